Background: an optimization exercise with open tools, aiming at small area, a short achievable clock period and few clock cycles. Do not read the settings as production practice.
Where RTL was checked, it was by simulation tests only, not by an equivalence proof against the original.
The runs stand in the order in which they began. Some may have run side by side, so a run need not build on the results above it, and the first need not be the original design.
Not every run is shown, and edits may drop behaviour that the tests do not exercise.
Only the layout flow was run in runs 2 to 7, 10 to 13, 16, 17 and 22; the RTL was not checked for function there.
No activity file was given, so power comes from the tool's default toggle rates.

==> flow/design.v <==
module mips_div(
    input         div_clk,
    input         resetn,
    input         div_signed,
    input         div,
    input  [31:0] x, 
    input  [31:0] y,
    output [31:0] s,       
    output [31:0] r,       
    output        complete
);
    reg [5 :0] count;
    reg [63:0] x_div;
    reg [32:0] y_div;
    reg [31:0] q_div;
    reg        div_signed_r;
    reg        complete_r;
    reg [32:0] temp_32;
    wire        x_signed = x[31] & div_signed;
    wire        y_signed = y[31] & div_signed;
    wire [63:0] x_abs = {32'd0, ({32{x_signed}}^x) + x_signed};
    wire [32:0] y_abs = {1'd0, ({32{y_signed}}^y) + y_signed};
    wire [31:0] r_abs;
    wire        s_signed = (x[31]^y[31])&div_signed_r;
    wire        r_signed = x[31] & div_signed_r;   
    wire [32:0] temp = count==6'd33 ? temp_32 : x_div[63:31] - y_div;
    always @(posedge div_clk) begin
      if(!resetn) begin
        count        <= 6'd0;
        x_div        <= 64'd0;
        y_div        <= 33'd0;
        q_div        <= 32'd0;
        complete_r   <= 1'd0;
        temp_32      <= 33'd0;
      end
      else if(div) begin
        y_div        <= y_abs;
        q_div        <= count==6'd33 ? 32'd0 : (q_div<<1) + {31'd0, ~temp[32]};
        count        <= count==6'd33 ? 6'd0  : (count + 6'd1);
        complete_r   <= count==6'd32;
        div_signed_r <= count==6'd0  ? div_signed : div_signed_r;
        temp_32      <= count==6'd32 ? x_div[63:31] - y_div : temp_32;
        x_div        <= count==6'd0  ? x_abs                  :
                        temp[32]     ? x_div << 1             :
                                      {temp, x_div[30:0]} << 1;
      end
      else begin
        complete_r   <= count==6'd33 ? 1'd0 : complete_r;
      end
    end
    assign complete = complete_r;
    assign r_abs    = temp[32] ? x_div[63:32] : temp[31:0];
    assign s        = ({32{s_signed}}^q_div) + {30'd0,s_signed};
    assign r        = ({32{r_signed}}^r_abs) + {30'd0,r_signed};
endmodule
==> flow/run.sh <==
#!/bin/bash
# synth_recipe.tcl (not shown) runs the flow's synth.tcl, then flattens the netlist and writes it again
# the make line also repeats each setting of config.mk as NAME=value (left out here)
make -C /OpenROAD-flow-scripts/flow DESIGN_CONFIG=/design/flow/config.mk WORK_HOME=/design/flow/orfs CLKGATE_MAP_FILE= SYNTH_SCRIPT=/design/flow/synth_recipe.tcl finish
==> flow/config.mk <==
export PLATFORM = sky130hd
export DESIGN_NAME = mips_div
export DESIGN_NICKNAME = mips_div
export VERILOG_FILES = /design/flow/design.v
export SDC_FILE = /design/flow/constraint.sdc
export NUM_CORES = 4
export LEC_CHECK = 0
export CAP_MARGIN = 20
export CORE_MARGIN = 2
export CORE_UTILIZATION = 40
export SLEW_MARGIN = 20
==> flow/constraint.sdc <==
create_clock -name core_clock -period 8.0 [get_ports {div_clk}]
set_input_delay 1.6000 -clock core_clock [delete_from_list [all_inputs] [get_ports {div_clk}]]
set_output_delay 1.6000 -clock core_clock [all_outputs]
set_load 0.01 [all_outputs]
==> summary.md, run 1 <==
| Metric | Value |
|---|---|
| Num CTS Buffers | `17` |
| Commonest non-fill, non-tap cell in the layout | `nand2_1` |
| Cell count after synthesis | `1,919` |
| Final Hold Viols | `0` |
| Hpwl dp | `31,500 um` |
| Critical path endpoint category | `output port` |
| Relative slew margins | `0.335` |
| Layout cells sized above 1 | `0.0513` |
| Power Density | `169 nW/um^2` |
| R2R setup slack | `4.24 ns` |
| Routability cong. | `0.929` |
| Hold Path Class | `flip-flop to flip-flop` |
| Post-synthesis sequential area ratio | `0.238` |
| RSZ-0062 raised after global routing | `no` |
| Mapped Area | `14,200 sq um` |
| Die height | `193 um` |
| Max frequency | `132 MHz` |
| Flop and latch count out of synthesis | `169` |
| # nets final | `2,065` |
| Comb power frac | `0.351` |
| Hold path start | `temp_32[3]` |
| Leak pwr | `6.29 nW` |
| Ports | `133` |
| CTS clk-pin slew, worst paths | `0.07 ns` |
| DR WL/cell | `17.9 um` |
| R2R Path End | `x_div[63]` |
| Power Internal | `1.78 mW` |
| Skew-Pair Late Insertion Delay | `0.44 ns` |
| Share of the synthesized area in the top cell type | `0.236` |
| Switch Pwr | `992 uW` |
| Row count | `69` |
| Vias in the first global route | `12,600` |
| Placeable Area | `35,300 sq um` |
| Syn_nets | `2,030` |
| Drt total wl | `43,400 um` |
| DR vias | `14,000` |
| Ant. Diodes | `0` |
| Sw frac | `0.357` |
| H-tree depth | `4` |
| Clock share of power | `0.325` |
| Initial Util | `0.404` |
| Hold Path Stages | `2` |
| Crit-path max FO | `7` |
| WP data arrival | `5.99 ns` |
| Worst clock skew | `0.0130 ns` |
| Final setup vio count | `0` |
| Post-route minimum period | `7.59 ns` |
| Status | `timing/DRC/antenna clean` |
| Count of different cell masters after synthesis | `86` |
| Initial antenna violation count | `0` |
| CTS Hold Bufs | `0` |
| Warnings from Yosys | `1` |
| FF-to-FF path depth | `13` |
| Max capacitance violation total | `0` |
| CTS tree | `built` |
| Max Slew Vio Count | `0` |
| Synth area leader | `dfxtp_1` |
| Vias/cell | `5.77` |
| Die Wd | `193 um` |
| Most frequent cells in the layout | `217 x nand2_1, 168 x dfxtp_1, 161 x o21ai_0` |
| Worst slew pin tran | `0.997 ns` |
| Die area | `37,100 sq um` |
| Synth top area cells | `dfxtp_1 24%, xnor2_1 9.7%, nand2_1 5.7%` |
| Critical Path RT | `6.40 ns` |
| Worst Hold End | `temp_32[3]` |
| First-pass GRT wire length | `67,800 um` |
| CTS Buffer Depth | `2` |
| Layout area overhead | `15.2%` |
| Critical path class | `flip-flop to output port` |
| Detail Route Antenna Nets | `0` |
| Crit Reg-Reg Startpoint | `x_div[35]` |
| DR pass1 iterations | `7` |
| Clk sinks | `169` |
| GRT Util Overall | `0.230` |
| Async SR Flop Fraction | `0` |
| DRC | `0` |
| Flop pwr share | `0.324` |
| Startpoint types | `flip-flop` |
| Pre-CTS WS | `0.456 ns` |
| Final period utilization | `0.949` |
| Congestion Overflow GR | `0` |
| Sum Neg Setup Slack | `0 ns` |
| Port bufs | `132` |
| Clock root cell | `clkbuf_16` |
| Final Non-Filler Cells | `2,428` |
| Post-synth EDFFs | `1` |
| Pin count of the biggest net entering global routing | `98` |
| Worst setup margin | `0.406 ns` |
| Initial DRC Count | `1,106` |
| Placed cells | `2,395` |
| VDD IR max | `0.113 mV` |
| Syn_area_per_cell | `7.43 sq um` |
| Post-synth top flop | `dfxtp_1` |
[state kept, by name (all words and copies together), names as in the netlist]
signal        count
count             6
q_div            32
x_div            64
div_signed_r      1
temp_32          33
complete_r        1
y_div            32
[Yosys cell counts, types with 6 or more instances]
cell        n
nand2b_1   25
a21oi_1   140
clkbuf_1  102
nand4_1    25
a22oi_1     9
buf_1      17
dfxtp_1   168
nor4_1     11
a31oi_1    23
and3_1     22
o31ai_1    14
nand3b_1    6
nor2_1    116
xnor2_1   157
xor2_1     49
o211ai_1   15
o21ai_0   161
nand2_1   217
nor3_1     41
nor3b_1     8
a22o_1     37
and4_1      9
buf_2      17
nor2b_1    35
o221ai_1    9
a32o_1      6
ha_1       42
a21boi_0   25
o21a_1      7
or3_1      27
o211a_1    21
inv_1      61
o22ai_1     7
or4_1       7
a211oi_1   12
mux2i_1    57
and2_1     31
nand3_1    56
or2_2      12
a21o_1     17
[worst max-delay path by stage]
stage	cells after the start	endpoint	from	slack, ns
global route	20	r[31]	x_div[31]	0.004
finish	19	r[30]	x_div[31]	0.41
global placement	20	r[29]	x_div[31]	0.64
CTS	20	r[29]	x_div[31]	0.19
detailed placement	20	r[29]	x_div[31]	0.46
floorplan	16	s[31]	y[31]	1.06
[worst max-delay path: stages, from the launching register on]
cell and delay, ns:
dfxtp_1 0.36, inv_1 0.06, ha_1 0.22, fa_1 0.41
and2b_1 0.27, o2111ai_1 0.21, a211oi_2 0.34, o211ai_2 0.23
a21boi_4 0.37, nor2_4 0.07, o211ai_1 0.11, a21boi_0 0.33
ha_1 0.28, ha_1 0.26, nand3_1 0.12, or4_4 0.48
nor4_4 0.47, nor3b_2 0.28, xnor2_1 0.14, clkdlybuf4s50_1 0.55
[layout make-up]
cell class                      instances  area, sq um
Fill cell                            3569        18900
Tap cell                              461          577
Sequential cell                       169         3390
Multi-Input combinational cell       1546        10100
Clock buffer                           18          429
Inverter                               63          236
Clock inverter                         14          190
Timing Repair Buffer                  157         1500
[power by group through the flow]
stage / clock network (mW) / logic (mW) / registers, mW
after floorplan: 0 / 0.639 / 0.908
after global placement: 0 / 0.955 / 0.915
after detailed placement: 0 / 0.959 / 0.918
after CTS: 0.924 / 0.964 / 0.898
after global routing: 0.953 / 1.06 / 0.902
final: 0.902 / 0.974 / 0.899
[repair_timing]
| item | in CTS | in global routing |
|---|---|---|
| gates cloned | 0 | 0 |
| setup endpoints to repair | 2 | 9 |
| gates resized for setup | 1 | 3 |
| buffers inserted | 0 | 1 |
| pin swaps | 0 | 2 |
[metrics by stage]
stage                     utilization  hold WS [ns]  cell area (sq um)  power [mW]
after floorplan                     -         0.425              14200        1.55
final                           0.465         0.467              16400        2.78
after detailed placement        0.446         0.459              15800        1.88
after CTS                       0.464         0.468              16400        2.79
after global routing            0.465         0.484              16400        2.92
after global placement          0.446         0.437              15800        1.87
[logic make-up after synthesis]
logic type,synth area share
buf+inv,0.0569
compound gates,0.262
simple gates,0.236
xor+xnor,0.127
flops,0.238
mux,0.0424
fa+ha+maj,0.0383
[metal layers]
metal | vias to the layer above | global-route usage | part of all wire
met2 | 455 | 0.340 | 0.43
met4 | 0 | 0.0722 | 0.021
met3 | 56 | 0.0315 | 0.060
met5 | - | 0 | 0
met1 | 6556 | 0.340 | 0.49
li1 | 6933 | - | -
Testbench counts, summed over its fixed seeds: cycles 167,992.
==> run 2: changes to the inputs <==
==> flow/design.v (replaced) <==
module mips_div(
    input         div_clk,
    input         resetn,
    input         div_signed,
    input         div,
    input  [31:0] x,
    input  [31:0] y,
    output [31:0] s,       
    output [31:0] r,       
    output        complete
);
    localparam ST_IDLE = 2'd0, ST_LZ = 2'd1, ST_SH = 2'd2, ST_IT = 2'd3;
    reg [1:0]  st;
    reg        complete_r;
    reg [32:0] rem;      
    reg [31:0] dv;       
    reg [31:0] q;
    reg [4:0]  cnt;
    reg        xn, yn;   
    wire sub  = ~(xn ^ yn);
    wire sneg = xn ^ yn;
    function [4:0] lzc;
        input [31:0] v;
        integer i;
        reg found;
        begin
            lzc = 5'd31;
            found = 1'b0;
            for (i = 31; i >= 1; i = i - 1)
                if (!found && v[i]) begin
                    lzc = 31 - i;
                    found = 1'b1;
                end
        end
    endfunction
    wire [4:0] lzx = lzc(rem[31:0] ^ {32{xn}});
    wire [4:0] lzy = lzc(dv ^ {32{yn}});
    wire [5:0] k   = {1'b0, lzy} - {1'b0, lzx} + {5'd0, xn};    
    wire [31:0] dsh = ((dv ^ {32{sub}}) << cnt) | ({32{sub}} & ~({32{1'b1}} << cnt));
    wire [32:0] b    = {~xn, dv};
    wire [32:0] t    = rem + b + {32'd0, sub};
    wire [32:0] pp   = rem ^ b;
    wire [32:0] kk   = {rem[31:0] | b[31:0], sub};
    wire        zero = (pp == kk);                         
    wire        acc  = xn ? (t[32] | zero) : ~t[32];
    wire        last = (cnt == 5'd0);
    wire [31:0] po;                                        
    genvar gi;
    generate
        for (gi = 0; gi < 32; gi = gi + 1) begin : g_po
            assign po[gi] = |q[gi:0];
        end
    endgenerate
    wire [31:0] negm = {po[29:0] | {30{acc}}, acc, 1'b0};
    wire [31:0] qn   = {q[30:0], acc} ^ ({32{last & sneg}} & negm);
    always @(posedge div_clk) begin
        if (!resetn) begin
            st         <= ST_IDLE;
            complete_r <= 1'b0;
        end else begin
            complete_r <= 1'b0;
            case (st)
            ST_IDLE: if (div) st <= ST_LZ;
            ST_LZ: begin
                if (!div) st <= ST_IDLE;
                else if (k[5]) begin
                    st         <= ST_IDLE;
                    complete_r <= 1'b1;
                end else st <= ST_SH;
            end
            ST_SH: st <= div ? ST_IT : ST_IDLE;
            ST_IT: begin
                if (!div) st <= ST_IDLE;
                else if (last) begin
                    st         <= ST_IDLE;
                    complete_r <= 1'b1;
                end
            end
            endcase
        end
    end
    always @(posedge div_clk) begin
        case (st)
        ST_IDLE: begin
            rem <= {div_signed & x[31], x};
            dv  <= y;
            xn  <= div_signed & x[31];
            yn  <= div_signed & y[31];
            q   <= 32'd0;
        end
        ST_LZ: cnt <= k[4:0];
        ST_SH: dv  <= dsh;
        ST_IT: begin
            if (acc) rem <= t;
            dv  <= {~xn, dv[31:1]};
            q   <= qn;
            cnt <= cnt - 5'd1;
        end
        endcase
    end
    assign complete = complete_r;
    assign s = q;
    assign r = rem[31:0];
endmodule
==> run 2 against run 1 <==
  * Still clean
  * Worst hold slack gained 0.20 ns
  * Cell area shrank 16%
  * Maximum frequency grew 35%
  * Sequential share of layout area grew 2.3 points
  * Global-route usage grew 2.0 points
  * Register-to-register slack lost 1.9 ns
  * Sequential power shrank 9.7%
  * Clock skew grew 0.0090 ns
  * Critical path depth shrank 6
  * Critical path type is now flip-flop to flip-flop
==> summary.md, run 2 <==
| Metric | Value |
|---|---|
| Routability cong. | `0.958` |
| Clk sinks | `107` |
| Setup bufs post-CTS | `0` |
| Count leader, synth | `edfxtp_1` |
| Switch Pwr | `1.13 mW` |
| Critical path class | `flip-flop to flip-flop` |
| Most frequent cells in the layout | `132 x clkdlybuf4s50_1, 104 x edfxtp_1, 101 x nand2_1` |
| Post-CTS sizing | `0` |
| Row count | `64` |
| Initial antenna violation count | `0` |
| DR pass1 iterations | `7` |
| Clock share of power | `0.182` |
| Sum Neg Setup Slack | `0 ns` |
| Detail Route Antenna Nets | `0` |
| Commonest non-fill, non-tap cell in the layout | `clkdlybuf4s50_1` |
| Syn_area_per_cell | `8.51 sq um` |
| Max frequency | `178 MHz` |
| Warnings from Yosys | `1` |
| Die area | `32,000 sq um` |
| Skew-Pair Late Insertion Delay | `0.39 ns` |
| Num CTS Buffers | `9` |
| Crit path top cell by count | `fa_1` |
| VDD IR max | `0.119 mV` |
| Layout fillers | `3,027` |
| Max Slew Vio Count | `0` |
| Hpwl dp | `30,000 um` |
| Port bufs | `132` |
| Critical Path RT | `8.14 ns` |
| Final setup vio count | `0` |
| Die height | `179 um` |
| Initial Util | `0.403` |
| Initial DRC Count | `1,272` |
| Post-route minimum period | `5.63 ns` |
| Clock root cell | `clkbuf_16` |
| Share of the synthesized area in the top cell type | `0.255` |
| # nets final | `1,613` |
| Relative slew margins | `0.289` |
| Async SR Flop Fraction | `0` |
| Ant. Diodes | `0` |
| DR WL/cell | `21.4 um` |
| CTS tree | `built` |
| Placeable Area | `30,300 sq um` |
| Flop and latch count out of synthesis | `107` |
| Die Wd | `179 um` |
| R2R setup slack | `2.37 ns` |
| Layout cells sized above 1 | `0.0737` |
| Comb power frac | `0.505` |
| Worst-path cell chain | `xor2_4, buf_4, inv_2, fa_1, fa_1, a211oi_1, o211ai_1, nand2_1, a2111oi_0, nor2_1, nand3_1, o41ai_1, mux2i_1` |
| GRT Util Overall | `0.250` |
| RSZ-0062 raised after global routing | `no` |
| Cell count after synthesis | `1,439` |
| Sw frac | `0.436` |
| Commonest cells post-synth | `104 x edfxtp_1, 101 x nand2_1, 100 x inv_1, 98 x o21ai_0, 97 x a21oi_1` |
| Pin count of the biggest net entering global routing | `75` |
| Biggest regs | `rem x33, dv x32, q x32` |
| Vias/cell | `6.07` |
| Syn_nets | `1,592` |
| Leak pwr | `5.28 nW` |
| Largest register FFs | `33` |
| Ports | `133` |
| Most flop-heavy register | `rem` |
| WHS | `0.663 ns` |
| Post-synth top flop | `edfxtp_1` |
| Status | `timing/DRC/antenna clean` |
| Synth area leader | `edfxtp_1` |
| Critical path endpoint category | `flip-flop` |
| Mapped Area | `12,200 sq um` |
| H-tree depth | `3` |
| CTS Buffer Depth | `2` |
| Worst slew pin tran | `1.07 ns` |
| DRC | `0` |
| Drt total wl | `39,800 um` |
| DR vias | `11,300` |
| Startpoint types | `flip-flop` |
| Vias in the first global route | `10,700` |
| CTS clk-pin slew, worst paths | `0.09 ns` |
| Layout area overhead | `13.2%` |
| Count of different cell masters after synthesis | `71` |
| Hold Path Class | `flip-flop to flip-flop` |
| Post-synth EDFFs | `104` |
| Power Density | `187 nW/um^2` |
| Flop pwr share | `0.313` |
| Crit-path max FO | `39` |
| CTS Hold Bufs | `0` |
| First-pass GRT wire length | `61,400 um` |
| CP max stage delay | `0.78 ns` |
| Synth top area cells | `edfxtp_1 26%, ha_1 8.4%, xnor2_1 6.3%` |
| Congestion Overflow GR | `0` |
| Max capacitance violation total | `0` |
| Final Hold Viols | `0` |
| WP data arrival | `5.77 ns` |
| Worst clock skew | `0.0220 ns` |
| CP max-delay cell | `edfxtp_1` |
| Power Internal | `1.46 mW` |
| Post-synthesis sequential area ratio | `0.260` |
| Final period utilization | `0.703` |
run 2: cell types whose count changed after synthesis, moves of 35 or more:
cell | previous run | this run
o21ai_0 | 161 | 98
edfxtp_1 | 1 | 104
nand2_1 | 217 | 101
inv_1 | 61 | 100
a22o_1 | 37 | 0
ha_1 | 42 | 82
nor2_1 | 116 | 78
xor2_1 | 49 | 14
xnor2_1 | 157 | 88
dfxtp_1 | 168 | 3
a21oi_1 | 140 | 97
run 2: cell families after synthesis:
logic type               share of synthesized area
AND/OR/NAND/NOR                              0.165
buffers and inverters                       0.0842
XOR/XNOR                                    0.0730
multiplexers                                 0.110
adder cells (fa/ha/maj)                     0.0887
AO/OA/AOI/OAI                                0.220
flip-flops                                   0.260
run 2: worst max-delay path: cells and delay by family (launching register included):
family | cells | cell delay [ns]
adders and majority gates | 2 | 1.01
DFF | 1 | 0.78
buffers and inverters | 2 | 0.89
and+or+nand+nor | 3 | 1.14
xor gates and xnor gates | 1 | 0.18
AOI/OAI and AO/OA | 4 | 1.25
muxes | 1 | 0.12
run 2: final timing paths:
path,cells past startpoint,from,endpoint
max,13,xn,q[15]
max reg2reg,13,xn,q[15]
min reg2reg,2,st[0],st[0]
min,2,st[0],st[0]
run 2: final cells by class:
class	instances	area, sq um	share of cell area
clock inverter	6	55.1	0.00397
sequential	107	3180	0.230
inverter	103	387	0.0279
clock buffer	10	229	0.0165
tap	396	495	0.0358
multi-input combinational	1091	8070	0.582
timing repair buffer	148	1440	0.104
run 2: power by group through the flow:
stage	Sequential, mW	Clock (mW)	Combinational, mW
after global routing	0.824	0.498	1.42
final	0.812	0.473	1.31
after CTS	0.809	0.477	1.30
after global placement	0.821	0	1.29
after detailed placement	0.822	0	1.29
after floorplan	0.762	0	0.950
run 2: per-layer routing:
layer | wire length (um) | global-route usage | vias to the layer above
li1 | - | - | 5326
met1 | 17500 | 0.333 | 5460
met2 | 18600 | 0.406 | 437
met3 | 2480 | 0.0418 | 72
met4 | 1270 | 0.0915 | 0
met5 | 0 | 0 | -
run 2: stage by stage:
| stage | instances | area, sq um | setup slack (ns) | total power, mW | util |
|---|---|---|---|---|---|
| CTS | 1861 | 13900 | 2.44 | 2.58 | 0.457 |
| finish | 1861 | 13900 | 2.37 | 2.59 | 0.457 |
| detailed placement | 1845 | 13600 | 2.44 | 2.11 | 0.447 |
| global placement | 1845 | 13600 | 2.60 | 2.11 | 0.447 |
| global route | 1861 | 13900 | 2.03 | 2.75 | 0.457 |
| floorplan | 1439 | 12200 | 3.23 | 1.71 | - |
==> run 3: changes to the inputs <==
==> flow/design.v (replaced) <==
module mips_div(
    input         div_clk,
    input         resetn,
    input         div_signed,
    input         div,
    input  [31:0] x,
    input  [31:0] y,
    output [31:0] s,       
    output [31:0] r,       
    output        complete
);
    localparam ST_IDLE = 2'd0, ST_LZ = 2'd1, ST_SH = 2'd2, ST_IT = 2'd3;
    reg [1:0]  st;
    reg        complete_r;
    reg [32:0] rem;      
    reg [31:0] dv;       
    reg [31:0] q;
    reg [4:0]  cnt;
    reg        xn, yn, sub;
    wire sx     = div_signed & x[31];
    wire sy     = div_signed & y[31];
    wire sub_in = ~(sx ^ sy);
    wire sneg   = ~sub;
    function [4:0] lzc;
        input [31:0] v;
        integer i;
        reg found;
        begin
            lzc = 5'd31;
            found = 1'b0;
            for (i = 31; i >= 1; i = i - 1)
                if (!found && v[i]) begin
                    lzc = 31 - i;
                    found = 1'b1;
                end
        end
    endfunction
    wire [4:0] lzx = lzc(rem[31:0] ^ {32{xn}});
    wire [4:0] lzy = lzc(dv ^ {32{~xn}});
    wire [5:0] k   = {1'b0, lzy} - {1'b0, lzx} + {5'd0, xn};
    wire [31:0] dsh = (dv << cnt) | ({32{sub}} & ~({32{1'b1}} << cnt));
    wire [32:0] b    = {~xn, dv};
    wire [33:0] sum  = {rem, 1'b1} + {b, sub};
    wire [32:0] t    = sum[33:1];
    wire [32:0] pp   = rem ^ b;
    wire [32:0] kk   = {rem[31:0] | b[31:0], sub};
    wire        zero = (pp == kk);                         
    wire        acc  = xn ? (t[32] | zero) : ~t[32];
    wire        last = &cnt;                             
    always @(posedge div_clk) begin
        if (!resetn) begin
            st         <= ST_IDLE;
            complete_r <= 1'b0;
        end else begin
            complete_r <= 1'b0;
            case (st)
            ST_IDLE: if (div) st <= ST_LZ;
            ST_LZ: begin
                if (!div) st <= ST_IDLE;
                else if (!acc) begin
                    st         <= ST_IDLE;
                    complete_r <= 1'b1;
                end else st <= ST_SH;
            end
            ST_SH: st <= div ? ST_IT : ST_IDLE;
            ST_IT: begin
                if (!div) st <= ST_IDLE;
                else if (last) begin
                    st         <= ST_IDLE;
                    complete_r <= 1'b1;
                end
            end
            endcase
        end
    end
    always @(posedge div_clk) begin
        xn  <= sx;
        yn  <= sy;
        sub <= sub_in;
        cnt <= (st == ST_LZ) ? k[4:0] : cnt - 5'd1;
        q   <= (st == ST_IT) ? {q[30:0], acc ^ sneg} : {32{sneg & (st == ST_SH)}};
        case (st)
        ST_IDLE: dv <= y ^ {32{sub_in}};
        ST_LZ:   dv <= y ^ {32{sub_in}};
        ST_SH:   dv <= dsh;
        default: dv <= {~xn, dv[31:1]};
        endcase
        if (st == ST_IDLE)
            rem <= {sx, x};
        else if (acc && (st == ST_IT || (st == ST_LZ && sneg)))
            rem <= t;
    end
    assign complete = complete_r;
    assign s = q;
    assign r = rem[31:0];
endmodule
--- a/flow/config.mk
+++ b/flow/config.mk
@@ -5,7 +5,9 @@
 export SDC_FILE = /design/flow/constraint.sdc
 export NUM_CORES = 4
 export LEC_CHECK = 0
+export ABC_CLOCK_PERIOD_IN_PS = 3000
 export CAP_MARGIN = 20
 export CORE_MARGIN = 2
 export CORE_UTILIZATION = 40
+export SETUP_SLACK_MARGIN = 5
 export SLEW_MARGIN = 20
==> run 3 against run 2 <==
  * Still clean on timing, DRC and antenna
  * Setup slack better by 1.7 ns
  * Clock power is 9.1% higher
  * Clock skew is 0.0080 ns lower
  * Count of clock-buffer cells in the layout down 1
  * Non-clock buffer count grew 109
  * Worst hold slack got worse by 0.21 ns
  * Sequential power is about 20% higher
  * Highest routed layer unchanged
==> summary.md, run 3 <==
| Metric | Value |
|---|---|
| Count leader, synth | `nand2_1` |
| Port bufs | `132` |
| Cell count after synthesis | `1,323` |
| Warnings from Yosys | `1` |
| Relative slew margins | `0.570` |
| Skew-Pair Late Insertion Delay | `0.38 ns` |
| Syn_nets | `1,470` |
| Max Slew Vio Count | `0` |
| Ports | `133` |
| Worst slew pin tran | `0.645 ns` |
| Ant. Diodes | `0` |
| Clock share of power | `0.108` |
| Critical path class | `flip-flop to flip-flop` |
| Worst Hold End | `q[1]` |
| Die height | `166 um` |
| Most flop-heavy register | `rem` |
| Flop pwr share | `0.203` |
| Power Density | `346 nW/um^2` |
| Placeable Area | `25,800 sq um` |
| Final setup vio count | `0` |
| Commonest cells post-synth | `169 x nand2_1, 95 x a21oi_1, 80 x inv_1, 77 x ha_1` |
| Mux contribution to synthesized area | `0.0810` |
| Async SR Flop Fraction | `0` |
| Die Wd | `166 um` |
| Mapped Area | `10,500 sq um` |
| DR vias | `10,500` |
| Initial antenna violation count | `0` |
| CTS Buffer Depth | `2` |
| Max capacitance violation total | `0` |
| R2R Path End | `cnt[4]` |
| Flop and latch count out of synthesis | `107` |
| CTS tree | `built` |
| Layout area overhead | `32.3%` |
| Pin count of the biggest net entering global routing | `68` |
| Initial Util | `0.405` |
| FF-to-FF path depth | `22` |
| Post-route minimum period | `3.96 ns` |
| Vias in the first global route | `9,772` |
| Critical path endpoint category | `flip-flop` |
| Num CTS Buffers | `9` |
| Syn_area_per_cell | `7.91 sq um` |
| Final period utilization | `0.495` |
| Hold path start | `q[0]` |
| Critical Path RT | `8.27 ns` |
| Status | `timing/DRC/antenna clean` |
| Hold Path Class | `flip-flop to flip-flop` |
| Post-synth EDFFs | `33` |
| Largest register FFs | `33` |
| Biggest regs | `rem x33, dv x32, q x32` |
| Simple-Gate Fraction of Synth Area | `0.168` |
| Synth area leader | `dfxtp_1` |
| Final Non-Filler Cells | `1,812` |
| Share of the synthesized area in the top cell type | `0.142` |
| Commonest non-fill, non-tap cell in the layout | `nand2_1` |
| Xor/xnor share of the synthesized area | `0.0884` |
| CTS Hold Bufs | `0` |
| VDD IR max | `0.154 mV` |
| Main combinational cell family by area after synthesis | `compound AO/OA/AOI/OAI gates` |
| Post-synth top flop | `dfxtp_1` |
| First-pass GRT wire length | `56,700 um` |
| # nets final | `1,619` |
| Initial DRC Count | `974` |
| Vias/cell | `5.80` |
| GRT Util Overall | `0.261` |
| Worst clock skew | `0.0140 ns` |
| Clock root cell | `clkbuf_16` |
| Startpoint types | `flip-flop` |
| Count of different cell masters after synthesis | `81` |
| DR pass1 iterations | `5` |
| R2R setup slack | `4.04 ns` |
| Placed cells | `1,683` |
| Max frequency | `253 MHz` |
| Most frequent cells in the layout | `167 x nand2_1, 102 x clkdlybuf4s50_1, 97 x buf_4` |
| WP data arrival | `4.23 ns` |
| Clk sinks | `107` |
| Power Internal | `2.44 mW` |
| DRC | `0` |
| Row count | `59` |
| Placed cell area | `11,900 sq um` |
| Crit Reg-Reg Startpoint | `xn` |
| Layout cells sized above 1 | `0.217` |
| DR WL/cell | `20.8 um` |
| Detail Route Antenna Nets | `0` |
| Hold Path Stages | `1` |
| Post-synthesis sequential area ratio | `0.236` |
| Comb power frac | `0.689` |
| Sum Neg Setup Slack | `0 ns` |
| H-tree depth | `3` |
| Switch Pwr | `2.36 mW` |
| WHS | `0.448 ns` |
| Synth top area cells | `dfxtp_1 14%, edfxtp_1 9.5%, ha_1 9.2%` |
| Sw frac | `0.492` |
| Routability cong. | `0.959` |
| CTS clk-pin slew, worst paths | `0.10 ns` |
| Adder-cell share of the synthesized area | `0.0959` |
| Final Hold Viols | `0` |
| Leak pwr | `6.05 nW` |
| Fin area | `13,800 sq um` |
| Drt total wl | `37,700 um` |
| Die area | `27,500 sq um` |
| Crit-path max FO | `6` |
| Hpwl dp | `26,000 um` |
| Compound-Gate Fraction of Synth Area | `0.244` |
| RSZ-0062 raised after global routing | `yes` |
| Total Power | `4.79 mW` |
| Congestion Overflow GR | `0` |
run 3: cell count changes after synthesis, sizes merged, moves of 22 or more:
cell,before,now
clkbuf,90,63
xor2,14,63
dfxtp,3,74
nand2,101,169
a22oi,29,0
a21o,19,56
xnor2,88,40
edfxtp,104,33
or3,28,6
run 3: layout make-up:
cell class	instances	area, sq um
clock inverter	7	98.8
sequential	107	2550
multi-input combinational	1011	7730
fill	2440	12000
inverter	86	339
timing repair buffer	257	2470
clock buffer	9	225
tap	335	419
run 3: worst max-delay path by stage:
| stage | startpoint | endpoint | slack (ns) | depth (start not counted) |
|---|---|---|---|---|
| finish | xn | cnt[4] | 4.04 | 22 |
| global route | xn | cnt[4] | 3.84 | 22 |
| detailed placement | xn | cnt[4] | 3.49 | 19 |
| global placement | xn | cnt[4] | 3.50 | 19 |
| CTS | xn | cnt[4] | 4.10 | 18 |
| floorplan | dv[31] | cnt[4] | 4.25 | 20 |
run 3: power groups by stage:
stage	Clock [mW]	Sequential, mW	Combinational (mW)
4_1_cts	0.530	0.976	3.02
2_1_floorplan	0	0.832	2.08
5_1_grt	0.542	0.988	3.55
3_3_place_gp	0	1.02	2.63
6_report	0.516	0.975	3.30
3_5_place_dp	0	1.02	2.62
run 3: per-layer routing:
layer	GRT usage	routed length [um]
met1	0.360	16800
met2	0.415	17300
met3	0.0562	2760
met4	0.0684	825
met5	0	0
run 3: worst max-delay path, stage by stage, from the launching register on:
cell	delay (ns)
dfxtp_4	0.42
buf_6	0.13
nand3_2	0.10
or4_4	0.44
o2bb2a_4	0.24
nand3_4	0.07
nand2b_4	0.16
or2_4	0.25
nor2_4	0.12
a21oi_2	0.05
nor4bb_4	0.16
ha_1	0.31
inv_2	0.07
ha_4	0.13
inv_2	0.04
fa_2	0.38
inv_1	0.06
a21o_1	0.13
a21oi_2	0.06
xnor2_1	0.19
xnor2_1	0.15
xnor2_1	0.14
o21ai_1	0.07
run 3: metrics by stage:
stage          worst slack [ns]   util
6_report                   4.04  0.536
3_5_place_dp               3.49  0.460
2_1_floorplan              4.25      -
3_3_place_gp               3.50  0.460
5_1_grt                    3.84  0.536
4_1_cts                    4.10  0.517
run 3: logic make-up (layout without fill, tap and decap cells):
| kind of cell | count (synthesis) | count (layout) |
|---|---|---|
| AOI/OAI and AO/OA | 392 | 392 |
| and+or+nand+nor | 380 | 380 |
| buffers and inverters | 205 | 359 |
| DFF | 107 | 107 |
| xor gates and xnor gates | 104 | 104 |
| adders and majority gates | 79 | 79 |
| muxes | 56 | 56 |
run 3: repair_timing:
| action | 4_1_cts | 5_1_grt |
|---|---|---|
| setup buffers | 77 | 32 |
| pin swaps | 45 | 37 |
| resized for setup | 156 | 58 |
| cloned | 4 | 0 |
| setup endpoints to repair | 118 | 79 |
| hold endpoints to repair | 0 | 0 |
==> run 4: changes to the inputs <==
--- a/flow/config.mk
+++ b/flow/config.mk
@@ -5,7 +5,6 @@
 export SDC_FILE = /design/flow/constraint.sdc
 export NUM_CORES = 4
 export LEC_CHECK = 0
-export ABC_CLOCK_PERIOD_IN_PS = 3000
 export CAP_MARGIN = 20
 export CORE_MARGIN = 2
 export CORE_UTILIZATION = 40
==> run 4 against run 3 <==
  * Sequential power is essentially flat
  * Total power unchanged
  * Maximum frequency did not move
  * Clock skew did not move
  * Still clean on timing, DRC and antenna
  * Global-route usage unchanged
  * Final cell count stayed put
  * Via count is the same
  * Core utilization unchanged
  * Non-clock buffer count unchanged
  * Combinational power hardly changed
  * Clock power about the same
  * Highest routed layer unchanged
==> summary.md, run 4 <==
| Metric | Value |
|---|---|
| Status | `timing/DRC/antenna clean` |
| Detail Route Antenna Nets | `0` |
| Switch Pwr | `2.36 mW` |
| Synth area leader | `dfxtp_1` |
| Commonest non-fill, non-tap cell in the layout | `nand2_1` |
| Die area | `27,500 sq um` |
| Largest register FFs | `33` |
| CTS Buffer Depth | `2` |
| CTS clk-pin slew, worst paths | `0.10 ns` |
| Layout cells sized above 1 | `0.217` |
| DR WL/cell | `20.8 um` |
| Comb power frac | `0.689` |
| Port bufs | `132` |
| Count of different cell masters after synthesis | `81` |
| Drt total wl | `37,700 um` |
| Most frequent cells in the layout | `167 x nand2_1, 102 x clkdlybuf4s50_1, 97 x buf_4` |
| WHS | `0.448 ns` |
| Placeable Area | `25,800 sq um` |
| Hpwl dp | `26,000 um` |
| Flop pwr share | `0.203` |
| Clock share of power | `0.108` |
| Startpoint types | `flip-flop` |
| Synth top area cells | `dfxtp_1 14%, edfxtp_1 9.5%, ha_1 9.2%` |
| WP data arrival | `4.23 ns` |
| Count leader, synth | `nand2_1` |
| Die Wd | `166 um` |
| CTS tree | `built` |
| Post-synth EDFFs | `33` |
| Ant. Diodes | `0` |
| Final setup vio count | `0` |
| Share of the synthesized area in the top cell type | `0.142` |
| Worst slew pin tran | `0.645 ns` |
| Post-route minimum period | `3.96 ns` |
| Cell count after synthesis | `1,323` |
| Pin count of the biggest net entering global routing | `68` |
| Post-synth top flop | `dfxtp_1` |
| Die height | `166 um` |
| DR pass1 iterations | `5` |
| Warnings from Yosys | `1` |
| Worst clock skew | `0.0140 ns` |
| Num CTS Buffers | `9` |
| CTS Hold Bufs | `0` |
| Final Hold Viols | `0` |
| Critical path class | `flip-flop to flip-flop` |
| Post-synthesis sequential area ratio | `0.236` |
| Most flop-heavy register | `rem` |
| Final period utilization | `0.495` |
| Clk sinks | `107` |
| Initial antenna violation count | `0` |
| Ports | `133` |
| H-tree depth | `3` |
| Skew-Pair Late Insertion Delay | `0.38 ns` |
| Row count | `59` |
| DRC | `0` |
| Commonest cells post-synth | `169 x nand2_1, 95 x a21oi_1, 80 x inv_1, 77 x ha_1` |
| Layout area overhead | `32.3%` |
| Max capacitance violation total | `0` |
| Hold Path Class | `flip-flop to flip-flop` |
| Leak pwr | `6.05 nW` |
| Congestion Overflow GR | `0` |
| Routability cong. | `0.959` |
| Clock root cell | `clkbuf_16` |
| Initial DRC Count | `974` |
| Crit-path max FO | `6` |
| VDD IR max | `0.154 mV` |
| Biggest regs | `rem x33, dv x32, q x32` |
| Power Density | `346 nW/um^2` |
| # nets final | `1,619` |
| Max frequency | `253 MHz` |
| First-pass GRT wire length | `56,700 um` |
| Initial Util | `0.405` |
| RSZ-0062 raised after global routing | `yes` |
| GRT Util Overall | `0.261` |
| Flop and latch count out of synthesis | `107` |
| Vias/cell | `5.80` |
| Critical Path RT | `8.27 ns` |
| Relative slew margins | `0.570` |
| DR vias | `10,500` |
| Pre-CTS WS | `3.49 ns` |
| Async SR Flop Fraction | `0` |
| Syn_nets | `1,470` |
| Max Slew Vio Count | `0` |
| Mapped Area | `10,500 sq um` |
| Sum Neg Setup Slack | `0 ns` |
| Power Internal | `2.44 mW` |
| Syn_area_per_cell | `7.91 sq um` |
| Critical path endpoint category | `flip-flop` |
| Vias in the first global route | `9,772` |
| Sw frac | `0.492` |
| Worst setup margin | `4.04 ns` |
run 4: cell counts after synthesis:
Identical to the previous run, type by type.
run 4: what timing repair did:
item,4_1_cts,5_1_grt
cloned,4,0
endpoints found under the setup margin,118,79
endpoints found under the hold margin,0,0
buffers inserted,77,32
pin swaps,45,37
resized for setup,156,58
run 4: routing by layer:
metal  GRT usage  vias up  wire (um)
li1            -     4975          -
met1       0.360     5002      16800
met2       0.415      472      17300
met3      0.0562       62       2760
met4      0.0684        0        825
met5           0        -          0
run 4: final timing paths:
| path | start | slack (ns) | cells past startpoint | to |
|---|---|---|---|---|
| worst max-delay path | xn | 4.04 | 22 | cnt[4] |
| worst min-delay path | q[0] | 0.45 | 1 | q[1] |
| worst max register to register | xn | 4.04 | 22 | cnt[4] |
| worst min register to register | q[0] | 0.45 | 1 | q[1] |
run 4: cell type report:
type / count / area, sq um
Clock buffer: 9 / 225
Clock inverter: 7 / 98.8
Fill cell: 2440 / 12000
Inverter: 86 / 339
Multi-Input combinational cell: 1011 / 7730
Sequential cell: 107 / 2550
Tap cell: 335 / 419
Timing Repair Buffer: 257 / 2470
run 4: critical path, cell delays in order, from the launching register on:
cell and delay (ns):
dfxtp_4 0.42, buf_6 0.13, nand3_2 0.10, or4_4 0.44, o2bb2a_4 0.24, nand3_4 0.07
nand2b_4 0.16, or2_4 0.25, nor2_4 0.12, a21oi_2 0.05, nor4bb_4 0.16, ha_1 0.31
inv_2 0.07, ha_4 0.13, inv_2 0.04, fa_2 0.38, inv_1 0.06, a21o_1 0.13
a21oi_2 0.06, xnor2_1 0.19, xnor2_1 0.15, xnor2_1 0.14, o21ai_1 0.07
run 4: cells by family (layout without fill, tap and decap cells):
group           Yosys count  count (layout)  synth area share
xor+xnor                104             104            0.0884
mux                      56              56            0.0810
simple gates            380             380             0.168
compound gates          392             392             0.244
fa+ha+maj                79              79            0.0959
flops                   107             107             0.236
buf+inv                 205             359            0.0863
run 4: stage by stage:
step	instances	power [mW]	utilization	cell area, sq um
2_1_floorplan	1323	2.91	-	10700
3_3_place_gp	1683	3.65	0.460	11900
3_5_place_dp	1683	3.64	0.460	11900
4_1_cts	1780	4.53	0.517	13400
5_1_grt	1812	5.08	0.536	13800
6_report	1812	4.79	0.536	13800
run 4: power groups by stage:
stage               clock network, mW  logic (mW)  registers, mW
floorplan                           0        2.08          0.832
global placement                    0        2.63           1.02
detailed placement                  0        2.62           1.02
CTS                             0.530        3.02          0.976
global route                    0.542        3.55          0.988
finish                          0.516        3.30          0.975
==> run 5: changes to the inputs <==
==> flow/design.v (replaced) <==
module mips_div(
    input         div_clk,
    input         resetn,
    input         div_signed,
    input         div,
    input  [31:0] x,
    input  [31:0] y,
    output [31:0] s,       
    output [31:0] r,       
    output        complete
);
    localparam ST_IDLE = 2'd0, ST_LZ = 2'd1, ST_IT = 2'd3;
    reg [1:0]  st;
    reg        complete_r;
    reg [32:0] rem;      
    reg [31:0] dv;       
    reg [31:0] q;
    reg [4:0]  cnt;
    reg [4:0]  lzx, lzy;
    reg        xn, yn, sub;
    wire sx     = div_signed & x[31];
    wire sy     = div_signed & y[31];
    wire sub_in = ~(sx ^ sy);
    wire sneg   = ~sub;
    function [4:0] lzc31;
        input [30:0] v;
        integer i;
        reg found;
        begin
            lzc31 = 5'd30;
            found = 1'b0;
            for (i = 30; i >= 1; i = i - 1)
                if (!found && v[i]) begin
                    lzc31 = 30 - i;
                    found = 1'b1;
                end
        end
    endfunction
    function [4:0] lzs;
        input [31:0] v;
        input        sgn;
        begin
            if (v[31] & ~sgn) lzs = 5'd0;
            else              lzs = 5'd1 + lzc31(v[30:0] ^ v[31:1]);
        end
    endfunction
    wire [5:0] k = {1'b0, lzy} - {1'b0, lzx} + {5'd0, xn};
    wire [31:0] dsh = (dv << k[4:0]) | ({32{sub}} & ~({32{1'b1}} << k[4:0]));
    wire [32:0] b    = {~xn, dv};
    wire [32:0] t;
    bk_add #(33) u_add(.a(rem), .b(b), .cin(sub), .s(t));
    wire [32:0] pp   = rem ^ b;
    wire [32:0] kk   = {rem[31:0] | b[31:0], sub};
    wire        zero = (pp == kk);                         
    wire        acc  = xn ? (t[32] | zero) : ~t[32];
    wire        last = (cnt == 5'd0);
    always @(posedge div_clk) begin
        if (!resetn) begin
            st         <= ST_IDLE;
            complete_r <= 1'b0;
        end else begin
            complete_r <= 1'b0;
            case (st)
            ST_IDLE: if (div) st <= ST_LZ;
            ST_LZ: begin
                if (!div) st <= ST_IDLE;
                else if (!acc) begin
                    st         <= ST_IDLE;
                    complete_r <= 1'b1;
                end else st <= ST_IT;
            end
            default: begin
                if (!div) st <= ST_IDLE;
                else if (last) begin
                    st         <= ST_IDLE;
                    complete_r <= 1'b1;
                end
            end
            endcase
        end
    end
    always @(posedge div_clk) begin
        xn  <= sx;
        yn  <= sy;
        sub <= sub_in;
        lzx <= lzs(x, div_signed);
        lzy <= lzs(y, div_signed);
        cnt <= (st == ST_LZ) ? k[4:0] : cnt - 5'd1;
        q   <= (st == ST_IT) ? {q[30:0], acc ^ sneg} : {32{sneg & acc & (st == ST_LZ)}};
        case (st)
        ST_IDLE: dv <= y ^ {32{sub_in}};
        ST_LZ:   dv <= dsh;
        default: dv <= {~xn, dv[31:1]};
        endcase
        if (st == ST_IDLE)
            rem <= {sx, x};
        else if (acc && (st == ST_IT || (st == ST_LZ && sneg)))
            rem <= t;
    end
    assign complete = complete_r;
    assign s = q;
    assign r = rem[31:0];
endmodule
module bk_add #(parameter N = 33) (
    input  [N-1:0] a,
    input  [N-1:0] b,
    input          cin,
    output [N-1:0] s
);
    localparam L = $clog2(N);
    wire [N-1:0] p = a ^ b;
    wire [N-1:0] g = (a & b) | {{(N-1){1'b0}}, p[0] & cin};
    genvar l, i;
    generate
        for (l = 0; l <= 2*L; l = l + 1) begin : lv
            wire [N-1:0] G, P;
            if (l == 0) begin : z
                assign G = g;
                assign P = p;
            end else if (l <= L) begin : u
                for (i = 0; i < N; i = i + 1) begin : b
                    if (((i + 1) % (1 << l)) == 0) begin : m
                        assign G[i] = lv[l-1].G[i] | (lv[l-1].P[i] & lv[l-1].G[i - (1 << (l-1))]);
                        assign P[i] = lv[l-1].P[i] & lv[l-1].P[i - (1 << (l-1))];
                    end else begin : k
                        assign G[i] = lv[l-1].G[i];
                        assign P[i] = lv[l-1].P[i];
                    end
                end
            end else begin : d
                localparam integer S = 1 << (2*L - l);
                for (i = 0; i < N; i = i + 1) begin : b
                    if (((i + 1) % (2*S)) == S && i >= 2*S) begin : m
                        assign G[i] = lv[l-1].G[i] | (lv[l-1].P[i] & lv[l-1].G[i - S]);
                        assign P[i] = lv[l-1].P[i] & lv[l-1].P[i - S];
                    end else begin : k
                        assign G[i] = lv[l-1].G[i];
                        assign P[i] = lv[l-1].P[i];
                    end
                end
            end
        end
    endgenerate
    wire [N-1:0] c = lv[2*L].G;
    assign s = p ^ {c[N-2:0], cin};
endmodule
==> run 5 against run 4 <==
  * Still clean on timing, DRC and antenna
  * Sequential share of layout area shrank 1.4 points
  * Wire length grew 6.8%
  * Flip-flop and latch count grew 10
  * Setup slack gained 0.39 ns
  * Highest routed layer unchanged
==> summary.md, run 5 <==
| Metric | Value |
|---|---|
| GRT Util Overall | `0.263` |
| Share of the synthesized area in the top cell type | `0.154` |
| Cell count after synthesis | `1,274` |
| DR vias | `11,000` |
| Vias in the first global route | `10,300` |
| Layout cells sized above 1 | `0.365` |
| DR pass1 iterations | `6` |
| Count leader, synth | `nand2_1` |
| Clock root cell | `clkbuf_16` |
| Commonest cells post-synth | `121 x nand2_1, 91 x inv_1, 84 x dfxtp_1, 76 x nor2_1, 75 x ha_1` |
| Most frequent cells in the layout | `102 x nand2_1, 101 x buf_4, 87 x inv_1` |
| Syn_area_per_cell | `8.59 sq um` |
| Initial Util | `0.407` |
| CTS Hold Bufs | `0` |
| R2R Path End | `dv[26]` |
| Final period utilization | `0.446` |
| Layout area overhead | `45.2%` |
| Pin count of the biggest net entering global routing | `64` |
| DRC | `0` |
| Final Hold Viols | `0` |
| Async SR Flop Fraction | `0` |
| Die area | `28,700 sq um` |
| Placed cell area | `12,400 sq um` |
| Critical Path RT | `8.32 ns` |
| FF-to-FF path depth | `11` |
| Final setup vio count | `0` |
| Die Wd | `169 um` |
| CTS clk-pin slew, worst paths | `0.06 ns` |
| Syn_nets | `1,435` |
| Biggest regs | `rem x33, dv x32, q x32` |
| Crit-path max FO | `3` |
| Most flop-heavy register | `rem` |
| H-tree depth | `4` |
| Die height | `169 um` |
| RSZ-0062 raised after global routing | `yes` |
| Crit path to | `dv[26]` |
| Row count | `60` |
| Ant. Diodes | `0` |
| Flop and latch count out of synthesis | `117` |
| Post-route minimum period | `3.57 ns` |
| Max Slew Vio Count | `0` |
| Post-synth top flop | `dfxtp_1` |
| Total Power | `6.58 mW` |
| Critical path endpoint category | `flip-flop` |
| Mapped Area | `10,900 sq um` |
| Detail Route Antenna Nets | `0` |
| Initial DRC Count | `1,295` |
| Max frequency | `280 MHz` |
| Max capacitance violation total | `0` |
| Worst setup margin | `4.43 ns` |
| Ports | `133` |
| Port bufs | `132` |
| Post-synth EDFFs | `33` |
| Hpwl dp | `25,200 um` |
| Status | `timing/DRC/antenna clean` |
| Vias/cell | `6.01` |
| R2R setup slack | `4.43 ns` |
| Leak pwr | `6.83 nW` |
| DR WL/cell | `21.9 um` |
| Crit path from | `xn` |
| Startpoint types | `flip-flop` |
| Synth top area cells | `dfxtp_1 15%, edfxtp_1 9.1%, ha_1 8.6%` |
| Post-synthesis sequential area ratio | `0.244` |
| VDD IR max | `0.221 mV` |
| Largest register FFs | `33` |
| Fin area | `15,900 sq um` |
| Commonest non-fill, non-tap cell in the layout | `nand2_1` |
| First-pass GRT wire length | `58,900 um` |
| Synth area leader | `dfxtp_1` |
| # nets final | `1,644` |
| Congestion Overflow GR | `0` |
| Hold Path Class | `flip-flop to flip-flop` |
| Count of different cell masters after synthesis | `92` |
| Relative slew margins | `0.353` |
| Crit Reg-Reg Startpoint | `xn` |
| Routability cong. | `0.889` |
| Power Density | `414 nW/um^2` |
| Drt total wl | `40,200 um` |
| Num CTS Buffers | `17` |
| Placeable Area | `26,900 sq um` |
| Clk sinks | `117` |
| CTS tree | `built` |
| Warnings from Yosys | `1` |
| Pre-CTS WS | `3.21 ns` |
| WP data arrival | `3.89 ns` |
| CTS Buffer Depth | `2` |
| Worst clock skew | `0.0112 ns` |
| Initial antenna violation count | `0` |
| Worst slew pin tran | `0.969 ns` |
| Sum Neg Setup Slack | `0 ns` |
| Skew-Pair Late Insertion Delay | `0.44 ns` |
| Critical path class | `flip-flop to flip-flop` |
[run 5: cell count changes after synthesis, sizes merged, moves of 11 or more]
cell	delta
a21o	-11
and3	-12
a21oi	-38
a22oi	+11
nand2	-48
xnor2	+11
clkbuf	-19
mux2	+22
fa	+16
xor2	-18
o21ai	-26
[run 5: worst min path at each step]
stage	start	endpoint	depth (start not counted)
CTS	q[26]	q[27]	1
detailed placement	q[20]	q[21]	1
global route	q[4]	q[5]	1
floorplan	cnt[0]	cnt[0]	1
global placement	q[11]	q[12]	1
finish	q[26]	q[27]	1
[run 5: routing by layer]
metal | GRT usage | wire, um | share of wire | up-vias
met2 | 0.412 | 18400 | 0.46 | 580
met1 | 0.360 | 16700 | 0.42 | 5333
li1 | - | - | - | 4985
met5 | 0 | 0 | 0 | -
met3 | 0.0590 | 3600 | 0.090 | 147
met4 | 0.0851 | 1490 | 0.037 | 0
[run 5: metrics by stage]
step / instances / utilization / hold slack (ns)
global placement: 1653 / 0.460 / 0.434
CTS: 1789 / 0.551 / 0.450
detailed placement: 1653 / 0.460 / 0.433
finish: 1837 / 0.591 / 0.447
floorplan: 1274 / - / 0.429
global route: 1837 / 0.591 / 0.464
[run 5: final cells by class]
class	instances	area, sq um
clock buffer	19	454
clock inverter	13	113
fill	2210	11000
inverter	93	352
multi-input combinational	963	8930
sequential	117	2720
tap	341	427
timing repair buffer	291	2900
[run 5: logic make-up (layout without fill, tap and decap cells)]
logic type | count (synthesis) | after routing | synth area share
compound gates | 322 | 322 | 0.203
xor+xnor | 97 | 98 | 0.0789
fa+ha+maj | 93 | 93 | 0.119
buf+inv | 198 | 416 | 0.0878
flops | 117 | 117 | 0.244
mux | 83 | 83 | 0.0997
simple gates | 364 | 367 | 0.168
[run 5: timing repair]
action	CTS	global route
gates cloned	9	3
pin swaps	101	76
gates resized for setup	461	193
buffers inserted	95	45
endpoints found under the setup margin	160	134
[run 5: worst max-delay path, stage by stage, from the launching register on]
cell and delay [ns]:
dfxtp_2 0.34, inv_2 0.06, ha_4 0.27, inv_4 0.04
ha_4 0.15, fa_4 0.81, mux4_2 0.56, mux2i_1 0.29
mux2i_1 0.21, a311oi_2 0.29, o22ai_2 0.16, mux2_4 0.29
[run 5: where the power goes]
group / switching, mW / total [mW] / internal [mW]
Sequential: 0.267 / 1.12 / 0.853
Combinational: 2.42 / 4.70 / 2.28
Clock: 0.333 / 0.757 / 0.424
Total: 3.02 / 6.58 / 3.55
==> run 6: changes to the inputs <==
--- a/flow/design.v
+++ b/flow/design.v
@@ -44,8 +44,10 @@
             else              lzs = 5'd1 + lzc31(v[30:0] ^ v[31:1]);
         end
     endfunction
-    wire [5:0] k = {1'b0, lzy} - {1'b0, lzx} + {5'd0, xn};
-    wire [31:0] dsh = (dv << k[4:0]) | ({32{sub}} & ~({32{1'b1}} << k[4:0]));
+    wire [5:0] k0  = {1'b0, lzy} - {1'b0, lzx};
+    wire [5:0] k   = k0 + {5'd0, xn};
+    wire [31:0] dv1 = xn ? {dv[30:0], sub} : dv;
+    wire [31:0] dsh = (dv1 << k0[4:0]) | ({32{sub}} & ~({32{1'b1}} << k0[4:0]));
     wire [32:0] b    = {~xn, dv};
     wire [32:0] t;
     bk_add #(33) u_add(.a(rem), .b(b), .cin(sub), .s(t));
--- a/flow/config.mk
+++ b/flow/config.mk
@@ -10,3 +10,4 @@
 export CORE_UTILIZATION = 40
 export SETUP_SLACK_MARGIN = 5
 export SLEW_MARGIN = 20
+export TNS_END_PERCENT = 0
==> run 6 against run 5 <==
  * Final cell count decreased by 2.6%
  * Still clean on timing, DRC and antenna
  * Wire length decreased by 9.8%
  * First-iteration DRC count is 18% lower
  * Total power shrank 31%
  * Largest cell class unchanged
  * Sequential share of layout area rose by 2.7 points
  * Critical path type is now input pin to flip-flop
==> summary.md, run 6 <==
| Metric | Value |
|---|---|
| Max Slew Vio Count | `0` |
| Layout area overhead | `21.2%` |
| CTS Hold Bufs | `0` |
| Syn_nets | `1,480` |
| Layout cells sized above 1 | `0.158` |
| # nets final | `1,557` |
| WP data arrival | `4.10 ns` |
| Final period utilization | `0.466` |
| Post-synth top flop | `dfxtp_1` |
| Count leader, synth | `nand2_1` |
| Congestion Overflow GR | `0` |
| Hold Path Stages | `1` |
| Die area | `29,300 sq um` |
| Row count | `61` |
| FF-to-FF path depth | `12` |
| Max frequency | `268 MHz` |
| Relative slew margins | `0.384` |
| Leak pwr | `5.93 nW` |
| Ports | `133` |
| VDD IR max | `0.164 mV` |
| Most flop-heavy register | `rem` |
| Max capacitance violation total | `0` |
| WL met2 | `16,400 um` |
| Most frequent cells in the layout | `103 x nand2_1, 89 x mux2i_1, 88 x inv_1` |
| Pin count of the biggest net entering global routing | `49` |
| Post-synth EDFFs | `33` |
| Vias/cell | `5.80` |
| DR pass1 iterations | `5` |
| Routability cong. | `0.934` |
| Initial DRC Count | `1,057` |
| Critical Path RT | `8.38 ns` |
| Count of different cell masters after synthesis | `88` |
| Startpoint types | `input pin` |
| Power Density | `336 nW/um^2` |
| DR WL/cell | `20.3 um` |
| Clk sinks | `117` |
| Crit Reg-Reg Startpoint | `sub` |
| Port bufs | `132` |
| CTS clk-pin slew, worst paths | `0.06 ns` |
| Hpwl dp | `27,300 um` |
| Skew-Pair Late Insertion Delay | `0.44 ns` |
| Clock root cell | `clkbuf_16` |
| Status | `timing/DRC/antenna clean` |
| Commonest non-fill, non-tap cell in the layout | `nand2_1` |
| Largest register FFs | `33` |
| GRT Util Overall | `0.251` |
| R2R setup slack | `4.28 ns` |
| Hold Path Class | `flip-flop to flip-flop` |
| Vias in the first global route | `9,919` |
| Final setup vio count | `0` |
| Hold path start | `q[7]` |
| DRC | `0` |
| Final Hold Viols | `0` |
| Placeable Area | `27,600 sq um` |
| Routed length on met1 | `16,000 um` |
| Synth top area cells | `dfxtp_1 15%, edfxtp_1 8.9%, ha_1 8.2%` |
| H-tree depth | `4` |
| Share of the synthesized area in the top cell type | `0.151` |
| Worst clock skew | `0.0101 ns` |
| Critical path endpoint category | `flip-flop` |
| RSZ-0062 raised after global routing | `yes` |
| Commonest cells post-synth | `104 x nand2_1, 90 x mux2i_1, 89 x inv_1, 84 x dfxtp_1, 77 x nor2_1` |
| Crit-path max FO | `10` |
| Initial Util | `0.404` |
| Critical path class | `input pin to flip-flop` |
| Initial antenna violation count | `0` |
| Die Wd | `171 um` |
| Uppermost routed layer | `met4` |
| Metal3 WL | `2730 um` |
| Warnings from Yosys | `1` |
| Layout fillers | `2,758` |
| Worst setup margin | `4.27 ns` |
| Die height | `171 um` |
| Sum Neg Setup Slack | `0 ns` |
| Post-route minimum period | `3.73 ns` |
| Synth area leader | `dfxtp_1` |
| DR vias | `10,400` |
| CTS tree | `built` |
| Drt total wl | `36,300 um` |
| Post-synthesis sequential area ratio | `0.239` |
| Syn_area_per_cell | `8.45 sq um` |
| R2R Path End | `rem[20]` |
| Pre-CTS WS | `2.99 ns` |
| Flop and latch count out of synthesis | `117` |
| CTS Buffer Depth | `2` |
| Biggest regs | `rem x33, dv x32, q x32` |
| Detail Route Antenna Nets | `0` |
| First-pass GRT wire length | `56,800 um` |
| Cell count after synthesis | `1,321` |
| Ant. Diodes | `0` |
| Mapped Area | `11,200 sq um` |
| Num CTS Buffers | `17` |
| Worst slew pin tran | `0.920 ns` |
| Async SR Flop Fraction | `0` |
| Worst Hold End | `q[8]` |
-- run 6: cell types whose count changed after synthesis, moves of 7 or more --
| cell | previous run | this run |
|---|---|---|
| mux2i_1 | 37 | 90 |
| nand2_1 | 121 | 104 |
| clkbuf_1 | 40 | 54 |
| mux4_2 | 18 | 6 |
| mux2_2 | 28 | 37 |
| nor3b_1 | 0 | 9 |
| and3_1 | 4 | 11 |
-- run 6: cell type report --
| class | instances | area [sq um] | share of cell area |
|---|---|---|---|
| Inverter | 91 | 342 | 0.0252 |
| Clock inverter | 8 | 56.3 | 0.00416 |
| Multi-Input combinational cell | 1000 | 7940 | 0.586 |
| Timing Repair Buffer | 171 | 1520 | 0.112 |
| Tap cell | 378 | 473 | 0.0349 |
| Sequential cell | 117 | 2670 | 0.198 |
| Clock buffer | 24 | 536 | 0.0396 |
-- run 6: cells by family after synthesis --
family	Yosys count	share of synthesized area
AO/OA/AOI/OAI	333	0.203
adder cells (fa/ha/maj)	91	0.114
AND/OR/NAND/NOR	348	0.156
XOR/XNOR	95	0.0757
multiplexers	133	0.130
flip-flops	117	0.239
buffers and inverters	204	0.0818
-- run 6: timing repair --
action,CTS,global route
pin swaps,22,20
setup endpoints to repair,158,166
buffers inserted,17,6
resized for setup,132,69
-- run 6: through the flow --
step | utilization | hold slack (ns) | instance area [sq um] | total power, mW | cells
after global routing | 0.490 | 0.465 | 13500 | 4.87 | 1789
after detailed placement | 0.456 | 0.436 | 12600 | 3.68 | 1734
after global placement | 0.456 | 0.432 | 12600 | 3.66 | 1733
after floorplan | - | 0.450 | 11200 | 2.88 | 1321
final | 0.490 | 0.452 | 13500 | 4.55 | 1789
after CTS | 0.488 | 0.453 | 13500 | 4.51 | 1783
-- run 6: worst max path at each step --
stage,startpoint,end,slack (ns),cells after the start
after floorplan,y[30],lzy[2],3.93,10
after global placement,x[31],lzx[2],3.13,10
after detailed placement,x[31],lzx[2],2.99,10
after CTS,y[28],lzy[2],4.19,11
after global routing,x[10],lzx[2],4.16,10
final,x[31],lzx[2],4.27,10
-- run 6: report_power, final --
group | internal, mW | switching, mW
logic | 1.17 | 1.54
registers | 0.817 | 0.247
clock network | 0.469 | 0.307
total | 2.45 | 2.10
-- run 6: per-layer routing --
| layer | track usage | vias up |
|---|---|---|
| li1 | - | 4884 |
| met1 | 0.344 | 4989 |
| met2 | 0.389 | 446 |
| met3 | 0.0523 | 63 |
| met4 | 0.0921 | 0 |
| met5 | 0 | - |
-- run 6: worst max-delay path, stage by stage --
cell and delay [ns]:
buf_4 0.17, or4_4 0.52, nor3_4 0.26, o211ai_4 0.14, nor3_4 0.32, a31oi_2 0.15
and4_1 0.24, ha_2 0.19, or3_1 0.39, a21oi_2 0.11
==> run 7: changes to the inputs <==
--- a/flow/design.v
+++ b/flow/design.v
@@ -44,10 +44,8 @@
             else              lzs = 5'd1 + lzc31(v[30:0] ^ v[31:1]);
         end
     endfunction
-    wire [5:0] k0  = {1'b0, lzy} - {1'b0, lzx};
-    wire [5:0] k   = k0 + {5'd0, xn};
-    wire [31:0] dv1 = xn ? {dv[30:0], sub} : dv;
-    wire [31:0] dsh = (dv1 << k0[4:0]) | ({32{sub}} & ~({32{1'b1}} << k0[4:0]));
+    wire [5:0] k = {1'b0, lzy} - {1'b0, lzx} + {5'd0, xn};
+    wire [31:0] dsh = (dv << k[4:0]) | ({32{sub}} & ~({32{1'b1}} << k[4:0]));
     wire [32:0] b    = {~xn, dv};
     wire [32:0] t;
     bk_add #(33) u_add(.a(rem), .b(b), .cin(sub), .s(t));
==> run 7 against run 6 <==
  * Largest power group unchanged
  * Flip-flop and latch count did not move
  * Non-clock buffer count did not move
  * Clock power barely moved
  * Count of clock-buffer cells in the layout fell by 6
  * Still clean
  * Combinational power rose by 21%
  * First-iteration DRC count fell by 23%
  * Register-to-register slack improved by 0.25 ns
==> summary.md, run 7 <==
| Metric | Value |
|---|---|
| Initial antenna violation count | `0` |
| Vias in the first global route | `9,372` |
| Port bufs | `132` |
| Startpoint types | `input pin` |
| Status | `timing/DRC/antenna clean` |
| Die area | `28,700 sq um` |
| First-pass GRT wire length | `52,700 um` |
| Num CTS Buffers | `17` |
| Clk sinks | `117` |
| Synth top area cells | `dfxtp_1 15%, edfxtp_1 9.1%, ha_1 8.6%` |
| CTS Hold Bufs | `0` |
| Count leader, synth | `nand2_1` |
| CTS Buffer Depth | `2` |
| # nets final | `1,521` |
| Placed cell area | `12,300 sq um` |
| WP data arrival | `3.89 ns` |
| Max capacitance violation total | `0` |
| Hold Path Class | `flip-flop to flip-flop` |
| Largest register FFs | `33` |
| Relative slew margins | `0.438` |
| Count of different cell masters after synthesis | `92` |
| Power Density | `385 nW/um^2` |
| Commonest non-fill, non-tap cell in the layout | `nand2_1` |
| Syn_nets | `1,435` |
| Ant. Diodes | `0` |
| Worst slew pin tran | `0.840 ns` |
| Pin count of the biggest net entering global routing | `54` |
| Hpwl dp | `25,200 um` |
| Layout area overhead | `22.8%` |
| Post-synth top flop | `dfxtp_1` |
| Congestion Overflow GR | `0` |
| Placeable Area | `26,900 sq um` |
| Syn_area_per_cell | `8.59 sq um` |
| VDD IR max | `0.176 mV` |
| Worst clock skew | `0.00974 ns` |
| Layout cells sized above 1 | `0.188` |
| Post-route minimum period | `3.52 ns` |
| Max frequency | `284 MHz` |
| WHS | `0.444 ns` |
| DR WL/cell | `19.9 um` |
| Final period utilization | `0.441` |
| Drt total wl | `34,100 um` |
| Layout fillers | `2,531` |
| Initial Util | `0.407` |
| Fin area | `13,400 sq um` |
| Clock root cell | `clkbuf_16` |
| CTS tree | `built` |
| Synth area leader | `dfxtp_1` |
| Post-synthesis sequential area ratio | `0.244` |
| Flop and latch count out of synthesis | `117` |
| Crit-path max FO | `11` |
| Biggest regs | `rem x33, dv x32, q x32` |
| DR pass1 iterations | `5` |
| Initial DRC Count | `809` |
| Die Wd | `169 um` |
| Final setup vio count | `0` |
| Warnings from Yosys | `1` |
| Commonest cells post-synth | `121 x nand2_1, 91 x inv_1, 84 x dfxtp_1, 76 x nor2_1, 75 x ha_1` |
| Leak pwr | `5.79 nW` |
| DRC | `0` |
| Ports | `133` |
| Critical path class | `input pin to flip-flop` |
| Post-Route Utilization | `0.500` |
| Die height | `169 um` |
| DR vias | `9,929` |
| Mapped Area | `10,900 sq um` |
| Skew-Pair Late Insertion Delay | `0.43 ns` |
| Share of the synthesized area in the top cell type | `0.154` |
| Detail Route Antenna Nets | `0` |
| RSZ-0062 raised after global routing | `yes` |
| Row count | `60` |
| Critical path endpoint category | `flip-flop` |
| Sum Neg Setup Slack | `0 ns` |
| Routability cong. | `0.922` |
| Total Power | `5.17 mW` |
| H-tree depth | `4` |
| Final Hold Viols | `0` |
| CTS clk-pin slew, worst paths | `0.06 ns` |
| Most flop-heavy register | `rem` |
| Async SR Flop Fraction | `0` |
| Max Slew Vio Count | `0` |
| Critical Path RT | `8.36 ns` |
| Vias/cell | `5.79` |
| Post-synth EDFFs | `33` |
| Most frequent cells in the layout | `120 x nand2_1, 88 x inv_1, 77 x clkdlybuf4s50_1` |
| Cell count after synthesis | `1,274` |
| GRT Util Overall | `0.237` |
==> run 7: cell count changes in the layout (fill, tap and decap cells not counted), moves of 7 or more <==
| cell | change |
|---|---|
| mux2i_1 | -57 |
| mux4_2 | +12 |
| nand2_1 | +17 |
| dfxtp_2 | +10 |
| dlygate4sd2_1 | +8 |
| mux2_2 | -9 |
| nor3b_1 | -9 |
| a221oi_1 | -7 |
| dfxtp_1 | -10 |
==> run 7: what timing repair did <==
item | in CTS | in global routing
gates cloned | 1 | 0
resized for setup | 163 | 76
endpoints found under the setup margin | 161 | 166
pin swaps | 30 | 27
buffers inserted | 20 | 6
hold endpoints to repair | 0 | 0
==> run 7: kinds of logic (layout without fill, tap and decap cells) <==
logic type | count (synthesis) | in the layout | synth area share
xor gates and xnor gates | 97 | 98 | 0.0789
AOI/OAI and AO/OA | 322 | 322 | 0.203
muxes | 83 | 83 | 0.0997
adders and majority gates | 93 | 93 | 0.119
DFF | 117 | 117 | 0.244
buffers and inverters | 198 | 296 | 0.0878
and+or+nand+nor | 364 | 364 | 0.168
==> run 7: final cells by class <==
| type | instances | area, sq um | share of cell area |
|---|---|---|---|
| tap | 341 | 427 | 0.0318 |
| clock buffer | 18 | 450 | 0.0335 |
| timing repair buffer | 171 | 1580 | 0.118 |
| inverter | 93 | 349 | 0.0260 |
| sequential | 117 | 2690 | 0.200 |
| clock inverter | 14 | 140 | 0.0104 |
| multi-input combinational | 960 | 7800 | 0.581 |
==> run 7: critical path, cell delays in order <==
cell and delay [ns]:
clkdlybuf4s15_2 0.30, or4_4 0.48, mux2i_4 0.20, o2111ai_4 0.20, a31oi_1 0.29, a2111oi_4 0.08
ha_4 0.20, o2111a_1 0.13, a211o_1 0.29, a21oi_1 0.13
==> run 7: power breakdown <==
| group | switching (mW) | total (mW) | internal [mW] |
|---|---|---|---|
| clock network | 0.323 | 0.776 | 0.453 |
| registers | 0.279 | 1.12 | 0.845 |
| logic | 1.79 | 3.27 | 1.48 |
==> run 7: worst paths after layout <==
| kind | from | endpoint | slack (ns) | cells after the start |
|---|---|---|---|---|
| setup / recovery | x[16] | lzx[4] | 4.48 | 10 |
| hold reg to reg | q[15] | q[16] | 0.44 | 1 |
| hold / removal | q[15] | q[16] | 0.44 | 1 |
| setup reg to reg | xn | dv[14] | 4.53 | 12 |
==> run 7: per-stage QoR <==
step                      worst slack [ns]  instances
after floorplan                       4.29       1274
after global placement                3.38       1655
after detailed placement              3.28       1655
after CTS                             4.49       1708
after global routing                  4.41       1714
final                                 4.48       1714
==> run 7: per-layer routing <==
metal	global-route usage	routed length [um]	vias to the layer above
li1	-	-	4728
met1	0.326	15000	4722
met2	0.375	15500	413
met3	0.0511	2780	66
met5	0	0	-
met4	0.0691	781	0
==> run 8: changes to the inputs <==
--- a/flow/design.v
+++ b/flow/design.v
@@ -107,7 +107,7 @@
     input          cin,
     output [N-1:0] s
 );
-    localparam L = $clog2(N);
+    localparam L = 6;             
     wire [N-1:0] p = a ^ b;
     wire [N-1:0] g = (a & b) | {{(N-1){1'b0}}, p[0] & cin};
     genvar l, i;
==> run 8 against run 7 <==
  * Clock skew stayed put
  * Synthesized cell count stayed put
  * Flip-flop and latch count stayed put
  * Count of clock-buffer cells in the layout did not move
  * Combinational power is essentially flat
  * Wire length did not move
  * Critical endpoint unchanged
  * Critical path type unchanged
  * Still clean on timing, DRC and antenna
  * Global-route usage unchanged
  * Register-to-register slack is essentially flat
  * Via count did not move
  * Sequential share of layout area is the same
  * Total power did not move
==> summary.md, run 8 <==
| Metric | Value |
|---|---|
| Ant. Diodes | `0` |
| Clock root cell | `clkbuf_16` |
| RSZ-0062 raised after global routing | `yes` |
| Critical Path RT | `8.36 ns` |
| Layout cells sized above 1 | `0.188` |
| CTS Hold Bufs | `0` |
| Num CTS Buffers | `17` |
| WHS | `0.444 ns` |
| Worst slew pin tran | `0.840 ns` |
| Crit path from | `x[16]` |
| Worst clock skew | `0.00974 ns` |
| Final setup vio count | `0` |
| Max capacitance violation total | `0` |
| Worst Hold End | `q[16]` |
| Switch Pwr | `2.39 mW` |
| Sw frac | `0.463` |
| Count leader, synth | `nand2_1` |
| Warnings from Yosys | `1` |
| CTS tree | `built` |
| Hold Path Class | `flip-flop to flip-flop` |
| H-tree depth | `4` |
| Cell count after synthesis | `1,274` |
| Drt total wl | `34,100 um` |
| Syn_nets | `1,435` |
| Status | `timing/DRC/antenna clean` |
| CTS Buffer Depth | `2` |
| Flop and latch count out of synthesis | `117` |
| Die height | `169 um` |
| Crit Reg-Reg Startpoint | `xn` |
| GRT Util Overall | `0.237` |
| Count of different cell masters after synthesis | `92` |
| Port bufs | `132` |
| Routability cong. | `0.922` |
| Final Non-Filler Cells | `1,714` |
| Pin count of the biggest net entering global routing | `54` |
| # nets final | `1,521` |
| WP data arrival | `3.89 ns` |
| DRC | `0` |
| Detail Route Antenna Nets | `0` |
| Synth top area cells | `dfxtp_1 15%, edfxtp_1 9.1%, ha_1 8.6%` |
| FF-to-FF path depth | `12` |
| Final period utilization | `0.441` |
| Sum Neg Setup Slack | `0 ns` |
| R2R setup slack | `4.53 ns` |
| Power Internal | `2.77 mW` |
| DR WL/cell | `19.9 um` |
| Storage cell area | `2690 sq um` |
| Die Wd | `169 um` |
| Hpwl dp | `25,200 um` |
| Power Density | `385 nW/um^2` |
| Final Hold Viols | `0` |
| Largest register FFs | `33` |
| First-pass GRT wire length | `52,700 um` |
| Vias in the first global route | `9,372` |
| Post-synthesis sequential area ratio | `0.244` |
| Critical path class | `input pin to flip-flop` |
| Critical path endpoint category | `flip-flop` |
| Ports | `133` |
| Layout fillers | `2,531` |
| Biggest regs | `rem x33, dv x32, q x32` |
| Clock share of power | `0.150` |
| Hold Path Stages | `1` |
| Synth area leader | `dfxtp_1` |
| Commonest cells post-synth | `121 x nand2_1, 91 x inv_1, 84 x dfxtp_1, 76 x nor2_1, 75 x ha_1` |
| Congestion Overflow GR | `0` |
| Hold path start | `q[15]` |
| Initial Util | `0.407` |
| Row count | `60` |
| Crit-path max FO | `11` |
| Initial DRC Count | `809` |
| Mapped Area | `10,900 sq um` |
| VDD IR max | `0.176 mV` |
| Most flop-heavy register | `rem` |
| DR pass1 iterations | `5` |
| Max Slew Vio Count | `0` |
| DR vias | `9,929` |
| Post-synth EDFFs | `33` |
| Post-synth top flop | `dfxtp_1` |
| Skew-Pair Late Insertion Delay | `0.43 ns` |
| Flop pwr share | `0.217` |
| CTS clk-pin slew, worst paths | `0.06 ns` |
| Initial antenna violation count | `0` |
| Comb power frac | `0.632` |
| Startpoint types | `input pin` |
| Footprint of the multi-input gates | `7800 sq um` |
| Syn_area_per_cell | `8.59 sq um` |
| Relative slew margins | `0.438` |
| Commonest non-fill, non-tap cell in the layout | `nand2_1` |
| Placeable Area | `26,900 sq um` |
| Clk sinks | `117` |
| R2R Path End | `dv[14]` |
| Placed cells | `1,655` |
| Post-route minimum period | `3.52 ns` |
| Max frequency | `284 MHz` |
| Vias/cell | `5.79` |
| Die area | `28,700 sq um` |
| Layout area overhead | `22.8%` |
| Leak pwr | `5.79 nW` |
| Async SR Flop Fraction | `0` |
| Most frequent cells in the layout | `120 x nand2_1, 88 x inv_1, 77 x clkdlybuf4s50_1` |
| Share of the synthesized area in the top cell type | `0.154` |
[run 8: critical path: stages]
cell	delay [ns]
clkdlybuf4s15_2	0.30
or4_4	0.48
mux2i_4	0.20
o2111ai_4	0.20
a31oi_1	0.29
a2111oi_4	0.08
ha_4	0.20
o2111a_1	0.13
a211o_1	0.29
a21oi_1	0.13
[run 8: per-stage QoR]
step / utilization / worst slack [ns] / cell area, sq um / power (mW)
global placement: 0.458 / 3.38 / 12300 / 4.09
detailed placement: 0.458 / 3.28 / 12300 / 4.11
finish: 0.500 / 4.48 / 13400 / 5.17
global route: 0.500 / 4.41 / 13400 / 5.53
CTS: 0.494 / 4.49 / 13300 / 5.05
floorplan: - / 4.29 / 11000 / 3.24
[run 8: layer usage]
layer  vias to the layer above  share of wire  GRT usage
li1                       4728              -          -
met1                      4722           0.44      0.326
met2                       413           0.45      0.375
met3                        66          0.081     0.0511
met4                         0          0.023     0.0691
met5                         -              0          0
[run 8: timing repair]
action | CTS | global route
gates resized for setup | 163 | 76
gates cloned | 1 | 0
buffers inserted | 20 | 6
pin swaps | 30 | 27
setup endpoints to repair | 161 | 166
[run 8: cell type report]
class / instances / share of cell area
multi-input cells: 960 / 0.581
flip-flops and latches: 117 / 0.200
repair buffers: 171 / 0.118
clock buffers: 18 / 0.0335
well taps: 341 / 0.0318
inverters: 93 / 0.0260
clock inverters: 14 / 0.0104
[run 8: cells by family after synthesis]
family	count (synthesis)	synth area share
AO/OA/AOI/OAI	322	0.203
XOR/XNOR	97	0.0789
adder cells (fa/ha/maj)	93	0.119
buffers and inverters	198	0.0878
flip-flops	117	0.244
multiplexers	83	0.0997
AND/OR/NAND/NOR	364	0.168
[run 8: power groups by stage]
| stage | clock network [mW] | registers (mW) | logic (mW) |
|---|---|---|---|
| after floorplan | 0 | 1.03 | 2.21 |
| after global placement | 0 | 1.12 | 2.96 |
| after detailed placement | 0 | 1.13 | 2.98 |
| after CTS | 0.786 | 1.12 | 3.15 |
| after global routing | 0.815 | 1.16 | 3.56 |
| final | 0.776 | 1.12 | 3.27 |
[run 8: how the worst max path moves through the flow]
| stage | endpoint | slack, ns | depth (start not counted) |
|---|---|---|---|
| 2_1_floorplan | lzx[4] | 4.29 | 12 |
| 4_1_cts | rem[30] | 4.49 | 12 |
| 5_1_grt | lzx[4] | 4.41 | 12 |
| 3_3_place_gp | lzx[4] | 3.38 | 10 |
| 3_5_place_dp | lzx[4] | 3.28 | 10 |
| 6_report | lzx[4] | 4.48 | 10 |
Testbench counts for the RTL of run 8, summed over its fixed seeds: cycles 42,337.
==> run 9: changes to the inputs <==
==> flow/flow/run.sh (new file) <==
#!/bin/bash
# The standard layout (standard.sh, unchanged synthesis), except that the
# port buffers are plain buf_2 cells instead of the default delay-buffer cell.
set -euo pipefail
bash standard.sh BUFFER_PORTS_ARGS="-buffer_cell sky130_fd_sc_hd__buf_2" finish > make_finish.log 2>&1
==> flow/standard.sh (new file) <==
#!/bin/bash
# synth_recipe.tcl (not shown) runs the flow's synth.tcl, then flattens the netlist and writes it again
# the make line also repeats each setting of config.mk as NAME=value (left out here)
make -C /OpenROAD-flow-scripts/flow DESIGN_CONFIG=/design/flow/config.mk WORK_HOME=/design/flow/orfs CLKGATE_MAP_FILE= SYNTH_SCRIPT=/design/flow/synth_recipe.tcl "${@:-finish}"
removed: flow/run.sh
==> run 9 against run 8 <==
  * Still clean
  * Flip-flop and latch count is the same
  * Sequential power about the same
  * Wire length decreased by 0.72%
  * Core utilization decreased by 2.0 points
  * Critical path depth increased by 2
  * First-iteration DRC count grew 11%
  * Non-clock buffer count up 9
  * Sequential share of layout area up 0.77 points
  * Critical endpoint unchanged
  * Setup slack got worse by 0.022 ns
  * Largest power group unchanged
==> summary.md, run 9 <==
| Metric | Value |
|---|---|
| Post-synth EDFFs | `33` |
| Crit Reg-Reg Startpoint | `dv[3]` |
| DRC | `0` |
| Row count | `60` |
| Max capacitance violation total | `0` |
| Worst slew pin tran | `1.00 ns` |
| Count leader, synth | `nand2_1` |
| Vias/cell | `5.72` |
| CTS tree | `built` |
| Layout area overhead | `17.9%` |
| Crit-path max FO | `4` |
| Power Density | `395 nW/um^2` |
| Layout cells sized above 1 | `0.251` |
| R2R Path End | `rem[30]` |
| Routability cong. | `0.940` |
| Ports | `133` |
| Die height | `169 um` |
| Commonest non-fill, non-tap cell in the layout | `buf_2` |
| Final Non-Filler Cells | `1,722` |
| Congestion Overflow GR | `0` |
| Flop and latch count out of synthesis | `117` |
| DR vias | `9,857` |
| Worst clock skew | `0.0143 ns` |
| Cell count after synthesis | `1,274` |
| Startpoint types | `input pin` |
| Port bufs | `132` |
| Final setup vio count | `0` |
| Total Power | `5.09 mW` |
| FF-to-FF path depth | `11` |
| GRT Util Overall | `0.235` |
| Detail Route Antenna Nets | `0` |
| Initial antenna violation count | `0` |
| Post-route minimum period | `3.55 ns` |
| Status | `timing/DRC/antenna clean` |
| Vias in the first global route | `9,336` |
| Worst Hold End | `q[6]` |
| Num CTS Buffers | `17` |
| Fin area | `12,900 sq um` |
| Sum Neg Setup Slack | `0 ns` |
| RSZ-0062 raised after global routing | `yes` |
| Placeable Area | `26,900 sq um` |
| Leak pwr | `5.85 nW` |
| # nets final | `1,529` |
| Most flop-heavy register | `rem` |
| Hold path start | `q[5]` |
| Syn_nets | `1,435` |
| Synth area leader | `dfxtp_1` |
| R2R setup slack | `4.54 ns` |
| Max frequency | `282 MHz` |
| Clk sinks | `117` |
| CTS clk-pin slew, worst paths | `0.06 ns` |
| Final Hold Viols | `0` |
| Placed cell area | `11,700 sq um` |
| Relative slew margins | `0.329` |
| Initial Util | `0.407` |
| Drt total wl | `33,800 um` |
| H-tree depth | `4` |
| Clock root cell | `clkbuf_16` |
| Pin count of the biggest net entering global routing | `56` |
| Most frequent cells in the layout | `127 x buf_2, 120 x nand2_1, 90 x inv_1` |
| Warnings from Yosys | `1` |
| Skew-Pair Late Insertion Delay | `0.43 ns` |
| Synth top area cells | `dfxtp_1 15%, edfxtp_1 9.1%, ha_1 8.6%` |
| DR WL/cell | `19.6 um` |
| Largest register FFs | `33` |
| Post-Route Utilization | `0.480` |
| Biggest regs | `rem x33, dv x32, q x32` |
| First-pass GRT wire length | `52,800 um` |
| Count of different cell masters after synthesis | `92` |
| Die Wd | `169 um` |
| Critical path endpoint category | `flip-flop` |
| Placed cells | `1,658` |
| Post-synth top flop | `dfxtp_1` |
| Critical Path RT | `8.35 ns` |
| Post-synthesis sequential area ratio | `0.244` |
| CP max-delay cell | `or4_4` |
| Max Slew Vio Count | `0` |
| CP max stage delay | `0.55 ns` |
| CTS Buffer Depth | `2` |
| CTS Hold Bufs | `0` |
| Critical path class | `input pin to flip-flop` |
| Hold Path Class | `flip-flop to flip-flop` |
| Hold Path Stages | `1` |
| DR pass1 iterations | `5` |
| Async SR Flop Fraction | `0` |
| WP data arrival | `3.90 ns` |
| Mapped Area | `10,900 sq um` |
| WHS | `0.444 ns` |
| Commonest cells post-synth | `121 x nand2_1, 91 x inv_1, 84 x dfxtp_1, 76 x nor2_1, 75 x ha_1` |
| Initial DRC Count | `898` |
| Pre-CTS WS | `3.82 ns` |
| Ant. Diodes | `0` |
| Final period utilization | `0.443` |
| Worst-path cell chain | `buf_8, or4_4, nor3_4, o2111ai_4, nor2_4, a21o_1, or2_4, a31o_4, ha_4, o2111a_1, o211ai_1, a21oi_1` |
| Hpwl dp | `25,000 um` |
| VDD IR max | `0.164 mV` |
| Worst setup margin | `4.45 ns` |
| Share of the synthesized area in the top cell type | `0.154` |
| Syn_area_per_cell | `8.59 sq um` |
| Die area | `28,700 sq um` |
## run 9: power breakdown
| group | switching (mW) | internal, mW |
|---|---|---|
| clock network | 0.307 | 0.517 |
| registers | 0.269 | 0.843 |
| logic | 1.77 | 1.39 |
## run 9: worst max path at each step
stage,to,cells after the start,slack [ns],from
floorplan,lzx[4],12,4.29,x[31]
global placement,lzx[4],10,3.95,x[26]
detailed placement,rem[30],12,3.82,sub
CTS,rem[30],12,4.52,sub
global route,lzx[4],12,4.37,x[28]
finish,lzx[4],12,4.45,x[28]
## run 9: cells by family after synthesis
| group | Yosys count | synth area share |
|---|---|---|
| XOR/XNOR | 97 | 0.0789 |
| flip-flops | 117 | 0.244 |
| adder cells (fa/ha/maj) | 93 | 0.119 |
| buffers and inverters | 198 | 0.0878 |
| AND/OR/NAND/NOR | 364 | 0.168 |
| AO/OA/AOI/OAI | 322 | 0.203 |
| multiplexers | 83 | 0.0997 |
## run 9: timing repair
action	in CTS	in global routing
setup buffers	17	13
endpoints found under the setup margin	132	131
gates resized for setup	47	29
gates cloned	2	0
pin swaps	20	17
## run 9: layout make-up
| cell class | count | area, sq um |
|---|---|---|
| Fill cell | 2627 | 14000 |
| Inverter | 93 | 349 |
| Clock buffer | 21 | 503 |
| Clock inverter | 11 | 134 |
| Timing Repair Buffer | 180 | 1150 |
| Sequential cell | 117 | 2680 |
| Multi-Input combinational cell | 959 | 7660 |
| Tap cell | 341 | 427 |
## run 9: worst max-delay path: cells and delay by family
| family | cells | cell delay [ns] |
|---|---|---|
| buffers and inverters | 1 | 0.10 |
| AO/OA/AOI/OAI | 6 | 0.88 |
| adder cells (fa/ha/maj) | 1 | 0.13 |
| AND/OR/NAND/NOR | 4 | 1.19 |
## run 9: routing by layer
layer / wire [um] / vias to the layer above / GRT usage
met4: 729 / 0 / 0.0728
met2: 15300 / 381 / 0.366
met3: 2300 / 48 / 0.0382
met5: 0 / - / 0
li1: - / 4749 / -
met1: 15500 / 4679 / 0.332
==> run 10: changes to the inputs <==
--- a/flow/design.v
+++ b/flow/design.v
@@ -18,32 +18,16 @@
     reg [4:0]  cnt;
     reg [4:0]  lzx, lzy;
     reg        xn, yn, sub;
+    reg        first;    
     wire sx     = div_signed & x[31];
     wire sy     = div_signed & y[31];
     wire sub_in = ~(sx ^ sy);
     wire sneg   = ~sub;
-    function [4:0] lzc31;
-        input [30:0] v;
-        integer i;
-        reg found;
-        begin
-            lzc31 = 5'd30;
-            found = 1'b0;
-            for (i = 30; i >= 1; i = i - 1)
-                if (!found && v[i]) begin
-                    lzc31 = 30 - i;
-                    found = 1'b1;
-                end
-        end
-    endfunction
-    function [4:0] lzs;
-        input [31:0] v;
-        input        sgn;
-        begin
-            if (v[31] & ~sgn) lzs = 5'd0;
-            else              lzs = 5'd1 + lzc31(v[30:0] ^ v[31:1]);
-        end
-    endfunction
+    wire [30:0] ux = x[30:0] ^ x[31:1];
+    wire [30:0] uy = y[30:0] ^ y[31:1];
+    wire [4:0]  lx, ly;
+    lzc32 u_lzx(.v({1'b0, ux[30:1], 1'b1}), .z(lx));
+    lzc32 u_lzy(.v({1'b0, uy[30:1], 1'b1}), .z(ly));
     wire [5:0] k = {1'b0, lzy} - {1'b0, lzx} + {5'd0, xn};
     wire [31:0] dsh = (dv << k[4:0]) | ({32{sub}} & ~({32{1'b1}} << k[4:0]));
     wire [32:0] b    = {~xn, dv};
@@ -83,10 +67,12 @@
         xn  <= sx;
         yn  <= sy;
         sub <= sub_in;
-        lzx <= lzs(x, div_signed);
-        lzy <= lzs(y, div_signed);
+        lzx <= (x[31] & ~div_signed) ? 5'd0 : lx;
+        lzy <= (y[31] & ~div_signed) ? 5'd0 : ly;
         cnt <= (st == ST_LZ) ? k[4:0] : cnt - 5'd1;
-        q   <= (st == ST_IT) ? {q[30:0], acc ^ sneg} : {32{sneg & acc & (st == ST_LZ)}};
+        first <= (st == ST_LZ);
+        if (st == ST_IT) q <= {(first ? {31{sneg}} : q[30:0]), acc ^ sneg};
+        else             q <= 32'd0;
         case (st)
         ST_IDLE: dv <= y ^ {32{sub_in}};
         ST_LZ:   dv <= dsh;
@@ -144,3 +130,35 @@
     wire [N-1:0] c = lv[2*L].G;
     assign s = p ^ {c[N-2:0], cin};
 endmodule
+module lzc32(
+    input  [31:0] v,
+    output [4:0]  z
+);
+    wire [15:0] a1, z1;
+    wire [7:0]  a2;
+    wire [15:0] z2;
+    wire [3:0]  a3;
+    wire [11:0] z3;
+    wire [1:0]  a4;
+    wire [7:0]  z4;
+    genvar i;
+    generate
+        for (i = 0; i < 16; i = i + 1) begin : l1
+            assign a1[i] = v[2*i+1] | v[2*i];
+            assign z1[i] = ~v[2*i+1];
+        end
+        for (i = 0; i < 8; i = i + 1) begin : l2
+            assign a2[i] = a1[2*i+1] | a1[2*i];
+            assign z2[2*i+1:2*i] = a1[2*i+1] ? {1'b0, z1[2*i+1]} : {1'b1, z1[2*i]};
+        end
+        for (i = 0; i < 4; i = i + 1) begin : l3
+            assign a3[i] = a2[2*i+1] | a2[2*i];
+            assign z3[3*i+2:3*i] = a2[2*i+1] ? {1'b0, z2[4*i+3:4*i+2]} : {1'b1, z2[4*i+1:4*i]};
+        end
+        for (i = 0; i < 2; i = i + 1) begin : l4
+            assign a4[i] = a3[2*i+1] | a3[2*i];
+            assign z4[4*i+3:4*i] = a3[2*i+1] ? {1'b0, z3[6*i+5:6*i+3]} : {1'b1, z3[6*i+2:6*i]};
+        end
+    endgenerate
+    assign z = a4[1] ? {1'b0, z4[7:4]} : {1'b1, z4[3:0]};
+endmodule
==> run 10 against run 9 <==
  * Still clean
  * Final cell count decreased by 2.4%
  * Sequential power about the same
  * Clock skew decreased by 0.0021 ns
  * Wire length decreased by 4.5%
  * Die area decreased by 5.0%
  * Register-to-register slack got worse by 0.48 ns
  * Non-clock buffer count decreased by 31
  * Flip-flop and latch count increased by 1
  * Maximum frequency decreased by 9.9%
  * Total power decreased by 11%
==> summary.md, run 10 <==
| Metric | Value |
|---|---|
| Status | `timing/DRC/antenna clean` |
| Skew-Pair Late Insertion Delay | `0.43 ns` |
| Commonest non-fill, non-tap cell in the layout | `buf_2` |
| Synth top area cells | `dfxtp_1 16%, edfxtp_1 9.5%, ha_1 8.7%` |
| Final setup vio count | `0` |
| Initial Util | `0.410` |
| Post-synthesis sequential area ratio | `0.259` |
| Crit-path leading delay family | `compound AO/OA/AOI/OAI gates` |
| Max capacitance violation total | `0` |
| Count of different cell masters after synthesis | `66` |
| Ports | `133` |
| Sum Neg Setup Slack | `0 ns` |
| Detail Route Antenna Nets | `0` |
| Warnings from Yosys | `1` |
| Worst clock skew | `0.0122 ns` |
| Cell count after synthesis | `1,275` |
| Layout area overhead | `13.1%` |
| Clk sinks | `118` |
| Ant. Diodes | `0` |
| Placed cell area | `11,100 sq um` |
| Num CTS Buffers | `17` |
| Critical Path RT | `8.19 ns` |
| DR WL/cell | `19.2 um` |
| Most frequent cells in the layout | `132 x buf_2, 126 x nand2_1, 120 x a21oi_1` |
| CTS tree | `built` |
| Biggest regs | `rem x33, dv x32, q x32` |
| Worst slew pin tran | `0.992 ns` |
| Die area | `27,300 sq um` |
| Hold Path Class | `flip-flop to flip-flop` |
| Commonest cells post-synth | `127 x nand2_1, 120 x a21oi_1, 95 x inv_1, 88 x o21ai_0, 85 x dfxtp_1` |
| Storage cell area | `2700 sq um` |
| Synth area leader | `dfxtp_1` |
| Comb power frac | `0.586` |
| Max Slew Vio Count | `0` |
| Worst-path cell chain | `fa_2, fa_2, a211oi_2, o211a_1, nor4_1, o31a_1, a311o_1, or2_2, a21o_1, a21o_1, fa_2, xor2_1, mux2_2` |
| Buf+Inv Stages, Crit Path | `0` |
| Die Wd | `165 um` |
| CTS clk-pin slew, worst paths | `0.06 ns` |
| Worst setup margin | `4.06 ns` |
| Pin count of the biggest net entering global routing | `62` |
| DR pass1 iterations | `6` |
| Most flop-heavy register | `rem` |
| Syn_area_per_cell | `8.14 sq um` |
| Relative slew margins | `0.337` |
| Mapped Area | `10,400 sq um` |
| Count leader, synth | `nand2_1` |
| First-pass GRT wire length | `49,300 um` |
| Congestion Overflow GR | `0` |
| Power Density | `386 nW/um^2` |
| DRC | `0` |
| Layout cells sized above 1 | `0.182` |
| Initial antenna violation count | `1` |
| Largest register FFs | `33` |
| Post-route minimum period | `3.94 ns` |
| Share of the synthesized area in the top cell type | `0.164` |
| Fin area | `11,700 sq um` |
| Post-synth EDFFs | `33` |
| DR vias | `9,410` |
| Die height | `165 um` |
| Final period utilization | `0.492` |
| Crit-path max FO | `10` |
| Footprint of the multi-input gates | `6880 sq um` |
| Port bufs | `132` |
| Routability cong. | `0.906` |
| Critical path endpoint category | `flip-flop` |
| Row count | `58` |
| RSZ-0062 raised after global routing | `yes` |
| WP data arrival | `4.12 ns` |
| Async SR Flop Fraction | `0` |
| Pre-CTS WS | `3.76 ns` |
| H-tree depth | `4` |
| Crit path top cell by count | `fa_2` |
| # nets final | `1,496` |
| Post-Route Utilization | `0.464` |
| CP max stage delay | `0.40 ns` |
| Final Hold Viols | `0` |
| Max frequency | `254 MHz` |
| Switch Pwr | `2.12 mW` |
| CTS Buffer Depth | `2` |
| Syn_nets | `1,433` |
| Leak pwr | `5.21 nW` |
| Flop pwr share | `0.239` |
| Sw frac | `0.467` |
| Post-synth top flop | `dfxtp_1` |
| Drt total wl | `32,300 um` |
| Vias/cell | `5.60` |
| Clock share of power | `0.175` |
| CP max-delay cell | `fa_2` |
| Hpwl dp | `24,400 um` |
| GRT Util Overall | `0.238` |
| Initial DRC Count | `930` |
| Critical path class | `flip-flop to flip-flop` |
| Vias in the first global route | `8,764` |
| Power Internal | `2.42 mW` |
| Clock root cell | `clkbuf_16` |
| Placeable Area | `25,300 sq um` |
| VDD IR max | `0.155 mV` |
| Flop and latch count out of synthesis | `118` |
| Startpoint types | `flip-flop` |
| Layout fillers | `2,560` |
[run 10: layout make-up]
cell class	instances	area share
clock inverter	13	0.0108
clock buffer	19	0.0405
tap	330	0.0351
timing repair buffer	149	0.0671
sequential	118	0.230
multi-input combinational	955	0.585
inverter	97	0.0310
[run 10: cell families after synthesis]
kind of cell / after synthesis / share of synthesized area
and+or+nand+nor: 356 / 0.160
AOI/OAI and AO/OA: 340 / 0.200
buffers and inverters: 202 / 0.0864
DFF: 118 / 0.259
xor gates and xnor gates: 91 / 0.0768
adders and majority gates: 90 / 0.121
muxes: 78 / 0.0962
[run 10: per-layer routing]
layer  vias to the layer above  GRT usage  share of wire
li1                       4570          -              -
met1                      4448      0.323           0.45
met2                       332      0.382           0.46
met3                        60     0.0507          0.071
met4                         0     0.0708          0.024
met5                         -          0              0
[run 10: through the flow]
step | hold slack (ns) | power [mW] | instances
floorplan | 0.450 | 3.01 | 1275
global placement | 0.453 | 3.67 | 1644
detailed placement | 0.457 | 3.69 | 1644
CTS | 0.459 | 4.53 | 1681
global route | 0.482 | 4.91 | 1681
finish | 0.464 | 4.54 | 1681
[run 10: path summary, 6_finish.rpt]
path              start      end  slack (ns)  cells past startpoint
setup / recovery  dv[0]  rem[31]        4.06                     13
hold / removal    q[14]    q[15]        0.46                      2
setup reg to reg  dv[0]  rem[31]        4.06                     13
hold reg to reg   q[14]    q[15]        0.46                      2
[run 10: timing repair]
action / in CTS / in global routing
setup buffers: 5 / 0
setup endpoints to repair: 92 / 92
pin swaps: 4 / 1
hold buffers: 0 / 0
resized for setup: 4 / 0
[run 10: power groups by stage]
stage / clock network [mW] / registers, mW / logic, mW
5_1_grt: 0.831 / 1.11 / 2.96
3_5_place_dp: 0 / 1.10 / 2.59
2_1_floorplan: 0 / 0.985 / 2.03
4_1_cts: 0.800 / 1.09 / 2.64
3_3_place_gp: 0 / 1.10 / 2.57
6_report: 0.793 / 1.09 / 2.66
[run 10: worst min-delay path: stages (launching register included)]
cell and delay [ns]:
dfxtp_1 0.30, nand2b_1 0.06, a21oi_1 0.06
==> run 11: changes to the inputs <==
--- a/flow/config.mk
+++ b/flow/config.mk
@@ -7,7 +7,7 @@
 export LEC_CHECK = 0
 export CAP_MARGIN = 20
 export CORE_MARGIN = 2
-export CORE_UTILIZATION = 40
+export CORE_UTILIZATION = 60
 export SETUP_SLACK_MARGIN = 5
 export SLEW_MARGIN = 20
 export TNS_END_PERCENT = 0
==> run 11 against run 10 <==
  * Final cell count down 6.2%
  * Count of clock-buffer cells in the layout fell by 2
  * Cell area decreased by 1.3%
  * Sequential power about the same
  * Critical endpoint unchanged
  * Clock skew fell by 0.0022 ns
  * Register-to-register slack got worse by 0.03 ns
  * Clock power fell by 3.2%
  * Flip-flop and latch count did not move
  * Wire length decreased by 7.0%
  * Sequential share of layout area up 0.31 points
  * First-iteration DRC count up 1.7%
==> summary.md, run 11 <==
| Metric | Value |
|---|---|
| Clk sinks | `118` |
| H-tree depth | `4` |
| Worst setup margin | `4.03 ns` |
| Most frequent cells in the layout | `132 x buf_2, 127 x nand2_1, 120 x a21oi_1` |
| CTS Buffer Depth | `2` |
| Crit-path leading delay family | `compound AO/OA/AOI/OAI gates` |
| WP data arrival | `4.14 ns` |
| DR pass1 iterations | `6` |
| Post-synth top flop | `dfxtp_1` |
| Die height | `136 um` |
| Crit path top cell by count | `fa_2` |
| Ports | `133` |
| Mapped Area | `10,400 sq um` |
| Cell count after synthesis | `1,275` |
| Buf+Inv Stages, Crit Path | `0` |
| Leak pwr | `5.20 nW` |
| Comb power frac | `0.588` |
| Async SR Flop Fraction | `0` |
| Syn_nets | `1,433` |
| Startpoint types | `flip-flop` |
| First-pass GRT wire length | `46,500 um` |
| Relative slew margins | `0.334` |
| Commonest non-fill, non-tap cell in the layout | `buf_2` |
| DRC | `0` |
| Pre-CTS WS | `3.80 ns` |
| Count of different cell masters after synthesis | `66` |
| Max frequency | `252 MHz` |
| Ant. Diodes | `0` |
| DR vias | `9,510` |
| GRT Util Overall | `0.333` |
| Die area | `18,400 sq um` |
| Worst-path cell chain | `fa_2, fa_2, a211oi_4, o211a_1, nor4_1, o31a_1, a311o_1, or2_2, a21o_1, a21o_1, fa_2, xor2_1, mux2_2` |
| Share of the synthesized area in the top cell type | `0.164` |
| Power Density | `389 nW/um^2` |
| Max capacitance violation total | `0` |
| Hpwl dp | `22,400 um` |
| Drt total wl | `30,000 um` |
| Pin count of the biggest net entering global routing | `57` |
| # nets final | `1,496` |
| Count leader, synth | `nand2_1` |
| Worst clock skew | `0.00998 ns` |
| Flop and latch count out of synthesis | `118` |
| Skew-Pair Late Insertion Delay | `0.43 ns` |
| Crit-path max FO | `3` |
| Critical path class | `flip-flop to flip-flop` |
| Commonest cells post-synth | `127 x nand2_1, 120 x a21oi_1, 95 x inv_1, 88 x o21ai_0, 85 x dfxtp_1` |
| Total Power | `4.51 mW` |
| Biggest regs | `rem x33, dv x32, q x32` |
| CTS tree | `built` |
| CTS clk-pin slew, worst paths | `0.06 ns` |
| Max Slew Vio Count | `0` |
| Num CTS Buffers | `17` |
| Most flop-heavy register | `rem` |
| Critical Path RT | `8.18 ns` |
| CP max-delay cell | `edfxtp_1` |
| VDD IR max | `0.223 mV` |
| Clock root cell | `clkbuf_16` |
| WHS | `0.468 ns` |
| Switch Pwr | `2.12 mW` |
| Synth area leader | `dfxtp_1` |
| Layout area overhead | `11.6%` |
| RSZ-0062 raised after global routing | `yes` |
| Initial Util | `0.607` |
| Hold Path Class | `flip-flop to flip-flop` |
| Power Internal | `2.39 mW` |
| Flop pwr share | `0.242` |
| Final Hold Viols | `0` |
| Synth top area cells | `dfxtp_1 16%, edfxtp_1 9.5%, ha_1 8.7%` |
| Placed cells | `1,540` |
| Final setup vio count | `0` |
| DR WL/cell | `19.0 um` |
| Placeable Area | `17,100 sq um` |
| Sw frac | `0.471` |
| Vias/cell | `6.03` |
| Detail Route Antenna Nets | `0` |
| Final Non-Filler Cells | `1,576` |
| Worst slew pin tran | `0.997 ns` |
| Routability cong. | `0.934` |
| Port bufs | `132` |
| Post-route minimum period | `3.97 ns` |
| Final period utilization | `0.496` |
| Layout cells sized above 1 | `0.181` |
| Status | `timing/DRC/antenna clean` |
| Clock share of power | `0.170` |
| Initial antenna violation count | `0` |
| CP max stage delay | `0.42 ns` |
| Post-synth EDFFs | `33` |
| Row count | `48` |
| Largest register FFs | `33` |
| Syn_area_per_cell | `8.14 sq um` |
| Initial DRC Count | `946` |
| Critical path endpoint category | `flip-flop` |
| Warnings from Yosys | `1` |
| Die Wd | `136 um` |
| Congestion Overflow GR | `0` |
| Vias in the first global route | `8,584` |
| Post-synthesis sequential area ratio | `0.259` |
| Sum Neg Setup Slack | `0 ns` |
-- run 11: cell counts after synthesis --
No cell type changed its count.
-- run 11: repair_timing --
action	4_1_cts	5_1_grt
setup buffers	3	1
cloned	0	0
setup endpoints to repair	91	92
hold buffers	0	0
pin swaps	4	1
resized for setup	4	2
-- run 11: per-layer routing --
metal  part of all wire  GRT usage  wire length [um]  up-vias
met5                  0          0                 0        -
met4              0.031      0.120               926        0
met3              0.067     0.0599              2020       68
met2               0.46      0.522             13800      369
met1               0.44      0.461             13300     4492
li1                   -          -                 -     4581
-- run 11: cells by family (layout without fill, tap and decap cells) --
logic type / after synthesis / after routing / share of synthesized area
DFF: 118 / 118 / 0.259
and+or+nand+nor: 356 / 356 / 0.160
xor gates and xnor gates: 91 / 91 / 0.0768
buffers and inverters: 202 / 278 / 0.0864
AOI/OAI and AO/OA: 340 / 340 / 0.200
adders and majority gates: 90 / 90 / 0.121
muxes: 78 / 78 / 0.0962
-- run 11: worst reg2reg max path, stage by stage, from the launching register on --
cell,delay (ns)
edfxtp_1,0.42
fa_2,0.36
fa_2,0.38
a211oi_4,0.23
o211a_1,0.20
nor4_1,0.08
o31a_1,0.31
a311o_1,0.30
or2_2,0.31
a21o_1,0.18
a21o_1,0.18
fa_2,0.33
xor2_1,0.16
mux2_2,0.26
-- run 11: through the flow --
step / utilization / area, sq um
after global routing: 0.677 / 11600
after floorplan: - / 10400
after detailed placement: 0.641 / 11000
after global placement: 0.641 / 11000
after CTS: 0.676 / 11600
final: 0.677 / 11600
-- run 11: layout make-up --
class | instances | area (sq um)
clock buffer | 17 | 425
clock inverter | 15 | 153
fill | 1494 | 5520
inverter | 97 | 364
multi-input combinational | 955 | 6880
sequential | 118 | 2700
tap | 225 | 282
timing repair buffer | 149 | 788
-- run 11: power by group through the flow --
| stage | combinational [mW] | sequential (mW) | clock (mW) |
|---|---|---|---|
| after detailed placement | 2.55 | 1.10 | 0 |
| after global placement | 2.53 | 1.10 | 0 |
| after CTS | 2.60 | 1.09 | 0.772 |
| after floorplan | 2.03 | 0.985 | 0 |
| after global routing | 2.93 | 1.12 | 0.798 |
| final | 2.65 | 1.09 | 0.768 |
-- run 11: path summary, 6_finish.rpt --
check	from	endpoint	slack, ns	depth (start not counted)
worst max register to register	rem[0]	rem[31]	4.03	13
worst min register to register	q[14]	q[15]	0.47	2
worst max-delay path	rem[0]	rem[31]	4.03	13
worst min-delay path	q[14]	q[15]	0.47	2
==> run 12: changes to the inputs <==
--- a/flow/design.v
+++ b/flow/design.v
@@ -16,7 +16,8 @@
     reg [31:0] dv;       
     reg [31:0] q;
     reg [4:0]  cnt;
-    reg [4:0]  lzx, lzy;
+    reg [4:0]  lzx;
+    reg [5:0]  lzy;
     reg        xn, yn, sub;
     reg        first;    
     wire sx     = div_signed & x[31];
@@ -26,10 +27,12 @@
     wire [30:0] ux = x[30:0] ^ x[31:1];
     wire [30:0] uy = y[30:0] ^ y[31:1];
     wire [4:0]  lx, ly;
-    lzc32 u_lzx(.v({1'b0, ux[30:1], 1'b1}), .z(lx));
-    lzc32 u_lzy(.v({1'b0, uy[30:1], 1'b1}), .z(ly));
-    wire [5:0] k = {1'b0, lzy} - {1'b0, lzx} + {5'd0, xn};
-    wire [31:0] dsh = (dv << k[4:0]) | ({32{sub}} & ~({32{1'b1}} << k[4:0]));
+    wire        ynz;
+    lzc32 u_lzx(.v({1'b0, ux[30:1], 1'b1}), .z(lx), .nz());
+    lzc32 u_lzy(.v({1'b0, uy[30:0]}), .z(ly), .nz(ynz));
+    wire [6:0] kd = {1'b0, lzy} - {2'b0, lzx};
+    wire [4:0] k  = kd[6] ? 5'd0 : kd[4:0];
+    wire [31:0] dsh = (dv << k) | ({32{sub}} & ~({32{1'b1}} << k));
     wire [32:0] b    = {~xn, dv};
     wire [32:0] t;
     bk_add #(33) u_add(.a(rem), .b(b), .cin(sub), .s(t));
@@ -68,8 +71,8 @@
         yn  <= sy;
         sub <= sub_in;
         lzx <= (x[31] & ~div_signed) ? 5'd0 : lx;
-        lzy <= (y[31] & ~div_signed) ? 5'd0 : ly;
-        cnt <= (st == ST_LZ) ? k[4:0] : cnt - 5'd1;
+        lzy <= (y[31] & ~div_signed) ? 6'd0 : (ynz ? {1'b0, ly} : 6'd32);
+        cnt <= (st == ST_LZ) ? k : cnt - 5'd1;
         first <= (st == ST_LZ);
         if (st == ST_IT) q <= {(first ? {31{sneg}} : q[30:0]), acc ^ sneg};
         else             q <= 32'd0;
@@ -132,7 +135,8 @@
 endmodule
 module lzc32(
     input  [31:0] v,
-    output [4:0]  z
+    output [4:0]  z,
+    output        nz
 );
     wire [15:0] a1, z1;
     wire [7:0]  a2;
@@ -160,5 +164,6 @@
             assign z4[4*i+3:4*i] = a3[2*i+1] ? {1'b0, z3[6*i+5:6*i+3]} : {1'b1, z3[6*i+2:6*i]};
         end
     endgenerate
-    assign z = a4[1] ? {1'b0, z4[7:4]} : {1'b1, z4[3:0]};
+    assign z  = a4[1] ? {1'b0, z4[7:4]} : {1'b1, z4[3:0]};
+    assign nz = a4[1] | a4[0];
 endmodule
--- a/flow/config.mk
+++ b/flow/config.mk
@@ -7,7 +7,7 @@
 export LEC_CHECK = 0
 export CAP_MARGIN = 20
 export CORE_MARGIN = 2
-export CORE_UTILIZATION = 60
+export CORE_UTILIZATION = 40
 export SETUP_SLACK_MARGIN = 5
 export SLEW_MARGIN = 20
 export TNS_END_PERCENT = 0
==> run 12 against run 11 <==
  * Still clean on timing, DRC and antenna
  * Sequential power grew 6%
  * Flip-flop and latch count grew 1
  * First-iteration DRC count increased by 22%
  * Via count is 17% higher
  * Synthesized cell count rose by 12%
  * Wire length increased by 31%
==> summary.md, run 12 <==
| Metric | Value |
|---|---|
| CP max-delay cell | `edfxtp_1` |
| Max Slew Vio Count | `0` |
| Post-synth EDFFs | `33` |
| Final period utilization | `0.455` |
| Num CTS Buffers | `17` |
| DR pass1 iterations | `5` |
| Layout fillers | `2,836` |
| Power Internal | `2.46 mW` |
| Simple-Gate Fraction of Synth Area | `0.188` |
| Cell count after synthesis | `1,430` |
| Crit-path max FO | `3` |
| Port bufs | `132` |
| H-tree depth | `4` |
| # nets final | `1,636` |
| Crit Reg-Reg Startpoint | `rem[0]` |
| Clk sinks | `119` |
| Initial DRC Count | `1,153` |
| Final Hold Viols | `0` |
| VDD IR max | `0.194 mV` |
| Mux contribution to synthesized area | `0.0324` |
| Hold Path Class | `flip-flop to flip-flop` |
| Startpoint types | `flip-flop` |
| Vias in the first global route | `10,100` |
| Drt total wl | `39,200 um` |
| Worst clock skew | `0.0155 ns` |
| Row count | `61` |
| Xor/xnor share of the synthesized area | `0.0660` |
| DRC | `0` |
| Congestion Overflow GR | `0` |
| Biggest regs | `rem x33, dv x32, q x32` |
| Warnings from Yosys | `1` |
| Fin area | `12,600 sq um` |
| Buf+Inv Stages, Crit Path | `0` |
| Hold path start | `q[25]` |
| Ports | `133` |
| Placed cell area | `11,800 sq um` |
| CP max stage delay | `0.42 ns` |
| Status | `timing/DRC/antenna clean` |
| Most frequent cells in the layout | `145 x nand2_1, 132 x buf_2, 121 x a21oi_1` |
| Clock share of power | `0.162` |
| Initial Util | `0.404` |
| Die Wd | `171 um` |
| Initial antenna violation count | `0` |
| Final setup vio count | `0` |
| Compound-Gate Fraction of Synth Area | `0.269` |
| Skew-Pair Late Insertion Delay | `0.44 ns` |
| Post-Route Utilization | `0.456` |
| Count of different cell masters after synthesis | `89` |
| Clock root cell | `clkbuf_16` |
| Critical path endpoint category | `flip-flop` |
| Max capacitance violation total | `0` |
| Post-route minimum period | `3.64 ns` |
| Adder-cell share of the synthesized area | `0.110` |
| Worst setup margin | `4.36 ns` |
| Main combinational cell family by area after synthesis | `compound AO/OA/AOI/OAI gates` |
| WP data arrival | `3.80 ns` |
| Detail Route Antenna Nets | `0` |
| CTS Buffer Depth | `2` |
| Leak pwr | `5.41 nW` |
| Syn_area_per_cell | `7.80 sq um` |
| Sw frac | `0.497` |
| Critical Path RT | `8.17 ns` |
| Layout cells sized above 1 | `0.161` |
| Worst-path cell chain | `fa_2, fa_2, a211o_1, a211oi_2, o211ai_1, o2bb2ai_2, or2_4, a21o_1, a21o_1, fa_2, xnor2_2, o21ai_1` |
| WHS | `0.467 ns` |
| Hpwl dp | `29,000 um` |
| Pin count of the biggest net entering global routing | `56` |
| Share of the synthesized area in the top cell type | `0.154` |
| Most flop-heavy register | `rem` |
| Flop and latch count out of synthesis | `119` |
| Commonest cells post-synth | `145 x nand2_1, 122 x a21oi_1, 95 x nor2_1, 93 x inv_1, 86 x dfxtp_1` |
| Worst slew pin tran | `1.08 ns` |
| Synth area leader | `dfxtp_1` |
| Async SR Flop Fraction | `0` |
| Vias/cell | `5.93` |
| RSZ-0062 raised after global routing | `yes` |
| Sum Neg Setup Slack | `0 ns` |
| Die area | `29,200 sq um` |
| CTS tree | `built` |
| Pre-CTS WS | `3.86 ns` |
| Post-synthesis sequential area ratio | `0.243` |
| Critical path class | `flip-flop to flip-flop` |
| CTS clk-pin slew, worst paths | `0.07 ns` |
| Synth top area cells | `dfxtp_1 15%, edfxtp_1 8.9%, ha_1 7.7%` |
| Syn_nets | `1,585` |
| DR vias | `11,100` |
| Commonest non-fill, non-tap cell in the layout | `nand2_1` |
| Crit path top cell by count | `fa_2` |
| Ant. Diodes | `0` |
| Placeable Area | `27,600 sq um` |
| First-pass GRT wire length | `59,100 um` |
| Largest register FFs | `33` |
| GRT Util Overall | `0.264` |
| Die height | `171 um` |
| Flop pwr share | `0.237` |
| Relative slew margins | `0.275` |
| Power Density | `388 nW/um^2` |
| Count leader, synth | `nand2_1` |
| Max frequency | `275 MHz` |
| Crit path from | `rem[0]` |
| Layout area overhead | `13.1%` |
| Switch Pwr | `2.43 mW` |
| Routability cong. | `0.937` |
| DR WL/cell | `20.9 um` |
| Comb power frac | `0.601` |
| Mapped Area | `11,200 sq um` |
| Crit-path leading delay family | `compound AO/OA/AOI/OAI gates` |
| Post-synth top flop | `dfxtp_1` |
-- run 12: metrics by stage --
step / instances / power, mW
final: 1872 / 4.89
after global placement: 1831 / 3.95
after detailed placement: 1831 / 3.95
after floorplan: 1430 / 3.17
after global routing: 1872 / 5.24
after CTS: 1871 / 4.82
-- run 12: final cells by class --
class | instances | area, sq um | share of cell area
inverter | 95 | 357 | 0.0283
clock buffer | 17 | 425 | 0.0337
clock inverter | 15 | 154 | 0.0122
timing repair buffer | 158 | 922 | 0.0731
tap | 378 | 473 | 0.0375
sequential | 119 | 2720 | 0.215
multi-input combinational | 1090 | 7560 | 0.600
-- run 12: power groups by stage --
stage	registers, mW	logic [mW]	clock network, mW
2_1_floorplan	1.03	2.14	0
3_3_place_gp	1.17	2.79	0
3_5_place_dp	1.17	2.78	0
4_1_cts	1.16	2.87	0.795
5_1_grt	1.18	3.23	0.823
6_report	1.16	2.94	0.794
-- run 12: cell families after synthesis --
kind of cell,Yosys count
flip-flops,119
AO/OA/AOI/OAI,440
XOR/XNOR,84
multiplexers,34
adder cells (fa/ha/maj),87
AND/OR/NAND/NOR,444
buffers and inverters,222
-- run 12: path summary, 6_finish.rpt --
check	to	slack [ns]	cells after the start
worst max-delay path	rem[31]	4.36	12
worst min register to register	q[26]	0.47	2
worst min-delay path	q[26]	0.47	2
worst max register to register	rem[31]	4.36	12
-- run 12: metal layers --
layer  vias to the layer above  track usage  wire [um]
met5                         -            0          0
met4                         0        0.107       1460
met3                        89       0.0361       2580
met2                       497        0.430      18100
met1                      5270        0.352      17100
li1                       5241            -          -
-- run 12: repair_timing --
| action | in CTS | in global routing |
|---|---|---|
| endpoints found under the setup margin | 88 | 94 |
| hold buffers | 0 | 0 |
| setup buffers | 6 | 1 |
| resized for setup | 17 | 11 |
| pin swaps | 11 | 10 |
| gates cloned | 2 | 0 |
-- run 12: worst register-to-register path: cells and delay by family, from the launching register on --
kind / cells / cell delay (ns)
flops: 1 / 0.42
fa+ha+maj: 3 / 1.17
xor+xnor: 1 / 0.13
compound gates: 7 / 1.37
simple gates: 1 / 0.27
==> run 13: changes to the inputs <==
==> flow/flow/run.sh (replaced) <==
#!/bin/bash
# The standard layout (standard.sh, unchanged synthesis), except that:
#  - the port buffers are plain buf_2 cells instead of the default delay-buffer cell;
#  - clock tree synthesis uses clkbuf_4/clkbuf_8 and no dummy loads.
set -euo pipefail
bash standard.sh \
  BUFFER_PORTS_ARGS="-buffer_cell sky130_fd_sc_hd__buf_2" \
  CTS_ARGS="-sink_clustering_enable -repair_clock_nets -buf_list {sky130_fd_sc_hd__clkbuf_4 sky130_fd_sc_hd__clkbuf_8} -dont_use_dummy_load" \
  finish > make_finish.log 2>&1
==> run 13 against run 12 <==
  * Count of clock-buffer cells in the layout stayed put
  * Die area stayed put
  * Clock power is 46% lower
  * Sequential power hardly changed
  * Clock skew is 0.027 ns higher
  * Sequential share of layout area is 0.66 points higher
  * Wire length is 0.36% lower
  * First-iteration DRC count is 6.7% higher
  * Non-clock buffer count is 3 lower
  * Flip-flop and latch count stayed put
  * Global-route usage is 0.14 points lower
  * Highest routed layer unchanged
==> summary.md, run 13 <==
| Metric | Value |
|---|---|
| Status | `timing/DRC/antenna clean` |
| Placed cell area | `11,800 sq um` |
| Layout fillers | `2,868` |
| Comb power frac | `0.648` |
| Final period utilization | `0.465` |
| Detail Route Antenna Nets | `0` |
| R2R setup slack | `4.28 ns` |
| Vias in the first global route | `10,100` |
| Commonest non-fill, non-tap cell in the layout | `nand2_1` |
| Largest register FFs | `33` |
| R2R Path End | `rem[31]` |
| Post-synth top flop | `dfxtp_1` |
| Clk sinks | `119` |
| CTS Buffer Depth | `2` |
| Max capacitance violation total | `0` |
| Crit-path max FO | `3` |
| DR WL/cell | `21.0 um` |
| Crit path to | `rem[31]` |
| Fin area | `12,200 sq um` |
| Drt total wl | `39,000 um` |
| Final Hold Viols | `0` |
| Async SR Flop Fraction | `0` |
| Post-Route Utilization | `0.443` |
| First-pass GRT wire length | `58,800 um` |
| Power Internal | `2.19 mW` |
| Worst slew pin tran | `1.07 ns` |
| DR vias | `11,000` |
| Power Density | `368 nW/um^2` |
| Relative slew margins | `0.283` |
| RSZ-0062 raised after global routing | `yes` |
| Clock root cell | `clkbuf_8` |
| Biggest regs | `rem x33, dv x32, q x32` |
| Vias/cell | `5.93` |
| Pin count of the biggest net entering global routing | `56` |
| VDD IR max | `0.152 mV` |
| Cell count after synthesis | `1,430` |
| Ant. Diodes | `0` |
| Post-route minimum period | `3.72 ns` |
| DRC | `0` |
| Critical Path RT | `8.18 ns` |
| Sw frac | `0.514` |
| Final setup vio count | `0` |
| Syn_nets | `1,585` |
| Commonest cells post-synth | `145 x nand2_1, 122 x a21oi_1, 95 x nor2_1, 93 x inv_1, 86 x dfxtp_1` |
| Most frequent cells in the layout | `145 x nand2_1, 132 x buf_2, 121 x a21oi_1` |
| Max frequency | `269 MHz` |
| DR pass1 iterations | `8` |
| CTS tree | `built` |
| Syn_area_per_cell | `7.80 sq um` |
| Crit Reg-Reg Startpoint | `sub` |
| Congestion Overflow GR | `0` |
| Ports | `133` |
| Clock share of power | `0.095` |
| WHS | `0.467 ns` |
| Die area | `29,200 sq um` |
| Sum Neg Setup Slack | `0 ns` |
| Count of different cell masters after synthesis | `89` |
| Initial DRC Count | `1,230` |
| Max Slew Vio Count | `0` |
| Share of the synthesized area in the top cell type | `0.154` |
| Synth area leader | `dfxtp_1` |
| Critical path class | `flip-flop to flip-flop` |
| Startpoint types | `flip-flop` |
| Critical path endpoint category | `flip-flop` |
| FF-to-FF path depth | `13` |
| Warnings from Yosys | `1` |
| Leak pwr | `5.22 nW` |
| Hpwl dp | `29,000 um` |
| GRT Util Overall | `0.262` |
| Worst clock skew | `0.0422 ns` |
| Row count | `61` |
| Routability cong. | `0.937` |
| Flop and latch count out of synthesis | `119` |
| Crit path from | `sub` |
| Die height | `171 um` |
| Post-synthesis sequential area ratio | `0.243` |
| Hold Path Class | `flip-flop to flip-flop` |
| H-tree depth | `4` |
| WP data arrival | `3.90 ns` |
| Initial antenna violation count | `0` |
| Switch Pwr | `2.31 mW` |
| # nets final | `1,633` |
| Mapped Area | `11,200 sq um` |
| Placeable Area | `27,600 sq um` |
| CTS clk-pin slew, worst paths | `0.10 ns` |
| Layout cells sized above 1 | `0.149` |
| Initial Util | `0.404` |
| Layout area overhead | `9.68%` |
| Die Wd | `171 um` |
| Most flop-heavy register | `rem` |
| Flop pwr share | `0.257` |
| Count leader, synth | `nand2_1` |
| Skew-Pair Late Insertion Delay | `0.47 ns` |
| Synth top area cells | `dfxtp_1 15%, edfxtp_1 8.9%, ha_1 7.7%` |
| Num CTS Buffers | `17` |
| Post-synth EDFFs | `33` |
| Port bufs | `132` |
run 13: cell types whose count changed in the layout (fill, tap and decap cells not counted), moves of 2 or more:
cell and change:
clkinv_4 -2, clkbuf_16 -17, buf_4 -3, inv_8 -3, inv_6 -7, clkbuf_8 +17
run 13: layer usage:
layer,up-vias,GRT usage,share of wire
met2,459,0.431,0.47
met4,0,0.101,0.035
met5,-,0,0
met1,5235,0.349,0.44
met3,83,0.0361,0.062
li1,5220,-,-
run 13: area by class of cell:
class	instances	area (sq um)	share of cell area
Multi-Input combinational cell	1090	7550	0.617
Inverter	95	357	0.0292
Tap cell	378	473	0.0387
Timing Repair Buffer	155	900	0.0735
Sequential cell	119	2720	0.222
Clock buffer	17	234	0.0191
run 13: how the worst min path moves through the flow:
| stage | from | end | slack (ns) | depth (start not counted) |
|---|---|---|---|---|
| 2_1_floorplan | cnt[0] | cnt[0] | 0.43 | 1 |
| 3_3_place_gp | cnt[0] | cnt[0] | 0.45 | 1 |
| 3_5_place_dp | cnt[0] | cnt[0] | 0.46 | 1 |
| 4_1_cts | q[5] | q[6] | 0.47 | 2 |
| 5_1_grt | q[5] | q[6] | 0.48 | 2 |
| 6_report | q[5] | q[6] | 0.47 | 2 |
run 13: per-stage QoR:
| stage | cells | total power [mW] | worst slack (ns) |
|---|---|---|---|
| CTS | 1854 | 4.44 | 4.32 |
| global placement | 1831 | 3.95 | 3.79 |
| detailed placement | 1831 | 3.95 | 3.86 |
| finish | 1854 | 4.51 | 4.28 |
| global route | 1854 | 4.84 | 4.22 |
| floorplan | 1430 | 3.17 | 4.64 |
run 13: cells by family (layout without fill, tap and decap cells):
kind of cell               count (synthesis)  after routing  share of synthesized area
AOI/OAI and AO/OA                        440            441                      0.269
and+or+nand+nor                          444            444                      0.188
buffers and inverters                    222            267                     0.0908
muxes                                     34             34                     0.0324
xor gates and xnor gates                  84             84                     0.0660
adders and majority gates                 87             87                      0.110
DFF                                      119            119                      0.243
run 13: power by group through the flow:
stage               Clock, mW  Combinational [mW]  Sequential [mW]
floorplan                   0                2.14             1.03
global placement            0                2.79             1.17
detailed placement          0                2.78             1.17
CTS                     0.432                2.85             1.16
global route            0.452                3.20             1.18
finish                  0.427                2.92             1.16
run 13: worst max-delay path, stage by stage (launching register included):
cell and delay, ns:
dfxtp_4 0.36, buf_12 0.12, fa_2 0.39, fa_2 0.36, a211o_1 0.29, a211oi_2 0.28, o211ai_1 0.20, o2bb2ai_2 0.19
or2_4 0.29, a21o_1 0.18, a21o_1 0.16, fa_2 0.35, xnor2_2 0.15, o21ai_1 0.07
run 13: repair_timing:
item | 4_1_cts | 5_1_grt
buffers inserted | 4 | 0
pin swaps | 11 | 2
endpoints found under the setup margin | 89 | 94
cloned | 2 | 0
gates resized for setup | 13 | 12
hold buffers | 0 | 0
==> run 14: changes to the inputs <==
--- a/flow/design.v
+++ b/flow/design.v
@@ -34,8 +34,8 @@
     wire [4:0] k  = kd[6] ? 5'd0 : kd[4:0];
     wire [31:0] dsh = (dv << k) | ({32{sub}} & ~({32{1'b1}} << k));
     wire [32:0] b    = {~xn, dv};
-    wire [32:0] t;
-    bk_add #(33) u_add(.a(rem), .b(b), .cin(sub), .s(t));
+    wire [33:0] sum  = {rem, 1'b1} + {b, sub};             
+    wire [32:0] t    = sum[33:1];
     wire [32:0] pp   = rem ^ b;
     wire [32:0] kk   = {rem[31:0] | b[31:0], sub};
     wire        zero = (pp == kk);                         
@@ -90,49 +90,6 @@
     assign s = q;
     assign r = rem[31:0];
 endmodule
-module bk_add #(parameter N = 33) (
-    input  [N-1:0] a,
-    input  [N-1:0] b,
-    input          cin,
-    output [N-1:0] s
-);
-    localparam L = 6;             
-    wire [N-1:0] p = a ^ b;
-    wire [N-1:0] g = (a & b) | {{(N-1){1'b0}}, p[0] & cin};
-    genvar l, i;
-    generate
-        for (l = 0; l <= 2*L; l = l + 1) begin : lv
-            wire [N-1:0] G, P;
-            if (l == 0) begin : z
-                assign G = g;
-                assign P = p;
-            end else if (l <= L) begin : u
-                for (i = 0; i < N; i = i + 1) begin : b
-                    if (((i + 1) % (1 << l)) == 0) begin : m
-                        assign G[i] = lv[l-1].G[i] | (lv[l-1].P[i] & lv[l-1].G[i - (1 << (l-1))]);
-                        assign P[i] = lv[l-1].P[i] & lv[l-1].P[i - (1 << (l-1))];
-                    end else begin : k
-                        assign G[i] = lv[l-1].G[i];
-                        assign P[i] = lv[l-1].P[i];
-                    end
-                end
-            end else begin : d
-                localparam integer S = 1 << (2*L - l);
-                for (i = 0; i < N; i = i + 1) begin : b
-                    if (((i + 1) % (2*S)) == S && i >= 2*S) begin : m
-                        assign G[i] = lv[l-1].G[i] | (lv[l-1].P[i] & lv[l-1].G[i - S]);
-                        assign P[i] = lv[l-1].P[i] & lv[l-1].P[i - S];
-                    end else begin : k
-                        assign G[i] = lv[l-1].G[i];
-                        assign P[i] = lv[l-1].P[i];
-                    end
-                end
-            end
-        end
-    endgenerate
-    wire [N-1:0] c = lv[2*L].G;
-    assign s = p ^ {c[N-2:0], cin};
-endmodule
 module lzc32(
     input  [31:0] v,
     output [4:0]  z,
==> flow/flow/run.sh (replaced) <==
#!/bin/bash
# The standard layout (standard.sh, unchanged synthesis), except that the
# port buffers are plain buf_2 cells instead of the default delay-buffer cell.
set -euo pipefail
bash standard.sh BUFFER_PORTS_ARGS="-buffer_cell sky130_fd_sc_hd__buf_2" finish > make_finish.log 2>&1
==> run 14 against run 13 <==
  * Cell area up 12%
  * Combinational power rose by 18%
  * Die area decreased by 1.2%
  * Maximum frequency is 19% higher
  * First-iteration DRC count down 1.6%
  * Sequential share of layout area down 2.0 points
  * Clock power up 83%
  * Clock skew is 0.030 ns lower
  * Non-clock buffer count up 69
  * Highest routed layer unchanged
==> summary.md, run 14 <==
| Metric | Value |
|---|---|
| Sum Neg Setup Slack | `0 ns` |
| Metal3 WL | `3090 um` |
| CTS Buffer Depth | `2` |
| Vias/cell | `5.93` |
| Storage cell area | `2760 sq um` |
| Uppermost routed layer | `met4` |
| Post-synth EDFFs | `33` |
| Buf+Inv Stages, Crit Path | `3` |
| Count leader, synth | `nand2_1` |
| Final Hold Viols | `0` |
| Skew-Pair Late Insertion Delay | `0.43 ns` |
| Die Wd | `170 um` |
| Worst Hold End | `q[8]` |
| Synth top area cells | `dfxtp_1 16%, edfxtp_1 9.0%, ha_1 8.1%` |
| Hpwl dp | `27,600 um` |
| Placeable Area | `27,000 sq um` |
| Startpoint types | `flip-flop` |
| Initial antenna violation count | `1` |
| Commonest non-fill, non-tap cell in the layout | `nand2_1` |
| Commonest cells post-synth | `148 x nand2_1, 146 x a21oi_1, 125 x nor2_1, 94 x o21ai_0, 92 x inv_1` |
| Pin count of the biggest net entering global routing | `60` |
| Final period utilization | `0.390` |
| Hold Path Stages | `2` |
| VDD IR max | `0.186 mV` |
| R2R Path End | `rem[10]` |
| GRT Util Overall | `0.257` |
| Clk sinks | `119` |
| Worst-path cell chain | `inv_1, ha_1, xnor2_2, nor4_2, nand4_1, nor4_4, nor4_1, o21ai_1, nand3_4, o21ai_4, buf_12, clkbuf_16` |
| Leak pwr | `5.75 nW` |
| Comb power frac | `0.654` |
| Clock root cell | `clkbuf_16` |
| # nets final | `1,705` |
| DR WL/cell | `20.8 um` |
| Share of the synthesized area in the top cell type | `0.156` |
| Critical Path RT | `8.15 ns` |
| Synth area leader | `dfxtp_1` |
| Max capacitance violation total | `0` |
| WL met2 | `18,300 um` |
| Syn_nets | `1,578` |
| Most frequent cells in the layout | `142 x nand2_1, 136 x a21oi_1, 129 x buf_2` |
| WP data arrival | `3.28 ns` |
| Worst slew pin tran | `1.01 ns` |
| Post-synthesis sequential area ratio | `0.246` |
| Footprint of the multi-input gates | `7940 sq um` |
| Initial DRC Count | `1,210` |
| Switch Pwr | `2.54 mW` |
| Syn_area_per_cell | `7.67 sq um` |
| Ports | `133` |
| Critical path class | `flip-flop to flip-flop` |
| Clock share of power | `0.148` |
| Congestion Overflow GR | `0` |
| Vias in the first global route | `10,300` |
| Routed length on met1 | `16,500 um` |
| First-pass GRT wire length | `57,300 um` |
| Biggest regs | `rem x33, dv x32, q x32` |
| Max Slew Vio Count | `0` |
| Drt total wl | `39,900 um` |
| CP max stage delay | `0.43 ns` |
| Row count | `60` |
| Cell count after synthesis | `1,437` |
| DR vias | `11,400` |
| Crit-path max FO | `8` |
| Die height | `170 um` |
| Layout fillers | `2,672` |
| Layout cells sized above 1 | `0.275` |
| Power Internal | `2.75 mW` |
| Routability cong. | `0.968` |
| Crit-path leading delay family | `simple AND/OR/NAND/NOR gates` |
| Hold path start | `q[7]` |
| Flop pwr share | `0.198` |
| Max frequency | `320 MHz` |
| Largest register FFs | `33` |
| CTS clk-pin slew, worst paths | `0.07 ns` |
| Warnings from Yosys | `1` |
| Post-Route Utilization | `0.506` |
| Mapped Area | `11,000 sq um` |
| Relative slew margins | `0.326` |
| Post-synth top flop | `dfxtp_1` |
| Port bufs | `132` |
| H-tree depth | `4` |
| Final setup vio count | `0` |
| Async SR Flop Fraction | `0` |
| Layout area overhead | `24.1%` |
| Most flop-heavy register | `rem` |
| FF-to-FF path depth | `12` |
| Initial Util | `0.408` |
| R2R setup slack | `4.88 ns` |
| DR pass1 iterations | `7` |
| Detail Route Antenna Nets | `0` |
| Count of different cell masters after synthesis | `85` |
| Post-route minimum period | `3.12 ns` |
| DRC | `0` |
| Num CTS Buffers | `17` |
| Hold Path Class | `flip-flop to flip-flop` |
| CTS tree | `built` |
| Die area | `28,900 sq um` |
| Status | `timing/DRC/antenna clean` |
| Critical path endpoint category | `flip-flop` |
| Crit Reg-Reg Startpoint | `rem[26]` |
| Power Density | `387 nW/um^2` |
| RSZ-0062 raised after global routing | `yes` |
| Worst clock skew | `0.0118 ns` |
| CP max-delay cell | `edfxtp_1` |
| Flop and latch count out of synthesis | `119` |
| Sw frac | `0.481` |
## run 14: worst max-delay path by stage
| stage | startpoint | to | slack [ns] | cells past startpoint |
|---|---|---|---|---|
| after floorplan | y[12] | lzy[2] | 4.50 | 8 |
| after global placement | dv[19] | rem[1] | 4.36 | 11 |
| after detailed placement | dv[29] | rem[1] | 4.20 | 11 |
| after CTS | y[9] | lzy[2] | 4.83 | 8 |
| after global routing | lzy[0] | dv[24] | 4.77 | 14 |
| final | rem[26] | rem[10] | 4.88 | 12 |
## run 14: logic make-up after synthesis
logic type,synth area share
AO/OA/AOI/OAI,0.249
XOR/XNOR,0.0790
adder cells (fa/ha/maj),0.0842
buffers and inverters,0.0920
flip-flops,0.246
multiplexers,0.0492
AND/OR/NAND/NOR,0.200
## run 14: repair_timing
item                                    4_1_cts  5_1_grt
pin swaps                                    10       39
gates cloned                                  3       10
endpoints found under the hold margin         0        0
endpoints found under the setup margin       81       88
buffers inserted                              9       64
resized for setup                            47      139
hold buffers                                  0        0
## run 14: stage by stage
stage / setup slack [ns] / total power, mW / hold slack [ns] / std cells / area [sq um]
floorplan: 4.50 / 3.14 / 0.494 / 1437 / 11000
CTS: 4.83 / 4.68 / 0.469 / 1843 / 12400
global placement: 4.36 / 3.79 / 0.453 / 1799 / 11500
finish: 4.88 / 5.29 / 0.468 / 1919 / 13700
detailed placement: 4.20 / 3.78 / 0.459 / 1799 / 11500
global route: 4.77 / 5.60 / 0.494 / 1918 / 13700
## run 14: power groups by stage
stage | logic (mW) | registers, mW | clock network [mW]
2_1_floorplan | 2.20 | 0.941 | 0
3_3_place_gp | 2.74 | 1.05 | 0
3_5_place_dp | 2.73 | 1.05 | 0
4_1_cts | 2.85 | 1.04 | 0.788
5_1_grt | 3.72 | 1.07 | 0.814
6_report | 3.45 | 1.05 | 0.783
## run 14: metal layers
| layer | global-route usage | vias to the layer above |
|---|---|---|
| li1 | - | 5356 |
| met1 | 0.330 | 5386 |
| met2 | 0.416 | 526 |
| met3 | 0.0474 | 106 |
| met4 | 0.127 | 0 |
| met5 | 0 | - |
## run 14: area by class of cell
type / instances / area share
Multi-Input combinational cell: 1110 / 0.581
Sequential cell: 119 / 0.202
Timing Repair Buffer: 224 / 0.117
Tap cell: 341 / 0.0312
Clock buffer: 17 / 0.0311
Inverter: 92 / 0.0255
Clock inverter: 15 / 0.0116
Antenna cell: 1 / 0.000183
## run 14: worst min-delay path, stage by stage (launching register included)
cell      delay [ns]
dfxtp_1         0.31
nand2b_1        0.06
a21oi_1         0.06
Testbench counts for the RTL of run 14, summed over its fixed seeds: cycles 41,778.
==> run 15: changes to the inputs <==
==> flow/flow/run.sh (replaced) <==
#!/bin/bash
# The standard layout (standard.sh, unchanged synthesis), except that:
#  - the port buffers are plain buf_2 cells instead of the default delay-buffer cell;
#  - clock tree synthesis uses clkbuf_4/clkbuf_8 and no dummy loads.
set -euo pipefail
bash standard.sh \
  BUFFER_PORTS_ARGS="-buffer_cell sky130_fd_sc_hd__buf_2" \
  CTS_ARGS="-sink_clustering_enable -repair_clock_nets -buf_list {sky130_fd_sc_hd__clkbuf_4 sky130_fd_sc_hd__clkbuf_8} -dont_use_dummy_load" \
  finish > make_finish.log 2>&1
==> run 15 against run 14 <==
  * Core utilization is 1.4 points lower
  * Flip-flop and latch count stayed put
  * Critical path depth is 1 higher
  * Area after synthesis stayed put
  * Global-route usage is 0.66 points higher
  * Setup slack worse by 0.075 ns
  * Non-clock buffer count is 14 lower
  * Clock power is 45% lower
  * Worst hold slack worse by 0.015 ns
==> summary.md, run 15 <==
| Metric | Value |
|---|---|
| Status | `timing/DRC/antenna clean` |
| Commonest non-fill, non-tap cell in the layout | `nand2_1` |
| Worst slew pin tran | `1.01 ns` |
| R2R setup slack | `4.80 ns` |
| Startpoint types | `flip-flop` |
| Pre-CTS WS | `4.20 ns` |
| Skew-Pair Late Insertion Delay | `0.47 ns` |
| First-pass GRT wire length | `58,500 um` |
| Most flop-heavy register | `rem` |
| Max frequency | `313 MHz` |
| Die height | `170 um` |
| Placed cell area | `11,500 sq um` |
| FF-to-FF path depth | `13` |
| Count leader, synth | `nand2_1` |
| Relative slew margins | `0.327` |
| Final setup vio count | `0` |
| Vias in the first global route | `10,400` |
| Row count | `60` |
| Routability cong. | `0.968` |
| Max Slew Vio Count | `0` |
| Worst setup margin | `4.80 ns` |
| DR vias | `11,400` |
| Synth top area cells | `dfxtp_1 16%, edfxtp_1 9.0%, ha_1 8.1%` |
| RSZ-0062 raised after global routing | `yes` |
| DR WL/cell | `21.1 um` |
| Critical path class | `flip-flop to flip-flop` |
| CTS Hold Bufs | `0` |
| Biggest regs | `rem x33, dv x32, q x32` |
| Initial Util | `0.408` |
| Max capacitance violation total | `0` |
| Placeable Area | `27,000 sq um` |
| Initial DRC Count | `1,346` |
| Clk sinks | `119` |
| Layout cells sized above 1 | `0.263` |
| Layout area overhead | `20.7%` |
| Syn_nets | `1,578` |
| Die area | `28,900 sq um` |
| Crit-path max FO | `8` |
| Crit path from | `lzy[0]` |
| GRT Util Overall | `0.264` |
| Most frequent cells in the layout | `140 x nand2_1, 134 x a21oi_1, 131 x buf_2` |
| Flop and latch count out of synthesis | `119` |
| Leak pwr | `5.56 nW` |
| Post-synth EDFFs | `33` |
| Ports | `133` |
| Critical path endpoint category | `flip-flop` |
| Commonest cells post-synth | `148 x nand2_1, 146 x a21oi_1, 125 x nor2_1, 94 x o21ai_0, 92 x inv_1` |
| DRC | `0` |
| CTS clk-pin slew, worst paths | `0.09 ns` |
| Share of the synthesized area in the top cell type | `0.156` |
| Largest register FFs | `33` |
| H-tree depth | `4` |
| Post-synth top flop | `dfxtp_1` |
| Crit path to | `dv[24]` |
| WP data arrival | `3.51 ns` |
| Sum Neg Setup Slack | `0 ns` |
| Pin count of the biggest net entering global routing | `60` |
| CTS tree | `built` |
| Async SR Flop Fraction | `0` |
| CTS Buffer Depth | `2` |
| Critical Path RT | `8.31 ns` |
| Vias/cell | `6.01` |
| Initial antenna violation count | `1` |
| VDD IR max | `0.139 mV` |
| Clock root cell | `clkbuf_8` |
| Syn_area_per_cell | `7.67 sq um` |
| Count of different cell masters after synthesis | `85` |
| Synth area leader | `dfxtp_1` |
| Port bufs | `132` |
| Final Hold Viols | `0` |
| Power Density | `366 nW/um^2` |
| Fin area | `13,300 sq um` |
| Detail Route Antenna Nets | `0` |
| Die Wd | `170 um` |
| # nets final | `1,690` |
| Hold Path Class | `flip-flop to flip-flop` |
| Hpwl dp | `27,600 um` |
| Warnings from Yosys | `1` |
| Cell count after synthesis | `1,437` |
| Drt total wl | `39,900 um` |
| R2R Path End | `dv[24]` |
| Final period utilization | `0.400` |
| Worst clock skew | `0.0218 ns` |
| Post-synthesis sequential area ratio | `0.246` |
| DR pass1 iterations | `7` |
| Post-route minimum period | `3.20 ns` |
| Congestion Overflow GR | `0` |
| Mapped Area | `11,000 sq um` |
| Crit Reg-Reg Startpoint | `lzy[0]` |
| Num CTS Buffers | `17` |
[run 15: cell types whose count changed in the layout (fill, tap and decap cells not counted), moves of 4 or more]
cell,change
inv_6,-6
dfxtp_2,+5
ha_1,+4
buf_4,-19
dfxtp_4,-4
clkbuf_8,+17
a21oi_4,+4
clkbuf_16,-18
o21ai_1,-4
[run 15: cells by family (layout without fill, tap and decap cells)]
| kind of cell | Yosys count | in the layout | synth area share |
|---|---|---|---|
| flip-flops | 119 | 119 | 0.246 |
| other | 0 | 1 | 0 |
| XOR/XNOR | 97 | 97 | 0.0790 |
| multiplexers | 34 | 34 | 0.0492 |
| AO/OA/AOI/OAI | 435 | 437 | 0.249 |
| AND/OR/NAND/NOR | 465 | 468 | 0.200 |
| buffers and inverters | 214 | 319 | 0.0920 |
| adder cells (fa/ha/maj) | 73 | 73 | 0.0842 |
[run 15: area by class of cell]
cell class | instances | area, sq um
Clock buffer | 17 | 234
Tap cell | 341 | 427
Multi-Input combinational cell | 1109 | 7980
Inverter | 92 | 348
Sequential cell | 119 | 2760
Antenna cell | 1 | 2.50
Fill cell | 2717 | 13700
Timing Repair Buffer | 210 | 1550
[run 15: worst min-delay path by stage]
stage,from,endpoint,slack (ns),cells past startpoint
2_1_floorplan,q[17],q[18],0.49,2
3_3_place_gp,q[24],q[25],0.45,2
3_5_place_dp,q[7],q[8],0.46,2
4_1_cts,q[15],q[16],0.45,2
5_1_grt,q[15],q[16],0.48,2
6_report,q[15],q[16],0.45,2
[run 15: critical path, stage by stage, from the launching register on]
cell	delay [ns]
dfxtp_1	0.31
inv_1	0.04
ha_2	0.17
inv_2	0.06
fa_2	0.30
a211oi_4	0.10
buf_4	0.15
o21ai_4	0.37
and2_4	0.34
mux4_2	0.56
mux2i_1	0.22
o22ai_1	0.12
a21oi_1	0.23
a21oi_1	0.10
[run 15: power breakdown]
group | internal, mW | switching, mW | leakage [nW]
Combinational | 1.44 | 1.95 | 4.39
Sequential | 0.832 | 0.219 | 1.05
Clock | 0.187 | 0.243 | 0.122
Total | 2.46 | 2.41 | 5.56
[run 15: stage by stage]
step | util | hold slack (ns) | total power [mW] | instances
2_1_floorplan | - | 0.494 | 3.14 | 1437
3_3_place_gp | 0.427 | 0.453 | 3.79 | 1799
3_5_place_dp | 0.427 | 0.459 | 3.78 | 1799
4_1_cts | 0.463 | 0.451 | 4.53 | 1847
5_1_grt | 0.492 | 0.483 | 5.18 | 1888
6_report | 0.492 | 0.452 | 4.87 | 1889
[run 15: per-layer routing]
metal	vias to the layer above	part of all wire	track usage
met3	142	0.082	0.0453
met1	5379	0.41	0.337
met4	0	0.056	0.135
li1	5283	-	-
met5	-	0	0
met2	550	0.45	0.429
[run 15: what timing repair did]
item,CTS,global route
setup buffers,24,34
gates resized for setup,105,75
setup endpoints to repair,81,84
pin swaps,20,27
gates cloned,7,6
==> run 16: changes to the inputs <==
--- a/flow/design.v
+++ b/flow/design.v
@@ -32,13 +32,12 @@
     lzc32 u_lzy(.v({1'b0, uy[30:0]}), .z(ly), .nz(ynz));
     wire [6:0] kd = {1'b0, lzy} - {2'b0, lzx};
     wire [4:0] k  = kd[6] ? 5'd0 : kd[4:0];
+    wire       kz1 = sub & (k == 5'd0);
     wire [31:0] dsh = (dv << k) | ({32{sub}} & ~({32{1'b1}} << k));
     wire [32:0] b    = {~xn, dv};
     wire [33:0] sum  = {rem, 1'b1} + {b, sub};             
     wire [32:0] t    = sum[33:1];
-    wire [32:0] pp   = rem ^ b;
-    wire [32:0] kk   = {rem[31:0] | b[31:0], sub};
-    wire        zero = (pp == kk);                         
+    wire        zero = ~|t;                                
     wire        acc  = xn ? (t[32] | zero) : ~t[32];
     wire        last = (cnt == 5'd0);
     always @(posedge div_clk) begin
@@ -51,7 +50,7 @@
             ST_IDLE: if (div) st <= ST_LZ;
             ST_LZ: begin
                 if (!div) st <= ST_IDLE;
-                else if (!acc) begin
+                else if (!acc || kz1) begin
                     st         <= ST_IDLE;
                     complete_r <= 1'b1;
                 end else st <= ST_IT;
@@ -75,7 +74,7 @@
         cnt <= (st == ST_LZ) ? k : cnt - 5'd1;
         first <= (st == ST_LZ);
         if (st == ST_IT) q <= {(first ? {31{sneg}} : q[30:0]), acc ^ sneg};
-        else             q <= 32'd0;
+        else             q <= {31'd0, (st == ST_LZ) & kz1 & acc};
         case (st)
         ST_IDLE: dv <= y ^ {32{sub_in}};
         ST_LZ:   dv <= dsh;
@@ -83,7 +82,7 @@
         endcase
         if (st == ST_IDLE)
             rem <= {sx, x};
-        else if (acc && (st == ST_IT || (st == ST_LZ && sneg)))
+        else if (acc && (st == ST_IT || (st == ST_LZ && (sneg || kz1))))
             rem <= t;
     end
     assign complete = complete_r;
==> run 16 against run 15 <==
  * Via count is 2.8% lower
  * Setup slack worse by 0.79 ns
  * Clock skew is 0.0099 ns higher
  * Critical path depth stayed put
  * Critical path type unchanged
==> summary.md, run 16 <==
| Metric | Value |
|---|---|
| Syn_nets | `1,487` |
| Layout area overhead | `14.8%` |
| Buf+Inv Stages, Crit Path | `3` |
| Initial Util | `0.404` |
| Most flop-heavy register | `rem` |
| DR vias | `11,000` |
| DR WL/cell | `22.1 um` |
| Post-Route Utilization | `0.464` |
| Crit-path leading delay family | `compound AO/OA/AOI/OAI gates` |
| Commonest non-fill, non-tap cell in the layout | `nand2_1` |
| Initial antenna violation count | `0` |
| Crit. path cell count | `13` |
| Share of the synthesized area in the top cell type | `0.164` |
| Status | `timing/DRC/antenna clean` |
| Routability cong. | `0.962` |
| Post-synth top flop | `dfxtp_1` |
| Critical Path RT | `8.34 ns` |
| Crit path top cell by count | `inv_1` |
| Final period utilization | `0.498` |
| DRC | `0` |
| WP data arrival | `4.32 ns` |
| Most frequent cells in the layout | `151 x nand2_1, 141 x a21oi_1, 132 x buf_2` |
| Worst slew pin tran | `1.12 ns` |
| CP max stage delay | `0.74 ns` |
| Pin count of the biggest net entering global routing | `45` |
| Clock root cell | `clkbuf_8` |
| Num CTS Buffers | `17` |
| Power Density | `498 nW/um^2` |
| Count of different cell masters after synthesis | `86` |
| First-pass GRT wire length | `60,000 um` |
| Post-synth EDFFs | `33` |
| Sum Neg Setup Slack | `0 ns` |
| CP max-delay cell | `xor2_1` |
| Drt total wl | `39,400 um` |
| Commonest cells post-synth | `153 x nand2_1, 143 x a21oi_1, 114 x nor2_1, 92 x o21ai_0, 86 x dfxtp_1` |
| Vias/cell | `6.19` |
| Synth area leader | `dfxtp_1` |
| Cell count after synthesis | `1,378` |
| Congestion Overflow GR | `0` |
| Port bufs | `132` |
| Critical path class | `flip-flop to flip-flop` |
| CTS clk-pin slew, worst paths | `0.09 ns` |
| Count leader, synth | `nand2_1` |
| Max capacitance violation total | `0` |
| R2R setup slack | `4.02 ns` |
| VDD IR max | `0.187 mV` |
| Max frequency | `251 MHz` |
| Synth top area cells | `dfxtp_1 16%, edfxtp_1 9.5%, a21oi_1 6.8%` |
| Die Wd | `166 um` |
| Post-route minimum period | `3.98 ns` |
| Total Power | `5.99 mW` |
| Skew-Pair Late Insertion Delay | `0.46 ns` |
| RSZ-0062 raised after global routing | `yes` |
| Die height | `166 um` |
| Relative slew margins | `0.251` |
| Final Hold Viols | `0` |
| Crit-path max FO | `19` |
| Clk sinks | `119` |
| Final setup vio count | `0` |
| Hold Path Stages | `2` |
| # nets final | `1,558` |
| Detail Route Antenna Nets | `0` |
| CTS tree | `built` |
| Vias in the first global route | `10,300` |
| Layout cells sized above 1 | `0.202` |
| Flop and latch count out of synthesis | `119` |
| Worst-path cell chain | `inv_1, ha_1, inv_1, fa_1, xor2_1, nand2_2, buf_4, nor2_1, a22o_1, a221oi_2, a211oi_1, o22ai_1, a221o_1` |
| Row count | `59` |
| Ant. Diodes | `0` |
| Die area | `27,500 sq um` |
| Leak pwr | `4.84 nW` |
| FF-to-FF path depth | `13` |
| Syn_area_per_cell | `7.61 sq um` |
| CTS Buffer Depth | `2` |
| R2R Path End | `dv[24]` |
| Initial DRC Count | `1,334` |
| Worst Hold End | `q[11]` |
| CTS Hold Bufs | `0` |
| Hold Path Class | `flip-flop to flip-flop` |
| Placeable Area | `25,900 sq um` |
| Layout fillers | `2,635` |
| Post-synthesis sequential area ratio | `0.259` |
| H-tree depth | `4` |
| DR pass1 iterations | `6` |
| Mapped Area | `10,500 sq um` |
| Biggest regs | `rem x33, dv x32, q x32` |
| Ports | `133` |
| Critical path endpoint category | `flip-flop` |
| Hpwl dp | `29,200 um` |
| Worst clock skew | `0.0317 ns` |
| Max Slew Vio Count | `0` |
| Hold path start | `q[10]` |
| Warnings from Yosys | `1` |
| Largest register FFs | `33` |
| Crit Reg-Reg Startpoint | `lzy[0]` |
| GRT Util Overall | `0.278` |
| Async SR Flop Fraction | `0` |
| Startpoint types | `flip-flop` |
## run 16: cell count changes after synthesis, moves of 9 or more
cell	before	now
inv_1	92	39
nor2_1	125	114
xnor2_1	53	29
clkbuf_1	54	78
mux4_2	14	4
mux2i_1	14	57
xor2_1	42	33
nand4_1	7	18
o31ai_1	7	18
ha_1	71	39
buf_2	15	4
a211oi_1	12	21
## run 16: stage by stage
step / area, sq um / hold WS, ns / worst slack, ns / std cells
global route: 12000 / 0.484 / 3.85 / 1782
finish: 12000 / 0.464 / 4.02 / 1782
global placement: 11200 / 0.445 / 3.27 / 1738
CTS: 11900 / 0.463 / 4.11 / 1781
detailed placement: 11200 / 0.455 / 3.08 / 1738
floorplan: 10600 / 0.429 / 4.14 / 1378
## run 16: power breakdown
group / switching, mW / internal, mW
registers: 0.306 / 0.913
clock network: 0.228 / 0.186
logic: 2.67 / 1.69
total: 3.20 / 2.79
## run 16: cell families (layout without fill, tap and decap cells)
kind of cell,after synthesis,after routing,share of synthesized area
AND/OR/NAND/NOR,468,469,0.213
AO/OA/AOI/OAI,453,454,0.279
buffers and inverters,163,230,0.0714
flip-flops,119,119,0.259
multiplexers,72,72,0.0749
XOR/XNOR,62,62,0.0518
adder cells (fa/ha/maj),41,41,0.0504
## run 16: final cells by class
class | count | area (sq um) | share of cell area
Sequential cell | 119 | 2740 | 0.228
Clock buffer | 17 | 234 | 0.0194
Timing Repair Buffer | 172 | 1040 | 0.0863
Multi-Input combinational cell | 1098 | 7450 | 0.619
Tap cell | 335 | 419 | 0.0348
Inverter | 41 | 154 | 0.0128
## run 16: timing repair
action | CTS | global route
gates resized for setup | 54 | 15
cloned | 3 | 0
endpoints found under the setup margin | 83 | 82
setup buffers | 23 | 1
pin swaps | 14 | 3
## run 16: metal layers
layer | up-vias | wire, um | GRT usage
met3 | 96 | 3440 | 0.0562
met4 | 0 | 1770 | 0.133
met5 | - | 0 | 0
met1 | 5167 | 17200 | 0.386
met2 | 578 | 17000 | 0.412
li1 | 5191 | - | -
## run 16: worst min-delay path, delay by kind of cell (launching register included)
family          cells  cell delay [ns]
compound gates      1             0.06
simple gates        1             0.06
flops               1             0.31
## run 16: worst max path at each step
stage          slack (ns)  startpoint      end
2_1_floorplan        4.14         sub   rem[0]
3_3_place_gp         3.27         sub  rem[12]
6_report             4.02      lzy[0]   dv[24]
4_1_cts              4.11      rem[6]  rem[12]
5_1_grt              3.85       dv[0]  rem[14]
3_5_place_dp         3.08         sub  rem[11]
==> run 17: changes to the inputs <==
--- a/flow/design.v
+++ b/flow/design.v
@@ -9,7 +9,7 @@
     output [31:0] r,       
     output        complete
 );
-    localparam ST_IDLE = 2'd0, ST_LZ = 2'd1, ST_IT = 2'd3;
+    localparam ST_IDLE = 2'd0, ST_LZ = 2'd1, ST_DEC = 2'd2, ST_IT = 2'd3;
     reg [1:0]  st;
     reg        complete_r;
     reg [32:0] rem;      
@@ -18,12 +18,14 @@
     reg [4:0]  cnt;
     reg [4:0]  lzx;
     reg [5:0]  lzy;
-    reg        xn, yn, sub;
+    reg        xn, sub, ci;
     reg        first;    
     wire sx     = div_signed & x[31];
     wire sy     = div_signed & y[31];
     wire sub_in = ~(sx ^ sy);
     wire sneg   = ~sub;
+    wire dec_in = sx & ~sy;
+    wire ci_in  = sub_in | dec_in;             
     wire [30:0] ux = x[30:0] ^ x[31:1];
     wire [30:0] uy = y[30:0] ^ y[31:1];
     wire [4:0]  lx, ly;
@@ -33,12 +35,12 @@
     wire [6:0] kd = {1'b0, lzy} - {2'b0, lzx};
     wire [4:0] k  = kd[6] ? 5'd0 : kd[4:0];
     wire       kz1 = sub & (k == 5'd0);
-    wire [31:0] dsh = (dv << k) | ({32{sub}} & ~({32{1'b1}} << k));
+    wire [31:0] dsh = (dv << k) | ({32{ci}} & ~({32{1'b1}} << k));
     wire [32:0] b    = {~xn, dv};
-    wire [33:0] sum  = {rem, 1'b1} + {b, sub};             
+    wire [33:0] sum  = {rem, 1'b1} + {b, ci};              
     wire [32:0] t    = sum[33:1];
-    wire        zero = ~|t;                                
-    wire        acc  = xn ? (t[32] | zero) : ~t[32];
+    wire        pall = &(rem ^ b);                         
+    wire        acc  = xn ? (t[32] | pall) : ~t[32];
     wire        last = (cnt == 5'd0);
     always @(posedge div_clk) begin
         if (!resetn) begin
@@ -47,7 +49,8 @@
         end else begin
             complete_r <= 1'b0;
             case (st)
-            ST_IDLE: if (div) st <= ST_LZ;
+            ST_IDLE: if (div) st <= dec_in ? ST_DEC : ST_LZ;
+            ST_DEC:  st <= div ? ST_LZ : ST_IDLE;
             ST_LZ: begin
                 if (!div) st <= ST_IDLE;
                 else if (!acc || kz1) begin
@@ -67,8 +70,8 @@
     end
     always @(posedge div_clk) begin
         xn  <= sx;
-        yn  <= sy;
         sub <= sub_in;
+        ci  <= ci_in;
         lzx <= (x[31] & ~div_signed) ? 5'd0 : lx;
         lzy <= (y[31] & ~div_signed) ? 6'd0 : (ynz ? {1'b0, ly} : 6'd32);
         cnt <= (st == ST_LZ) ? k : cnt - 5'd1;
@@ -76,11 +79,14 @@
         if (st == ST_IT) q <= {(first ? {31{sneg}} : q[30:0]), acc ^ sneg};
         else             q <= {31'd0, (st == ST_LZ) & kz1 & acc};
         case (st)
-        ST_IDLE: dv <= y ^ {32{sub_in}};
+        ST_IDLE: dv <= dec_in ? 32'hfffffffe : y ^ {32{sub_in}};
+        ST_DEC:  dv <= t[31:0];                   
         ST_LZ:   dv <= dsh;
         default: dv <= {~xn, dv[31:1]};
         endcase
         if (st == ST_IDLE)
+            rem <= dec_in ? {1'b0, y} : {sx, x};
+        else if (st == ST_DEC)
             rem <= {sx, x};
         else if (acc && (st == ST_IT || (st == ST_LZ && (sneg || kz1))))
             rem <= t;
==> run 17 against run 16 <==
  * Via count increased by 14%
  * Cell area rose by 12%
  * Still clean on timing, DRC and antenna
  * Highest routed layer unchanged
  * Combinational power fell by 25%
  * Setup slack improved by 0.75 ns
  * Largest cell class unchanged
  * Critical endpoint is now dv[14]
==> summary.md, run 17 <==
| Metric | Value |
|---|---|
| GRT Util Overall | `0.302` |
| Initial Util | `0.407` |
| Sum Neg Setup Slack | `0 ns` |
| Comb power frac | `0.682` |
| Final Hold Viols | `0` |
| Flop and latch count out of synthesis | `120` |
| Worst setup margin | `4.77 ns` |
| Port bufs | `132` |
| Skew-Pair Late Insertion Delay | `0.47 ns` |
| Sw frac | `0.520` |
| Total Power | `4.79 mW` |
| Commonest non-fill, non-tap cell in the layout | `nand2_1` |
| DR vias | `12,500` |
| Clock share of power | `0.088` |
| Worst clock skew | `0.0465 ns` |
| Synth top area cells | `dfxtp_1 15%, edfxtp_1 8.8%, nand2_1 7.3%` |
| Max capacitance violation total | `0` |
| Final period utilization | `0.404` |
| Pin count of the biggest net entering global routing | `82` |
| Status | `timing/DRC/antenna clean` |
| Count leader, synth | `nand2_1` |
| Crit-path max FO | `7` |
| Placed cell area | `11,900 sq um` |
| Initial antenna violation count | `0` |
| Layout cells sized above 1 | `0.233` |
| Async SR Flop Fraction | `0` |
| Hold Path Class | `flip-flop to flip-flop` |
| Mux contribution to synthesized area | `0.0774` |
| Post-synth top flop | `dfxtp_1` |
| WP data arrival | `3.59 ns` |
| Crit-path leading delay family | `compound AO/OA/AOI/OAI gates` |
| Synth area leader | `dfxtp_1` |
| Die Wd | `172 um` |
| CTS Buffer Depth | `2` |
| Most frequent cells in the layout | `214 x nand2_1, 148 x a21oi_1, 130 x buf_2` |
| Critical path class | `flip-flop to flip-flop` |
| Row count | `61` |
| Layout area overhead | `19.4%` |
| Die area | `29,600 sq um` |
| Ant. Diodes | `0` |
| CTS clk-pin slew, worst paths | `0.10 ns` |
| Placeable Area | `27,800 sq um` |
| Syn_nets | `1,650` |
| Post-synth EDFFs | `33` |
| Main combinational cell family by area after synthesis | `compound AO/OA/AOI/OAI gates` |
| Worst-path cell chain | `inv_1, ha_2, inv_1, fa_2, a21o_4, a31oi_4, buf_6, nor3_1, a211oi_2, o2bb2ai_1, a21oi_1, o21ai_0, o221a_2` |
| Flop pwr share | `0.229` |
| Post-route minimum period | `3.23 ns` |
| CP max stage delay | `0.41 ns` |
| Post-synthesis sequential area ratio | `0.242` |
| Critical Path RT | `8.36 ns` |
| Count of different cell masters after synthesis | `82` |
| Hpwl dp | `32,800 um` |
| RSZ-0062 raised after global routing | `yes` |
| Clock root cell | `clkbuf_8` |
| Biggest regs | `rem x33, dv x32, q x32` |
| Layout fillers | `2,819` |
| Syn_area_per_cell | `7.35 sq um` |
| Relative slew margins | `0.403` |
| H-tree depth | `4` |
| Max frequency | `309 MHz` |
| Most flop-heavy register | `rem` |
| Warnings from Yosys | `1` |
| Final Non-Filler Cells | `1,994` |
| CP max-delay cell | `fa_2` |
| Share of the synthesized area in the top cell type | `0.154` |
| Crit path top cell by count | `inv_1` |
| Xor/xnor share of the synthesized area | `0.0504` |
| Vias/cell | `6.29` |
| Fin area | `13,500 sq um` |
| Switch Pwr | `2.49 mW` |
| Num CTS Buffers | `17` |
| Routability cong. | `1.02` |
| Initial DRC Count | `1,502` |
| Die height | `172 um` |
| Critical path endpoint category | `flip-flop` |
| # nets final | `1,730` |
| Cell count after synthesis | `1,538` |
| Buf+Inv Stages, Crit Path | `3` |
| Pre-CTS WS | `3.75 ns` |
| DR pass1 iterations | `6` |
| Commonest cells post-synth | `220 x nand2_1, 159 x a21oi_1, 128 x o21ai_0, 118 x nor2_1, 87 x dfxtp_1` |
| Startpoint types | `flip-flop` |
| Congestion Overflow GR | `0` |
| Vias in the first global route | `11,200` |
| Detail Route Antenna Nets | `0` |
| Power Internal | `2.30 mW` |
| Placed cells | `1,927` |
| CTS tree | `built` |
| CTS Hold Bufs | `0` |
| Leak pwr | `5.45 nW` |
| Power Density | `355 nW/um^2` |
| Ports | `133` |
| Simple-Gate Fraction of Synth Area | `0.219` |
| Largest register FFs | `33` |
| VDD IR max | `0.137 mV` |
| DR WL/cell | `23.2 um` |
| Mapped Area | `11,300 sq um` |
| Compound-Gate Fraction of Synth Area | `0.286` |
| Final setup vio count | `0` |
| First-pass GRT wire length | `67,700 um` |
| Clk sinks | `120` |
| Max Slew Vio Count | `0` |
| Worst slew pin tran | `0.895 ns` |
| Adder-cell share of the synthesized area | `0.0501` |
| Drt total wl | `46,300 um` |
| DRC | `0` |
## run 17: cell types whose count changed after synthesis, moves of 8 or more
cell / delta
buf_2: +17
o31ai_1: -11
nor4_1: -8
clkbuf_1: -8
mux2_2: +11
a31oi_1: +13
nand2_1: +67
o21ai_0: +36
a21oi_1: +16
## run 17: power by group through the flow
stage | sequential [mW] | combinational (mW) | clock [mW]
6_report | 1.10 | 3.27 | 0.424
5_1_grt | 1.10 | 3.47 | 0.445
4_1_cts | 1.06 | 2.96 | 0.429
3_5_place_dp | 1.06 | 2.67 | 0
3_3_place_gp | 1.07 | 2.69 | 0
2_1_floorplan | 0.925 | 2.04 | 0
## run 17: layer usage
layer,routed length [um],up-vias,track usage,share of wire
li1,-,5712,-,-
met1,19700,5871,0.423,0.42
met2,20400,812,0.467,0.44
met3,4470,152,0.0545,0.096
met4,1750,0,0.103,0.038
met5,0,-,0,0
## run 17: worst min-delay path: stages (launching register included)
cell,delay (ns)
dfxtp_1,0.31
nand2b_1,0.06
a21oi_1,0.06
## run 17: worst paths after layout
kind,start,endpoint,slack [ns],cells past startpoint
hold reg to reg,q[0],q[1],0.44,2
setup / recovery,lzy[0],dv[14],4.77,13
setup reg to reg,lzy[0],dv[14],4.77,13
hold / removal,q[0],q[1],0.44,2
## run 17: stage by stage
step	hold slack, ns	util
final	0.445	0.486
after global routing	0.459	0.486
after CTS	0.445	0.466
after floorplan	0.448	-
after global placement	0.452	0.428
after detailed placement	0.461	0.428
## run 17: kinds of logic (layout without fill, tap and decap cells)
family / count (synthesis) / in the layout
multiplexers: 83 / 84
adder cells (fa/ha/maj): 44 / 44
AND/OR/NAND/NOR: 539 / 540
AO/OA/AOI/OAI: 510 / 511
flip-flops: 120 / 120
buffers and inverters: 177 / 252
XOR/XNOR: 65 / 65
## run 17: what timing repair did
| item | in CTS | in global routing |
|---|---|---|
| buffers inserted | 23 | 17 |
| gates cloned | 6 | 4 |
| endpoints found under the setup margin | 108 | 108 |
| resized for setup | 110 | 75 |
| hold endpoints to repair | 0 | 0 |
| pin swaps | 21 | 25 |
## run 17: cell type report
cell class	instances	area (sq um)	area share
multi-input cells	1244	8530	0.632
flip-flops and latches	120	2740	0.203
repair buffers	198	1370	0.101
well taps	378	473	0.0351
clock buffers	17	234	0.0173
inverters	37	141	0.0105
==> run 18: changes to the inputs <==
--- a/flow/design.v
+++ b/flow/design.v
@@ -9,7 +9,7 @@
     output [31:0] r,       
     output        complete
 );
-    localparam ST_IDLE = 2'd0, ST_LZ = 2'd1, ST_DEC = 2'd2, ST_IT = 2'd3;
+    localparam ST_IDLE = 2'd0, ST_LZ = 2'd1, ST_IT = 2'd3;
     reg [1:0]  st;
     reg        complete_r;
     reg [32:0] rem;      
@@ -18,14 +18,12 @@
     reg [4:0]  cnt;
     reg [4:0]  lzx;
     reg [5:0]  lzy;
-    reg        xn, sub, ci;
+    reg        xn, yn, sub;
     reg        first;    
     wire sx     = div_signed & x[31];
     wire sy     = div_signed & y[31];
     wire sub_in = ~(sx ^ sy);
     wire sneg   = ~sub;
-    wire dec_in = sx & ~sy;
-    wire ci_in  = sub_in | dec_in;             
     wire [30:0] ux = x[30:0] ^ x[31:1];
     wire [30:0] uy = y[30:0] ^ y[31:1];
     wire [4:0]  lx, ly;
@@ -35,12 +33,14 @@
     wire [6:0] kd = {1'b0, lzy} - {2'b0, lzx};
     wire [4:0] k  = kd[6] ? 5'd0 : kd[4:0];
     wire       kz1 = sub & (k == 5'd0);
-    wire [31:0] dsh = (dv << k) | ({32{ci}} & ~({32{1'b1}} << k));
+    wire [31:0] dsh = (dv << k) | ({32{sub}} & ~({32{1'b1}} << k));
     wire [32:0] b    = {~xn, dv};
-    wire [33:0] sum  = {rem, 1'b1} + {b, ci};              
+    wire [33:0] sum  = {rem, 1'b1} + {b, sub};             
     wire [32:0] t    = sum[33:1];
-    wire        pall = &(rem ^ b);                         
-    wire        acc  = xn ? (t[32] | pall) : ~t[32];
+    wire [32:0] pp   = rem ^ b;
+    wire [32:0] kk   = {rem[31:0] | b[31:0], sub};
+    wire        zero = (pp == kk);                         
+    wire        acc  = xn ? (t[32] | zero) : ~t[32];
     wire        last = (cnt == 5'd0);
     always @(posedge div_clk) begin
         if (!resetn) begin
@@ -49,8 +49,7 @@
         end else begin
             complete_r <= 1'b0;
             case (st)
-            ST_IDLE: if (div) st <= dec_in ? ST_DEC : ST_LZ;
-            ST_DEC:  st <= div ? ST_LZ : ST_IDLE;
+            ST_IDLE: if (div) st <= ST_LZ;
             ST_LZ: begin
                 if (!div) st <= ST_IDLE;
                 else if (!acc || kz1) begin
@@ -70,8 +69,8 @@
     end
     always @(posedge div_clk) begin
         xn  <= sx;
+        yn  <= sy;
         sub <= sub_in;
-        ci  <= ci_in;
         lzx <= (x[31] & ~div_signed) ? 5'd0 : lx;
         lzy <= (y[31] & ~div_signed) ? 6'd0 : (ynz ? {1'b0, ly} : 6'd32);
         cnt <= (st == ST_LZ) ? k : cnt - 5'd1;
@@ -79,14 +78,11 @@
         if (st == ST_IT) q <= {(first ? {31{sneg}} : q[30:0]), acc ^ sneg};
         else             q <= {31'd0, (st == ST_LZ) & kz1 & acc};
         case (st)
-        ST_IDLE: dv <= dec_in ? 32'hfffffffe : y ^ {32{sub_in}};
-        ST_DEC:  dv <= t[31:0];                   
+        ST_IDLE: dv <= y ^ {32{sub_in}};
         ST_LZ:   dv <= dsh;
         default: dv <= {~xn, dv[31:1]};
         endcase
         if (st == ST_IDLE)
-            rem <= dec_in ? {1'b0, y} : {sx, x};
-        else if (st == ST_DEC)
             rem <= {sx, x};
         else if (acc && (st == ST_IT || (st == ST_LZ && (sneg || kz1))))
             rem <= t;
--- a/flow/config.mk
+++ b/flow/config.mk
@@ -8,6 +8,7 @@
 export CAP_MARGIN = 20
 export CORE_MARGIN = 2
 export CORE_UTILIZATION = 40
+export PLACE_DENSITY = 0.8
 export SETUP_SLACK_MARGIN = 5
 export SLEW_MARGIN = 20
 export TNS_END_PERCENT = 0
==> run 18 against run 17 <==
  * Still clean
  * Final cell count decreased by 6.4%
  * Worst hold slack got worse by 0.0055 ns
  * Flip-flop and latch count decreased by 1
  * Register-to-register slack got worse by 0.15 ns
  * Largest cell class unchanged
  * Critical path type unchanged
  * Setup slack got worse by 0.15 ns
  * Count of clock-buffer cells in the layout unchanged
  * Maximum frequency decreased by 4.5%
  * Sequential power decreased by 4%
==> summary.md, run 18 <==
| Metric | Value |
|---|---|
| Worst slew pin tran | `0.965 ns` |
| Clock root cell | `clkbuf_8` |
| # nets final | `1,667` |
| CTS clk-pin slew, worst paths | `0.09 ns` |
| Die Wd | `170 um` |
| Post-Route Utilization | `0.463` |
| Hold Path Class | `flip-flop to flip-flop` |
| Crit-path max FO | `21` |
| Initial antenna violation count | `0` |
| Commonest non-fill, non-tap cell in the layout | `nand2_1` |
| Congestion Overflow GR | `0` |
| Warnings from Yosys | `1` |
| Num CTS Buffers | `17` |
| Vias/cell | `6.13` |
| Post-synth EDFFs | `33` |
| Placeable Area | `27,000 sq um` |
| Die height | `170 um` |
| CTS Hold Bufs | `0` |
| Final setup vio count | `0` |
| Routability cong. | `0.995` |
| Leak pwr | `5.37 nW` |
| Max capacitance violation total | `0` |
| Status | `timing/DRC/antenna clean` |
| Drt total wl | `39,800 um` |
| Most flop-heavy register | `rem` |
| Critical path endpoint category | `flip-flop` |
| CTS tree | `built` |
| Hpwl dp | `28,700 um` |
| GRT Util Overall | `0.270` |
| Layout cells sized above 1 | `0.177` |
| Ports | `133` |
| Final Hold Viols | `0` |
| H-tree depth | `4` |
| Clk sinks | `119` |
| First-pass GRT wire length | `60,600 um` |
| Syn_area_per_cell | `7.56 sq um` |
| Share of the synthesized area in the top cell type | `0.156` |
| Synth area leader | `dfxtp_1` |
| Synth top area cells | `dfxtp_1 16%, edfxtp_1 9.0%, ha_1 8.1%` |
| Crit path from | `lzy[0]` |
| Largest register FFs | `33` |
| Post-synthesis sequential area ratio | `0.246` |
| DRC | `0` |
| Count of different cell masters after synthesis | `75` |
| RSZ-0062 raised after global routing | `yes` |
| Post-route minimum period | `3.38 ns` |
| Initial Util | `0.408` |
| Worst setup margin | `4.62 ns` |
| Mapped Area | `11,000 sq um` |
| VDD IR max | `0.143 mV` |
| CTS Buffer Depth | `2` |
| Layout area overhead | `13.4%` |
| Pin count of the biggest net entering global routing | `49` |
| FF-to-FF path depth | `13` |
| Startpoint types | `flip-flop` |
| Critical path class | `flip-flop to flip-flop` |
| Initial DRC Count | `1,609` |
| Commonest cells post-synth | `155 x nand2_1, 137 x a21oi_1, 107 x nor2_1, 105 x inv_1, 88 x o21ai_0` |
| Relative slew margins | `0.355` |
| WP data arrival | `3.70 ns` |
| Flop and latch count out of synthesis | `119` |
| Async SR Flop Fraction | `0` |
| Cell count after synthesis | `1,460` |
| Power Density | `362 nW/um^2` |
| Port bufs | `132` |
| Post-synth top flop | `dfxtp_1` |
| Crit Reg-Reg Startpoint | `lzy[0]` |
| Hold path start | `q[17]` |
| Skew-Pair Late Insertion Delay | `0.45 ns` |
| Hold Path Stages | `2` |
| DR WL/cell | `21.4 um` |
| Syn_nets | `1,601` |
| Pre-CTS WS | `3.94 ns` |
| Biggest regs | `rem x33, dv x32, q x32` |
| Critical Path RT | `8.32 ns` |
| DR vias | `11,400` |
| DR pass1 iterations | `8` |
| Sum Neg Setup Slack | `0 ns` |
| Final period utilization | `0.423` |
| Most frequent cells in the layout | `151 x nand2_1, 134 x a21oi_1, 133 x buf_2` |
| Count leader, synth | `nand2_1` |
| Worst clock skew | `0.0280 ns` |
| Die area | `28,900 sq um` |
| Detail Route Antenna Nets | `0` |
| Max frequency | `296 MHz` |
| Max Slew Vio Count | `0` |
| Vias in the first global route | `10,500` |
| Row count | `60` |
run 18: cell types whose count changed after synthesis, moves of 9 or more:
cell,before,now
mux2_2,21,8
nor2_1,118,107
nand2_1,220,155
xnor2_1,32,58
a21oi_1,159,137
o21ai_0,128,88
o211ai_1,13,25
ha_1,42,71
nor2b_1,15,6
inv_1,34,105
run 18: power breakdown:
part / switching (mW) / internal, mW / leakage [nW]
Sequential: 0.243 / 0.814 / 1.05
Clock: 0.238 / 0.187 / 0.122
Combinational: 1.82 / 1.23 / 4.20
Total: 2.30 / 2.23 / 5.37
run 18: cell families after synthesis:
kind of cell,after synthesis,share of synthesized area
simple gates,451,0.190
fa+ha+maj,73,0.0842
xor+xnor,99,0.0798
mux,70,0.0668
compound gates,416,0.238
buf+inv,232,0.0950
flops,119,0.246
run 18: worst paths after layout:
kind,end,slack [ns]
max reg2reg,dv[30],4.62
min,q[18],0.44
max,dv[30],4.62
min reg2reg,q[18],0.44
run 18: critical path: stages, from the launching register on:
cell	delay, ns
dfxtp_1	0.31
inv_1	0.04
ha_2	0.17
inv_2	0.05
fa_2	0.46
and3_4	0.21
a211o_4	0.41
buf_4	0.18
bufbuf_16	0.30
o21ai_4	0.22
mux2i_2	0.16
mux2_2	0.31
o311a_1	0.17
o31ai_2	0.26
run 18: stage by stage:
stage | instance area [sq um] | hold WS, ns | power (mW) | std cells
floorplan | 11100 | 0.429 | 3.04 | 1460
global placement | 11600 | 0.449 | 3.69 | 1821
detailed placement | 11600 | 0.461 | 3.72 | 1821
CTS | 12400 | 0.439 | 4.39 | 1860
global route | 12500 | 0.457 | 4.79 | 1865
finish | 12500 | 0.439 | 4.53 | 1866
run 18: cell type report:
type                       count  area (sq um)
fill                        2671         14500
multi-input combinational   1110          7600
sequential                   119          2720
timing repair buffer         173          1140
tap                          341           427
inverter                     105           398
clock buffer                  17           234
antenna                        1          2.50
run 18: repair_timing:
item / in CTS / in global routing
cloned: 6 / 0
endpoints found under the setup margin: 86 / 93
gates resized for setup: 66 / 7
buffers inserted: 16 / 5
pin swaps: 11 / 5
run 18: per-layer routing:
metal | global-route usage | up-vias | routed length [um]
met1 | 0.371 | 5313 | 16400
met3 | 0.0465 | 126 | 4090
li1 | - | 5268 | -
met4 | 0.101 | 0 | 1560
met2 | 0.423 | 733 | 17800
met5 | 0 | - | 0
Testbench counts for the RTL of run 18, summed over its fixed seeds: cycles 41,434.
==> run 19: changes to the inputs <==
--- a/flow/config.mk
+++ b/flow/config.mk
@@ -8,7 +8,6 @@
 export CAP_MARGIN = 20
 export CORE_MARGIN = 2
 export CORE_UTILIZATION = 40
-export PLACE_DENSITY = 0.8
 export SETUP_SLACK_MARGIN = 5
 export SLEW_MARGIN = 20
-export TNS_END_PERCENT = 0
+export TNS_END_PERCENT = 100
==> run 19 against run 18 <==
  * Register-to-register slack about the same
  * Core utilization up 5.9 points
  * Worst hold slack improved by 0.0076 ns
  * Largest cell class unchanged
  * Critical path depth up 3
  * Clock power increased by 2%
  * Global-route usage increased by 1.7 points
  * Area after synthesis did not move
  * Setup slack lost 0.0029 ns
  * Sequential share of layout area decreased by 2.1 points
==> summary.md, run 19 <==
| Metric | Value |
|---|---|
| Commonest cells post-synth | `155 x nand2_1, 137 x a21oi_1, 107 x nor2_1, 105 x inv_1, 88 x o21ai_0` |
| Die Wd | `170 um` |
| WP data arrival | `3.57 ns` |
| Congestion Overflow GR | `0` |
| Syn_nets | `1,601` |
| Warnings from Yosys | `1` |
| Worst-path cell chain | `inv_1, ha_2, inv_2, fa_2, and3_4, a211o_4, buf_4, buf_6, buf_16, nor2_4, nand2_4, nor2_4, o21ai_4, o21ai_4, buf_6, clkbuf_16` |
| Port bufs | `132` |
| Die area | `28,900 sq um` |
| Power Internal | `2.56 mW` |
| CP max-delay cell | `fa_2` |
| Cell count after synthesis | `1,460` |
| Clk sinks | `119` |
| # nets final | `1,719` |
| DR pass1 iterations | `6` |
| Die height | `170 um` |
| Post-Route Utilization | `0.522` |
| CTS tree | `built` |
| Relative slew margins | `0.339` |
| R2R setup slack | `4.61 ns` |
| Status | `timing/DRC/antenna clean` |
| Crit-path leading delay family | `buffers and inverters` |
| Pre-CTS WS | `3.93 ns` |
| Critical path class | `flip-flop to flip-flop` |
| DR WL/cell | `22.9 um` |
| Vias/cell | `6.25` |
| Most frequent cells in the layout | `140 x nand2_1, 125 x buf_2, 119 x a21oi_1` |
| Flop and latch count out of synthesis | `119` |
| CTS clk-pin slew, worst paths | `0.11 ns` |
| Startpoint types | `flip-flop` |
| Most flop-heavy register | `rem` |
| Comb power frac | `0.705` |
| Routability cong. | `1.01` |
| Final period utilization | `0.423` |
| Count of different cell masters after synthesis | `75` |
| Worst setup margin | `4.61 ns` |
| CTS Buffer Depth | `2` |
| Initial DRC Count | `1,573` |
| Placed cells | `1,821` |
| Crit-path max FO | `5` |
| Drt total wl | `43,900 um` |
| Post-route minimum period | `3.39 ns` |
| Hpwl dp | `29,500 um` |
| CTS Hold Bufs | `0` |
| Synth top area cells | `dfxtp_1 16%, edfxtp_1 9.0%, ha_1 8.1%` |
| Detail Route Antenna Nets | `0` |
| Layout area overhead | `27.9%` |
| Initial Util | `0.408` |
| Skew-Pair Late Insertion Delay | `0.49 ns` |
| Post-synth top flop | `dfxtp_1` |
| Clock share of power | `0.084` |
| Async SR Flop Fraction | `0` |
| Mapped Area | `11,000 sq um` |
| Leak pwr | `5.83 nW` |
| Row count | `60` |
| Worst clock skew | `0.0515 ns` |
| Clock root cell | `clkbuf_8` |
| CP max stage delay | `0.48 ns` |
| Commonest non-fill, non-tap cell in the layout | `nand2_1` |
| Layout cells sized above 1 | `0.296` |
| Critical path endpoint category | `flip-flop` |
| Max frequency | `295 MHz` |
| Share of the synthesized area in the top cell type | `0.156` |
| Final Non-Filler Cells | `1,918` |
| Switch Pwr | `2.60 mW` |
| Max capacitance violation total | `0` |
| Initial antenna violation count | `1` |
| Max Slew Vio Count | `0` |
| First-pass GRT wire length | `63,300 um` |
| Largest register FFs | `33` |
| Ports | `133` |
| Critical Path RT | `8.18 ns` |
| Worst slew pin tran | `0.990 ns` |
| Syn_area_per_cell | `7.56 sq um` |
| Sum Neg Setup Slack | `0 ns` |
| H-tree depth | `4` |
| Placeable Area | `27,000 sq um` |
| Vias in the first global route | `10,800` |
| Num CTS Buffers | `17` |
| Final setup vio count | `0` |
| Count leader, synth | `nand2_1` |
| DR vias | `12,000` |
| Biggest regs | `rem x33, dv x32, q x32` |
| Buf+Inv Stages, Crit Path | `7` |
| Final Hold Viols | `0` |
| VDD IR max | `0.158 mV` |
| GRT Util Overall | `0.287` |
| Pin count of the biggest net entering global routing | `44` |
| DRC | `0` |
| Post-synth EDFFs | `33` |
| Sw frac | `0.503` |
| Hold Path Class | `flip-flop to flip-flop` |
| Post-synthesis sequential area ratio | `0.246` |
| Flop pwr share | `0.211` |
| RSZ-0062 raised after global routing | `yes` |
| Synth area leader | `dfxtp_1` |
| Power Density | `366 nW/um^2` |
[run 19: cell types whose count changed in the layout (fill, tap and decap cells not counted), moves of 12 or more]
cell,previous run,this run
dfxtp_1,84,58
buf_4,28,53
o21ai_0,82,61
buf_6,2,20
dfxtp_2,2,19
mux2i_1,43,27
a21oi_1,134,119
ha_1,69,56
o21ai_1,4,16
[run 19: path summary, 6_finish.rpt]
check,start,to,depth (start not counted)
hold / removal,q[16],q[17],2
hold reg to reg,q[16],q[17],2
setup / recovery,lzy[0],rem[17],16
setup reg to reg,lzy[0],rem[17],16
[run 19: layout make-up]
cell class	instances	area (sq um)
fillers	2579	12900
multi-input cells	1110	8430
flip-flops and latches	119	2770
repair buffers	225	1850
well taps	341	427
inverters	105	394
clock buffers	17	234
diodes	1	2.50
[run 19: timing repair]
action	in CTS	in global routing
gates resized for setup	152	185
gates cloned	9	4
setup buffers	34	31
pin swaps	31	62
setup endpoints to repair	86	84
[run 19: cell families (layout without fill, tap and decap cells)]
| group | after synthesis | count (layout) | share of synthesized area |
|---|---|---|---|
| fa+ha+maj | 73 | 73 | 0.0842 |
| simple gates | 451 | 451 | 0.190 |
| buf+inv | 232 | 347 | 0.0950 |
| mux | 70 | 70 | 0.0668 |
| other cells | 0 | 1 | 0 |
| xor+xnor | 99 | 99 | 0.0798 |
| flops | 119 | 119 | 0.246 |
| compound gates | 416 | 417 | 0.238 |
[run 19: power groups by stage]
stage          Combinational [mW]  Clock [mW]  Sequential, mW
6_report                     3.64       0.433            1.09
5_1_grt                      3.86       0.454            1.10
4_1_cts                      3.11       0.432            1.05
3_5_place_dp                 2.70           0            1.05
3_3_place_gp                 2.71           0            1.05
2_1_floorplan                2.12           0           0.938
[run 19: stage by stage]
stage | power, mW | area (sq um) | hold slack (ns)
floorplan | 3.06 | 11200 | 0.429
global placement | 3.76 | 11700 | 0.453
detailed placement | 3.76 | 11700 | 0.458
CTS | 4.59 | 13000 | 0.455
global route | 5.41 | 14100 | 0.482
finish | 5.16 | 14100 | 0.447
[run 19: worst register-to-register path, delay by kind of cell (launching register included)]
| kind | cells | cell delay, ns |
|---|---|---|
| AO/OA/AOI/OAI | 3 | 0.71 |
| adder cells (fa/ha/maj) | 2 | 0.65 |
| buffers and inverters | 7 | 0.83 |
| flip-flops | 1 | 0.30 |
| AND/OR/NAND/NOR | 4 | 0.63 |
[run 19: per-layer routing]
metal	vias to the layer above	routed length, um	global-route usage	share of wire
li1	5386	-	-	-
met2	741	19100	0.438	0.44
met4	0	2050	0.118	0.047
met1	5687	17700	0.375	0.40
met5	-	0	0	0
met3	177	5010	0.0909	0.11
==> run 20: changes to the inputs <==
--- a/flow/config.mk
+++ b/flow/config.mk
@@ -8,6 +8,6 @@
 export CAP_MARGIN = 20
 export CORE_MARGIN = 2
 export CORE_UTILIZATION = 40
-export SETUP_SLACK_MARGIN = 5
+export SETUP_SLACK_MARGIN = 4.8
 export SLEW_MARGIN = 20
 export TNS_END_PERCENT = 100
==> run 20 against run 19 <==
  * Wire length down 6.9%
  * Core utilization fell by 3.5 points
  * Critical path depth shrank 1
  * Critical endpoint is now dv[15]
  * Largest cell class unchanged
  * Non-clock buffer count is 29 lower
  * Area after synthesis unchanged
  * Count of clock-buffer cells in the layout stayed put
  * First-iteration DRC count decreased by 23%
  * Synthesized cell count unchanged
==> summary.md, run 20 <==
| Metric | Value |
|---|---|
| Status | `timing/DRC/antenna clean` |
| Commonest cells post-synth | `155 x nand2_1, 137 x a21oi_1, 107 x nor2_1, 105 x inv_1, 88 x o21ai_0` |
| DR WL/cell | `21.6 um` |
| VDD IR max | `0.161 mV` |
| RSZ-0062 raised after global routing | `yes` |
| Ports | `133` |
| Row count | `60` |
| Skew-Pair Late Insertion Delay | `0.46 ns` |
| Die height | `170 um` |
| Crit path top cell by count | `mux2i_1` |
| Count leader, synth | `nand2_1` |
| Leak pwr | `5.56 nW` |
| CTS Hold Bufs | `0` |
| Most flop-heavy register | `rem` |
| Die area | `28,900 sq um` |
| Drt total wl | `40,800 um` |
| Cell count after synthesis | `1,460` |
| CTS Buffer Depth | `2` |
| Hpwl dp | `29,000 um` |
| DRC | `0` |
| Post-route minimum period | `3.32 ns` |
| Share of the synthesized area in the top cell type | `0.156` |
| Pre-CTS WS | `3.94 ns` |
| R2R setup slack | `4.68 ns` |
| Final period utilization | `0.415` |
| Count of different cell masters after synthesis | `75` |
| Biggest regs | `rem x33, dv x32, q x32` |
| Post-synthesis sequential area ratio | `0.246` |
| Port bufs | `132` |
| CTS tree | `built` |
| Largest register FFs | `33` |
| Max Slew Vio Count | `0` |
| Startpoint types | `flip-flop` |
| Final setup vio count | `0` |
| Syn_area_per_cell | `7.56 sq um` |
| Post-Route Utilization | `0.487` |
| Hold Path Stages | `2` |
| Layout cells sized above 1 | `0.241` |
| Detail Route Antenna Nets | `0` |
| Relative slew margins | `0.334` |
| Num CTS Buffers | `17` |
| Initial antenna violation count | `0` |
| Vias/cell | `5.98` |
| Vias in the first global route | `10,500` |
| Layout area overhead | `19.4%` |
| Routability cong. | `0.983` |
| Initial Util | `0.408` |
| CP max stage delay | `0.49 ns` |
| Crit-path max FO | `5` |
| Worst Hold End | `q[25]` |
| DR vias | `11,300` |
| Commonest non-fill, non-tap cell in the layout | `nand2_1` |
| Hold path start | `q[24]` |
| Synth top area cells | `dfxtp_1 16%, edfxtp_1 9.0%, ha_1 8.1%` |
| Max capacitance violation total | `0` |
| Sum Neg Setup Slack | `0 ns` |
| Clk sinks | `119` |
| # nets final | `1,691` |
| Synth area leader | `dfxtp_1` |
| Placed cells | `1,820` |
| DR pass1 iterations | `6` |
| CTS clk-pin slew, worst paths | `0.08 ns` |
| Initial DRC Count | `1,210` |
| Congestion Overflow GR | `0` |
| Critical path class | `flip-flop to flip-flop` |
| Mapped Area | `11,000 sq um` |
| Final Hold Viols | `0` |
| Post-synth top flop | `dfxtp_1` |
| First-pass GRT wire length | `60,900 um` |
| Warnings from Yosys | `1` |
| Die Wd | `170 um` |
| Syn_nets | `1,601` |
| Ant. Diodes | `0` |
| Crit Reg-Reg Startpoint | `lzy[0]` |
| Placed cell area | `11,600 sq um` |
| Critical Path RT | `8.37 ns` |
| Max frequency | `301 MHz` |
| Worst setup margin | `4.68 ns` |
| Clock root cell | `clkbuf_8` |
| CP max-delay cell | `fa_2` |
| Flop and latch count out of synthesis | `119` |
| Worst slew pin tran | `0.997 ns` |
| Power Density | `364 nW/um^2` |
| Final Non-Filler Cells | `1,889` |
| Post-synth EDFFs | `33` |
| Placeable Area | `27,000 sq um` |
| WP data arrival | `3.69 ns` |
| GRT Util Overall | `0.274` |
| H-tree depth | `4` |
| Worst clock skew | `0.0387 ns` |
| Hold Path Class | `flip-flop to flip-flop` |
| Fin area | `13,200 sq um` |
| Most frequent cells in the layout | `146 x nand2_1, 132 x buf_2, 130 x a21oi_1` |
| Pin count of the biggest net entering global routing | `46` |
| Critical path endpoint category | `flip-flop` |
| R2R Path End | `dv[15]` |
| Worst-path cell chain | `inv_1, ha_2, inv_2, fa_2, and3_4, a211o_4, buf_12, buf_16, mux2i_1, mux2i_1, mux2i_1, mux2i_1, nand2_1, a21oi_1, a221o_1` |
| Async SR Flop Fraction | `0` |
| FF-to-FF path depth | `15` |
==> run 20: power by group <==
part	internal (mW)	switching, mW	total (mW)
combinational	1.37	1.92	3.30
clock	0.187	0.238	0.425
sequential	0.824	0.242	1.07
total	2.39	2.40	4.79
==> run 20: kinds of logic (layout without fill, tap and decap cells) <==
kind of cell               after synthesis  after routing  synth area share
DFF                                    119            119             0.246
AOI/OAI and AO/OA                      416            417             0.238
and+or+nand+nor                        451            451             0.190
xor gates and xnor gates                99             99            0.0798
muxes                                   70             70            0.0668
buffers and inverters                  232            319            0.0950
adders and majority gates               73             73            0.0842
==> run 20: repair_timing <==
action / in CTS / in global routing
hold endpoints to repair: 0 / 0
cloned: 6 / 4
resized for setup: 78 / 105
setup buffers: 25 / 17
pin swaps: 15 / 28
endpoints found under the setup margin: 71 / 75
==> run 20: area by class of cell <==
cell class | count | area, sq um
clock buffer | 17 | 234
fill | 2655 | 13900
inverter | 105 | 398
multi-input combinational | 1110 | 7930
sequential | 119 | 2750
tap | 341 | 427
timing repair buffer | 196 | 1430
timing repair inverter | 1 | 5.00
==> run 20: how the worst max path moves through the flow <==
stage               startpoint  endpoint  slack, ns  cells after the start
floorplan                y[20]    lzy[1]       4.61                      8
global placement         dv[0]    rem[0]       4.05                     10
detailed placement       dv[3]    rem[0]       3.94                     10
CTS                     lzy[0]    dv[31]       4.72                     13
global route            lzy[0]    dv[31]       4.62                     13
finish                  lzy[0]    dv[15]       4.68                     15
==> run 20: worst max-delay path, delay by kind of cell (launching register included) <==
kind                     cells  cell delay (ns)
AO/OA/AOI/OAI                3             0.91
multiplexers                 4             0.71
adder cells (fa/ha/maj)      2             0.66
buffers and inverters        4             0.37
flip-flops                   1             0.29
AND/OR/NAND/NOR              2             0.29
==> run 20: per-layer routing <==
metal  vias to the layer above  track usage  routed length [um]
li1                       5315            -                   -
met1                      5332        0.370               17500
met2                       555        0.424               17800
met3                        90       0.0749                4210
met4                         0       0.0840                1370
met5                         -            0                   0
==> run 20: metrics by stage <==
stage               power, mW  hold slack, ns
finish                   4.79           0.461
CTS                      4.46           0.463
floorplan                3.05           0.429
global placement         3.74           0.453
global route             5.07           0.487
detailed placement       3.74           0.458
==> run 21: changes to the inputs <==
--- a/flow/config.mk
+++ b/flow/config.mk
@@ -8,6 +8,6 @@
 export CAP_MARGIN = 20
 export CORE_MARGIN = 2
 export CORE_UTILIZATION = 40
-export SETUP_SLACK_MARGIN = 4.8
+export SETUP_SLACK_MARGIN = 5
 export SLEW_MARGIN = 20
-export TNS_END_PERCENT = 100
+export TNS_END_PERCENT = 0
==> run 21 against run 20 <==
  * Register-to-register slack worse by 0.02 ns
  * Total power down 5.1%
  * Clock power down 1%
  * Sequential power about the same
  * Critical path depth down 1
  * Wire length down 1.2%
  * Cell area down 4.4%
  * Largest power group unchanged
==> summary.md, run 21 <==
| Metric | Value |
|---|---|
| Count of different cell masters after synthesis | `75` |
| Worst clock skew | `0.0355 ns` |
| Synth top area cells | `dfxtp_1 16%, edfxtp_1 9.0%, ha_1 8.1%` |
| Final setup vio count | `0` |
| R2R Path End | `dv[29]` |
| Final Hold Viols | `0` |
| Pin count of the biggest net entering global routing | `49` |
| Skew-Pair Late Insertion Delay | `0.46 ns` |
| Cell count after synthesis | `1,460` |
| # nets final | `1,672` |
| Commonest non-fill, non-tap cell in the layout | `nand2_1` |
| Placed cells | `1,821` |
| Post-route minimum period | `3.34 ns` |
| Placeable Area | `27,000 sq um` |
| Row count | `60` |
| Relative slew margins | `0.346` |
| Final period utilization | `0.418` |
| Async SR Flop Fraction | `0` |
| Main combinational cell family by area after synthesis | `compound AO/OA/AOI/OAI gates` |
| Vias in the first global route | `10,400` |
| Max frequency | `299 MHz` |
| Worst slew pin tran | `0.979 ns` |
| WP data arrival | `3.67 ns` |
| DRC | `0` |
| Layout area overhead | `14.1%` |
| DR WL/cell | `21.6 um` |
| CTS Hold Bufs | `0` |
| Drt total wl | `40,300 um` |
| Num CTS Buffers | `17` |
| Biggest regs | `rem x33, dv x32, q x32` |
| Post-synth EDFFs | `33` |
| Routability cong. | `0.993` |
| Startpoint types | `flip-flop` |
| Synth area leader | `dfxtp_1` |
| Worst Hold End | `q[30]` |
| CTS tree | `built` |
| Ant. Diodes | `0` |
| Status | `timing/DRC/antenna clean` |
| Mapped Area | `11,000 sq um` |
| Xor/xnor share of the synthesized area | `0.0798` |
| Layout fillers | `2,765` |
| Simple-Gate Fraction of Synth Area | `0.190` |
| Most frequent cells in the layout | `150 x nand2_1, 134 x a21oi_1, 133 x buf_2` |
| Clock root cell | `clkbuf_8` |
| Worst setup margin | `4.66 ns` |
| Critical Path RT | `8.33 ns` |
| Leak pwr | `5.35 nW` |
| GRT Util Overall | `0.274` |
| CTS Buffer Depth | `2` |
| Compound-Gate Fraction of Synth Area | `0.238` |
| VDD IR max | `0.176 mV` |
| Count leader, synth | `nand2_1` |
| Crit Reg-Reg Startpoint | `lzy[0]` |
| Clk sinks | `119` |
| R2R setup slack | `4.66 ns` |
| Hold Path Class | `flip-flop to flip-flop` |
| Crit-path max FO | `6` |
| Post-synthesis sequential area ratio | `0.246` |
| Post-synth top flop | `dfxtp_1` |
| Die area | `28,900 sq um` |
| Most flop-heavy register | `rem` |
| DR pass1 iterations | `6` |
| Detail Route Antenna Nets | `0` |
| Vias/cell | `6.02` |
| Max capacitance violation total | `0` |
| Congestion Overflow GR | `0` |
| Warnings from Yosys | `1` |
| Adder-cell share of the synthesized area | `0.0842` |
| Hpwl dp | `29,600 um` |
| Hold path start | `q[29]` |
| Commonest cells post-synth | `155 x nand2_1, 137 x a21oi_1, 107 x nor2_1, 105 x inv_1, 88 x o21ai_0` |
| Port bufs | `132` |
| FF-to-FF path depth | `14` |
| Critical path class | `flip-flop to flip-flop` |
| Die Wd | `170 um` |
| Critical path endpoint category | `flip-flop` |
| Syn_area_per_cell | `7.56 sq um` |
| Mux contribution to synthesized area | `0.0668` |
| Syn_nets | `1,601` |
| Layout cells sized above 1 | `0.188` |
| Pre-CTS WS | `3.85 ns` |
| Power Density | `361 nW/um^2` |
| CTS clk-pin slew, worst paths | `0.09 ns` |
| Max Slew Vio Count | `0` |
| DR vias | `11,300` |
| Largest register FFs | `33` |
| Initial DRC Count | `1,134` |
| Final Non-Filler Cells | `1,870` |
| Ports | `133` |
| Sum Neg Setup Slack | `0 ns` |
| H-tree depth | `4` |
| Initial antenna violation count | `2` |
| Hold Path Stages | `2` |
| Flop and latch count out of synthesis | `119` |
| First-pass GRT wire length | `60,500 um` |
| Share of the synthesized area in the top cell type | `0.156` |
| Die height | `170 um` |
| Initial Util | `0.408` |
| Crit path from | `lzy[0]` |
| RSZ-0062 raised after global routing | `yes` |
-- run 21: changes by cell type in the layout (fill, tap and decap cells not counted), moves of 4 or more --
cell     change
buf_4        -6
dfxtp_2     -20
dfxtp_1     +21
ha_1         +9
ha_2         -9
o21ai_0      +7
nand2_1      +4
buf_12       -4
a21oi_1      +4
-- run 21: routing by layer --
layer / part of all wire / vias to the layer above / track usage
met3: 0.082 / 109 / 0.0574
met2: 0.43 / 515 / 0.417
met4: 0.036 / 4 / 0.105
met5: 0.00057 / - / 0
met1: 0.45 / 5355 / 0.380
li1: - / 5278 / -
-- run 21: final cells by class --
cell class              instances  area, sq um  share of cell area
well taps                     341          427              0.0339
inverters                     105          398              0.0316
multi-input cells            1110         7660               0.609
clock buffers                  17          234              0.0186
repair buffers                178         1150              0.0912
flip-flops and latches        119         2720               0.216
-- run 21: logic make-up (layout without fill, tap and decap cells) --
kind of cell / count (synthesis) / after routing
XOR/XNOR: 99 / 99
buffers and inverters: 232 / 300
adder cells (fa/ha/maj): 73 / 73
multiplexers: 70 / 70
flip-flops: 119 / 119
AND/OR/NAND/NOR: 451 / 451
AO/OA/AOI/OAI: 416 / 417
-- run 21: worst max path at each step --
stage,end,slack [ns],cells past startpoint
6_report,dv[29],4.66,14
5_1_grt,dv[29],4.59,14
3_5_place_dp,rem[0],3.85,12
2_1_floorplan,lzy[1],4.61,8
4_1_cts,dv[31],4.74,13
3_3_place_gp,rem[0],3.98,12
-- run 21: power by group --
part / internal [mW] / total, mW / switching [mW] / leakage, nW
clock network: 0.187 / 0.420 / 0.233 / 0.122
logic: 1.25 / 3.07 / 1.82 / 4.18
registers: 0.814 / 1.05 / 0.239 / 1.05
-- run 21: stage by stage --
| stage | hold WS (ns) | area, sq um | power, mW | utilization |
|---|---|---|---|---|
| 2_1_floorplan | 0.429 | 11100 | 3.04 | - |
| 3_5_place_dp | 0.458 | 11600 | 3.75 | 0.430 |
| 6_report | 0.462 | 12600 | 4.54 | 0.466 |
| 4_1_cts | 0.461 | 12400 | 4.41 | 0.460 |
| 5_1_grt | 0.475 | 12600 | 4.84 | 0.466 |
| 3_3_place_gp | 0.453 | 11600 | 3.76 | 0.430 |
-- run 21: worst max-delay path, stage by stage (launching register included) --
cell      delay, ns
dfxtp_2        0.32
inv_2          0.04
ha_4           0.15
inv_2          0.05
fa_2           0.46
and3_4         0.20
buf_6          0.12
a211oi_4       0.24
buf_6          0.19
mux2i_2        0.24
mux2i_1        0.14
mux2_4         0.32
a311o_1        0.40
a31oi_1        0.24
o32ai_2        0.12
-- run 21: repair_timing --
action | 4_1_cts | 5_1_grt
setup buffers | 20 | 7
endpoints found under the hold margin | 0 | 0
gates resized for setup | 71 | 21
setup endpoints to repair | 86 | 92
pin swaps | 10 | 6
cloned | 5 | 0
==> run 22: changes to the inputs <==
--- a/flow/design.v
+++ b/flow/design.v
@@ -9,7 +9,7 @@
     output [31:0] r,       
     output        complete
 );
-    localparam ST_IDLE = 2'd0, ST_LZ = 2'd1, ST_IT = 2'd3;
+    localparam ST_IDLE = 2'd0, ST_LZ = 2'd1, ST_FIX = 2'd2, ST_IT = 2'd3;
     reg [1:0]  st;
     reg        complete_r;
     reg [32:0] rem;      
@@ -20,6 +20,8 @@
     reg [5:0]  lzy;
     reg        xn, yn, sub;
     reg        first;    
+    reg        zfix;     
+    reg        fromlz;   
     wire sx     = div_signed & x[31];
     wire sy     = div_signed & y[31];
     wire sub_in = ~(sx ^ sy);
@@ -32,15 +34,13 @@
     lzc32 u_lzy(.v({1'b0, uy[30:0]}), .z(ly), .nz(ynz));
     wire [6:0] kd = {1'b0, lzy} - {2'b0, lzx};
     wire [4:0] k  = kd[6] ? 5'd0 : kd[4:0];
-    wire       kz1 = sub & (k == 5'd0);
+    wire       kz1 = sub & (lzy <= {1'b0, lzx});           
     wire [31:0] dsh = (dv << k) | ({32{sub}} & ~({32{1'b1}} << k));
     wire [32:0] b    = {~xn, dv};
     wire [33:0] sum  = {rem, 1'b1} + {b, sub};             
     wire [32:0] t    = sum[33:1];
-    wire [32:0] pp   = rem ^ b;
-    wire [32:0] kk   = {rem[31:0] | b[31:0], sub};
-    wire        zero = (pp == kk);                         
-    wire        acc  = xn ? (t[32] | zero) : ~t[32];
+    wire        zt   = xn & ~|t;                           
+    wire        acc  = (xn ? t[32] : ~t[32]) & ~zfix;
     wire        last = (cnt == 5'd0);
     always @(posedge div_clk) begin
         if (!resetn) begin
@@ -52,13 +52,19 @@
             ST_IDLE: if (div) st <= ST_LZ;
             ST_LZ: begin
                 if (!div) st <= ST_IDLE;
+                else if (zt) st <= ST_FIX;
                 else if (!acc || kz1) begin
                     st         <= ST_IDLE;
                     complete_r <= 1'b1;
                 end else st <= ST_IT;
             end
+            ST_FIX: begin
+                st         <= ST_IDLE;
+                complete_r <= div;
+            end
             default: begin
                 if (!div) st <= ST_IDLE;
+                else if (last && zt && !zfix) st <= ST_FIX;
                 else if (last) begin
                     st         <= ST_IDLE;
                     complete_r <= 1'b1;
@@ -74,9 +80,15 @@
         lzx <= (x[31] & ~div_signed) ? 5'd0 : lx;
         lzy <= (y[31] & ~div_signed) ? 6'd0 : (ynz ? {1'b0, ly} : 6'd32);
         cnt <= (st == ST_LZ) ? k : cnt - 5'd1;
-        first <= (st == ST_LZ);
-        if (st == ST_IT) q <= {(first ? {31{sneg}} : q[30:0]), acc ^ sneg};
-        else             q <= {31'd0, (st == ST_LZ) & kz1 & acc};
+        first  <= (st == ST_LZ);
+        zfix   <= (st == ST_IT) & zt & ~zfix & ~last;
+        fromlz <= (st == ST_LZ);
+        case (st)
+        ST_IT:   q <= {(first ? {31{sneg}} : {q[30:1], q[0] ^ zfix}), acc ^ sneg};
+        ST_FIX:  q <= fromlz ? {{31{sneg}}, 1'b1} : {q[31:1], ~q[0]};
+        ST_LZ:   q <= {31'd0, kz1 & acc};
+        default: q <= 32'd0;
+        endcase
         case (st)
         ST_IDLE: dv <= y ^ {32{sub_in}};
         ST_LZ:   dv <= dsh;
@@ -84,6 +96,8 @@
         endcase
         if (st == ST_IDLE)
             rem <= {sx, x};
+        else if (st == ST_FIX || zfix)
+            rem <= 33'd0;
         else if (acc && (st == ST_IT || (st == ST_LZ && (sneg || kz1))))
             rem <= t;
     end
==> run 22 against run 21 <==
  * Still clean
  * Via count decreased by 4.6%
  * Wire length decreased by 5.9%
  * Critical path depth unchanged
  * Flip-flop and latch count increased by 1
  * Area after synthesis decreased by 3.6%
  * Core utilization about the same
  * Count of clock-buffer cells in the layout unchanged
==> summary.md, run 22 <==
| Metric | Value |
|---|---|
| Compound-Gate Fraction of Synth Area | `0.277` |
| Synth top area cells | `edfxtp_1 18%, dfxtp_1 11%, mux2i_1 5.3%` |
| Adder-cell share of the synthesized area | `0.0485` |
| Max capacitance violation total | `0` |
| Vias/cell | `6.25` |
| Largest register FFs | `33` |
| Crit-path max FO | `5` |
| Synth area leader | `edfxtp_1` |
| WP data arrival | `3.65 ns` |
| Mapped Area | `10,600 sq um` |
| Final setup vio count | `0` |
| Initial antenna violation count | `0` |
| Max Slew Vio Count | `0` |
| Pre-CTS WS | `3.96 ns` |
| CTS Buffer Depth | `2` |
| Storage cell area | `3050 sq um` |
| Initial Util | `0.408` |
| Initial DRC Count | `1,458` |
| RSZ-0062 raised after global routing | `yes` |
| Relative slew margins | `0.479` |
| Layout area overhead | `14.1%` |
| Layout fillers | `2,628` |
| Layout cells sized above 1 | `0.223` |
| Num CTS Buffers | `17` |
| Clock root cell | `clkbuf_8` |
| Port bufs | `132` |
| Main combinational cell family by area after synthesis | `compound AO/OA/AOI/OAI gates` |
| DRC | `0` |
| CTS tree | `built` |
| Row count | `59` |
| Xor/xnor share of the synthesized area | `0.0576` |
| Hold Path Stages | `2` |
| Async SR Flop Fraction | `0` |
| DR pass1 iterations | `7` |
| Skew-Pair Late Insertion Delay | `0.47 ns` |
| Final period utilization | `0.419` |
| Commonest cells post-synth | `142 x nand2_1, 104 x nor2_1, 96 x a21oi_1, 93 x o21ai_0, 64 x edfxtp_1` |
| Most frequent cells in the layout | `138 x nand2_1, 132 x buf_2, 95 x nor2_1` |
| Count leader, synth | `nand2_1` |
| FF-to-FF path depth | `14` |
| Drt total wl | `37,900 um` |
| Post-synth top flop | `edfxtp_1` |
| GRT Util Overall | `0.266` |
| Die Wd | `167 um` |
| Hpwl dp | `27,900 um` |
| CTS clk-pin slew, worst paths | `0.07 ns` |
| Worst slew pin tran | `0.774 ns` |
| H-tree depth | `4` |
| Max frequency | `298 MHz` |
| Pin count of the biggest net entering global routing | `35` |
| Power Density | `353 nW/um^2` |
| Startpoint types | `flip-flop` |
| Simple-Gate Fraction of Synth Area | `0.188` |
| DR WL/cell | `22.1 um` |
| Share of the synthesized area in the top cell type | `0.181` |
| Ant. Diodes | `0` |
| R2R setup slack | `4.65 ns` |
| Footprint of the multi-input gates | `7240 sq um` |
| Leak pwr | `5.28 nW` |
| Post-synthesis sequential area ratio | `0.286` |
| Critical path class | `flip-flop to flip-flop` |
| Commonest non-fill, non-tap cell in the layout | `nand2_1` |
| R2R Path End | `dv[25]` |
| Cell count after synthesis | `1,303` |
| Most flop-heavy register | `rem` |
| Crit Reg-Reg Startpoint | `lzx[0]` |
| DR vias | `10,700` |
| CP max stage delay | `0.39 ns` |
| Die area | `27,900 sq um` |
| Placeable Area | `26,100 sq um` |
| Worst setup margin | `4.65 ns` |
| Syn_area_per_cell | `8.16 sq um` |
| # nets final | `1,492` |
| Critical Path RT | `8.29 ns` |
| CP max-delay cell | `fa_2` |
| VDD IR max | `0.153 mV` |
| Congestion Overflow GR | `0` |
| Placed cell area | `11,200 sq um` |
| Die height | `167 um` |
| Clk sinks | `120` |
| Flop and latch count out of synthesis | `120` |
| Ports | `133` |
| Post-route minimum period | `3.35 ns` |
| Detail Route Antenna Nets | `0` |
| Warnings from Yosys | `1` |
| First-pass GRT wire length | `58,400 um` |
| Hold Path Class | `flip-flop to flip-flop` |
| Final Hold Viols | `0` |
| Crit path top cell by count | `mux2i_1` |
| Vias in the first global route | `10,100` |
| Worst-path cell chain | `ha_1, inv_1, fa_2, a21o_1, a21oi_4, o21a_4, buf_4, nor2_4, mux2i_1, mux2i_1, mux2i_1, nor3_1, a222oi_1, o21ai_0` |
| Sum Neg Setup Slack | `0 ns` |
| Mux contribution to synthesized area | `0.0680` |
| Worst clock skew | `0.0381 ns` |
| Worst Hold End | `cnt[4]` |
| Status | `timing/DRC/antenna clean` |
| Post-synth EDFFs | `64` |
| Critical path endpoint category | `flip-flop` |
| Biggest regs | `rem x33, dv x32, q x32` |
| Routability cong. | `0.997` |
| Count of different cell masters after synthesis | `97` |
| Syn_nets | `1,411` |
| Fin area | `12,100 sq um` |
| Hold path start | `cnt[4]` |
==> run 22: critical path, delay by kind of cell, from the launching register on <==
family                   cells  cell delay (ns)
AO/OA/AOI/OAI                5             1.13
multiplexers                 3             0.78
adder cells (fa/ha/maj)      2             0.55
flip-flops                   1             0.36
buffers and inverters        2             0.25
AND/OR/NAND/NOR              2             0.16
==> run 22: cell families (layout without fill, tap and decap cells) <==
logic type,after synthesis,count (layout)
AO/OA/AOI/OAI,433,433
XOR/XNOR,70,70
adder cells (fa/ha/maj),40,40
buffers and inverters,154,229
flip-flops,120,120
multiplexers,68,68
AND/OR/NAND/NOR,418,422
==> run 22: worst max-delay path by stage <==
stage / from / end / slack, ns
2_1_floorplan: y[12] / lzy[3] / 4.57
3_3_place_gp: dv[9] / rem[0] / 3.99
3_5_place_dp: dv[9] / rem[0] / 3.96
4_1_cts: sub / complete_r / 4.63
5_1_grt: lzx[0] / dv[24] / 4.50
6_report: lzx[0] / dv[25] / 4.65
==> run 22: layer usage <==
layer	track usage	share of wire
met1	0.372	0.44
met2	0.402	0.43
met3	0.0520	0.090
met4	0.106	0.040
met5	0	0
==> run 22: area by class of cell <==
class | instances | share of cell area
clock buffer | 17 | 0.0193
inverter | 39 | 0.0122
multi-input combinational | 1033 | 0.596
sequential | 120 | 0.251
tap | 335 | 0.0345
timing repair buffer | 173 | 0.0862
==> run 22: power by group <==
| part | internal (mW) | total, mW | switching (mW) |
|---|---|---|---|
| clock network | 0.186 | 0.411 | 0.225 |
| registers | 0.830 | 1.02 | 0.192 |
| logic | 1.11 | 2.85 | 1.74 |
==> run 22: repair_timing <==
item,CTS,global route
hold buffers,0,0
resized for setup,65,33
endpoints found under the setup margin,86,87
cloned,4,1
pin swaps,18,15
buffers inserted,22,4
==> run 22: per-stage QoR <==
stage                     instances   util  hold slack (ns)  power, mW
after global routing           1717  0.466            0.524       4.54
final                          1717  0.466            0.481       4.28
after global placement         1669  0.429            0.470       3.50
after detailed placement       1669  0.430            0.475       3.49
after floorplan                1303      -            0.453       2.88
after CTS                      1712  0.458            0.486       4.11
==> run 23: changes to the inputs <==
--- a/flow/design.v
+++ b/flow/design.v
@@ -34,7 +34,7 @@
     lzc32 u_lzy(.v({1'b0, uy[30:0]}), .z(ly), .nz(ynz));
     wire [6:0] kd = {1'b0, lzy} - {2'b0, lzx};
     wire [4:0] k  = kd[6] ? 5'd0 : kd[4:0];
-    wire       kz1 = sub & (lzy <= {1'b0, lzx});           
+    wire       kz1 = sub & (k == 5'd0);
     wire [31:0] dsh = (dv << k) | ({32{sub}} & ~({32{1'b1}} << k));
     wire [32:0] b    = {~xn, dv};
     wire [33:0] sum  = {rem, 1'b1} + {b, sub};             
==> run 23 against run 22 <==
  * Clock power decreased by 1%
  * Count of clock-buffer cells in the layout unchanged
  * Highest routed layer unchanged
  * Combinational power hardly changed
  * Sequential power about the same
  * Global-route usage fell by 0.40 points
  * Non-clock buffer count fell by 7
  * Die area decreased by 1.8%
==> summary.md, run 23 <==
| Metric | Value |
|---|---|
| CP max stage delay | `0.56 ns` |
| Leak pwr | `5.30 nW` |
| CTS clk-pin slew, worst paths | `0.08 ns` |
| Die Wd | `166 um` |
| Layout area overhead | `15.1%` |
| Critical Path RT | `8.36 ns` |
| Footprint of the multi-input gates | `7080 sq um` |
| Final Hold Viols | `0` |
| Max Slew Vio Count | `0` |
| Crit Reg-Reg Startpoint | `sub` |
| Crit-path leading delay family | `simple AND/OR/NAND/NOR gates` |
| CTS Buffer Depth | `2` |
| Hold Path Class | `flip-flop to flip-flop` |
| Synth area leader | `edfxtp_1` |
| Most flop-heavy register | `rem` |
| RSZ-0062 raised after global routing | `yes` |
| Post-route minimum period | `3.35 ns` |
| Commonest non-fill, non-tap cell in the layout | `nand2_1` |
| Layout cells sized above 1 | `0.210` |
| Worst Hold End | `cnt[0]` |
| CTS tree | `built` |
| Post-synth top flop | `edfxtp_1` |
| Critical path endpoint category | `flip-flop` |
| WHS | `0.468 ns` |
| Synth top area cells | `edfxtp_1 18%, dfxtp_1 11%, mux2i_1 7.6%` |
| Warnings from Yosys | `1` |
| Routability cong. | `0.987` |
| Syn_area_per_cell | `8.06 sq um` |
| Max frequency | `299 MHz` |
| Hold Path Stages | `1` |
| Clk sinks | `120` |
| CTS Hold Bufs | `0` |
| Final period utilization | `0.418` |
| Skew-Pair Late Insertion Delay | `0.46 ns` |
| Die area | `27,400 sq um` |
| Crit path from | `sub` |
| DR WL/cell | `21.0 um` |
| Clock root cell | `clkbuf_8` |
| Port bufs | `132` |
| Count of different cell masters after synthesis | `88` |
| Congestion Overflow GR | `0` |
| Initial Util | `0.404` |
| Worst clock skew | `0.0277 ns` |
| Flop and latch count out of synthesis | `120` |
| Status | `timing/DRC/antenna clean` |
| Commonest cells post-synth | `158 x nand2_1, 98 x nor2_1, 97 x o21ai_0, 94 x a21oi_1, 79 x mux2i_1` |
| Mapped Area | `10,400 sq um` |
| Hold path start | `cnt[0]` |
| Worst setup margin | `4.65 ns` |
| Placed cell area | `11,100 sq um` |
| VDD IR max | `0.202 mV` |
| Post-Route Utilization | `0.465` |
| Post-synth EDFFs | `64` |
| DRC | `0` |
| DR vias | `10,400` |
| Detail Route Antenna Nets | `0` |
| Initial antenna violation count | `1` |
| Share of the synthesized area in the top cell type | `0.184` |
| CP max-delay cell | `or4_4` |
| Ant. Diodes | `0` |
| Num CTS Buffers | `17` |
| Max capacitance violation total | `0` |
| Sum Neg Setup Slack | `0 ns` |
| Critical path class | `flip-flop to flip-flop` |
| H-tree depth | `4` |
| R2R Path End | `st[1]` |
| Die height | `166 um` |
| First-pass GRT wire length | `55,200 um` |
| Ports | `133` |
| Power Density | `351 nW/um^2` |
| Pin count of the biggest net entering global routing | `37` |
| Cell count after synthesis | `1,295` |
| Final setup vio count | `0` |
| Storage cell area | `3050 sq um` |
| Pre-CTS WS | `3.81 ns` |
| Placeable Area | `25,800 sq um` |
| DR pass1 iterations | `8` |
| Biggest regs | `rem x33, dv x32, q x32` |
| Layout fillers | `2,592` |
| Worst-path cell chain | `buf_12, fa_2, a211oi_4, nor2_1, xor2_1, nor4_2, nand3_1, or4_4, or4b_4, nor3_4, nand4_1, o31ai_1` |
| Vias in the first global route | `9,821` |
| Post-synthesis sequential area ratio | `0.291` |
| Drt total wl | `35,900 um` |
| Syn_nets | `1,403` |
| Async SR Flop Fraction | `0` |
| Buf+Inv Stages, Crit Path | `1` |
| Row count | `59` |
| Most frequent cells in the layout | `155 x nand2_1, 132 x buf_2, 94 x nor2_1` |
| Largest register FFs | `33` |
| Hpwl dp | `26,700 um` |
| Relative slew margins | `0.467` |
| GRT Util Overall | `0.262` |
| Fin area | `12,000 sq um` |
| Count leader, synth | `nand2_1` |
| WP data arrival | `3.71 ns` |
| Crit-path max FO | `3` |
| R2R setup slack | `4.65 ns` |
| Worst slew pin tran | `0.797 ns` |
| Vias/cell | `6.09` |
| Initial DRC Count | `1,161` |
| FF-to-FF path depth | `12` |
| Startpoint types | `flip-flop` |
| # nets final | `1,484` |
-- run 23: logic make-up (layout without fill, tap and decap cells) --
logic type,after synthesis,in the layout,share of synthesized area
AO/OA/AOI/OAI,401,401,0.254
XOR/XNOR,67,67,0.0569
adder cells (fa/ha/maj),40,40,0.0494
buffers and inverters,143,221,0.0673
flip-flops,120,120,0.291
multiplexers,86,86,0.0843
AND/OR/NAND/NOR,438,439,0.196
-- run 23: cell type report --
| cell class | count | area share |
|---|---|---|
| inverters | 38 | 0.0122 |
| clock buffers | 17 | 0.0195 |
| repair buffers | 166 | 0.0899 |
| flip-flops and latches | 120 | 0.254 |
| multi-input cells | 1033 | 0.589 |
| well taps | 335 | 0.0349 |
-- run 23: how the worst max path moves through the flow --
stage,to,slack [ns],cells after the start
2_1_floorplan,lzy[1],4.76,10
3_3_place_gp,rem[1],4.00,13
3_5_place_dp,rem[1],3.81,13
4_1_cts,st[1],4.69,12
5_1_grt,dv[23],4.50,16
6_report,st[1],4.65,12
-- run 23: timing repair --
item / 4_1_cts / 5_1_grt
buffers inserted: 17 / 1
endpoints found under the setup margin: 80 / 85
cloned: 4 / 0
pin swaps: 24 / 5
hold endpoints to repair: 0 / 0
resized for setup: 79 / 29
-- run 23: report_power, final --
part,internal [mW],total [mW],switching [mW]
clock,0.186,0.407,0.220
combinational,1.08,2.82,1.74
sequential,0.826,0.999,0.173
total,2.09,4.22,2.13
-- run 23: layer usage --
metal / wire length, um / global-route usage / vias to the layer above
met5: 0 / 0 / -
met4: 1570 / 0.113 / 0
met3: 2450 / 0.0427 / 78
met2: 16000 / 0.413 / 444
met1: 15900 / 0.353 / 4943
li1: - / - / 4946
-- run 23: metrics by stage --
step / std cells / power, mW
after floorplan: 1295 / 2.79
after global placement: 1670 / 3.44
after detailed placement: 1670 / 3.43
after CTS: 1708 / 4.11
after global routing: 1709 / 4.50
final: 1709 / 4.22
Testbench counts for the RTL of run 23, summed over its fixed seeds: cycles 41,468.
==> run 24: changes to the inputs <==
--- a/flow/design.v
+++ b/flow/design.v
@@ -33,7 +33,7 @@
     lzc32 u_lzx(.v({1'b0, ux[30:1], 1'b1}), .z(lx), .nz());
     lzc32 u_lzy(.v({1'b0, uy[30:0]}), .z(ly), .nz(ynz));
     wire [6:0] kd = {1'b0, lzy} - {2'b0, lzx};
-    wire [4:0] k  = kd[6] ? 5'd0 : kd[4:0];
+    wire [4:0] k  = kd[4:0];
     wire       kz1 = sub & (k == 5'd0);
     wire [31:0] dsh = (dv << k) | ({32{sub}} & ~({32{1'b1}} << k));
     wire [32:0] b    = {~xn, dv};
==> run 24 against run 23 <==
  * Combinational power rose by 13%
  * First-iteration DRC count rose by 5.3%
  * Global-route usage fell by 1.4 points
  * Count of clock-buffer cells in the layout is the same
  * Core utilization increased by 0.21 points
  * Clock skew rose by 0.0055 ns
  * Via count increased by 0.47%
  * Critical path type unchanged
  * Non-clock buffer count rose by 2
  * Critical path depth increased by 2
==> summary.md, run 24 <==
| Metric | Value |
|---|---|
| Status | `timing/DRC/antenna clean` |
| CTS Buffer Depth | `2` |
| Hpwl dp | `26,000 um` |
| First-pass GRT wire length | `54,700 um` |
| Final setup vio count | `0` |
| Synth area leader | `edfxtp_1` |
| Syn_nets | `1,440` |
| Relative slew margins | `0.458` |
| Max Slew Vio Count | `0` |
| Worst slew pin tran | `0.805 ns` |
| Worst setup margin | `4.88 ns` |
| Post-synth top flop | `edfxtp_1` |
| Ant. Diodes | `0` |
| Startpoint types | `flip-flop` |
| Vias in the first global route | `9,794` |
| GRT Util Overall | `0.247` |
| Share of the synthesized area in the top cell type | `0.181` |
| Initial antenna violation count | `1` |
| Commonest cells post-synth | `153 x nand2_1, 109 x a21oi_1, 109 x nor2_1, 105 x o21ai_0, 64 x edfxtp_1` |
| Switch Pwr | `2.36 mW` |
| Worst clock skew | `0.0332 ns` |
| Placed cell area | `11,300 sq um` |
| DR WL/cell | `20.4 um` |
| Largest register FFs | `33` |
| Port bufs | `132` |
| Num CTS Buffers | `17` |
| Detail Route Antenna Nets | `0` |
| Critical Path RT | `8.36 ns` |
| Congestion Overflow GR | `0` |
| CP max stage delay | `0.50 ns` |
| Count of different cell masters after synthesis | `89` |
| Post-Route Utilization | `0.467` |
| Placeable Area | `26,100 sq um` |
| Row count | `59` |
| Crit-path max FO | `19` |
| Most frequent cells in the layout | `150 x nand2_1, 132 x buf_2, 103 x nor2_1` |
| Max frequency | `321 MHz` |
| Post-route minimum period | `3.12 ns` |
| Buf+Inv Stages, Crit Path | `5` |
| Ports | `133` |
| Synth top area cells | `edfxtp_1 18%, dfxtp_1 10%, nand2_1 5.4%` |
| Flop and latch count out of synthesis | `119` |
| VDD IR max | `0.130 mV` |
| Die height | `167 um` |
| CTS clk-pin slew, worst paths | `0.07 ns` |
| Critical path class | `flip-flop to flip-flop` |
| Pre-CTS WS | `4.10 ns` |
| Layout fillers | `2,609` |
| Crit-path leading delay family | `compound AO/OA/AOI/OAI gates` |
| Clock share of power | `0.088` |
| DR pass1 iterations | `6` |
| Hold Path Class | `flip-flop to flip-flop` |
| Final period utilization | `0.390` |
| Drt total wl | `35,400 um` |
| Vias/cell | `6.05` |
| Final Hold Viols | `0` |
| Layout area overhead | `14.4%` |
| Die Wd | `167 um` |
| Commonest non-fill, non-tap cell in the layout | `nand2_1` |
| Flop pwr share | `0.224` |
| Clock root cell | `clkbuf_8` |
| Cell count after synthesis | `1,333` |
| Power Density | `382 nW/um^2` |
| Post-synthesis sequential area ratio | `0.284` |
| Count leader, synth | `nand2_1` |
| Biggest regs | `rem x33, dv x32, q x32` |
| Layout cells sized above 1 | `0.237` |
| DRC | `0` |
| CTS Hold Bufs | `0` |
| Fin area | `12,200 sq um` |
| Post-synth EDFFs | `64` |
| Power Internal | `2.29 mW` |
| Initial DRC Count | `1,222` |
| Pin count of the biggest net entering global routing | `56` |
| H-tree depth | `4` |
| Die area | `27,900 sq um` |
| Warnings from Yosys | `1` |
| Max capacitance violation total | `0` |
| Footprint of the multi-input gates | `7300 sq um` |
| Critical path endpoint category | `flip-flop` |
| # nets final | `1,504` |
| Syn_area_per_cell | `7.98 sq um` |
| WP data arrival | `3.48 ns` |
| Comb power frac | `0.688` |
| Sw frac | `0.507` |
| Leak pwr | `5.18 nW` |
| CP max-delay cell | `fa_2` |
| DR vias | `10,500` |
| Worst-path cell chain | `inv_1, ha_2, inv_1, fa_2, buf_12, buf_4, inv_4, mux2i_1, nand2_1, o21a_1, a211oi_1, a21oi_1, a21oi_1, mux2_2` |
| Sum Neg Setup Slack | `0 ns` |
| Most flop-heavy register | `rem` |
| Clk sinks | `119` |
| Storage cell area | `3040 sq um` |
| Routability cong. | `0.936` |
| Initial Util | `0.408` |
| RSZ-0062 raised after global routing | `yes` |
| Skew-Pair Late Insertion Delay | `0.47 ns` |
| CTS tree | `built` |
| Async SR Flop Fraction | `0` |
| Mapped Area | `10,600 sq um` |
## run 24: changes by cell type in the layout (fill, tap and decap cells not counted), sizes merged, moves of 7 or more
cell,previous run,this run
nor3,40,30
xnor2,21,32
a211oi,14,31
a21oi,96,116
nor2,98,109
mux2,6,15
mux2i,79,38
a21boi,3,11
a22o,22,15
xor2,46,34
o21ai,104,112
inv,37,45
mux4,1,10
## run 24: through the flow
stage	hold slack, ns	cells	power (mW)
after CTS	0.508	1727	4.48
after global placement	0.491	1692	3.75
final	0.507	1730	4.65
after floorplan	0.448	1333	3.07
after detailed placement	0.492	1692	3.75
after global routing	0.539	1730	4.95
## run 24: power by group through the flow
stage	Clock (mW)	Sequential [mW]	Combinational (mW)
after floorplan	0	0.952	2.12
after global placement	0	1.02	2.73
after detailed placement	0	1.03	2.72
after CTS	0.416	1.03	3.03
after global routing	0.437	1.06	3.45
final	0.410	1.04	3.19
## run 24: area by class of cell
class | count | area share
Inverter | 45 | 0.0141
Tap cell | 335 | 0.0344
Sequential cell | 119 | 0.250
Multi-Input combinational cell | 1046 | 0.600
Timing Repair Buffer | 168 | 0.0827
Clock buffer | 17 | 0.0192
## run 24: worst register-to-register path: cells and delay by family (launching register included)
family                   cells  cell delay (ns)
flip-flops                   1             0.30
AO/OA/AOI/OAI                4             0.75
buffers and inverters        5             0.62
AND/OR/NAND/NOR              1             0.10
adder cells (fa/ha/maj)      2             0.65
multiplexers                 2             0.63
## run 24: timing repair
action / in CTS / in global routing
pin swaps: 20 / 11
setup endpoints to repair: 65 / 67
endpoints found under the hold margin: 0 / 0
cloned: 1 / 0
gates resized for setup: 85 / 32
buffers inserted: 17 / 3
## run 24: cell families after synthesis
logic type / count (synthesis) / synth area share
DFF: 119 / 0.284
xor gates and xnor gates: 66 / 0.0550
and+or+nand+nor: 432 / 0.192
adders and majority gates: 39 / 0.0473
AOI/OAI and AO/OA: 446 / 0.274
buffers and inverters: 168 / 0.0748
muxes: 63 / 0.0728
## run 24: final timing paths
| kind | slack (ns) | startpoint | endpoint | cells past startpoint |
|---|---|---|---|---|
| setup / recovery | 4.88 | lzy[0] | dv[17] | 14 |
| hold / removal | 0.51 | cnt[4] | cnt[4] | 2 |
| setup reg to reg | 4.88 | lzy[0] | dv[17] | 14 |
| hold reg to reg | 0.51 | cnt[4] | cnt[4] | 2 |
## run 24: metal layers
metal	track usage	wire length (um)	vias to the layer above
li1	-	-	5017
met1	0.353	16200	4907
met2	0.396	15900	482
met3	0.0338	2520	54
met4	0.0618	781	0
met5	0	0	-
Testbench counts for the RTL of run 24, summed over its fixed seeds: cycles 41,468.
==> run 25: changes to the inputs <==
--- a/flow/config.mk
+++ b/flow/config.mk
@@ -5,6 +5,7 @@
 export SDC_FILE = /design/flow/constraint.sdc
 export NUM_CORES = 4
 export LEC_CHECK = 0
+export ABC_AREA = 1
 export CAP_MARGIN = 20
 export CORE_MARGIN = 2
 export CORE_UTILIZATION = 40
==> run 25 against run 24 <==
  * Total power rose by 15%
  * First-iteration DRC count fell by 5.9%
  * Synthesized cell count rose by 42%
  * Still clean on timing, DRC and antenna
  * Critical path type unchanged
  * Die area rose by 7.6%
  * Register-to-register slack improved by 0.12 ns
  * Flip-flop and latch count did not move
  * Via count rose by 23%
==> summary.md, run 25 <==
| Metric | Value |
|---|---|
| Crit-path max FO | `25` |
| Die area | `30,000 sq um` |
| Clock root cell | `clkbuf_8` |
| Most flop-heavy register | `rem` |
| Layout cells sized above 1 | `0.139` |
| GRT Util Overall | `0.288` |
| DRC | `0` |
| Congestion Overflow GR | `0` |
| Final Hold Viols | `0` |
| Commonest non-fill, non-tap cell in the layout | `nand2_1` |
| VDD IR max | `0.180 mV` |
| Initial antenna violation count | `0` |
| Critical path endpoint category | `flip-flop` |
| Post-route minimum period | `3.00 ns` |
| Post-Route Utilization | `0.460` |
| Pre-CTS WS | `4.30 ns` |
| Most frequent cells in the layout | `606 x nand2_1, 270 x inv_1, 160 x o21ai_0` |
| Count leader, synth | `nand2_1` |
| Max capacitance violation total | `0` |
| Worst slew pin tran | `0.957 ns` |
| Num CTS Buffers | `17` |
| Synth area leader | `nand2_1` |
| DR vias | `12,900` |
| Fin area | `12,900 sq um` |
| Initial DRC Count | `1,150` |
| Storage cell area | `3020 sq um` |
| Routability cong. | `0.994` |
| Count of different cell masters after synthesis | `56` |
| WP data arrival | `3.31 ns` |
| Max Slew Vio Count | `0` |
| Port bufs | `132` |
| Row count | `61` |
| Max frequency | `334 MHz` |
| Largest register FFs | `33` |
| CTS Hold Bufs | `0` |
| Post-synth EDFFs | `64` |
| Startpoint types | `flip-flop` |
| WHS | `0.462 ns` |
| # nets final | `2,096` |
| Hpwl dp | `34,900 um` |
| Sum Neg Setup Slack | `0 ns` |
| Final period utilization | `0.375` |
| Synth top area cells | `nand2_1 20%, edfxtp_1 17%, dfxtp_1 9.6%` |
| Worst setup margin | `5.00 ns` |
| H-tree depth | `4` |
| Post-synthesis sequential area ratio | `0.264` |
| Status | `timing/DRC/antenna clean` |
| DR pass1 iterations | `6` |
| Layout area overhead | `12.4%` |
| Flop and latch count out of synthesis | `119` |
| Initial Util | `0.409` |
| Final setup vio count | `0` |
| Ant. Diodes | `0` |
| Placed cell area | `12,200 sq um` |
| CTS Buffer Depth | `2` |
| Syn_nets | `2,004` |
| DR WL/cell | `18.8 um` |
| Hold Path Class | `flip-flop to flip-flop` |
| Critical Path RT | `8.31 ns` |
| Detail Route Antenna Nets | `0` |
| Post-synth top flop | `edfxtp_1` |
| Commonest cells post-synth | `607 x nand2_1, 276 x inv_1, 171 x o21ai_0, 157 x nor2_1, 133 x nand3_1` |
| Mapped Area | `11,500 sq um` |
| Leak pwr | `6.72 nW` |
| Layout fillers | `3,038` |
| CTS clk-pin slew, worst paths | `0.07 ns` |
| Drt total wl | `44,400 um` |
| Die Wd | `173 um` |
| Warnings from Yosys | `1` |
| Syn_area_per_cell | `6.04 sq um` |
| Skew-Pair Late Insertion Delay | `0.46 ns` |
| Share of the synthesized area in the top cell type | `0.199` |
| Footprint of the multi-input gates | `7060 sq um` |
| Biggest regs | `rem x33, dv x32, q x32` |
| Power Density | `414 nW/um^2` |
| Vias in the first global route | `11,300` |
| Relative slew margins | `0.361` |
| Ports | `133` |
| Vias/cell | `5.44` |
| First-pass GRT wire length | `66,900 um` |
| CTS tree | `built` |
| Critical path class | `flip-flop to flip-flop` |
| Placeable Area | `28,000 sq um` |
| Worst clock skew | `0.0344 ns` |
| Cell count after synthesis | `1,897` |
| Async SR Flop Fraction | `0` |
| Clk sinks | `119` |
| Pin count of the biggest net entering global routing | `57` |
| Die height | `173 um` |
| RSZ-0062 raised after global routing | `yes` |
==> run 25: metrics by stage <==
| stage | cells | power [mW] |
|---|---|---|
| floorplan | 1897 | 3.67 |
| global placement | 2327 | 4.69 |
| finish | 2365 | 5.34 |
| CTS | 2356 | 5.20 |
| detailed placement | 2327 | 4.71 |
| global route | 2365 | 5.80 |
==> run 25: cell families after synthesis <==
group                      synth area share
AOI/OAI and AO/OA                     0.169
buffers and inverters                 0.135
and+or+nand+nor                       0.358
DFF                                   0.264
xor gates and xnor gates             0.0121
adders and majority gates            0.0439
muxes                                0.0183
==> run 25: critical path, stage by stage, from the launching register on <==
cell and delay (ns):
dfxtp_1 0.32, inv_1 0.04, ha_1 0.17, inv_1 0.09, fa_1 0.45, buf_12 0.19, clkinvlp_4 0.07, buf_4 0.19
buf_4 0.26, a21oi_1 0.09, inv_1 0.08, nor2_1 0.05, nor2_1 0.34, a31oi_1 0.19, a31oi_1 0.21, o21ai_0 0.11
==> run 25: final timing paths <==
kind,startpoint,to,slack [ns],cells after the start
worst max-delay path,lzy[0],dv[4],5.00,15
worst min-delay path,cnt[0],cnt[0],0.46,1
worst max register to register,lzy[0],dv[4],5.00,15
worst min register to register,cnt[0],cnt[0],0.46,1
==> run 25: area by class of cell <==
| cell class | count | area share |
|---|---|---|
| Sequential cell | 119 | 0.235 |
| Multi-Input combinational cell | 1400 | 0.548 |
| Timing Repair Buffer | 164 | 0.0769 |
| Inverter | 286 | 0.0848 |
| Timing Repair inverter | 1 | 0.000583 |
| Clock buffer | 17 | 0.0182 |
| Tap cell | 378 | 0.0367 |
==> run 25: per-layer routing <==
metal	vias up	track usage	part of all wire
met4	0	0.0787	0.024
met3	65	0.0443	0.081
met1	5910	0.408	0.45
met5	-	0	0
met2	579	0.454	0.44
li1	6303	-	-
==> run 25: where the power goes <==
part	leakage, nW	switching (mW)	internal [mW]
logic	5.42	2.61	1.22
clock network	0.122	0.227	0.187
registers	1.18	0.222	0.873
total	6.72	3.06	2.28
==> run 25: what timing repair did <==
item | CTS | global route
gates cloned | 2 | 0
setup buffers | 10 | 9
endpoints found under the setup margin | 73 | 82
pin swaps | 2 | 7
gates resized for setup | 5 | 67

[static timing again, ports no longer ideal]
Ports are ideal in the flow. The routed layouts listed here were re-timed in OpenROAD. Step 1 sets driving cells, clkbuf_16 on the clock port and buf_2 on the other inputs (assumed; they add their load-dependent delay and slew). Step 2 moves the port delays by t, midway between the first and last clock arrival at a register: inputs arrive t later, outputs are due t later. That takes back most of the time a late clock gives input paths. a / b / c = no drivers / after step 1 / after step 2; a / b = the first two.
run | t, ns | setup slack, ns | worst register clock-pin slew, ns | pins driven straight from the clock port
run 1 | 0.492 | 0.406 / 0.354 / 0.597 | 0.08 / 0.08 | 1
run 2 | 0.429 | 2.372 / 2.372 / 2.372 | 0.09 / 0.09 | 1
run 3 | 0.423 | 4.042 / 4.042 / 4.042 | 0.10 / 0.10 | 1
run 4 | 0.423 | 4.042 / 4.042 / 4.042 | 0.10 / 0.10 | 1
run 5 | 0.482 | 4.430 / 4.430 / 4.116 | 0.07 / 0.07 | 1
run 6 | 0.483 | 4.271 / 4.280 / 3.797 | 0.06 / 0.06 | 1
run 7 | 0.474 | 4.476 / 4.482 / 4.008 | 0.06 / 0.06 | 1
run 8 | 0.474 | 4.476 / 4.482 / 4.008 | 0.06 / 0.06 | 1
run 9 | 0.471 | 4.454 / 4.465 / 3.994 | 0.06 / 0.06 | 1
run 10 | 0.475 | 4.064 / 4.064 / 4.064 | 0.06 / 0.06 | 1
run 11 | 0.472 | 4.034 / 4.034 / 4.034 | 0.07 / 0.07 | 1
run 12 | 0.482 | 4.363 / 4.363 / 4.363 | 0.07 / 0.07 | 1
run 13 | 0.499 | 4.283 / 4.283 / 4.283 | 0.10 / 0.10 | 1
run 14 | 0.482 | 4.877 / 4.877 / 4.407 | 0.07 / 0.07 | 1
run 15 | 0.500 | 4.802 / 4.802 / 4.448 | 0.09 / 0.09 | 1
run 16 | 0.492 | 4.016 / 4.016 / 4.016 | 0.09 / 0.09 | 1
run 17 | 0.498 | 4.767 / 4.767 / 4.336 | 0.10 / 0.10 | 1
run 18 | 0.478 | 4.616 / 4.616 / 4.299 | 0.09 / 0.09 | 1
run 19 | 0.515 | 4.613 / 4.613 / 4.307 | 0.11 / 0.11 | 1
run 20 | 0.482 | 4.683 / 4.683 / 4.384 | 0.09 / 0.09 | 1
run 21 | 0.489 | 4.660 / 4.660 / 4.296 | 0.09 / 0.09 | 1
run 22 | 0.492 | 4.647 / 4.647 / 4.242 | 0.09 / 0.09 | 1
run 23 | 0.492 | 4.653 / 4.653 / 4.276 | 0.08 / 0.08 | 1
run 24 | 0.484 | 4.884 / 4.884 / 4.427 | 0.10 / 0.10 | 1
run 25 | 0.483 | 5.003 / 5.003 / 4.550 | 0.09 / 0.09 | 1
After both steps every run listed still meets setup and hold. The setup slack of run 6, which loses most, moves by +0.009 ns with the drivers and by -0.474 ns with both steps.
